Source: an optimization exercise on an open RTL-to-GDS flow (aim: small area). Production flows keep margins and buffers that such runs may drop. RTL that was checked went through simulation tests only; none was proved equivalent to the original. Order is by start time. A run may have started before the one above it ended, and the first run may already hold edits. Some runs may be left out. An edit can pass the tests and still lose a function that they never use. For run 1, only the layout was checked, not whether the RTL still works.

**flow/config.mk**
```make
export PLATFORM = sky130hd
export DESIGN_NAME = riscv_kernel
export DESIGN_NICKNAME = riscv_kernel
export VERILOG_FILES = /design/flow/design.v
export SDC_FILE = /design/flow/constraint.sdc
export NUM_CORES = 4
export LEC_CHECK = 0
export CAP_MARGIN = 20
export CORE_MARGIN = 2
export CORE_UTILIZATION = 40
export SLEW_MARGIN = 20
```
**flow/constraint.sdc**
```tcl
create_clock -name core_clock -period 15.0 [get_ports {ap_clk}]
set_input_delay 3.0000 -clock core_clock [delete_from_list [all_inputs] [get_ports {ap_clk}]]
set_output_delay 3.0000 -clock core_clock [all_outputs]
set_load 0.01 [all_outputs]
```
**flow/design.v**
```verilog
module ALU(
    input [31:0] Operand1,
    input [31:0] Operand2,
    input [3:0] AluType,
    output reg [31:0] AluOut,
	output reg [31:0] AluToPC
);
    wire [63:0] Product;
    assign Product = Operand1 * Operand2;
	always@(*) begin
		case (AluType)
			4'b0000: AluToPC = Operand1 + Operand2;
			4'b1000: AluToPC = Operand1 - Operand2;
			4'b0111: AluToPC = Operand1 & Operand2;
			4'b0110 : AluToPC = Operand1 | Operand2;
			4'b0100: AluToPC = Operand1 ^ Operand2;
			4'b0010: begin
					if(Operand1[31] == Operand2[31]) 
						AluToPC = (Operand1 < Operand2) ? 32'b1 : 32'b0;
					else 
						AluToPC = (Operand1[31] < Operand2[31]) ? 32'b0 : 32'b1; 
                  end
			4'b0011: AluToPC = (Operand1 < Operand2) ? 32'b1 : 32'b0;
			4'b0001: AluToPC = Operand1 << Operand2[4:0];
			4'b0101: AluToPC = Operand1 >> Operand2[4:0];
			4'b1101: AluToPC = $signed(Operand1) >>> Operand2[4:0]; 
			4'b1010: AluToPC = Operand2;
			default: AluToPC = 32'h0;
		endcase
	end
	always@(*) begin
		case (AluType)
			4'b1011: AluOut = Product[31:0];
			default: AluOut = AluToPC;
		endcase
	end
endmodule
module BranchDecision(
    input [2:0] BranchType,
    input [31:0] Operand1,
    input [31:0] Operand2,
    output reg BranchJump
);
	always@(*) begin
		case (BranchType)
			3'b000: BranchJump = 1'b0; 
			3'b110: BranchJump = Operand1 == Operand2 ? 1'b1 : 1'b0; 
			3'b111: BranchJump = Operand1 != Operand2 ? 1'b1 : 1'b0;
			3'b010: BranchJump = $signed(Operand1) < $signed(Operand2) ? 1'b1 : 1'b0;
			3'b011: BranchJump = $signed(Operand1) >= $signed(Operand2) ? 1'b1 : 1'b0;
			3'b100: BranchJump = Operand1 < Operand2 ? 1'b1 : 1'b0; 
			3'b101: BranchJump = Operand1 >= Operand2 ? 1'b1 : 1'b0; 
			default: BranchJump = 1'b0;
		endcase
	end
endmodule
module ControlSignal(
    input [6:0] Opcode,
    input [2:0] Funct3,
    input [6:0] Funct7,
    output reg JalD, 
    output reg JalrD, 
    output reg [2:0] RegWriteD,
    output reg MemToRegD, 
    output reg [3:0] MemWriteD, 
    output reg LoadNpcD, 
    output reg [1:0] RegReadD, 
    output reg [2:0] BranchTypeD, 
    output reg [3:0] AluTypeD, 
    output reg AluSrc1D, 
    output reg [1:0] AluSrc2D, 
    output reg [2:0] ImmType, 
	output reg VecRegWriteD,
    output reg VecSrcSel,
	output reg MemWriteVecD
);
	always@(*) begin
		JalD         =  Opcode == 7'b1101111;  
		JalrD        =  Opcode == 7'b1100111;  
		RegWriteD = Opcode == 7'b1000011 ? (Funct3 == 3'b001 ? 3'b011 : 3'b000) : (Opcode == 7'b0000011 ? Funct3 + 3'b001 : (Opcode == 7'b0100011 || Opcode == 7'b1100011 ? 3'b000 : 3'b011));
		VecRegWriteD =  (Opcode == 7'b1000011 && Funct3 == 3'b010) ? 1'b1 : 1'b0;
		MemWriteVecD =  Opcode == 7'b1000011 && Funct3 == 3'b100;
		MemToRegD    =  Opcode == 7'b0000011;  
		MemWriteD    =  Opcode == 7'b0100011 ? 4'b1111 >> (3'b100 - (3'b001 << Funct3)) : 4'b0000; 
		LoadNpcD     =  Opcode == 7'b1101111 || Opcode == 7'b1100111;  
		RegReadD[1]  =  Opcode != 7'b0110111 && Opcode != 7'b0010111 && Opcode != 7'b1101111;  
		RegReadD[0]  =  Opcode == 7'b0100011 || Opcode == 7'b0110011 || Opcode == 7'b1100011;  
		BranchTypeD  =  Opcode == 7'b1100011 ? Funct3 - 3'b010 : 3'b000;  
		AluSrc1D     =  Opcode == 7'b0010111; 
		AluSrc2D[1]  =  Opcode != 7'b0110011 && Opcode != 7'b1100011 && ~(Opcode == 7'b0010011 && (Funct3 == 3'b001 || Funct3 == 3'b101)); 
		AluSrc2D[0]  =  Opcode == 7'b0010011 && (Funct3 == 3'b001 || Funct3 == 3'b101);
		VecSrcSel = Opcode == 7'b1000011 && Funct3 == 3'b001;
		case(Opcode)
			7'b0000011:   ImmType = 3'd1;
			7'b0100011:  ImmType = 3'd2;
			7'b0010011: ImmType = 3'd1;
			7'b0110111:    ImmType = 3'd4;
			7'b0010111:  ImmType = 3'd4;
			7'b1100011: ImmType = 3'd3;
			7'b1101111:    ImmType = 3'd5;
			7'b1100111:   ImmType = 3'd1;
			7'b1000011: ImmType = Funct3 == 3'b010 ? 3'd1 : 3'd2;
			default:    ImmType = 3'b000;
		endcase
		case(Opcode) 
			7'b0110011: AluTypeD = {1'b0 ,Funct3} + (Funct7 == 7'b0000001 ? 4'b1011 : (Funct7 == 7'b0100000 ? 4'b1000 : 4'b0000));
			7'b0010011: AluTypeD = {1'b0 ,Funct3} + (Funct7 == 7'b0100000 && Funct3 == 3'b101 ? 4'b1000 : 4'b0000);
			7'b0110111:    AluTypeD = 4'b1010;
			7'b1000011: AluTypeD = Funct3 == 3'b001 ? 4'b1111 : 4'b0000;
			default:    AluTypeD = 4'b0000;
		endcase
	end
endmodule
module DataProcess(
    input [31:0] din,
    input [1:0] LoadedBytesSelect,
    input [2:0] RegWriteW,
    output reg [31:0] dout
);    
	always@(*) begin
		case(RegWriteW)
			3'b000: dout = 32'h00000000;
			3'b001: 
				case(LoadedBytesSelect)
					2'b00: dout = {{24{din[7]}}, din[7:0]};
					2'b01: dout = {{24{din[15]}}, din[15:8]};
					2'b10: dout = {{24{din[23]}}, din[23:16]};
					2'b11: dout = {{24{din[31]}}, din[31:24]};
					default: dout = 32'h00000000;
				endcase
			3'b010:
				case(LoadedBytesSelect)
					2'b00: dout = {{16{din[15]}}, din[15:0]};
					2'b10: dout = {{16{din[31]}}, din[31:16]};
					default: dout = 32'h00000000;
				endcase
			3'b011:
				dout = din;
			3'b101:
				case(LoadedBytesSelect)
					2'b00: dout = {{24{1'b0}}, din[7:0]};
					2'b01: dout = {{24{1'b0}}, din[15:8]};
					2'b10: dout = {{24{1'b0}}, din[23:16]};
					2'b11: dout = {{24{1'b0}}, din[31:24]};
					default: dout = 32'h00000000;
				endcase
			3'b110:
				case(LoadedBytesSelect)
					2'b00: dout = {{16{1'b0}}, din[15:0]};
					2'b10: dout = {{16{1'b0}}, din[31:16]};
					default: dout = 32'h00000000;
				endcase
			default: dout = 32'h00000000;
		endcase
	end
endmodule
module HazardSolving(
    input rst,
	input start,
    input BranchE, 
	input JalrE,
	input JalD, 
    input [4:0] Rs1D, 
	input [4:0] Rs2D,
	input [4:0] Rs1E,
	input [4:0] Rs2E,
	input [4:0] RdE,
	input [4:0] RdM,
	input [4:0] RdW,
    input [1:0] RegReadE,
    input MemToRegE,
    input [2:0] RegWriteM, 
    input [2:0] RegWriteW,
    output reg StallF, FlushF, StallD, FlushD, StallE, FlushE, StallM, FlushM, StallW, FlushW,
    output reg [1:0] Forward1E, 
    output reg [1:0] Forward2E
);
	always@(*) begin
		FlushF <= rst; 
		FlushD <= rst || (BranchE || JalrE || JalD);
		FlushE <= rst || (MemToRegE && (RdE == Rs1D || RdE == Rs2D)) || (BranchE || JalrE);
		FlushM <= rst;
		FlushW <= rst;
		StallF <= (~rst && (MemToRegE && (RdE == Rs1D || RdE == Rs2D))) || (~rst && ~start);
		StallD <= (~rst && (MemToRegE && (RdE == Rs1D || RdE == Rs2D))) || (~rst && ~start);
		StallE <= ~rst && ~start; 
		StallM <= ~rst && ~start; 
		StallW <= ~rst && ~start; 
	end
	always@(*) begin
		Forward1E[0] <= RdW != 0 && |RegWriteW && RegReadE[1] && (RdW == Rs1E) && ~(|RegWriteM && RegReadE[1] && (RdM == Rs1E));
		Forward1E[1] <= RdM != 0 && |RegWriteM && RegReadE[1] && (RdM == Rs1E);
		Forward2E[0] <= RdW != 0 && |RegWriteW && RegReadE[0] && (RdW == Rs2E) && ~(|RegWriteM && RegReadE[0] && (RdM == Rs2E));
		Forward2E[1] <= RdM != 0 && |RegWriteM && RegReadE[0] && (RdM == Rs2E);
	end
endmodule
module ImmOperand(
    input [31:7] Instpart,
    input [2:0] ImmType,
    output reg [31:0] Out
);
	always@(*) begin
		case(ImmType)
			3'd1: Out <= { {21{Instpart[31]}}, Instpart[30:20] };
			3'd2: Out <= { {21{Instpart[31]}}, Instpart[30:25], Instpart[11:7] };
			3'd3: Out <= { {20{Instpart[31]}}, Instpart[7], Instpart[30:25], Instpart[11:8], 1'b0 };
			3'd4: Out <= { Instpart[31:12], {12{1'b0}} };
			3'd5: Out <= { {12{Instpart[31]}}, Instpart[19:12], Instpart[20], Instpart[30:21], 1'b0 };
			default: Out <= 32'h0;
		endcase
	end
endmodule
module IFIDreg(
    input clk,
    input en,
    input clear,
    input [31:0] PC_IF, 
    input [31:0] DataInstF, 
    output reg [31:0] DataInstD,
    output reg [31:0] PC_ID
);
    always @(posedge clk) begin
        if(en) begin
            PC_ID <= clear ? 32'b0 : PC_IF;
            DataInstD <= clear ? 32'b0 : DataInstF;
        end
        else begin
            PC_ID <= PC_ID;
            DataInstD <= DataInstD;
        end
    end
endmodule
module IDEXreg (
    input clk,
    input en,
    input clear,
    input [31:0] PC_ID,
    input [31:0] JalNPC,
    input [31:0] ImmD,
    input [4:0] RdD,
    input [4:0] Rs1D,
    input [4:0] Rs2D,
    input [31:0] RegOut1D,
    input [31:0] RegOut2D,
    input [31:0] VecRegOut1D,
    input [31:0] VecRegOut2D,
    input JalrD,
    input [2:0] RegWriteD,
    input MemToRegD,
    input [3:0] MemWriteD,
    input LoadNpcD,
    input [1:0] RegReadD,
    input [2:0] BranchTypeD,
    input [3:0] AluTypeD,
    input AluSrc1D,
    input [1:0] AluSrc2D,
    input VecSrcSelD,
    input VecRegWriteD,
    input MemWriteVecD,
    output reg [31:0] PC_EX,
    output reg [31:0] BrNPC,
    output reg [31:0] ImmE,
    output reg [4:0] RdE,
    output reg [4:0] Rs1E,
    output reg [4:0] Rs2E,
    output reg [31:0] RegOut1E,
    output reg [31:0] RegOut2E,
    output reg [31:0] VecRegOut1E,
    output reg [31:0] VecRegOut2E,
    output reg JalrE,
    output reg [2:0] RegWriteE,
    output reg MemToRegE,
    output reg [3:0] MemWriteE,
    output reg LoadNpcE,
    output reg [1:0] RegReadE,
    output reg [2:0] BranchTypeE,
    output reg [3:0] AluTypeE,
    output reg AluSrc1E,
    output reg [1:0] AluSrc2E,
    output reg VecSrcSelE,
    output reg VecRegWriteE,
    output reg MemWriteVecE
);
    always @(posedge clk) begin
        if (en)
            if (clear) begin
                PC_EX <= 32'b0;
                BrNPC <= 32'b0;
                ImmE <= 32'b0;
                RdE <= 32'b0;
                Rs1E <= 5'b0;
                Rs2E <= 5'b0;
                RegOut1E <= 32'b0;
                RegOut2E <= 32'b0;
                VecRegOut1E <= 32'b0;
                VecRegOut2E <= 32'b0;
                JalrE <= 1'b0;
                RegWriteE <= 1'b0;
                MemToRegE <= 1'b0;
                MemWriteE <= 1'b0;
                LoadNpcE <= 1'b0;
                RegReadE <= 2'b00;
                BranchTypeE <= 3'b0;
                AluTypeE <= 5'b0;
                AluSrc1E <= 1'b0;
                AluSrc2E <= 2'b0;
                VecSrcSelE <= 1'b0;
                VecRegWriteE <= 1'b0;
                MemWriteVecE <= 1'b0;
            end
            else begin
                PC_EX <= PC_ID;
                BrNPC <= JalNPC;
                ImmE <= ImmD;
                RdE <= RdD;
                Rs1E <= Rs1D;
                Rs2E <= Rs2D;
                RegOut1E <= RegOut1D;
                RegOut2E <= RegOut2D;
                VecRegOut1E <= VecRegOut1D;
                VecRegOut2E <= VecRegOut2D;
                JalrE <= JalrD;
                RegWriteE <= RegWriteD;
                MemToRegE <= MemToRegD;
                MemWriteE <= MemWriteD;
                LoadNpcE <= LoadNpcD;
                RegReadE <= RegReadD;
                BranchTypeE <= BranchTypeD;
                AluTypeE <= AluTypeD;
                AluSrc1E <= AluSrc1D;
                AluSrc2E <= AluSrc2D;
                VecSrcSelE <= VecSrcSelD;
                VecRegWriteE <= VecRegWriteD;
                MemWriteVecE <= MemWriteVecD;
            end
        else begin
            PC_EX <= PC_EX;
            BrNPC <= BrNPC;
            ImmE <= ImmE;
            RdE <= RdE;
            Rs1E <= Rs1E;
            Rs2E <= Rs2E;
            RegOut1E <= RegOut1E;
            RegOut2E <= RegOut2E;
            VecRegOut1E <= VecRegOut1D;
            VecRegOut2E <= VecRegOut2E;
            JalrE <= JalrE;
            RegWriteE <= RegWriteE;
            MemToRegE <= MemToRegE;
            MemWriteE <= MemWriteE;
            LoadNpcE <= LoadNpcE;
            RegReadE <= RegReadE;
            BranchTypeE <= BranchTypeE;
            AluTypeE <= AluTypeE;
            AluSrc1E <= AluSrc1E;
            AluSrc2E <= AluSrc2E;
            VecSrcSelE <= VecSrcSelE;
            VecRegWriteE <= VecRegWriteE;
            MemWriteVecE <= MemWriteVecE;
        end
    end
endmodule
module EXMEMreg (
    input clk,
    input en,
    input clear,
    input [31:0] PC_EX,
    input [31:0] AluOutE,
    input [31:0] ForwardData2,
    input [31:0] VecRegOut1E,
    input [31:0] VecRegOut2E,
    input [4:0] RdE,
    input [2:0] RegWriteE,
    input MemToRegE,
    input [3:0] MemWriteE,
    input LoadNpcE,
    input VecSrcSelE,
    input VecRegWriteE,
    input MemWriteVecE,
    output reg [31:0] PC_MEM,
    output reg [31:0] AluOutM,
    output reg [31:0] StoreDataM,
    output reg [4:0] RdM,
    output reg [2:0] RegWriteM,
    output reg MemToRegM,
    output reg [3:0] MemWriteM,
    output reg [63:0] VecRegWriteData,
    output reg LoadNpcM,
    output reg VecSrcSelM,
    output reg VecRegWriteM,
    output reg MemWriteVecM
);
    always @(posedge clk) begin
        if (en) begin
            AluOutM <= clear ? 32'b0 : AluOutE;
            StoreDataM <= clear ? 32'b0 : ForwardData2;
            RdM <= clear ? 5'h0 : RdE;
            PC_MEM <= clear ? 32'b0 : PC_EX;
            RegWriteM <= clear ? 3'b0 : RegWriteE;
            MemToRegM <= clear ? 1'b0 : MemToRegE;
            MemWriteM <= clear ? 4'b0 : MemWriteE;
            LoadNpcM <= clear ? 1'b0 : LoadNpcE;
            VecRegWriteData <= clear ? 64'b0 : {VecRegOut2E, VecRegOut1E};
            VecSrcSelM <= clear ? 64'b0 : VecSrcSelE;
            VecRegWriteM <= clear ? 64'b0 : VecRegWriteE;
            MemWriteVecM <= clear ? 1'b0 : MemWriteVecE;
        end 
        else begin
            AluOutM <= AluOutM;
            StoreDataM <= StoreDataM;
            RdM <= RdM;
            PC_MEM <= PC_MEM;
            RegWriteM <= RegWriteM;
            MemToRegM <= MemToRegM;
            MemWriteM <= MemWriteM;
            LoadNpcM <= LoadNpcM;
            VecRegWriteData <= VecRegWriteData;
            VecSrcSelM <= VecSrcSelM;
            VecRegWriteM <= VecRegWriteM;
            MemWriteVecM <= MemWriteVecM;
        end
    end
endmodule
module MEMWBreg (
    input clk,
    input en,
    input clear,
    input [31:0] AluOutM,
    input [31:0] RamDataM,
    input [63:0] VecDataM,
    output reg [63:0] VecDataW,
    output reg [31:0] RamDataW,
    output reg [1:0] LoadedBytesSelect,
    input  [31:0] ResultM,
    output reg  [31:0] ResultW,
    input  [ 4:0] RdM,
    output reg  [ 4:0] RdW,
    input [2:0] RegWriteM,
    output reg [2:0] RegWriteW,
    input MemToRegM,
    output reg MemToRegW,
    input VecRegWriteM,
    output reg VecRegWriteW
);
    always @(posedge clk) begin
        if (en) begin
            LoadedBytesSelect <= clear ? 2'b00 : AluOutM[1:0];
            RegWriteW <= clear ? 3'b0 : RegWriteM;
            MemToRegW <= clear ? 1'b0 : MemToRegM;
            ResultW <= clear ? 0 : ResultM;
            RdW <= clear ? 5'b0 : RdM;
            RamDataW <= clear ? 32'b0 : RamDataM;
            VecDataW <= VecDataM;
            VecRegWriteW <= clear ? 1'b0 : VecRegWriteM;
        end
        else begin
            LoadedBytesSelect <= LoadedBytesSelect;
            RegWriteW <= RegWriteW;
            MemToRegW <= MemToRegW;
            ResultW <= ResultW;
            RdW <= RdW;
            RamDataW <= RamDataM;
            VecDataW <= VecDataW;
            VecRegWriteW <= VecRegWriteW;
        end
    end
endmodule
module PCGenerator(
    input clk,
    input clear,
    input en,
    input [31:0] PC_IF, 
    input [31:0] JalTarget,
    input [31:0] JalrTarget,
    input [31:0] BranchTarget,
    input JalD,
    input BranchE,
    input JalrE,
    output reg [31:0] PC_Out
);
    always @(posedge clk) begin
        if(clear)
            PC_Out <= 32'd0;
        else if(en) begin
            if(BranchE)
		         PC_Out <= BranchTarget;
            else if(JalrE)
			     PC_Out <= JalrTarget;
		    else if(JalD) 
			     PC_Out <= JalTarget;
		    else
			     PC_Out <= PC_IF + 32'd4;
	    end
	    else 
	       PC_Out <= PC_Out;
	end
endmodule
module RegisterFile(
    input clk,
    input rst,
    input [4:0] Address1,
    input [4:0] Address2,
    input [4:0] Address3,
    input RegWriteEN3,
    input [31:0] RegDataW3,
    output wire [31:0] RegDataR1,
    output wire [31:0] RegDataR2
);
    reg [31:0] RegFile[31:1];
    integer i;
    always@(posedge clk) begin
        if(rst) begin
            for(i=1; i<32; i=i+1)
                RegFile[i] <= 32'b0;
        end
        else if( (RegWriteEN3 == 1'b1) && (Address3 != 5'b0) )
            RegFile[Address3] <= RegDataW3;
    end
    wire wr = RegWriteEN3 && (Address3 != 5'b0);
    assign RegDataR1 = (Address1==5'b0) ? 32'b0 : ((wr && Address1 == Address3) ? RegDataW3 : RegFile[Address1]);
    assign RegDataR2 = (Address2==5'b0) ? 32'b0 : ((wr && Address2 == Address3) ? RegDataW3 : RegFile[Address2]);
endmodule
module VecALU(
    input [31:0] Operand1,
    input [31:0] Operand2,
    input Vec_en,
    input [3:0] AluType,
    output [31:0] AluOut
);
    reg [31:0] a;
    reg [31:0] b;
    assign AluOut = a + b;
    always @(*) begin
        if(Vec_en) begin
            a = Operand1 * Operand1;
            b = Operand2 * Operand2;
        end
        else begin
            a = 32'b0;
            b = 32'b0;
        end
    end
endmodule
module Vec_reg(
    input clk,
    input rst,
    input [1:0] AddressR,
    input [1:0] AddressW,
    input RegWriteEN,
    input [63:0] RegDataW,
    output wire [31:0] RegDataR1,
    output wire [31:0] RegDataR2
);
    reg [31:0] RegFile[3:0];
    integer i;
    wire [1:0] AddressW1 = AddressW + 2'd1;
    wire [1:0] AddressR1 = AddressR + 2'd1;
    always@(posedge clk) begin
        if(rst)
            for(i=0; i<4; i=i+1)
                RegFile[i] <= 32'b0;
        else if(RegWriteEN == 1'b1) begin
                RegFile[AddressW] <= RegDataW[31:0];
                RegFile[AddressW1] <= RegDataW[63:32];
            end
    end
    assign RegDataR1 = (RegWriteEN && AddressR == AddressW) ? RegDataW[31:0] :
                       (RegWriteEN && AddressR == AddressW1) ? RegDataW[63:32] : RegFile[AddressR];
    assign RegDataR2 = (RegWriteEN && AddressR1 == AddressW) ? RegDataW[31:0] :
                       (RegWriteEN && AddressR1 == AddressW1) ? RegDataW[63:32] : RegFile[AddressR1];
endmodule
module riscv_kernel #(
    parameter AddressWidth_imem = 32'd6,   
    parameter AddressWidth_dmem = 32'd5,   
    parameter imem_size = 32'd40,
    parameter DataWidth = 32'd32
) (
    input ap_clk,
    input ap_rst,
    input ap_start,
    output ap_done,
    output ap_idle,
    output [AddressWidth_imem-1:0] imem_address0,
    output imem_ce0,
    input [DataWidth-1:0] imem_q0,
    output [AddressWidth_dmem-1:0] dmem_address0,
    output dmem_ce0,
    output dmem_we0,
    output [DataWidth-1:0] dmem_d0,
    output [63:0] dmem_vecd,
    input [DataWidth-1:0] dmem_q0,
    input [63:0] dmem_vecq,
    output dmem_vec_en
);
  wire StallF, FlushF, StallD, FlushD, StallE, FlushE, StallM, FlushM, StallW, FlushW;
  wire [31:0] PC_In;
  wire [31:0] PC_IF;
  wire [31:0] Inst;
  wire [31:0] PC_ID;
  wire JalD, JalrD, LoadNpcD, MemToRegD, AluSrc1D;
  wire [ 2:0] RegWriteD;
  wire [ 3:0] MemWriteD;
  wire [ 1:0] RegReadD;
  wire [ 2:0] BranchTypeD;
  wire [ 3:0] AluTypeD;
  wire [ 1:0] AluSrc2D;
  wire [ 2:0] RegWriteW;
  wire [ 4:0] RdW;
  wire [31:0] RegWriteData;
  wire [31:0] RamDataW_Ext;
  wire [ 2:0] ImmType;
  wire [31:0] ImmD;
  wire [31:0] JalNPC;
  wire [31:0] BrNPC;
  wire [31:0] ImmE;
  wire [6:0] OpcodeD, Funct7D;
  wire [2:0] Funct3D;
  wire [4:0] Rs1D, Rs2D, RdD;
  wire [4:0] Rs1E, Rs2E, RdE;
  wire [31:0] RegOut1D;
  wire [31:0] RegOut1E;
  wire [31:0] RegOut2D;
  wire [31:0] RegOut2E;
  wire [31:0] VecRegOut1D;
  wire [31:0] VecRegOut2D;
  wire [31:0] VecRegOut1E;
  wire [31:0] VecRegOut2E;
  wire JalrE;
  wire [2:0] RegWriteE;
  wire MemToRegE;
  wire [3:0] MemWriteE;
  wire LoadNpcE;
  wire [1:0] RegReadE;
  wire [2:0] BranchTypeE;
  wire [3:0] AluTypeE;
  wire AluSrc1E;
  wire [1:0] AluSrc2E;
  wire [31:0] Operand1;
  wire [31:0] Operand2;
  wire BranchE;
  wire [31:0] AluOutE;
  wire [31:0] AluOutM;
  wire [31:0] ForwardData1;
  wire [31:0] ForwardData2;
  wire [31:0] PC_EX;
  wire [31:0] StoreDataM;
  wire [4:0] RdM;
  wire [31:0] PC_MEM;
  wire [2:0] RegWriteM;
  wire MemToRegM;
  wire [3:0] MemWriteM;
  wire LoadNpcM;
  wire [31:0] RamDataW;
  wire [63:0] VecDataW;
  wire [31:0] ResultM;
  wire [31:0] ResultW;
  wire MemToRegW;
  wire [1:0] Forward1E;
  wire [1:0] Forward2E;
  wire [1:0] LoadedBytesSelect;
  wire [31:0] AluToPC;
  wire [63:0] VecData_raw;
  reg  kernel_start_reg;
  wire clk = ap_clk;
  wire rst = ap_rst;
  PCGenerator PCGenerator (
      .clk(clk),
      .clear(FlushF),
      .en(~StallF),
      .PC_IF(PC_In),
      .JalrTarget(AluToPC),
      .JalTarget(JalNPC),
      .BranchTarget(BrNPC),
      .BranchE(BranchE),
      .JalD(JalD),
      .JalrE(JalrE),
      .PC_Out(PC_In)
  );
  wire [31:0] DataInstF;
  assign imem_address0 = PC_In[(AddressWidth_imem+1):2];
  assign imem_ce0 = 1'b1;
  assign DataInstF = imem_q0;
  IFIDreg IFIDreg (
      .clk(clk),
      .en(~StallD),
      .clear(FlushD),
      .DataInstF(DataInstF),
      .DataInstD(Inst),
      .PC_IF(PC_In),
      .PC_ID(PC_ID)
  );
  assign {Funct7D, Rs2D, Rs1D, Funct3D, RdD, OpcodeD} = Inst;
  assign JalNPC = ImmD + PC_ID;
  wire VecSrcSelD, VecSrcSelE, VecSrcSelM;
  wire VecRegWriteD, VecRegWriteE, VecRegWriteM, VecRegWriteW;
  wire MemWriteVecD, MemWriteVecE, MemWriteVecM;
  ControlSignal ControlSignal (
      .Opcode(OpcodeD),
      .Funct3(Funct3D),
      .Funct7(Funct7D),
      .JalD(JalD),
      .JalrD(JalrD),
      .RegWriteD(RegWriteD),
      .VecRegWriteD(VecRegWriteD),
      .MemToRegD(MemToRegD),
      .MemWriteD(MemWriteD),
      .LoadNpcD(LoadNpcD),
      .RegReadD(RegReadD),
      .BranchTypeD(BranchTypeD),
      .AluTypeD(AluTypeD),
      .AluSrc1D(AluSrc1D),
      .AluSrc2D(AluSrc2D),
      .ImmType(ImmType),
      .VecSrcSel(VecSrcSelD),
      .MemWriteVecD(MemWriteVecD)
  );
  ImmOperand ImmOperand (
      .Instpart(Inst[31:7]),
      .ImmType(ImmType),
      .Out(ImmD)
  );
  RegisterFile RegisterFile (
      .clk(clk),
      .rst(rst),
      .Address1(Rs1D),
      .Address2(Rs2D),
      .Address3(RdW),
      .RegWriteEN3(|RegWriteW),
      .RegDataW3(RegWriteData),
      .RegDataR1(RegOut1D),
      .RegDataR2(RegOut2D)
  );
  Vec_reg Vec_registerfile (
      .clk(clk),
      .rst(rst),
      .AddressR(Rs2D[1:0]),
      .AddressW(RdW[1:0]),
      .RegWriteEN(VecRegWriteW),
      .RegDataW(VecDataW),
      .RegDataR1(VecRegOut1D),
      .RegDataR2(VecRegOut2D)
  );
  IDEXreg IDEXreg (
      .clk(clk),
      .en(~StallE),
      .clear(FlushE),
      .PC_ID(PC_ID),
      .PC_EX(PC_EX),
      .JalNPC(JalNPC),
      .BrNPC(BrNPC),
      .ImmD(ImmD),
      .ImmE(ImmE),
      .RdD(RdD),
      .RdE(RdE),
      .Rs1D(Rs1D),
      .Rs1E(Rs1E),
      .Rs2D(Rs2D),
      .Rs2E(Rs2E),
      .RegOut1D(RegOut1D),
      .RegOut1E(RegOut1E),
      .RegOut2D(RegOut2D),
      .RegOut2E(RegOut2E),
      .VecRegOut1D(VecRegOut1D),
      .VecRegOut1E(VecRegOut1E),
      .VecRegOut2D(VecRegOut2D),
      .VecRegOut2E(VecRegOut2E),
      .JalrD(JalrD),
      .JalrE(JalrE),
      .RegWriteD(RegWriteD),
      .RegWriteE(RegWriteE),
      .MemToRegD(MemToRegD),
      .MemToRegE(MemToRegE),
      .MemWriteD(MemWriteD),
      .MemWriteE(MemWriteE),
      .LoadNpcD(LoadNpcD),
      .LoadNpcE(LoadNpcE),
      .RegReadD(RegReadD),
      .RegReadE(RegReadE),
      .BranchTypeD(BranchTypeD),
      .BranchTypeE(BranchTypeE),
      .AluTypeD(AluTypeD),
      .AluTypeE(AluTypeE),
      .AluSrc1D(AluSrc1D),
      .AluSrc1E(AluSrc1E),
      .AluSrc2D(AluSrc2D),
      .AluSrc2E(AluSrc2E),
      .VecSrcSelD(VecSrcSelD),
      .VecSrcSelE(VecSrcSelE),
      .VecRegWriteD(VecRegWriteD),
      .VecRegWriteE(VecRegWriteE),
      .MemWriteVecD(MemWriteVecD),
      .MemWriteVecE(MemWriteVecE)
  );
  wire [31:0] VecRegSrc1;
  wire [31:0] VecRegSrc2;
  wire [31:0] VecAluOutE;
  assign VecRegSrc1 = VecRegWriteM && RdM == Rs2E ? VecData_raw[31:0] : VecRegOut1E;
  assign VecRegSrc2 = VecRegWriteM && RdM == Rs2E ? VecData_raw[63:32] : VecRegOut2E;
  assign ForwardData1 = Forward1E[1] ? (AluOutM) : (Forward1E[0] ? RegWriteData : RegOut1E);
  assign Operand1 = AluSrc1E ? PC_EX : ForwardData1;
  assign ForwardData2 = Forward2E[1] ? (AluOutM) : (Forward2E[0] ? RegWriteData : RegOut2E);
  assign Operand2 = AluSrc2E[1] ? (ImmE) : (AluSrc2E[0] ? Rs2E : ForwardData2);
  VecALU u_VecALU (
      .Operand1(VecRegSrc1),
      .Operand2(VecRegSrc2),
      .AluType (),
      .Vec_en  (VecSrcSelE),
      .AluOut  (VecAluOutE)
  );
  ALU ALU (
      .Operand1(Operand1),
      .Operand2(Operand2),
      .AluType (AluTypeE),
      .AluOut  (AluOutE),
      .AluToPC (AluToPC)
  );
  BranchDecision BranchDecision (
      .BranchType(BranchTypeE),
      .Operand1  (Operand1),
      .Operand2  (Operand2),
      .BranchJump(BranchE)
  );
  wire [31:0] AluOut_muxed = VecSrcSelE ? VecAluOutE : AluOutE;
  EXMEMreg EXMEMreg (
      .clk(clk),
      .en(~StallM),
      .clear(FlushM),
      .AluOutE(AluOut_muxed),
      .AluOutM(AluOutM),
      .VecRegOut1E(VecRegOut1E),
      .VecRegOut2E(VecRegOut2E),
      .ForwardData2(ForwardData2),
      .StoreDataM(StoreDataM),
      .RdE(RdE),
      .RdM(RdM),
      .PC_EX(PC_EX),
      .PC_MEM(PC_MEM),
      .RegWriteE(RegWriteE),
      .RegWriteM(RegWriteM),
      .MemToRegE(MemToRegE),
      .MemToRegM(MemToRegM),
      .MemWriteE(MemWriteE),
      .MemWriteM(MemWriteM),
      .LoadNpcE(LoadNpcE),
      .LoadNpcM(LoadNpcM),
      .VecRegWriteData(dmem_vecd),
      .VecSrcSelE(VecSrcSelE),
      .VecSrcSelM(VecSrcSelM),
      .VecRegWriteE(VecRegWriteE),
      .VecRegWriteM(VecRegWriteM),
      .MemWriteVecE(MemWriteVecE),
      .MemWriteVecM(MemWriteVecM)
  );
  assign ResultM = LoadNpcM ? (PC_MEM + 4) : AluOutM;
  wire [31:0] RamData_raw;
  wire [31:0] din;
  wire [ 3:0] WriteEN;
  assign din = StoreDataM << ({3'b000, AluOutM[1:0]} << 3'd3);
  assign WriteEN = MemWriteM << AluOutM[1:0];
  assign dmem_vec_en = MemWriteVecM;
  wire [31:0] d0;
  assign d0[31:24] = WriteEN[3] ? din[31:24] : 8'b0;
  assign d0[23:16] = WriteEN[2] ? din[23:16] : 8'b0;
  assign d0[15:8] = WriteEN[1] ? din[15:8] : 8'b0;
  assign d0[7:0] = WriteEN[0] ? din[7:0] : 8'b0;
  assign dmem_address0 = AluOutM[(AddressWidth_dmem+1):2];
  assign dmem_ce0 = 1'b1;
  assign dmem_we0 = |WriteEN || MemWriteVecM;
  assign dmem_d0 = d0;
  assign RamData_raw = dmem_q0;
  assign VecData_raw = dmem_vecq;
  MEMWBreg MEMWBreg (
      .clk(clk),
      .en(~StallW),
      .clear(FlushW),
      .AluOutM(AluOutM),
      .RamDataM(RamData_raw),
      .VecDataM(VecData_raw),
      .VecDataW(VecDataW),
      .RamDataW(RamDataW),
      .LoadedBytesSelect(LoadedBytesSelect),
      .ResultM(ResultM),
      .ResultW(ResultW),
      .RdM(RdM),
      .RdW(RdW),
      .RegWriteM(RegWriteM),
      .RegWriteW(RegWriteW),
      .MemToRegM(MemToRegM),
      .MemToRegW(MemToRegW),
      .VecRegWriteM(VecRegWriteM),
      .VecRegWriteW(VecRegWriteW)
  );
  DataProcess DataProcess (
      .din(RamDataW),
      .LoadedBytesSelect(LoadedBytesSelect),
      .RegWriteW(RegWriteW),
      .dout(RamDataW_Ext)
  );
  assign RegWriteData = ~MemToRegW ? ResultW : RamDataW_Ext;
  HazardSolving HazardSolving (
      .rst(rst),
      .start(kernel_start_reg),
      .BranchE(BranchE),
      .JalrE(JalrE),
      .JalD(JalD),
      .Rs1D(Rs1D),
      .Rs2D(Rs2D),
      .Rs1E(Rs1E),
      .Rs2E(Rs2E),
      .RegReadE(RegReadE),
      .MemToRegE(MemToRegE),
      .RdE(RdE),
      .RdM(RdM),
      .RegWriteM(RegWriteM),
      .RdW(RdW),
      .RegWriteW(RegWriteW),
      .StallF(StallF),
      .FlushF(FlushF),
      .StallD(StallD),
      .FlushD(FlushD),
      .StallE(StallE),
      .FlushE(FlushE),
      .StallM(StallM),
      .FlushM(FlushM),
      .StallW(StallW),
      .FlushW(FlushW),
      .Forward1E(Forward1E),
      .Forward2E(Forward2E)
  );
  wire kernel_done = PC_In[(AddressWidth_imem+1):2] == (imem_size);
  reg  kernel_done_reg;
  reg  kernel_idle_reg;
  always @(posedge clk) begin
    if (rst) kernel_idle_reg <= 1'b0;
    else if (PC_In[(AddressWidth_imem+1):2] == (imem_size - 1)) kernel_idle_reg <= 1'b1;
    else kernel_idle_reg <= kernel_idle_reg;
  end
  always @(posedge clk) begin
    if (rst) kernel_start_reg <= 1'b0;
    else if (ap_start) kernel_start_reg <= 1'b1;
    else kernel_start_reg <= kernel_start_reg;
  end
  assign ap_done = kernel_done;
  assign ap_idle = kernel_idle_reg;
endmodule
```
**flow/run.sh**
```bash
#!/bin/bash
# synth_recipe.tcl (not shown) runs the flow's synth.tcl, then flattens the netlist and writes it again
# the make line also repeats each setting of config.mk as NAME=value (left out here)
make -C /OpenROAD-flow-scripts/flow DESIGN_CONFIG=/design/flow/config.mk WORK_HOME=/design/flow/orfs CLKGATE_MAP_FILE= SYNTH_SCRIPT=/design/flow/synth_recipe.tcl finish
```
==> results of run 1 <==
[critical path, delay by kind of cell, from the launching register on]
| kind | cells | cell delay, ps |
|---|---|---|
| compound gates | 15 | 4330 |
| buf+inv | 5 | 800 |
| simple gates | 3 | 1750 |
| flops | 1 | 320 |
| fa+ha+maj | 11 | 4700 |
| xor+xnor | 1 | 680 |
[synth_stat cells (106+ instances only)]
cell	number	area [µm²]
and2_1	217	1360
ha_1	548	6860
mux4_2	705	15900
nor2_1	2119	7950
a21oi_1	296	1480
fa_1	1146	22900
nor2b_1	279	1750
inv_1	1367	5130
o21ai_0	274	1370
buf_1	133	499
a211oi_1	268	2010
nor3_1	110	551
nand2_1	827	3100
xor2_1	109	955
clkbuf_1	676	2540
a32o_1	106	1060
edfxtp_1	1732	52000
mux2i_1	287	2870
xnor2_1	207	1810
[metal layers]
layer | routed length [µm] | share of wire | track usage
met1 | 204000 | 0.37 | 0.383
met2 | 244000 | 0.45 | 0.450
met3 | 58900 | 0.11 | 0.0652
met4 | 36700 | 0.068 | 0.169
met5 | 75 | 0.00014 | 0
[cells by family (layout without fill, tap and decap cells)]
kind of cell             Yosys count  count (layout)  share of synthesized area
AO/OA/AOI/OAI                   1696            1696                     0.0845
XOR/XNOR                         325             325                     0.0205
adder cells (fa/ha/maj)         1694            1694                      0.206
buffers and inverters           2322            2328                     0.0621
flip-flops                      1832            1832                      0.373
multiplexers                    1065            1065                      0.135
other                              2              76                  0.0000519
AND/OR/NAND/NOR                 3922            3922                      0.118
[through the flow]
stage / worst slack [ps] / utilization / hold slack [ps] / area, µm² / std cells
6_report: 2180 / 0.442 / 476 / 159000 / 17700
5_1_grt: 1760 / 0.442 / 513 / 159000 / 17700
4_1_cts: 2450 / 0.441 / 479 / 159000 / 17700
3_5_place_dp: 1620 / 0.425 / 464 / 153000 / 17300
3_3_place_gp: 1720 / 0.425 / 451 / 153000 / 17300
2_1_floorplan: 3370 / - / 441 / 145000 / 12900
[final cells by class]
cell class,instances,area share
Clock inverter,93,0.00514
Antenna cell,42,0.000662
Clock buffer,244,0.0319
Multi-Input combinational cell,8736,0.519
Tap cell,4773,0.0376
Inverter,1412,0.0334
Sequential cell,1832,0.340
Timing Repair Buffer,579,0.0317
[final timing paths]
check                                  start                                  end  slack [ps]  depth (start not counted)
max            MEMWBreg.RdW[1]$_SDFFCE_PP0N_   EXMEMreg.AluOutM[31]$_SDFFCE_PP0N_        2180                         35
min          IDEXreg.BrNPC[12]$_SDFFCE_PN0N_  PCGenerator.PC_Out[12]$_SDFFE_PP0N_         480                          2
max reg2reg    MEMWBreg.RdW[1]$_SDFFCE_PP0N_   EXMEMreg.AluOutM[31]$_SDFFCE_PP0N_        2180                         35
min reg2reg  IDEXreg.BrNPC[12]$_SDFFCE_PN0N_  PCGenerator.PC_Out[12]$_SDFFE_PP0N_         480                          2
==> flow_summary.json, run 1 <==
{
  "clkSlewWorstSetupHoldPaths_ps": 60,
  "htreeDepth": 4,
  "synth_area_um2": 145000,
  "yosysWarnings": 15,
  "regMostFlops": "RegisterFile.RegFile",
  "startpoint_type": "register",
  "initialDrtViolationCount": 14100,
  "hold_path.class": "reg2reg",
  "max_freq_ghz": 0.0780,
  "routed_wl_um": 543000,
  "rsz0062_at_grt": "no",
  "drv_cap": 0,
  "clk_path_buf_depth": 4,
  "routed_via_density": 6.03,
  "fillCellCount": 33700,
  "required_ps": 15650,
  "synth_cell_types": 120,
  "period_minus_slack_ps": 12820,
  "cts_root_buffer": "clkbuf_16",
  "cp_max_fo": 13,
  "syn_area_per_cell_um2": 11.3,
  "postCtsSetupRepairBufs": 0,
  "hold_buffers": 0,
  "via_count": 107000,
  "path_class": "reg2reg",
  "slew_violations": 0,
  "netlist_instances": 12900,
  "regArea_um2": 54000,
  "post_cts_resized": 0,
  "final_common_cell": "nor2_1",
  "ant_nets": 0,
  "avgRoutedWirePerCell_um": 30.6,
  "fp.dieH_um": 605,
  "finalNetCount": 14600,
  "grt.total_usage": 0.293,
  "synth_edf_count": 1732,
  "insertion_delay_ps": 920,
  "mostFrequentLayoutCells": "nor2_1 (2,110), edfxtp_1 (1,732), inv_1 (1,365)",
  "final_hold_viol_count": 0,
  "slew_headroom": 0.121,
  "place.gp.congestion": 1.02,
  "outcome": "finished clean",
  "route.detailed.drc": 0,
  "numCtsBuffers": 191,
  "grt_max_degree": 188,
  "setup_viol": 0,
  "cts.sinks": 1832,
  "cp_slowest_cell": "nor4_1",
  "grt_overflow": 0,
  "fp.coreArea_um2": 359000,
  "syn_to_final_growth_pct": 9.77,
  "start_util": 0.402,
  "io_buffers": 241,
  "drive_gt1_frac": 0.128,
  "end_kind": "register",
  "antenna_found_initial": 49,
  "largest_register_ffs": 1024,
  "synth_ff_type": "edfxtp_1",
  "multi_input_area_um2": 82500,
  "grt_pass1_vias": 107000,
  "cts_tree": "built",
  "crit_top_cell": "fa_1",
  "yosysSeqAreaShare": 0.373,
  "place_hpwl_um": 382000,
  "arrival_ps": 13470,
  "dr.pass1.iters": 9,
  "skew_ps": 115,
  "dieArea_um2": 367000,
  "ys_async_sr_fraction": 0,
  "die_w_um": 605,
  "core.rowCount": 220,
  "ios": 244,
  "grt_pass1_wl_um": 773000,
  "tns_ps": 0,
  "tightest_slew_ps": 1310,
  "top_regs": "RegisterFile.RegFile: 1024 flops, Vec_registerfile.RegFile: 128 flops",
  "fin_crit_sh": 0.855,
  "crit_path_max_incr_delay_ps": 830,
  "ys_ff_latch": 1832
}
Power of run 1 is not shown: the default activity estimate is doubtful for this run.
==> run 2, diff against run 1 <==
==> flow/design.v (replaced) <==
module MulSq (
    input         sq,
    input  [31:0] a,
    input  [31:0] b,
    input  [31:0] x,
    input  [31:0] y,
    output [31:0] p
);
  wire [31:0] xu, yu, xl, yl;
  genvar r, c;
  generate
    for (r = 0; r < 32; r = r + 1) begin : g_op
      assign xu[r] = sq ? x[r] : a[r];
      assign yl[r] = sq ? y[r] : b[r];
      if (r == 0) begin : g_z
        assign yu[r] = b[r];
        assign xl[r] = a[r];
      end else begin : g_nz
        assign yu[r] = sq ? x[r-1] : b[r];
        assign xl[r] = sq ? y[r-1] : a[r];
      end
    end
  endgenerate
  wire [31:0] row[0:31];
  generate
    for (r = 0; r < 32; r = r + 1) begin : g_row
      for (c = 0; c < 32; c = c + 1) begin : g_bit
        if (c < r) begin : g_lo
          assign row[r][c] = 1'b0;
        end else if (c - r >= r + 2) begin : g_u
          assign row[r][c] = xu[r] & yu[c-r];
        end else if (r >= (c - r) + 2) begin : g_l
          assign row[r][c] = xl[r] & yl[c-r];
        end else if (c - r == r) begin : g_d
          assign row[r][c] = sq ? (x[r] ^ y[r]) : (a[r] & b[r]);
        end else if (c - r == r + 1) begin : g_e
          assign row[r][c] = sq ? (x[r] & y[r]) : (a[r] & b[r+1]);
        end else begin : g_f
          assign row[r][c] = ~sq & a[r] & b[r-1];
        end
      end
    end
  endgenerate
  assign p = row[0] + row[1] + row[2] + row[3] + row[4] + row[5] + row[6] + row[7]
           + row[8] + row[9] + row[10] + row[11] + row[12] + row[13] + row[14] + row[15]
           + row[16] + row[17] + row[18] + row[19] + row[20] + row[21] + row[22] + row[23]
           + row[24] + row[25] + row[26] + row[27] + row[28] + row[29] + row[30] + row[31];
endmodule
module riscv_kernel #(
    parameter AddressWidth_imem = 32'd6,
    parameter AddressWidth_dmem = 32'd5,
    parameter imem_size = 32'd40,
    parameter DataWidth = 32'd32
) (
    input ap_clk,
    input ap_rst,
    input ap_start,
    output ap_done,
    output ap_idle,
    output [AddressWidth_imem-1:0] imem_address0,
    output imem_ce0,
    input [DataWidth-1:0] imem_q0,
    output [AddressWidth_dmem-1:0] dmem_address0,
    output dmem_ce0,
    output dmem_we0,
    output [DataWidth-1:0] dmem_d0,
    output [63:0] dmem_vecd,
    input [DataWidth-1:0] dmem_q0,
    input [63:0] dmem_vecq,
    output dmem_vec_en
);
  wire clk = ap_clk;
  wire rst = ap_rst;
  reg        started;
  reg        idle_r;
  reg [31:0] pc;
  reg        vD;
  reg [31:2] instD;
  reg        vE;
  reg [31:2] instE;
  reg [31:0] pcE;
  reg [63:0] vecE;
  reg        wrM;        
  reg        loadM, storeM, vstoreM, vloadM;
  reg [ 2:0] f3M;
  reg [ 4:0] rdM;
  reg [31:0] aluM;
  reg [63:0] dataM;
  reg [31:0] rf[1:31];
  reg [31:0] vr[0:3];
  wire [4:0] opD  = instD[6:2];
  wire [4:0] rs1D = instD[19:15];
  wire [4:0] rs2D = instD[24:20];
  wire jalD = vD & (opD == 5'b11011);
  wire [31:0] immJ = {{12{instD[31]}}, instD[19:12], instD[20], instD[30:21], 1'b0};
  wire [31:0] pcD = pc - 32'd4;
  wire [1:0] vrs0D = rs2D[1:0];
  wire [1:0] vrs1D = rs2D[1:0] + 2'd1;
  wire [1:0] vwa0 = rdM[1:0];
  wire [1:0] vwa1 = rdM[1:0] + 2'd1;
  wire [4:0] opE  = instE[6:2];
  wire [2:0] f3E  = instE[14:12];
  wire [4:0] rdE  = instE[11:7];
  wire [4:0] rs1E = instE[19:15];
  wire [4:0] rs2E = instE[24:20];
  wire isLoadE   = opE == 5'b00000;
  wire isOpImmE  = opE == 5'b00100;
  wire isAuipcE  = opE == 5'b00101;
  wire isStoreE  = opE == 5'b01000;
  wire isOpE     = opE == 5'b01100;
  wire isLuiE    = opE == 5'b01101;
  wire isVecE    = opE == 5'b10000;
  wire isBranchE = opE == 5'b11000;
  wire isJalrE   = opE == 5'b11001;
  wire isJalE    = opE == 5'b11011;
  wire isVsqE    = isVecE & (f3E == 3'b001);
  wire isVloadE  = isVecE & (f3E == 3'b010);
  wire isVstoreE = isVecE & (f3E == 3'b100);
  wire isMulE    = isOpE & instE[25];
  wire writesE   = isLoadE | isOpImmE | isAuipcE | isOpE | isLuiE | isJalrE | isJalE | isVsqE;
  wire [31:0] immI = {{20{instE[31]}}, instE[31:20]};
  wire [31:0] immS = {{20{instE[31]}}, instE[31:25], instE[11:7]};
  wire [31:0] immB = {{20{instE[31]}}, instE[7], instE[30:25], instE[11:8], 1'b0};
  wire [31:0] immU = {instE[31:12], 12'b0};
  wire [31:0] immE = (isStoreE | isVstoreE) ? immS :
                     (isLuiE | isAuipcE)   ? immU : immI;
  wire loaduse = vE & isLoadE & ((rdE == rs1D) | (rdE == rs2D));
  wire hold    = ~started | loaduse;
  wire [32*32-1:0] rflat;
  assign rflat[31:0] = 32'b0;
  genvar gi;
  generate
    for (gi = 1; gi < 32; gi = gi + 1) begin : g_rflat
      assign rflat[gi*32 +: 32] = rf[gi];
    end
  endgenerate
  wire [31:0] rd1 = rflat[rs1E*32 +: 32];
  wire [31:0] rd2 = rflat[rs2E*32 +: 32];
  wire fwd1 = wrM & (rdM == rs1E);
  wire fwd2 = wrM & (rdM == rs2E);
  wire [31:0] opA = fwd1 ? aluM : rd1;
  wire [31:0] opB = fwd2 ? aluM : rd2;
  wire [31:0] op1 = isAuipcE ? pcE : isLuiE ? 32'b0 : opA;
  wire [31:0] op2 = (isOpE | isBranchE) ? opB : immE;
  wire isSltE = (isOpE | isOpImmE) & (f3E[2:1] == 2'b01);
  wire subE   = isBranchE | isSltE | (isOpE & instE[30] & (f3E == 3'b000));
  wire [32:0] sum = {1'b0, op1} + {1'b0, subE ? ~op2 : op2} + {32'b0, subE};
  wire eq  = op1 == op2;
  wire ltu = ~sum[32];
  wire lt  = (op1[31] ^ op2[31]) ? op1[31] : sum[31];
  reg takeE;
  always @(*) begin
    case (f3E)
      3'b000:  takeE = eq;
      3'b001:  takeE = ~eq;
      3'b100:  takeE = lt;
      3'b101:  takeE = ~lt;
      3'b110:  takeE = ltu;
      3'b111:  takeE = ~ltu;
      default: takeE = 1'b0;
    endcase
  end
  wire branchE = vE & isBranchE & takeE;
  wire jalrE   = vE & isJalrE;
  wire [31:0] pcAdd = pcE + (isBranchE ? immB : 32'd4);
  wire [4:0] sh = op2[4:0];
  wire sra = instE[30];
  wire [31:0] shl = op1 << sh;
  wire [31:0] shr = $signed({sra & op1[31], op1}) >>> sh;
  wire fwdV = vloadM & (rdM == rs2E);
  wire [31:0] lane0 = fwdV ? dmem_vecq[31:0]  : vecE[31:0];
  wire [31:0] lane1 = fwdV ? dmem_vecq[63:32] : vecE[63:32];
  wire [31:0] prod;
  MulSq u_mul (
      .sq(isVecE),
      .a (opA),
      .b (opB),
      .x (lane0),
      .y (lane1),
      .p (prod)
  );
  reg [31:0] resE;
  always @(*) begin
    if (isJalE | isJalrE) resE = pcAdd;
    else if (isVsqE | isMulE) resE = prod;
    else if (isOpE | isOpImmE) begin
      case (f3E)
        3'b001:  resE = shl;
        3'b010:  resE = {31'b0, lt};
        3'b011:  resE = {31'b0, ltu};
        3'b100:  resE = op1 ^ op2;
        3'b101:  resE = shr;
        3'b110:  resE = op1 | op2;
        3'b111:  resE = op1 & op2;
        default: resE = sum[31:0];
      endcase
    end else resE = sum[31:0];
  end
  wire [1:0] ba = aluM[1:0];
  wire [31:0] stData = f3M[1] ? dataM[31:0] : f3M[0] ? {16'b0, dataM[15:0]} : {24'b0, dataM[7:0]};
  assign dmem_d0 = stData << {ba, 3'b000};
  assign dmem_vecd = dataM;
  assign dmem_address0 = aluM[6:2];
  assign dmem_we0 = storeM | vstoreM;
  assign dmem_vec_en = vstoreM;
  assign dmem_ce0 = 1'b1;
  wire [31:0] qs = dmem_q0 >> {ba, 3'b000};
  reg  [31:0] ldData;
  always @(*) begin
    case (f3M[1:0])
      2'b00:   ldData = {{24{qs[7] & ~f3M[2]}}, qs[7:0]};
      2'b01:   ldData = ba[0] ? 32'b0 : {{16{qs[15] & ~f3M[2]}}, qs[15:0]};
      default: ldData = dmem_q0;
    endcase
  end
  wire [31:0] wbData = loadM ? ldData : aluM;
  always @(posedge clk) begin
    if (rst) started <= 1'b0;
    else if (ap_start) started <= 1'b1;
    if (rst) idle_r <= 1'b0;
    else if (pc[7:2] == imem_size - 1) idle_r <= 1'b1;
    if (rst) pc <= 32'b0;
    else if (!hold) begin
      if (branchE) pc <= pcAdd;
      else if (jalrE) pc <= sum[31:0];
      else if (jalD) pc <= pcD + immJ;
      else pc <= pc + 32'd4;
    end
    if (!hold) instD <= imem_q0[31:2];
    if (rst) vD <= 1'b0;
    else if (!hold) vD <= ~(branchE | jalrE | jalD);
    instE <= instD;
    pcE   <= pcD;
    vecE  <= {vr[vrs1D], vr[vrs0D]};
    vE    <= ~rst & vD & ~hold & ~branchE & ~jalrE;
    aluM    <= resE;
    dataM   <= {vecE[63:32], isVecE ? vecE[31:0] : opB};
    rdM     <= rdE;
    f3M     <= f3E;
    wrM     <= ~rst & vE & writesE & (rdE != 5'd0);
    loadM   <= vE & isLoadE;
    storeM  <= ~rst & vE & isStoreE;
    vstoreM <= ~rst & vE & isVstoreE;
    vloadM  <= ~rst & vE & isVloadE;
  end
  generate
    for (gi = 1; gi < 32; gi = gi + 1) begin : g_rf
      always @(posedge clk) begin
        if (rst) rf[gi] <= 32'b0;
        else if (wrM && rdM == gi) rf[gi] <= wbData;
      end
    end
    for (gi = 0; gi < 4; gi = gi + 1) begin : g_vr
      always @(posedge clk) begin
        if (rst) vr[gi] <= 32'b0;
        else if (vloadM && vwa0 == gi) vr[gi] <= dmem_vecq[31:0];
        else if (vloadM && vwa1 == gi) vr[gi] <= dmem_vecq[63:32];
      end
    end
  endgenerate
  assign imem_address0 = pc[7:2];
  assign imem_ce0 = 1'b1;
  assign ap_done = pc[7:2] == imem_size;
  assign ap_idle = idle_r;
endmodule
==> run 2 against run 1 <==
Compared with the run above: sequential share of layout area down 7.3 points; global-route usage up 2.8 points; wire length down 26%; critical path depth down 4; cell count down 24%; critical endpoint is now aluM[31]$_DFF_P_; largest cell class unchanged.
==> flow_summary.json, run 2 <==
{
  "place_hpwl_um": 288000,
  "outcome": "finished clean",
  "ys_async_sr_fraction": 0,
  "ios": 244,
  "avgRoutedWirePerCell_um": 29.9,
  "dr.pass1.iters": 8,
  "finalNetCount": 11000,
  "synth_area_um2": 96900,
  "routed_wl_um": 404000,
  "met1_usage": 0.417,
  "crit_path_max_incr_delay_ps": 810,
  "cp_max_fo": 44,
  "final_common_cell": "nor2_1",
  "grt_max_degree": 232,
  "yosys-top-cells-count": "nor2_1 (1,470), dfxtp_1 (1,391), nand2_1 (1,017)",
  "setup_viol": 0,
  "grt.total_usage": 0.321,
  "cts.sinks": 1421,
  "antenna_found_initial": 26,
  "fp.coreArea_um2": 241000,
  "start_util": 0.403,
  "crit_start": "instE[20]$_DFF_P_",
  "yosysSeqAreaShare": 0.297,
  "path_class": "reg2reg",
  "die_w_um": 496,
  "routed_via_density": 6.26,
  "ys_ff_latch": 1421,
  "synth_edf_count": 30,
  "fp.dieH_um": 496,
  "io_buffers": 239,
  "worstReg2RegStart": "instE[20]$_DFF_P_",
  "hold_path.class": "reg2reg",
  "hold_depth": 0,
  "synth_cell_types": 104,
  "fillCellCount": 22800,
  "mostFrequentLayoutCells": "nor2_1 (1,435), dfxtp_1 (1,382), nand2_1 (1,013)",
  "regMostFlops": "rf",
  "tightest_slew_ps": 1290,
  "final_hold_viol_count": 0,
  "initialDrtViolationCount": 9721,
  "startpoint_type": "register",
  "synth_most_common_cell": "nor2_1",
  "grt_pass1_wl_um": 580000,
  "end_kind": "register",
  "critPathTopFamily": "adder cells",
  "cts_root_buffer": "clkbuf_16",
  "final_cells": 13500,
  "core.rowCount": 180,
  "numCtsBuffers": 162,
  "post_cts_resized": 0,
  "fin_crit_sh": 0.796,
  "postCtsSetupRepairBufs": 0,
  "cts_tree": "built",
  "grt_overflow": 0,
  "htreeDepth": 4,
  "largest_register_ffs": 992,
  "top_regs": "rf: 992 flops, vr: 128 flops",
  "yosysWarnings": 4,
  "ant_nets": 0,
  "use_met2": 0.490,
  "yosysTopAreaCell": "dfxtp_1",
  "place.gp.congestion": 1.04,
  "placed_cells": 13200,
  "skew_ps": 79.7,
  "synth.area.top_cells": "dfxtp_1 (29%), mux4_2 (15%), fa_1 (8.6%)",
  "period_minus_slack_ps": 11940,
  "drive_gt1_frac": 0.146,
  "drv_cap": 0,
  "tns_ps": 0,
  "slew_violations": 0,
  "cp.depth": 31,
  "use_met3": 0.0667,
  "insertion_delay_ps": 860,
  "slew_headroom": 0.143,
  "rrSetupSlack_ps": 3060,
  "rsz0062_at_grt": "no",
  "syn_area_per_cell_um2": 9.27,
  "clkSlewWorstSetupHoldPaths_ps": 60,
  "synth_ff_type": "dfxtp_1",
  "dieArea_um2": 246000,
  "hold_buffers": 0,
  "crit_top_cell": "xnor2_1",
  "crit_end": "aluM[31]$_DFF_P_",
  "max_freq_ghz": 0.0837,
  "cp_num_buf_inv": 4,
  "clk_path_buf_depth": 3,
  "cp_slowest_cell": "buf_4",
  "arrival_ps": 12660,
  "route.detailed.drc": 0,
  "r2r_end": "aluM[31]$_DFF_P_",
  "syn_to_final_growth_pct": 11.0,
  "netlist_instances": 10500,
  "r2r_cells": 31,
  "globalRoute.busiestLayer": "met2",
  "yosys.area.top_type_share": 0.287,
  "grt_pass1_vias": 81400,
  "required_ps": 15720,
  "via_count": 84400
}
-- run 2: cell count changes after synthesis, moves of 90 or more --
cell,delta
edfxtp_1,-1702
dfxtp_1,+1291
inv_1,-838
fa_1,-729
nor2_1,-649
a211oi_1,+558
ha_1,-256
a21oi_1,+252
nor2b_1,-218
nand2_1,+190
and2_1,-154
nand3_1,+120
a32o_1,-102
mux2i_1,-90
-- run 2: worst min-delay path by stage --
stage | from | endpoint | slack [ps]
2_1_floorplan | vecE[63]$_DFF_P_ | dataM[63]$_DFF_P_ | 310
3_3_place_gp | vecE[63]$_DFF_P_ | dataM[63]$_DFF_P_ | 310
3_5_place_dp | vecE[63]$_DFF_P_ | dataM[63]$_DFF_P_ | 320
4_1_cts | vecE[63]$_DFF_P_ | dataM[63]$_DFF_P_ | 340
5_1_grt | vecE[63]$_DFF_P_ | dataM[63]$_DFF_P_ | 350
6_report | vecE[63]$_DFF_P_ | dataM[63]$_DFF_P_ | 330
-- run 2: cell families (layout without fill, tap and decap cells) --
group | after synthesis | in the layout | synth area share
flip-flops | 1421 | 1421 | 0.297
adder cells (fa/ha/maj) | 709 | 709 | 0.124
AO/OA/AOI/OAI | 2346 | 2346 | 0.167
buffers and inverters | 1507 | 1342 | 0.0650
multiplexers | 926 | 926 | 0.178
XOR/XNOR | 269 | 269 | 0.0252
other | 1 | 21 | 0.0000387
AND/OR/NAND/NOR | 3278 | 3278 | 0.145
-- run 2: per-stage QoR --
| stage | hold WS (ps) | utilization | area [µm²] | setup slack (ps) |
|---|---|---|---|---|
| 6_report | 333 | 0.447 | 108000 | 3060 |
| 5_1_grt | 348 | 0.447 | 108000 | 2550 |
| 2_1_floorplan | 310 | - | 97000 | 4830 |
| 3_5_place_dp | 323 | 0.424 | 102000 | 2700 |
| 4_1_cts | 335 | 0.447 | 108000 | 3090 |
| 3_3_place_gp | 312 | 0.423 | 102000 | 2680 |
-- run 2: final cells by class --
type / instances / area, µm² / share of cell area
multi-input combinational: 7530 / 62700 / 0.583
sequential: 1421 / 28800 / 0.267
clock buffer: 234 / 4680 / 0.0434
timing repair buffer: 505 / 4530 / 0.0421
tap: 3185 / 3990 / 0.0370
inverter: 540 / 2030 / 0.0189
clock inverter: 63 / 867 / 0.00805
antenna: 19 / 47.5 / 0.000442
-- run 2: layer usage --
metal / vias to the layer above / wire length (µm)
li1: 36800 / -
met1: 42000 / 158000
met2: 4550 / 179000
met3: 1080 / 37400
met4: 12 / 28700
met5: - / 83
Power of run 2 is not shown: the default activity estimate is doubtful for this run.
==> run 3, diff against run 2 <==
==> flow/design.v (replaced) <==
module MulSq (
    input         sq,
    input  [31:0] a,
    input  [31:0] b,
    input  [31:0] x,
    input  [31:0] y,
    output [31:0] ps,
    output [31:0] pc
);
  wire [31:0] xu, yu, xl, yl;
  genvar r;
  generate
    for (r = 0; r < 32; r = r + 1) begin : g_op
      assign xu[r] = sq ? x[r] : a[r];
      assign yl[r] = sq ? y[r] : b[r];
      if (r == 0) begin : g_z
        assign yu[r] = b[r];
        assign xl[r] = a[r];
      end else begin : g_nz
        assign yu[r] = sq ? x[r-1] : b[r];
        assign xl[r] = sq ? y[r-1] : a[r];
      end
    end
  endgenerate
  wire t1 = (sq ? (x[0] ^ y[0]) : (a[0] & b[0]));
  wire t2 = (sq ? (x[0] & y[0]) : (a[0] & b[1]));
  wire t3 = (xu[0] & yu[2]);
  wire t4 = (xu[0] & yu[3]);
  wire t5 = (xu[0] & yu[4]);
  wire t6 = (xu[0] & yu[5]);
  wire t7 = (xu[0] & yu[6]);
  wire t8 = (xu[0] & yu[7]);
  wire t9 = (xu[0] & yu[8]);
  wire t10 = (xu[0] & yu[9]);
  wire t11 = (xu[0] & yu[10]);
  wire t12 = (xu[0] & yu[11]);
  wire t13 = (xu[0] & yu[12]);
  wire t14 = (xu[0] & yu[13]);
  wire t15 = (xu[0] & yu[14]);
  wire t16 = (xu[0] & yu[15]);
  wire t17 = (xu[0] & yu[16]);
  wire t18 = (xu[0] & yu[17]);
  wire t19 = (xu[0] & yu[18]);
  wire t20 = (xu[0] & yu[19]);
  wire t21 = (xu[0] & yu[20]);
  wire t22 = (xu[0] & yu[21]);
  wire t23 = (xu[0] & yu[22]);
  wire t24 = (xu[0] & yu[23]);
  wire t25 = (xu[0] & yu[24]);
  wire t26 = (xu[0] & yu[25]);
  wire t27 = (xu[0] & yu[26]);
  wire t28 = (xu[0] & yu[27]);
  wire t29 = (xu[0] & yu[28]);
  wire t30 = (xu[0] & yu[29]);
  wire t31 = (xu[0] & yu[30]);
  wire t32 = (xu[0] & yu[31]);
  wire t33 = (~sq & a[1] & b[0]);
  wire t34 = (sq ? (x[1] ^ y[1]) : (a[1] & b[1]));
  wire t35 = (sq ? (x[1] & y[1]) : (a[1] & b[2]));
  wire t36 = (xu[1] & yu[3]);
  wire t37 = (xu[1] & yu[4]);
  wire t38 = (xu[1] & yu[5]);
  wire t39 = (xu[1] & yu[6]);
  wire t40 = (xu[1] & yu[7]);
  wire t41 = (xu[1] & yu[8]);
  wire t42 = (xu[1] & yu[9]);
  wire t43 = (xu[1] & yu[10]);
  wire t44 = (xu[1] & yu[11]);
  wire t45 = (xu[1] & yu[12]);
  wire t46 = (xu[1] & yu[13]);
  wire t47 = (xu[1] & yu[14]);
  wire t48 = (xu[1] & yu[15]);
  wire t49 = (xu[1] & yu[16]);
  wire t50 = (xu[1] & yu[17]);
  wire t51 = (xu[1] & yu[18]);
  wire t52 = (xu[1] & yu[19]);
  wire t53 = (xu[1] & yu[20]);
  wire t54 = (xu[1] & yu[21]);
  wire t55 = (xu[1] & yu[22]);
  wire t56 = (xu[1] & yu[23]);
  wire t57 = (xu[1] & yu[24]);
  wire t58 = (xu[1] & yu[25]);
  wire t59 = (xu[1] & yu[26]);
  wire t60 = (xu[1] & yu[27]);
  wire t61 = (xu[1] & yu[28]);
  wire t62 = (xu[1] & yu[29]);
  wire t63 = (xu[1] & yu[30]);
  wire t64 = (xl[2] & yl[0]);
  wire t65 = (~sq & a[2] & b[1]);
  wire t66 = (sq ? (x[2] ^ y[2]) : (a[2] & b[2]));
  wire t67 = (sq ? (x[2] & y[2]) : (a[2] & b[3]));
  wire t68 = (xu[2] & yu[4]);
  wire t69 = (xu[2] & yu[5]);
  wire t70 = (xu[2] & yu[6]);
  wire t71 = (xu[2] & yu[7]);
  wire t72 = (xu[2] & yu[8]);
  wire t73 = (xu[2] & yu[9]);
  wire t74 = (xu[2] & yu[10]);
  wire t75 = (xu[2] & yu[11]);
  wire t76 = (xu[2] & yu[12]);
  wire t77 = (xu[2] & yu[13]);
  wire t78 = (xu[2] & yu[14]);
  wire t79 = (xu[2] & yu[15]);
  wire t80 = (xu[2] & yu[16]);
  wire t81 = (xu[2] & yu[17]);
  wire t82 = (xu[2] & yu[18]);
  wire t83 = (xu[2] & yu[19]);
  wire t84 = (xu[2] & yu[20]);
  wire t85 = (xu[2] & yu[21]);
  wire t86 = (xu[2] & yu[22]);
  wire t87 = (xu[2] & yu[23]);
  wire t88 = (xu[2] & yu[24]);
  wire t89 = (xu[2] & yu[25]);
  wire t90 = (xu[2] & yu[26]);
  wire t91 = (xu[2] & yu[27]);
  wire t92 = (xu[2] & yu[28]);
  wire t93 = (xu[2] & yu[29]);
  wire t94 = (xl[3] & yl[0]);
  wire t95 = (xl[3] & yl[1]);
  wire t96 = (~sq & a[3] & b[2]);
  wire t97 = (sq ? (x[3] ^ y[3]) : (a[3] & b[3]));
  wire t98 = (sq ? (x[3] & y[3]) : (a[3] & b[4]));
  wire t99 = (xu[3] & yu[5]);
  wire t100 = (xu[3] & yu[6]);
  wire t101 = (xu[3] & yu[7]);
  wire t102 = (xu[3] & yu[8]);
  wire t103 = (xu[3] & yu[9]);
  wire t104 = (xu[3] & yu[10]);
  wire t105 = (xu[3] & yu[11]);
  wire t106 = (xu[3] & yu[12]);
  wire t107 = (xu[3] & yu[13]);
  wire t108 = (xu[3] & yu[14]);
  wire t109 = (xu[3] & yu[15]);
  wire t110 = (xu[3] & yu[16]);
  wire t111 = (xu[3] & yu[17]);
  wire t112 = (xu[3] & yu[18]);
  wire t113 = (xu[3] & yu[19]);
  wire t114 = (xu[3] & yu[20]);
  wire t115 = (xu[3] & yu[21]);
  wire t116 = (xu[3] & yu[22]);
  wire t117 = (xu[3] & yu[23]);
  wire t118 = (xu[3] & yu[24]);
  wire t119 = (xu[3] & yu[25]);
  wire t120 = (xu[3] & yu[26]);
  wire t121 = (xu[3] & yu[27]);
  wire t122 = (xu[3] & yu[28]);
  wire t123 = (xl[4] & yl[0]);
  wire t124 = (xl[4] & yl[1]);
  wire t125 = (xl[4] & yl[2]);
  wire t126 = (~sq & a[4] & b[3]);
  wire t127 = (sq ? (x[4] ^ y[4]) : (a[4] & b[4]));
  wire t128 = (sq ? (x[4] & y[4]) : (a[4] & b[5]));
  wire t129 = (xu[4] & yu[6]);
  wire t130 = (xu[4] & yu[7]);
  wire t131 = (xu[4] & yu[8]);
  wire t132 = (xu[4] & yu[9]);
  wire t133 = (xu[4] & yu[10]);
  wire t134 = (xu[4] & yu[11]);
  wire t135 = (xu[4] & yu[12]);
  wire t136 = (xu[4] & yu[13]);
  wire t137 = (xu[4] & yu[14]);
  wire t138 = (xu[4] & yu[15]);
  wire t139 = (xu[4] & yu[16]);
  wire t140 = (xu[4] & yu[17]);
  wire t141 = (xu[4] & yu[18]);
  wire t142 = (xu[4] & yu[19]);
  wire t143 = (xu[4] & yu[20]);
  wire t144 = (xu[4] & yu[21]);
  wire t145 = (xu[4] & yu[22]);
  wire t146 = (xu[4] & yu[23]);
  wire t147 = (xu[4] & yu[24]);
  wire t148 = (xu[4] & yu[25]);
  wire t149 = (xu[4] & yu[26]);
  wire t150 = (xu[4] & yu[27]);
  wire t151 = (xl[5] & yl[0]);
  wire t152 = (xl[5] & yl[1]);
  wire t153 = (xl[5] & yl[2]);
  wire t154 = (xl[5] & yl[3]);
  wire t155 = (~sq & a[5] & b[4]);
  wire t156 = (sq ? (x[5] ^ y[5]) : (a[5] & b[5]));
  wire t157 = (sq ? (x[5] & y[5]) : (a[5] & b[6]));
  wire t158 = (xu[5] & yu[7]);
  wire t159 = (xu[5] & yu[8]);
  wire t160 = (xu[5] & yu[9]);
  wire t161 = (xu[5] & yu[10]);
  wire t162 = (xu[5] & yu[11]);
  wire t163 = (xu[5] & yu[12]);
  wire t164 = (xu[5] & yu[13]);
  wire t165 = (xu[5] & yu[14]);
  wire t166 = (xu[5] & yu[15]);
  wire t167 = (xu[5] & yu[16]);
  wire t168 = (xu[5] & yu[17]);
  wire t169 = (xu[5] & yu[18]);
  wire t170 = (xu[5] & yu[19]);
  wire t171 = (xu[5] & yu[20]);
  wire t172 = (xu[5] & yu[21]);
  wire t173 = (xu[5] & yu[22]);
  wire t174 = (xu[5] & yu[23]);
  wire t175 = (xu[5] & yu[24]);
  wire t176 = (xu[5] & yu[25]);
  wire t177 = (xu[5] & yu[26]);
  wire t178 = (xl[6] & yl[0]);
  wire t179 = (xl[6] & yl[1]);
  wire t180 = (xl[6] & yl[2]);
  wire t181 = (xl[6] & yl[3]);
  wire t182 = (xl[6] & yl[4]);
  wire t183 = (~sq & a[6] & b[5]);
  wire t184 = (sq ? (x[6] ^ y[6]) : (a[6] & b[6]));
  wire t185 = (sq ? (x[6] & y[6]) : (a[6] & b[7]));
  wire t186 = (xu[6] & yu[8]);
  wire t187 = (xu[6] & yu[9]);
  wire t188 = (xu[6] & yu[10]);
  wire t189 = (xu[6] & yu[11]);
  wire t190 = (xu[6] & yu[12]);
  wire t191 = (xu[6] & yu[13]);
  wire t192 = (xu[6] & yu[14]);
  wire t193 = (xu[6] & yu[15]);
  wire t194 = (xu[6] & yu[16]);
  wire t195 = (xu[6] & yu[17]);
  wire t196 = (xu[6] & yu[18]);
  wire t197 = (xu[6] & yu[19]);
  wire t198 = (xu[6] & yu[20]);
  wire t199 = (xu[6] & yu[21]);
  wire t200 = (xu[6] & yu[22]);
  wire t201 = (xu[6] & yu[23]);
  wire t202 = (xu[6] & yu[24]);
  wire t203 = (xu[6] & yu[25]);
  wire t204 = (xl[7] & yl[0]);
  wire t205 = (xl[7] & yl[1]);
  wire t206 = (xl[7] & yl[2]);
  wire t207 = (xl[7] & yl[3]);
  wire t208 = (xl[7] & yl[4]);
  wire t209 = (xl[7] & yl[5]);
  wire t210 = (~sq & a[7] & b[6]);
  wire t211 = (sq ? (x[7] ^ y[7]) : (a[7] & b[7]));
  wire t212 = (sq ? (x[7] & y[7]) : (a[7] & b[8]));
  wire t213 = (xu[7] & yu[9]);
  wire t214 = (xu[7] & yu[10]);
  wire t215 = (xu[7] & yu[11]);
  wire t216 = (xu[7] & yu[12]);
  wire t217 = (xu[7] & yu[13]);
  wire t218 = (xu[7] & yu[14]);
  wire t219 = (xu[7] & yu[15]);
  wire t220 = (xu[7] & yu[16]);
  wire t221 = (xu[7] & yu[17]);
  wire t222 = (xu[7] & yu[18]);
  wire t223 = (xu[7] & yu[19]);
  wire t224 = (xu[7] & yu[20]);
  wire t225 = (xu[7] & yu[21]);
  wire t226 = (xu[7] & yu[22]);
  wire t227 = (xu[7] & yu[23]);
  wire t228 = (xu[7] & yu[24]);
  wire t229 = (xl[8] & yl[0]);
  wire t230 = (xl[8] & yl[1]);
  wire t231 = (xl[8] & yl[2]);
  wire t232 = (xl[8] & yl[3]);
  wire t233 = (xl[8] & yl[4]);
  wire t234 = (xl[8] & yl[5]);
  wire t235 = (xl[8] & yl[6]);
  wire t236 = (~sq & a[8] & b[7]);
  wire t237 = (sq ? (x[8] ^ y[8]) : (a[8] & b[8]));
  wire t238 = (sq ? (x[8] & y[8]) : (a[8] & b[9]));
  wire t239 = (xu[8] & yu[10]);
  wire t240 = (xu[8] & yu[11]);
  wire t241 = (xu[8] & yu[12]);
  wire t242 = (xu[8] & yu[13]);
  wire t243 = (xu[8] & yu[14]);
  wire t244 = (xu[8] & yu[15]);
  wire t245 = (xu[8] & yu[16]);
  wire t246 = (xu[8] & yu[17]);
  wire t247 = (xu[8] & yu[18]);
  wire t248 = (xu[8] & yu[19]);
  wire t249 = (xu[8] & yu[20]);
  wire t250 = (xu[8] & yu[21]);
  wire t251 = (xu[8] & yu[22]);
  wire t252 = (xu[8] & yu[23]);
  wire t253 = (xl[9] & yl[0]);
  wire t254 = (xl[9] & yl[1]);
  wire t255 = (xl[9] & yl[2]);
  wire t256 = (xl[9] & yl[3]);
  wire t257 = (xl[9] & yl[4]);
  wire t258 = (xl[9] & yl[5]);
  wire t259 = (xl[9] & yl[6]);
  wire t260 = (xl[9] & yl[7]);
  wire t261 = (~sq & a[9] & b[8]);
  wire t262 = (sq ? (x[9] ^ y[9]) : (a[9] & b[9]));
  wire t263 = (sq ? (x[9] & y[9]) : (a[9] & b[10]));
  wire t264 = (xu[9] & yu[11]);
  wire t265 = (xu[9] & yu[12]);
  wire t266 = (xu[9] & yu[13]);
  wire t267 = (xu[9] & yu[14]);
  wire t268 = (xu[9] & yu[15]);
  wire t269 = (xu[9] & yu[16]);
  wire t270 = (xu[9] & yu[17]);
  wire t271 = (xu[9] & yu[18]);
  wire t272 = (xu[9] & yu[19]);
  wire t273 = (xu[9] & yu[20]);
  wire t274 = (xu[9] & yu[21]);
  wire t275 = (xu[9] & yu[22]);
  wire t276 = (xl[10] & yl[0]);
  wire t277 = (xl[10] & yl[1]);
  wire t278 = (xl[10] & yl[2]);
  wire t279 = (xl[10] & yl[3]);
  wire t280 = (xl[10] & yl[4]);
  wire t281 = (xl[10] & yl[5]);
  wire t282 = (xl[10] & yl[6]);
  wire t283 = (xl[10] & yl[7]);
  wire t284 = (xl[10] & yl[8]);
  wire t285 = (~sq & a[10] & b[9]);
  wire t286 = (sq ? (x[10] ^ y[10]) : (a[10] & b[10]));
  wire t287 = (sq ? (x[10] & y[10]) : (a[10] & b[11]));
  wire t288 = (xu[10] & yu[12]);
  wire t289 = (xu[10] & yu[13]);
  wire t290 = (xu[10] & yu[14]);
  wire t291 = (xu[10] & yu[15]);
  wire t292 = (xu[10] & yu[16]);
  wire t293 = (xu[10] & yu[17]);
  wire t294 = (xu[10] & yu[18]);
  wire t295 = (xu[10] & yu[19]);
  wire t296 = (xu[10] & yu[20]);
  wire t297 = (xu[10] & yu[21]);
  wire t298 = (xl[11] & yl[0]);
  wire t299 = (xl[11] & yl[1]);
  wire t300 = (xl[11] & yl[2]);
  wire t301 = (xl[11] & yl[3]);
  wire t302 = (xl[11] & yl[4]);
  wire t303 = (xl[11] & yl[5]);
  wire t304 = (xl[11] & yl[6]);
  wire t305 = (xl[11] & yl[7]);
  wire t306 = (xl[11] & yl[8]);
  wire t307 = (xl[11] & yl[9]);
  wire t308 = (~sq & a[11] & b[10]);
  wire t309 = (sq ? (x[11] ^ y[11]) : (a[11] & b[11]));
  wire t310 = (sq ? (x[11] & y[11]) : (a[11] & b[12]));
  wire t311 = (xu[11] & yu[13]);
  wire t312 = (xu[11] & yu[14]);
  wire t313 = (xu[11] & yu[15]);
  wire t314 = (xu[11] & yu[16]);
  wire t315 = (xu[11] & yu[17]);
  wire t316 = (xu[11] & yu[18]);
  wire t317 = (xu[11] & yu[19]);
  wire t318 = (xu[11] & yu[20]);
  wire t319 = (xl[12] & yl[0]);
  wire t320 = (xl[12] & yl[1]);
  wire t321 = (xl[12] & yl[2]);
  wire t322 = (xl[12] & yl[3]);
  wire t323 = (xl[12] & yl[4]);
  wire t324 = (xl[12] & yl[5]);
  wire t325 = (xl[12] & yl[6]);
  wire t326 = (xl[12] & yl[7]);
  wire t327 = (xl[12] & yl[8]);
  wire t328 = (xl[12] & yl[9]);
  wire t329 = (xl[12] & yl[10]);
  wire t330 = (~sq & a[12] & b[11]);
  wire t331 = (sq ? (x[12] ^ y[12]) : (a[12] & b[12]));
  wire t332 = (sq ? (x[12] & y[12]) : (a[12] & b[13]));
  wire t333 = (xu[12] & yu[14]);
  wire t334 = (xu[12] & yu[15]);
  wire t335 = (xu[12] & yu[16]);
  wire t336 = (xu[12] & yu[17]);
  wire t337 = (xu[12] & yu[18]);
  wire t338 = (xu[12] & yu[19]);
  wire t339 = (xl[13] & yl[0]);
  wire t340 = (xl[13] & yl[1]);
  wire t341 = (xl[13] & yl[2]);
  wire t342 = (xl[13] & yl[3]);
  wire t343 = (xl[13] & yl[4]);
  wire t344 = (xl[13] & yl[5]);
  wire t345 = (xl[13] & yl[6]);
  wire t346 = (xl[13] & yl[7]);
  wire t347 = (xl[13] & yl[8]);
  wire t348 = (xl[13] & yl[9]);
  wire t349 = (xl[13] & yl[10]);
  wire t350 = (xl[13] & yl[11]);
  wire t351 = (~sq & a[13] & b[12]);
  wire t352 = (sq ? (x[13] ^ y[13]) : (a[13] & b[13]));
  wire t353 = (sq ? (x[13] & y[13]) : (a[13] & b[14]));
  wire t354 = (xu[13] & yu[15]);
  wire t355 = (xu[13] & yu[16]);
  wire t356 = (xu[13] & yu[17]);
  wire t357 = (xu[13] & yu[18]);
  wire t358 = (xl[14] & yl[0]);
  wire t359 = (xl[14] & yl[1]);
  wire t360 = (xl[14] & yl[2]);
  wire t361 = (xl[14] & yl[3]);
  wire t362 = (xl[14] & yl[4]);
  wire t363 = (xl[14] & yl[5]);
  wire t364 = (xl[14] & yl[6]);
  wire t365 = (xl[14] & yl[7]);
  wire t366 = (xl[14] & yl[8]);
  wire t367 = (xl[14] & yl[9]);
  wire t368 = (xl[14] & yl[10]);
  wire t369 = (xl[14] & yl[11]);
  wire t370 = (xl[14] & yl[12]);
  wire t371 = (~sq & a[14] & b[13]);
  wire t372 = (sq ? (x[14] ^ y[14]) : (a[14] & b[14]));
  wire t373 = (sq ? (x[14] & y[14]) : (a[14] & b[15]));
  wire t374 = (xu[14] & yu[16]);
  wire t375 = (xu[14] & yu[17]);
  wire t376 = (xl[15] & yl[0]);
  wire t377 = (xl[15] & yl[1]);
  wire t378 = (xl[15] & yl[2]);
  wire t379 = (xl[15] & yl[3]);
  wire t380 = (xl[15] & yl[4]);
  wire t381 = (xl[15] & yl[5]);
  wire t382 = (xl[15] & yl[6]);
  wire t383 = (xl[15] & yl[7]);
  wire t384 = (xl[15] & yl[8]);
  wire t385 = (xl[15] & yl[9]);
  wire t386 = (xl[15] & yl[10]);
  wire t387 = (xl[15] & yl[11]);
  wire t388 = (xl[15] & yl[12]);
  wire t389 = (xl[15] & yl[13]);
  wire t390 = (~sq & a[15] & b[14]);
  wire t391 = (sq ? (x[15] ^ y[15]) : (a[15] & b[15]));
  wire t392 = (sq ? (x[15] & y[15]) : (a[15] & b[16]));
  wire t393 = (xl[16] & yl[0]);
  wire t394 = (xl[16] & yl[1]);
  wire t395 = (xl[16] & yl[2]);
  wire t396 = (xl[16] & yl[3]);
  wire t397 = (xl[16] & yl[4]);
  wire t398 = (xl[16] & yl[5]);
  wire t399 = (xl[16] & yl[6]);
  wire t400 = (xl[16] & yl[7]);
  wire t401 = (xl[16] & yl[8]);
  wire t402 = (xl[16] & yl[9]);
  wire t403 = (xl[16] & yl[10]);
  wire t404 = (xl[16] & yl[11]);
  wire t405 = (xl[16] & yl[12]);
  wire t406 = (xl[16] & yl[13]);
  wire t407 = (xl[16] & yl[14]);
  wire t408 = (~sq & a[16] & b[15]);
  wire t409 = (xl[17] & yl[0]);
  wire t410 = (xl[17] & yl[1]);
  wire t411 = (xl[17] & yl[2]);
  wire t412 = (xl[17] & yl[3]);
  wire t413 = (xl[17] & yl[4]);
  wire t414 = (xl[17] & yl[5]);
  wire t415 = (xl[17] & yl[6]);
  wire t416 = (xl[17] & yl[7]);
  wire t417 = (xl[17] & yl[8]);
  wire t418 = (xl[17] & yl[9]);
  wire t419 = (xl[17] & yl[10]);
  wire t420 = (xl[17] & yl[11]);
  wire t421 = (xl[17] & yl[12]);
  wire t422 = (xl[17] & yl[13]);
  wire t423 = (xl[17] & yl[14]);
  wire t424 = (xl[18] & yl[0]);
  wire t425 = (xl[18] & yl[1]);
  wire t426 = (xl[18] & yl[2]);
  wire t427 = (xl[18] & yl[3]);
  wire t428 = (xl[18] & yl[4]);
  wire t429 = (xl[18] & yl[5]);
  wire t430 = (xl[18] & yl[6]);
  wire t431 = (xl[18] & yl[7]);
  wire t432 = (xl[18] & yl[8]);
  wire t433 = (xl[18] & yl[9]);
  wire t434 = (xl[18] & yl[10]);
  wire t435 = (xl[18] & yl[11]);
  wire t436 = (xl[18] & yl[12]);
  wire t437 = (xl[18] & yl[13]);
  wire t438 = (xl[19] & yl[0]);
  wire t439 = (xl[19] & yl[1]);
  wire t440 = (xl[19] & yl[2]);
  wire t441 = (xl[19] & yl[3]);
  wire t442 = (xl[19] & yl[4]);
  wire t443 = (xl[19] & yl[5]);
  wire t444 = (xl[19] & yl[6]);
  wire t445 = (xl[19] & yl[7]);
  wire t446 = (xl[19] & yl[8]);
  wire t447 = (xl[19] & yl[9]);
  wire t448 = (xl[19] & yl[10]);
  wire t449 = (xl[19] & yl[11]);
  wire t450 = (xl[19] & yl[12]);
  wire t451 = (xl[20] & yl[0]);
  wire t452 = (xl[20] & yl[1]);
  wire t453 = (xl[20] & yl[2]);
  wire t454 = (xl[20] & yl[3]);
  wire t455 = (xl[20] & yl[4]);
  wire t456 = (xl[20] & yl[5]);
  wire t457 = (xl[20] & yl[6]);
  wire t458 = (xl[20] & yl[7]);
  wire t459 = (xl[20] & yl[8]);
  wire t460 = (xl[20] & yl[9]);
  wire t461 = (xl[20] & yl[10]);
  wire t462 = (xl[20] & yl[11]);
  wire t463 = (xl[21] & yl[0]);
  wire t464 = (xl[21] & yl[1]);
  wire t465 = (xl[21] & yl[2]);
  wire t466 = (xl[21] & yl[3]);
  wire t467 = (xl[21] & yl[4]);
  wire t468 = (xl[21] & yl[5]);
  wire t469 = (xl[21] & yl[6]);
  wire t470 = (xl[21] & yl[7]);
  wire t471 = (xl[21] & yl[8]);
  wire t472 = (xl[21] & yl[9]);
  wire t473 = (xl[21] & yl[10]);
  wire t474 = (xl[22] & yl[0]);
  wire t475 = (xl[22] & yl[1]);
  wire t476 = (xl[22] & yl[2]);
  wire t477 = (xl[22] & yl[3]);
  wire t478 = (xl[22] & yl[4]);
  wire t479 = (xl[22] & yl[5]);
  wire t480 = (xl[22] & yl[6]);
  wire t481 = (xl[22] & yl[7]);
  wire t482 = (xl[22] & yl[8]);
  wire t483 = (xl[22] & yl[9]);
  wire t484 = (xl[23] & yl[0]);
  wire t485 = (xl[23] & yl[1]);
  wire t486 = (xl[23] & yl[2]);
  wire t487 = (xl[23] & yl[3]);
  wire t488 = (xl[23] & yl[4]);
  wire t489 = (xl[23] & yl[5]);
  wire t490 = (xl[23] & yl[6]);
  wire t491 = (xl[23] & yl[7]);
  wire t492 = (xl[23] & yl[8]);
  wire t493 = (xl[24] & yl[0]);
  wire t494 = (xl[24] & yl[1]);
  wire t495 = (xl[24] & yl[2]);
  wire t496 = (xl[24] & yl[3]);
  wire t497 = (xl[24] & yl[4]);
  wire t498 = (xl[24] & yl[5]);
  wire t499 = (xl[24] & yl[6]);
  wire t500 = (xl[24] & yl[7]);
  wire t501 = (xl[25] & yl[0]);
  wire t502 = (xl[25] & yl[1]);
  wire t503 = (xl[25] & yl[2]);
  wire t504 = (xl[25] & yl[3]);
  wire t505 = (xl[25] & yl[4]);
  wire t506 = (xl[25] & yl[5]);
  wire t507 = (xl[25] & yl[6]);
  wire t508 = (xl[26] & yl[0]);
  wire t509 = (xl[26] & yl[1]);
  wire t510 = (xl[26] & yl[2]);
  wire t511 = (xl[26] & yl[3]);
  wire t512 = (xl[26] & yl[4]);
  wire t513 = (xl[26] & yl[5]);
  wire t514 = (xl[27] & yl[0]);
  wire t515 = (xl[27] & yl[1]);
  wire t516 = (xl[27] & yl[2]);
  wire t517 = (xl[27] & yl[3]);
  wire t518 = (xl[27] & yl[4]);
  wire t519 = (xl[28] & yl[0]);
  wire t520 = (xl[28] & yl[1]);
  wire t521 = (xl[28] & yl[2]);
  wire t522 = (xl[28] & yl[3]);
  wire t523 = (xl[29] & yl[0]);
  wire t524 = (xl[29] & yl[1]);
  wire t525 = (xl[29] & yl[2]);
  wire t526 = (xl[30] & yl[0]);
  wire t527 = (xl[30] & yl[1]);
  wire t528 = (xl[31] & yl[0]);
  wire t529 = t29 ^ t60;
  wire t530 = t29 & t60;
  wire t531 = t30 ^ t61 ^ t91;
  wire t532 = (t30 & t61) | (t91 & (t30 ^ t61));
  wire t533 = t120 ^ t148;
  wire t534 = t120 & t148;
  wire t535 = t31 ^ t62 ^ t92;
  wire t536 = (t31 & t62) | (t92 & (t31 ^ t62));
  wire t537 = t121 ^ t149 ^ t176;
  wire t538 = (t121 & t149) | (t176 & (t121 ^ t149));
  wire t539 = t202 ^ t227;
  wire t540 = t202 & t227;
  wire t541 = t32 ^ t63 ^ t93;
  wire t542 = (t32 & t63) | (t93 & (t32 ^ t63));
  wire t543 = t122 ^ t150 ^ t177;
  wire t544 = (t122 & t150) | (t177 & (t122 ^ t150));
  wire t545 = t203 ^ t228 ^ t252;
  wire t546 = (t203 & t228) | (t252 & (t203 ^ t228));
  wire t547 = t275 ^ t297;
  wire t548 = t275 & t297;
  wire t549 = t20 ^ t51;
  wire t550 = t20 & t51;
  wire t551 = t21 ^ t52 ^ t82;
  wire t552 = (t21 & t52) | (t82 & (t21 ^ t52));
  wire t553 = t111 ^ t139;
  wire t554 = t111 & t139;
  wire t555 = t22 ^ t53 ^ t83;
  wire t556 = (t22 & t53) | (t83 & (t22 ^ t53));
  wire t557 = t112 ^ t140 ^ t167;
  wire t558 = (t112 & t140) | (t167 & (t112 ^ t140));
  wire t559 = t193 ^ t218;
  wire t560 = t193 & t218;
  wire t561 = t23 ^ t54 ^ t84;
  wire t562 = (t23 & t54) | (t84 & (t23 ^ t54));
  wire t563 = t113 ^ t141 ^ t168;
  wire t564 = (t113 & t141) | (t168 & (t113 ^ t141));
  wire t565 = t194 ^ t219 ^ t243;
  wire t566 = (t194 & t219) | (t243 & (t194 ^ t219));
  wire t567 = t266 ^ t288;
  wire t568 = t266 & t288;
  wire t569 = t24 ^ t55 ^ t85;
  wire t570 = (t24 & t55) | (t85 & (t24 ^ t55));
  wire t571 = t114 ^ t142 ^ t169;
  wire t572 = (t114 & t142) | (t169 & (t114 ^ t142));
  wire t573 = t195 ^ t220 ^ t244;
  wire t574 = (t195 & t220) | (t244 & (t195 ^ t220));
  wire t575 = t267 ^ t289 ^ t310;
  wire t576 = (t267 & t289) | (t310 & (t267 ^ t289));
  wire t577 = t330 ^ t349;
  wire t578 = t330 & t349;
  wire t579 = t25 ^ t56 ^ t86;
  wire t580 = (t25 & t56) | (t86 & (t25 ^ t56));
  wire t581 = t115 ^ t143 ^ t170;
  wire t582 = (t115 & t143) | (t170 & (t115 ^ t143));
  wire t583 = t196 ^ t221 ^ t245;
  wire t584 = (t196 & t221) | (t245 & (t196 ^ t221));
  wire t585 = t268 ^ t290 ^ t311;
  wire t586 = (t268 & t290) | (t311 & (t268 ^ t290));
  wire t587 = t331 ^ t350 ^ t368;
  wire t588 = (t331 & t350) | (t368 & (t331 ^ t350));
  wire t589 = t385 ^ t401;
  wire t590 = t385 & t401;
  wire t591 = t26 ^ t57 ^ t87;
  wire t592 = (t26 & t57) | (t87 & (t26 ^ t57));
  wire t593 = t116 ^ t144 ^ t171;
  wire t594 = (t116 & t144) | (t171 & (t116 ^ t144));
  wire t595 = t197 ^ t222 ^ t246;
  wire t596 = (t197 & t222) | (t246 & (t197 ^ t222));
  wire t597 = t269 ^ t291 ^ t312;
  wire t598 = (t269 & t291) | (t312 & (t269 ^ t291));
  wire t599 = t332 ^ t351 ^ t369;
  wire t600 = (t332 & t351) | (t369 & (t332 ^ t351));
  wire t601 = t386 ^ t402 ^ t417;
  wire t602 = (t386 & t402) | (t417 & (t386 ^ t402));
  wire t603 = t431 ^ t444;
  wire t604 = t431 & t444;
  wire t605 = t27 ^ t58 ^ t88;
  wire t606 = (t27 & t58) | (t88 & (t27 ^ t58));
  wire t607 = t117 ^ t145 ^ t172;
  wire t608 = (t117 & t145) | (t172 & (t117 ^ t145));
  wire t609 = t198 ^ t223 ^ t247;
  wire t610 = (t198 & t223) | (t247 & (t198 ^ t223));
  wire t611 = t270 ^ t292 ^ t313;
  wire t612 = (t270 & t292) | (t313 & (t270 ^ t292));
  wire t613 = t333 ^ t352 ^ t370;
  wire t614 = (t333 & t352) | (t370 & (t333 ^ t352));
  wire t615 = t387 ^ t403 ^ t418;
  wire t616 = (t387 & t403) | (t418 & (t387 ^ t403));
  wire t617 = t432 ^ t445 ^ t457;
  wire t618 = (t432 & t445) | (t457 & (t432 ^ t445));
  wire t619 = t468 ^ t478;
  wire t620 = t468 & t478;
  wire t621 = t28 ^ t59 ^ t89;
  wire t622 = (t28 & t59) | (t89 & (t28 ^ t59));
  wire t623 = t118 ^ t146 ^ t173;
  wire t624 = (t118 & t146) | (t173 & (t118 ^ t146));
  wire t625 = t199 ^ t224 ^ t248;
  wire t626 = (t199 & t224) | (t248 & (t199 ^ t224));
  wire t627 = t271 ^ t293 ^ t314;
  wire t628 = (t271 & t293) | (t314 & (t271 ^ t293));
  wire t629 = t334 ^ t353 ^ t371;
  wire t630 = (t334 & t353) | (t371 & (t334 ^ t353));
  wire t631 = t388 ^ t404 ^ t419;
  wire t632 = (t388 & t404) | (t419 & (t388 ^ t404));
  wire t633 = t433 ^ t446 ^ t458;
  wire t634 = (t433 & t446) | (t458 & (t433 ^ t446));
  wire t635 = t469 ^ t479 ^ t488;
  wire t636 = (t469 & t479) | (t488 & (t469 ^ t479));
  wire t637 = t496 ^ t503;
  wire t638 = t496 & t503;
  wire t639 = t90 ^ t119 ^ t147;
  wire t640 = (t90 & t119) | (t147 & (t90 ^ t119));
  wire t641 = t174 ^ t200 ^ t225;
  wire t642 = (t174 & t200) | (t225 & (t174 ^ t200));
  wire t643 = t249 ^ t272 ^ t294;
  wire t644 = (t249 & t272) | (t294 & (t249 ^ t272));
  wire t645 = t315 ^ t335 ^ t354;
  wire t646 = (t315 & t335) | (t354 & (t315 ^ t335));
  wire t647 = t372 ^ t389 ^ t405;
  wire t648 = (t372 & t389) | (t405 & (t372 ^ t389));
  wire t649 = t420 ^ t434 ^ t447;
  wire t650 = (t420 & t434) | (t447 & (t420 ^ t434));
  wire t651 = t459 ^ t470 ^ t480;
  wire t652 = (t459 & t470) | (t480 & (t459 ^ t470));
  wire t653 = t489 ^ t497 ^ t504;
  wire t654 = (t489 & t497) | (t504 & (t489 ^ t497));
  wire t655 = t510 ^ t515 ^ t519;
  wire t656 = (t510 & t515) | (t519 & (t510 ^ t515));
  wire t657 = t175 ^ t201 ^ t226;
  wire t658 = (t175 & t201) | (t226 & (t175 ^ t201));
  wire t659 = t250 ^ t273 ^ t295;
  wire t660 = (t250 & t273) | (t295 & (t250 ^ t273));
  wire t661 = t316 ^ t336 ^ t355;
  wire t662 = (t316 & t336) | (t355 & (t316 ^ t336));
  wire t663 = t373 ^ t390 ^ t406;
  wire t664 = (t373 & t390) | (t406 & (t373 ^ t390));
  wire t665 = t421 ^ t435 ^ t448;
  wire t666 = (t421 & t435) | (t448 & (t421 ^ t435));
  wire t667 = t460 ^ t471 ^ t481;
  wire t668 = (t460 & t471) | (t481 & (t460 ^ t471));
  wire t669 = t490 ^ t498 ^ t505;
  wire t670 = (t490 & t498) | (t505 & (t490 ^ t498));
  wire t671 = t511 ^ t516 ^ t520;
  wire t672 = (t511 & t516) | (t520 & (t511 ^ t516));
  wire t673 = t523 ^ t531 ^ t533;
  wire t674 = (t523 & t531) | (t533 & (t523 ^ t531));
  wire t675 = t251 ^ t274 ^ t296;
  wire t676 = (t251 & t274) | (t296 & (t251 ^ t274));
  wire t677 = t317 ^ t337 ^ t356;
  wire t678 = (t317 & t337) | (t356 & (t317 ^ t337));
  wire t679 = t374 ^ t391 ^ t407;
  wire t680 = (t374 & t391) | (t407 & (t374 ^ t391));
  wire t681 = t422 ^ t436 ^ t449;
  wire t682 = (t422 & t436) | (t449 & (t422 ^ t436));
  wire t683 = t461 ^ t472 ^ t482;
  wire t684 = (t461 & t472) | (t482 & (t461 ^ t472));
  wire t685 = t491 ^ t499 ^ t506;
  wire t686 = (t491 & t499) | (t506 & (t491 ^ t499));
  wire t687 = t512 ^ t517 ^ t521;
  wire t688 = (t512 & t517) | (t521 & (t512 ^ t517));
  wire t689 = t524 ^ t526 ^ t535;
  wire t690 = (t524 & t526) | (t535 & (t524 ^ t526));
  wire t691 = t537 ^ t539 ^ t532;
  wire t692 = (t537 & t539) | (t532 & (t537 ^ t539));
  wire t693 = t318 ^ t338 ^ t357;
  wire t694 = (t318 & t338) | (t357 & (t318 ^ t338));
  wire t695 = t375 ^ t392 ^ t408;
  wire t696 = (t375 & t392) | (t408 & (t375 ^ t392));
  wire t697 = t423 ^ t437 ^ t450;
  wire t698 = (t423 & t437) | (t450 & (t423 ^ t437));
  wire t699 = t462 ^ t473 ^ t483;
  wire t700 = (t462 & t473) | (t483 & (t462 ^ t473));
  wire t701 = t492 ^ t500 ^ t507;
  wire t702 = (t492 & t500) | (t507 & (t492 ^ t500));
  wire t703 = t513 ^ t518 ^ t522;
  wire t704 = (t513 & t518) | (t522 & (t513 ^ t518));
  wire t705 = t525 ^ t527 ^ t528;
  wire t706 = (t525 & t527) | (t528 & (t525 ^ t527));
  wire t707 = t541 ^ t543 ^ t545;
  wire t708 = (t541 & t543) | (t545 & (t541 ^ t543));
  wire t709 = t547 ^ t536 ^ t538;
  wire t710 = (t547 & t536) | (t538 & (t547 ^ t536));
  wire t711 = t14 ^ t45;
  wire t712 = t14 & t45;
  wire t713 = t15 ^ t46 ^ t76;
  wire t714 = (t15 & t46) | (t76 & (t15 ^ t46));
  wire t715 = t105 ^ t133;
  wire t716 = t105 & t133;
  wire t717 = t16 ^ t47 ^ t77;
  wire t718 = (t16 & t47) | (t77 & (t16 ^ t47));
  wire t719 = t106 ^ t134 ^ t161;
  wire t720 = (t106 & t134) | (t161 & (t106 ^ t134));
  wire t721 = t187 ^ t212;
  wire t722 = t187 & t212;
  wire t723 = t17 ^ t48 ^ t78;
  wire t724 = (t17 & t48) | (t78 & (t17 ^ t48));
  wire t725 = t107 ^ t135 ^ t162;
  wire t726 = (t107 & t135) | (t162 & (t107 ^ t135));
  wire t727 = t188 ^ t213 ^ t237;
  wire t728 = (t188 & t213) | (t237 & (t188 ^ t213));
  wire t729 = t260 ^ t282;
  wire t730 = t260 & t282;
  wire t731 = t18 ^ t49 ^ t79;
  wire t732 = (t18 & t49) | (t79 & (t18 ^ t49));
  wire t733 = t108 ^ t136 ^ t163;
  wire t734 = (t108 & t136) | (t163 & (t108 ^ t136));
  wire t735 = t189 ^ t214 ^ t238;
  wire t736 = (t189 & t214) | (t238 & (t189 ^ t214));
  wire t737 = t261 ^ t283 ^ t304;
  wire t738 = (t261 & t283) | (t304 & (t261 ^ t283));
  wire t739 = t324 ^ t343;
  wire t740 = t324 & t343;
  wire t741 = t19 ^ t50 ^ t80;
  wire t742 = (t19 & t50) | (t80 & (t19 ^ t50));
  wire t743 = t109 ^ t137 ^ t164;
  wire t744 = (t109 & t137) | (t164 & (t109 ^ t137));
  wire t745 = t190 ^ t215 ^ t239;
  wire t746 = (t190 & t215) | (t239 & (t190 ^ t215));
  wire t747 = t262 ^ t284 ^ t305;
  wire t748 = (t262 & t284) | (t305 & (t262 ^ t284));
  wire t749 = t325 ^ t344 ^ t362;
  wire t750 = (t325 & t344) | (t362 & (t325 ^ t344));
  wire t751 = t379 ^ t395;
  wire t752 = t379 & t395;
  wire t753 = t81 ^ t110 ^ t138;
  wire t754 = (t81 & t110) | (t138 & (t81 ^ t110));
  wire t755 = t165 ^ t191 ^ t216;
  wire t756 = (t165 & t191) | (t216 & (t165 ^ t191));
  wire t757 = t240 ^ t263 ^ t285;
  wire t758 = (t240 & t263) | (t285 & (t240 ^ t263));
  wire t759 = t306 ^ t326 ^ t345;
  wire t760 = (t306 & t326) | (t345 & (t306 ^ t326));
  wire t761 = t363 ^ t380 ^ t396;
  wire t762 = (t363 & t380) | (t396 & (t363 ^ t380));
  wire t763 = t411 ^ t425 ^ t438;
  wire t764 = (t411 & t425) | (t438 & (t411 ^ t425));
  wire t765 = t166 ^ t192 ^ t217;
  wire t766 = (t166 & t192) | (t217 & (t166 ^ t192));
  wire t767 = t241 ^ t264 ^ t286;
  wire t768 = (t241 & t264) | (t286 & (t241 ^ t264));
  wire t769 = t307 ^ t327 ^ t346;
  wire t770 = (t307 & t327) | (t346 & (t307 ^ t327));
  wire t771 = t364 ^ t381 ^ t397;
  wire t772 = (t364 & t381) | (t397 & (t364 ^ t381));
  wire t773 = t412 ^ t426 ^ t439;
  wire t774 = (t412 & t426) | (t439 & (t412 ^ t426));
  wire t775 = t451 ^ t551 ^ t553;
  wire t776 = (t451 & t551) | (t553 & (t451 ^ t551));
  wire t777 = t242 ^ t265 ^ t287;
  wire t778 = (t242 & t265) | (t287 & (t242 ^ t265));
  wire t779 = t308 ^ t328 ^ t347;
  wire t780 = (t308 & t328) | (t347 & (t308 ^ t328));
  wire t781 = t365 ^ t382 ^ t398;
  wire t782 = (t365 & t382) | (t398 & (t365 ^ t382));
  wire t783 = t413 ^ t427 ^ t440;
  wire t784 = (t413 & t427) | (t440 & (t413 ^ t427));
  wire t785 = t452 ^ t463 ^ t555;
  wire t786 = (t452 & t463) | (t555 & (t452 ^ t463));
  wire t787 = t557 ^ t559 ^ t552;
  wire t788 = (t557 & t559) | (t552 & (t557 ^ t559));
  wire t789 = t309 ^ t329 ^ t348;
  wire t790 = (t309 & t329) | (t348 & (t309 ^ t329));
  wire t791 = t366 ^ t383 ^ t399;
  wire t792 = (t366 & t383) | (t399 & (t366 ^ t383));
  wire t793 = t414 ^ t428 ^ t441;
  wire t794 = (t414 & t428) | (t441 & (t414 ^ t428));
  wire t795 = t453 ^ t464 ^ t474;
  wire t796 = (t453 & t464) | (t474 & (t453 ^ t464));
  wire t797 = t561 ^ t563 ^ t565;
  wire t798 = (t561 & t563) | (t565 & (t561 ^ t563));
  wire t799 = t567 ^ t556 ^ t558;
  wire t800 = (t567 & t556) | (t558 & (t567 ^ t556));
  wire t801 = t367 ^ t384 ^ t400;
  wire t802 = (t367 & t384) | (t400 & (t367 ^ t384));
  wire t803 = t415 ^ t429 ^ t442;
  wire t804 = (t415 & t429) | (t442 & (t415 ^ t429));
  wire t805 = t454 ^ t465 ^ t475;
  wire t806 = (t454 & t465) | (t475 & (t454 ^ t465));
  wire t807 = t484 ^ t569 ^ t571;
  wire t808 = (t484 & t569) | (t571 & (t484 ^ t569));
  wire t809 = t573 ^ t575 ^ t577;
  wire t810 = (t573 & t575) | (t577 & (t573 ^ t575));
  wire t811 = t562 ^ t564 ^ t566;
  wire t812 = (t562 & t564) | (t566 & (t562 ^ t564));
  wire t813 = t416 ^ t430 ^ t443;
  wire t814 = (t416 & t430) | (t443 & (t416 ^ t430));
  wire t815 = t455 ^ t466 ^ t476;
  wire t816 = (t455 & t466) | (t476 & (t455 ^ t466));
  wire t817 = t485 ^ t493 ^ t579;
  wire t818 = (t485 & t493) | (t579 & (t485 ^ t493));
  wire t819 = t581 ^ t583 ^ t585;
  wire t820 = (t581 & t583) | (t585 & (t581 ^ t583));
  wire t821 = t587 ^ t589 ^ t570;
  wire t822 = (t587 & t589) | (t570 & (t587 ^ t589));
  wire t823 = t572 ^ t574 ^ t576;
  wire t824 = (t572 & t574) | (t576 & (t572 ^ t574));
  wire t825 = t456 ^ t467 ^ t477;
  wire t826 = (t456 & t467) | (t477 & (t456 ^ t467));
  wire t827 = t486 ^ t494 ^ t501;
  wire t828 = (t486 & t494) | (t501 & (t486 ^ t494));
  wire t829 = t591 ^ t593 ^ t595;
  wire t830 = (t591 & t593) | (t595 & (t591 ^ t593));
  wire t831 = t597 ^ t599 ^ t601;
  wire t832 = (t597 & t599) | (t601 & (t597 ^ t599));
  wire t833 = t603 ^ t580 ^ t582;
  wire t834 = (t603 & t580) | (t582 & (t603 ^ t580));
  wire t835 = t584 ^ t586 ^ t588;
  wire t836 = (t584 & t586) | (t588 & (t584 ^ t586));
  wire t837 = t487 ^ t495 ^ t502;
  wire t838 = (t487 & t495) | (t502 & (t487 ^ t495));
  wire t839 = t508 ^ t605 ^ t607;
  wire t840 = (t508 & t605) | (t607 & (t508 ^ t605));
  wire t841 = t609 ^ t611 ^ t613;
  wire t842 = (t609 & t611) | (t613 & (t609 ^ t611));
  wire t843 = t615 ^ t617 ^ t619;
  wire t844 = (t615 & t617) | (t619 & (t615 ^ t617));
  wire t845 = t592 ^ t594 ^ t596;
  wire t846 = (t592 & t594) | (t596 & (t592 ^ t594));
  wire t847 = t598 ^ t600 ^ t602;
  wire t848 = (t598 & t600) | (t602 & (t598 ^ t600));
  wire t849 = t509 ^ t514 ^ t621;
  wire t850 = (t509 & t514) | (t621 & (t509 ^ t514));
  wire t851 = t623 ^ t625 ^ t627;
  wire t852 = (t623 & t625) | (t627 & (t623 ^ t625));
  wire t853 = t629 ^ t631 ^ t633;
  wire t854 = (t629 & t631) | (t633 & (t629 ^ t631));
  wire t855 = t635 ^ t637 ^ t606;
  wire t856 = (t635 & t637) | (t606 & (t635 ^ t637));
  wire t857 = t608 ^ t610 ^ t612;
  wire t858 = (t608 & t610) | (t612 & (t608 ^ t610));
  wire t859 = t614 ^ t616 ^ t618;
  wire t860 = (t614 & t616) | (t618 & (t614 ^ t616));
  wire t861 = t529 ^ t639 ^ t641;
  wire t862 = (t529 & t639) | (t641 & (t529 ^ t639));
  wire t863 = t643 ^ t645 ^ t647;
  wire t864 = (t643 & t645) | (t647 & (t643 ^ t645));
  wire t865 = t649 ^ t651 ^ t653;
  wire t866 = (t649 & t651) | (t653 & (t649 ^ t651));
  wire t867 = t655 ^ t622 ^ t624;
  wire t868 = (t655 & t622) | (t624 & (t655 ^ t622));
  wire t869 = t626 ^ t628 ^ t630;
  wire t870 = (t626 & t628) | (t630 & (t626 ^ t628));
  wire t871 = t632 ^ t634 ^ t636;
  wire t872 = (t632 & t634) | (t636 & (t632 ^ t634));
  wire t873 = t530 ^ t657 ^ t659;
  wire t874 = (t530 & t657) | (t659 & (t530 ^ t657));
  wire t875 = t661 ^ t663 ^ t665;
  wire t876 = (t661 & t663) | (t665 & (t661 ^ t663));
  wire t877 = t667 ^ t669 ^ t671;
  wire t878 = (t667 & t669) | (t671 & (t667 ^ t669));
  wire t879 = t673 ^ t640 ^ t642;
  wire t880 = (t673 & t640) | (t642 & (t673 ^ t640));
  wire t881 = t644 ^ t646 ^ t648;
  wire t882 = (t644 & t646) | (t648 & (t644 ^ t646));
  wire t883 = t650 ^ t652 ^ t654;
  wire t884 = (t650 & t652) | (t654 & (t650 ^ t652));
  wire t885 = t534 ^ t675 ^ t677;
  wire t886 = (t534 & t675) | (t677 & (t534 ^ t675));
  wire t887 = t679 ^ t681 ^ t683;
  wire t888 = (t679 & t681) | (t683 & (t679 ^ t681));
  wire t889 = t685 ^ t687 ^ t689;
  wire t890 = (t685 & t687) | (t689 & (t685 ^ t687));
  wire t891 = t691 ^ t658 ^ t660;
  wire t892 = (t691 & t658) | (t660 & (t691 ^ t658));
  wire t893 = t662 ^ t664 ^ t666;
  wire t894 = (t662 & t664) | (t666 & (t662 ^ t664));
  wire t895 = t668 ^ t670 ^ t672;
  wire t896 = (t668 & t670) | (t672 & (t668 ^ t670));
  wire t897 = t540 ^ t693 ^ t695;
  wire t898 = (t540 & t693) | (t695 & (t540 ^ t693));
  wire t899 = t697 ^ t699 ^ t701;
  wire t900 = (t697 & t699) | (t701 & (t697 ^ t699));
  wire t901 = t703 ^ t705 ^ t707;
  wire t902 = (t703 & t705) | (t707 & (t703 ^ t705));
  wire t903 = t709 ^ t676 ^ t678;
  wire t904 = (t709 & t676) | (t678 & (t709 ^ t676));
  wire t905 = t680 ^ t682 ^ t684;
  wire t906 = (t680 & t682) | (t684 & (t680 ^ t682));
  wire t907 = t686 ^ t688 ^ t690;
  wire t908 = (t686 & t688) | (t690 & (t686 ^ t688));
  wire t909 = t10 ^ t41;
  wire t910 = t10 & t41;
  wire t911 = t11 ^ t42 ^ t72;
  wire t912 = (t11 & t42) | (t72 & (t11 ^ t42));
  wire t913 = t101 ^ t129;
  wire t914 = t101 & t129;
  wire t915 = t12 ^ t43 ^ t73;
  wire t916 = (t12 & t43) | (t73 & (t12 ^ t43));
  wire t917 = t102 ^ t130 ^ t157;
  wire t918 = (t102 & t130) | (t157 & (t102 ^ t130));
  wire t919 = t183 ^ t208;
  wire t920 = t183 & t208;
  wire t921 = t13 ^ t44 ^ t74;
  wire t922 = (t13 & t44) | (t74 & (t13 ^ t44));
  wire t923 = t103 ^ t131 ^ t158;
  wire t924 = (t103 & t131) | (t158 & (t103 ^ t131));
  wire t925 = t184 ^ t209 ^ t233;
  wire t926 = (t184 & t209) | (t233 & (t184 ^ t209));
  wire t927 = t256 ^ t278;
  wire t928 = t256 & t278;
  wire t929 = t75 ^ t104 ^ t132;
  wire t930 = (t75 & t104) | (t132 & (t75 ^ t104));
  wire t931 = t159 ^ t185 ^ t210;
  wire t932 = (t159 & t185) | (t210 & (t159 ^ t185));
  wire t933 = t234 ^ t257 ^ t279;
  wire t934 = (t234 & t257) | (t279 & (t234 ^ t257));
  wire t935 = t300 ^ t320 ^ t339;
  wire t936 = (t300 & t320) | (t339 & (t300 ^ t320));
  wire t937 = t160 ^ t186 ^ t211;
  wire t938 = (t160 & t186) | (t211 & (t160 ^ t186));
  wire t939 = t235 ^ t258 ^ t280;
  wire t940 = (t235 & t258) | (t280 & (t235 ^ t258));
  wire t941 = t301 ^ t321 ^ t340;
  wire t942 = (t301 & t321) | (t340 & (t301 ^ t321));
  wire t943 = t358 ^ t713 ^ t715;
  wire t944 = (t358 & t713) | (t715 & (t358 ^ t713));
  wire t945 = t236 ^ t259 ^ t281;
  wire t946 = (t236 & t259) | (t281 & (t236 ^ t259));
  wire t947 = t302 ^ t322 ^ t341;
  wire t948 = (t302 & t322) | (t341 & (t302 ^ t322));
  wire t949 = t359 ^ t376 ^ t717;
  wire t950 = (t359 & t376) | (t717 & (t359 ^ t376));
  wire t951 = t719 ^ t721 ^ t714;
  wire t952 = (t719 & t721) | (t714 & (t719 ^ t721));
  wire t953 = t303 ^ t323 ^ t342;
  wire t954 = (t303 & t323) | (t342 & (t303 ^ t323));
  wire t955 = t360 ^ t377 ^ t393;
  wire t956 = (t360 & t377) | (t393 & (t360 ^ t377));
  wire t957 = t723 ^ t725 ^ t727;
  wire t958 = (t723 & t725) | (t727 & (t723 ^ t725));
  wire t959 = t729 ^ t718 ^ t720;
  wire t960 = (t729 & t718) | (t720 & (t729 ^ t718));
  wire t961 = t361 ^ t378 ^ t394;
  wire t962 = (t361 & t378) | (t394 & (t361 ^ t378));
  wire t963 = t409 ^ t731 ^ t733;
  wire t964 = (t409 & t731) | (t733 & (t409 ^ t731));
  wire t965 = t735 ^ t737 ^ t739;
  wire t966 = (t735 & t737) | (t739 & (t735 ^ t737));
  wire t967 = t724 ^ t726 ^ t728;
  wire t968 = (t724 & t726) | (t728 & (t724 ^ t726));
  wire t969 = t410 ^ t424 ^ t741;
  wire t970 = (t410 & t424) | (t741 & (t410 ^ t424));
  wire t971 = t743 ^ t745 ^ t747;
  wire t972 = (t743 & t745) | (t747 & (t743 ^ t745));
  wire t973 = t749 ^ t751 ^ t732;
  wire t974 = (t749 & t751) | (t732 & (t749 ^ t751));
  wire t975 = t734 ^ t736 ^ t738;
  wire t976 = (t734 & t736) | (t738 & (t734 ^ t736));
  wire t977 = t549 ^ t753 ^ t755;
  wire t978 = (t549 & t753) | (t755 & (t549 ^ t753));
  wire t979 = t757 ^ t759 ^ t761;
  wire t980 = (t757 & t759) | (t761 & (t757 ^ t759));
  wire t981 = t763 ^ t742 ^ t744;
  wire t982 = (t763 & t742) | (t744 & (t763 ^ t742));
  wire t983 = t746 ^ t748 ^ t750;
  wire t984 = (t746 & t748) | (t750 & (t746 ^ t748));
  wire t985 = t550 ^ t765 ^ t767;
  wire t986 = (t550 & t765) | (t767 & (t550 ^ t765));
  wire t987 = t769 ^ t771 ^ t773;
  wire t988 = (t769 & t771) | (t773 & (t769 ^ t771));
  wire t989 = t775 ^ t754 ^ t756;
  wire t990 = (t775 & t754) | (t756 & (t775 ^ t754));
  wire t991 = t758 ^ t760 ^ t762;
  wire t992 = (t758 & t760) | (t762 & (t758 ^ t760));
  wire t993 = t554 ^ t777 ^ t779;
  wire t994 = (t554 & t777) | (t779 & (t554 ^ t777));
  wire t995 = t781 ^ t783 ^ t785;
  wire t996 = (t781 & t783) | (t785 & (t781 ^ t783));
  wire t997 = t787 ^ t766 ^ t768;
  wire t998 = (t787 & t766) | (t768 & (t787 ^ t766));
  wire t999 = t770 ^ t772 ^ t774;
  wire t1000 = (t770 & t772) | (t774 & (t770 ^ t772));
  wire t1001 = t560 ^ t789 ^ t791;
  wire t1002 = (t560 & t789) | (t791 & (t560 ^ t789));
  wire t1003 = t793 ^ t795 ^ t797;
  wire t1004 = (t793 & t795) | (t797 & (t793 ^ t795));
  wire t1005 = t799 ^ t778 ^ t780;
  wire t1006 = (t799 & t778) | (t780 & (t799 ^ t778));
  wire t1007 = t782 ^ t784 ^ t786;
  wire t1008 = (t782 & t784) | (t786 & (t782 ^ t784));
  wire t1009 = t568 ^ t801 ^ t803;
  wire t1010 = (t568 & t801) | (t803 & (t568 ^ t801));
  wire t1011 = t805 ^ t807 ^ t809;
  wire t1012 = (t805 & t807) | (t809 & (t805 ^ t807));
  wire t1013 = t811 ^ t790 ^ t792;
  wire t1014 = (t811 & t790) | (t792 & (t811 ^ t790));
  wire t1015 = t794 ^ t796 ^ t798;
  wire t1016 = (t794 & t796) | (t798 & (t794 ^ t796));
  wire t1017 = t578 ^ t813 ^ t815;
  wire t1018 = (t578 & t813) | (t815 & (t578 ^ t813));
  wire t1019 = t817 ^ t819 ^ t821;
  wire t1020 = (t817 & t819) | (t821 & (t817 ^ t819));
  wire t1021 = t823 ^ t802 ^ t804;
  wire t1022 = (t823 & t802) | (t804 & (t823 ^ t802));
  wire t1023 = t806 ^ t808 ^ t810;
  wire t1024 = (t806 & t808) | (t810 & (t806 ^ t808));
  wire t1025 = t590 ^ t825 ^ t827;
  wire t1026 = (t590 & t825) | (t827 & (t590 ^ t825));
  wire t1027 = t829 ^ t831 ^ t833;
  wire t1028 = (t829 & t831) | (t833 & (t829 ^ t831));
  wire t1029 = t835 ^ t814 ^ t816;
  wire t1030 = (t835 & t814) | (t816 & (t835 ^ t814));
  wire t1031 = t818 ^ t820 ^ t822;
  wire t1032 = (t818 & t820) | (t822 & (t818 ^ t820));
  wire t1033 = t604 ^ t837 ^ t839;
  wire t1034 = (t604 & t837) | (t839 & (t604 ^ t837));
  wire t1035 = t841 ^ t843 ^ t845;
  wire t1036 = (t841 & t843) | (t845 & (t841 ^ t843));
  wire t1037 = t847 ^ t826 ^ t828;
  wire t1038 = (t847 & t826) | (t828 & (t847 ^ t826));
  wire t1039 = t830 ^ t832 ^ t834;
  wire t1040 = (t830 & t832) | (t834 & (t830 ^ t832));
  wire t1041 = t620 ^ t849 ^ t851;
  wire t1042 = (t620 & t849) | (t851 & (t620 ^ t849));
  wire t1043 = t853 ^ t855 ^ t857;
  wire t1044 = (t853 & t855) | (t857 & (t853 ^ t855));
  wire t1045 = t859 ^ t838 ^ t840;
  wire t1046 = (t859 & t838) | (t840 & (t859 ^ t838));
  wire t1047 = t842 ^ t844 ^ t846;
  wire t1048 = (t842 & t844) | (t846 & (t842 ^ t844));
  wire t1049 = t638 ^ t861 ^ t863;
  wire t1050 = (t638 & t861) | (t863 & (t638 ^ t861));
  wire t1051 = t865 ^ t867 ^ t869;
  wire t1052 = (t865 & t867) | (t869 & (t865 ^ t867));
  wire t1053 = t871 ^ t850 ^ t852;
  wire t1054 = (t871 & t850) | (t852 & (t871 ^ t850));
  wire t1055 = t854 ^ t856 ^ t858;
  wire t1056 = (t854 & t856) | (t858 & (t854 ^ t856));
  wire t1057 = t656 ^ t873 ^ t875;
  wire t1058 = (t656 & t873) | (t875 & (t656 ^ t873));
  wire t1059 = t877 ^ t879 ^ t881;
  wire t1060 = (t877 & t879) | (t881 & (t877 ^ t879));
  wire t1061 = t883 ^ t862 ^ t864;
  wire t1062 = (t883 & t862) | (t864 & (t883 ^ t862));
  wire t1063 = t866 ^ t868 ^ t870;
  wire t1064 = (t866 & t868) | (t870 & (t866 ^ t868));
  wire t1065 = t674 ^ t885 ^ t887;
  wire t1066 = (t674 & t885) | (t887 & (t674 ^ t885));
  wire t1067 = t889 ^ t891 ^ t893;
  wire t1068 = (t889 & t891) | (t893 & (t889 ^ t891));
  wire t1069 = t895 ^ t874 ^ t876;
  wire t1070 = (t895 & t874) | (t876 & (t895 ^ t874));
  wire t1071 = t878 ^ t880 ^ t882;
  wire t1072 = (t878 & t880) | (t882 & (t878 ^ t880));
  wire t1073 = t692 ^ t897 ^ t899;
  wire t1074 = (t692 & t897) | (t899 & (t692 ^ t897));
  wire t1075 = t901 ^ t903 ^ t905;
  wire t1076 = (t901 & t903) | (t905 & (t901 ^ t903));
  wire t1077 = t907 ^ t886 ^ t888;
  wire t1078 = (t907 & t886) | (t888 & (t907 ^ t886));
  wire t1079 = t890 ^ t892 ^ t894;
  wire t1080 = (t890 & t892) | (t894 & (t890 ^ t892));
  wire t1081 = t7 ^ t38;
  wire t1082 = t7 & t38;
  wire t1083 = t8 ^ t39 ^ t69;
  wire t1084 = (t8 & t39) | (t69 & (t8 ^ t39));
  wire t1085 = t98 ^ t126;
  wire t1086 = t98 & t126;
  wire t1087 = t9 ^ t40 ^ t70;
  wire t1088 = (t9 & t40) | (t70 & (t9 ^ t40));
  wire t1089 = t99 ^ t127 ^ t154;
  wire t1090 = (t99 & t127) | (t154 & (t99 ^ t127));
  wire t1091 = t180 ^ t205;
  wire t1092 = t180 & t205;
  wire t1093 = t71 ^ t100 ^ t128;
  wire t1094 = (t71 & t100) | (t128 & (t71 ^ t100));
  wire t1095 = t155 ^ t181 ^ t206;
  wire t1096 = (t155 & t181) | (t206 & (t155 ^ t181));
  wire t1097 = t230 ^ t253 ^ t909;
  wire t1098 = (t230 & t253) | (t909 & (t230 ^ t253));
  wire t1099 = t156 ^ t182 ^ t207;
  wire t1100 = (t156 & t182) | (t207 & (t156 ^ t182));
  wire t1101 = t231 ^ t254 ^ t276;
  wire t1102 = (t231 & t254) | (t276 & (t231 ^ t254));
  wire t1103 = t911 ^ t913 ^ t910;
  wire t1104 = (t911 & t913) | (t910 & (t911 ^ t913));
  wire t1105 = t232 ^ t255 ^ t277;
  wire t1106 = (t232 & t255) | (t277 & (t232 ^ t255));
  wire t1107 = t298 ^ t915 ^ t917;
  wire t1108 = (t298 & t915) | (t917 & (t298 ^ t915));
  wire t1109 = t919 ^ t912 ^ t914;
  wire t1110 = (t919 & t912) | (t914 & (t919 ^ t912));
  wire t1111 = t299 ^ t319 ^ t921;
  wire t1112 = (t299 & t319) | (t921 & (t299 ^ t319));
  wire t1113 = t923 ^ t925 ^ t927;
  wire t1114 = (t923 & t925) | (t927 & (t923 ^ t925));
  wire t1115 = t916 ^ t918 ^ t920;
  wire t1116 = (t916 & t918) | (t920 & (t916 ^ t918));
  wire t1117 = t711 ^ t929 ^ t931;
  wire t1118 = (t711 & t929) | (t931 & (t711 ^ t929));
  wire t1119 = t933 ^ t935 ^ t922;
  wire t1120 = (t933 & t935) | (t922 & (t933 ^ t935));
  wire t1121 = t924 ^ t926 ^ t928;
  wire t1122 = (t924 & t926) | (t928 & (t924 ^ t926));
  wire t1123 = t712 ^ t937 ^ t939;
  wire t1124 = (t712 & t937) | (t939 & (t712 ^ t937));
  wire t1125 = t941 ^ t943 ^ t930;
  wire t1126 = (t941 & t943) | (t930 & (t941 ^ t943));
  wire t1127 = t932 ^ t934 ^ t936;
  wire t1128 = (t932 & t934) | (t936 & (t932 ^ t934));
  wire t1129 = t716 ^ t945 ^ t947;
  wire t1130 = (t716 & t945) | (t947 & (t716 ^ t945));
  wire t1131 = t949 ^ t951 ^ t938;
  wire t1132 = (t949 & t951) | (t938 & (t949 ^ t951));
  wire t1133 = t940 ^ t942 ^ t944;
  wire t1134 = (t940 & t942) | (t944 & (t940 ^ t942));
  wire t1135 = t722 ^ t953 ^ t955;
  wire t1136 = (t722 & t953) | (t955 & (t722 ^ t953));
  wire t1137 = t957 ^ t959 ^ t946;
  wire t1138 = (t957 & t959) | (t946 & (t957 ^ t959));
  wire t1139 = t948 ^ t950 ^ t952;
  wire t1140 = (t948 & t950) | (t952 & (t948 ^ t950));
  wire t1141 = t730 ^ t961 ^ t963;
  wire t1142 = (t730 & t961) | (t963 & (t730 ^ t961));
  wire t1143 = t965 ^ t967 ^ t954;
  wire t1144 = (t965 & t967) | (t954 & (t965 ^ t967));
  wire t1145 = t956 ^ t958 ^ t960;
  wire t1146 = (t956 & t958) | (t960 & (t956 ^ t958));
  wire t1147 = t740 ^ t969 ^ t971;
  wire t1148 = (t740 & t969) | (t971 & (t740 ^ t969));
  wire t1149 = t973 ^ t975 ^ t962;
  wire t1150 = (t973 & t975) | (t962 & (t973 ^ t975));
  wire t1151 = t964 ^ t966 ^ t968;
  wire t1152 = (t964 & t966) | (t968 & (t964 ^ t966));
  wire t1153 = t752 ^ t977 ^ t979;
  wire t1154 = (t752 & t977) | (t979 & (t752 ^ t977));
  wire t1155 = t981 ^ t983 ^ t970;
  wire t1156 = (t981 & t983) | (t970 & (t981 ^ t983));
  wire t1157 = t972 ^ t974 ^ t976;
  wire t1158 = (t972 & t974) | (t976 & (t972 ^ t974));
  wire t1159 = t764 ^ t985 ^ t987;
  wire t1160 = (t764 & t985) | (t987 & (t764 ^ t985));
  wire t1161 = t989 ^ t991 ^ t978;
  wire t1162 = (t989 & t991) | (t978 & (t989 ^ t991));
  wire t1163 = t980 ^ t982 ^ t984;
  wire t1164 = (t980 & t982) | (t984 & (t980 ^ t982));
  wire t1165 = t776 ^ t993 ^ t995;
  wire t1166 = (t776 & t993) | (t995 & (t776 ^ t993));
  wire t1167 = t997 ^ t999 ^ t986;
  wire t1168 = (t997 & t999) | (t986 & (t997 ^ t999));
  wire t1169 = t988 ^ t990 ^ t992;
  wire t1170 = (t988 & t990) | (t992 & (t988 ^ t990));
  wire t1171 = t788 ^ t1001 ^ t1003;
  wire t1172 = (t788 & t1001) | (t1003 & (t788 ^ t1001));
  wire t1173 = t1005 ^ t1007 ^ t994;
  wire t1174 = (t1005 & t1007) | (t994 & (t1005 ^ t1007));
  wire t1175 = t996 ^ t998 ^ t1000;
  wire t1176 = (t996 & t998) | (t1000 & (t996 ^ t998));
  wire t1177 = t800 ^ t1009 ^ t1011;
  wire t1178 = (t800 & t1009) | (t1011 & (t800 ^ t1009));
  wire t1179 = t1013 ^ t1015 ^ t1002;
  wire t1180 = (t1013 & t1015) | (t1002 & (t1013 ^ t1015));
  wire t1181 = t1004 ^ t1006 ^ t1008;
  wire t1182 = (t1004 & t1006) | (t1008 & (t1004 ^ t1006));
  wire t1183 = t812 ^ t1017 ^ t1019;
  wire t1184 = (t812 & t1017) | (t1019 & (t812 ^ t1017));
  wire t1185 = t1021 ^ t1023 ^ t1010;
  wire t1186 = (t1021 & t1023) | (t1010 & (t1021 ^ t1023));
  wire t1187 = t1012 ^ t1014 ^ t1016;
  wire t1188 = (t1012 & t1014) | (t1016 & (t1012 ^ t1014));
  wire t1189 = t824 ^ t1025 ^ t1027;
  wire t1190 = (t824 & t1025) | (t1027 & (t824 ^ t1025));
  wire t1191 = t1029 ^ t1031 ^ t1018;
  wire t1192 = (t1029 & t1031) | (t1018 & (t1029 ^ t1031));
  wire t1193 = t1020 ^ t1022 ^ t1024;
  wire t1194 = (t1020 & t1022) | (t1024 & (t1020 ^ t1022));
  wire t1195 = t836 ^ t1033 ^ t1035;
  wire t1196 = (t836 & t1033) | (t1035 & (t836 ^ t1033));
  wire t1197 = t1037 ^ t1039 ^ t1026;
  wire t1198 = (t1037 & t1039) | (t1026 & (t1037 ^ t1039));
  wire t1199 = t1028 ^ t1030 ^ t1032;
  wire t1200 = (t1028 & t1030) | (t1032 & (t1028 ^ t1030));
  wire t1201 = t848 ^ t1041 ^ t1043;
  wire t1202 = (t848 & t1041) | (t1043 & (t848 ^ t1041));
  wire t1203 = t1045 ^ t1047 ^ t1034;
  wire t1204 = (t1045 & t1047) | (t1034 & (t1045 ^ t1047));
  wire t1205 = t1036 ^ t1038 ^ t1040;
  wire t1206 = (t1036 & t1038) | (t1040 & (t1036 ^ t1038));
  wire t1207 = t860 ^ t1049 ^ t1051;
  wire t1208 = (t860 & t1049) | (t1051 & (t860 ^ t1049));
  wire t1209 = t1053 ^ t1055 ^ t1042;
  wire t1210 = (t1053 & t1055) | (t1042 & (t1053 ^ t1055));
  wire t1211 = t1044 ^ t1046 ^ t1048;
  wire t1212 = (t1044 & t1046) | (t1048 & (t1044 ^ t1046));
  wire t1213 = t872 ^ t1057 ^ t1059;
  wire t1214 = (t872 & t1057) | (t1059 & (t872 ^ t1057));
  wire t1215 = t1061 ^ t1063 ^ t1050;
  wire t1216 = (t1061 & t1063) | (t1050 & (t1061 ^ t1063));
  wire t1217 = t1052 ^ t1054 ^ t1056;
  wire t1218 = (t1052 & t1054) | (t1056 & (t1052 ^ t1054));
  wire t1219 = t884 ^ t1065 ^ t1067;
  wire t1220 = (t884 & t1065) | (t1067 & (t884 ^ t1065));
  wire t1221 = t1069 ^ t1071 ^ t1058;
  wire t1222 = (t1069 & t1071) | (t1058 & (t1069 ^ t1071));
  wire t1223 = t1060 ^ t1062 ^ t1064;
  wire t1224 = (t1060 & t1062) | (t1064 & (t1060 ^ t1062));
  wire t1225 = t896 ^ t1073 ^ t1075;
  wire t1226 = (t896 & t1073) | (t1075 & (t896 ^ t1073));
  wire t1227 = t1077 ^ t1079 ^ t1066;
  wire t1228 = (t1077 & t1079) | (t1066 & (t1077 ^ t1079));
  wire t1229 = t1068 ^ t1070 ^ t1072;
  wire t1230 = (t1068 & t1070) | (t1072 & (t1068 ^ t1070));
  wire t1231 = t5 ^ t36;
  wire t1232 = t5 & t36;
  wire t1233 = t6 ^ t37 ^ t67;
  wire t1234 = (t6 & t37) | (t67 & (t6 ^ t37));
  wire t1235 = t96 ^ t124;
  wire t1236 = t96 & t124;
  wire t1237 = t68 ^ t97 ^ t125;
  wire t1238 = (t68 & t97) | (t125 & (t68 ^ t97));
  wire t1239 = t152 ^ t178 ^ t1081;
  wire t1240 = (t152 & t178) | (t1081 & (t152 ^ t178));
  wire t1241 = t153 ^ t179 ^ t204;
  wire t1242 = (t153 & t179) | (t204 & (t153 ^ t179));
  wire t1243 = t1083 ^ t1085 ^ t1082;
  wire t1244 = (t1083 & t1085) | (t1082 & (t1083 ^ t1085));
  wire t1245 = t229 ^ t1087 ^ t1089;
  wire t1246 = (t229 & t1087) | (t1089 & (t229 ^ t1087));
  wire t1247 = t1091 ^ t1084 ^ t1086;
  wire t1248 = (t1091 & t1084) | (t1086 & (t1091 ^ t1084));
  wire t1249 = t1093 ^ t1095 ^ t1097;
  wire t1250 = (t1093 & t1095) | (t1097 & (t1093 ^ t1095));
  wire t1251 = t1088 ^ t1090 ^ t1092;
  wire t1252 = (t1088 & t1090) | (t1092 & (t1088 ^ t1090));
  wire t1253 = t1099 ^ t1101 ^ t1103;
  wire t1254 = (t1099 & t1101) | (t1103 & (t1099 ^ t1101));
  wire t1255 = t1094 ^ t1096 ^ t1098;
  wire t1256 = (t1094 & t1096) | (t1098 & (t1094 ^ t1096));
  wire t1257 = t1105 ^ t1107 ^ t1109;
  wire t1258 = (t1105 & t1107) | (t1109 & (t1105 ^ t1107));
  wire t1259 = t1100 ^ t1102 ^ t1104;
  wire t1260 = (t1100 & t1102) | (t1104 & (t1100 ^ t1102));
  wire t1261 = t1111 ^ t1113 ^ t1115;
  wire t1262 = (t1111 & t1113) | (t1115 & (t1111 ^ t1113));
  wire t1263 = t1106 ^ t1108 ^ t1110;
  wire t1264 = (t1106 & t1108) | (t1110 & (t1106 ^ t1108));
  wire t1265 = t1117 ^ t1119 ^ t1121;
  wire t1266 = (t1117 & t1119) | (t1121 & (t1117 ^ t1119));
  wire t1267 = t1112 ^ t1114 ^ t1116;
  wire t1268 = (t1112 & t1114) | (t1116 & (t1112 ^ t1114));
  wire t1269 = t1123 ^ t1125 ^ t1127;
  wire t1270 = (t1123 & t1125) | (t1127 & (t1123 ^ t1125));
  wire t1271 = t1118 ^ t1120 ^ t1122;
  wire t1272 = (t1118 & t1120) | (t1122 & (t1118 ^ t1120));
  wire t1273 = t1129 ^ t1131 ^ t1133;
  wire t1274 = (t1129 & t1131) | (t1133 & (t1129 ^ t1131));
  wire t1275 = t1124 ^ t1126 ^ t1128;
  wire t1276 = (t1124 & t1126) | (t1128 & (t1124 ^ t1126));
  wire t1277 = t1135 ^ t1137 ^ t1139;
  wire t1278 = (t1135 & t1137) | (t1139 & (t1135 ^ t1137));
  wire t1279 = t1130 ^ t1132 ^ t1134;
  wire t1280 = (t1130 & t1132) | (t1134 & (t1130 ^ t1132));
  wire t1281 = t1141 ^ t1143 ^ t1145;
  wire t1282 = (t1141 & t1143) | (t1145 & (t1141 ^ t1143));
  wire t1283 = t1136 ^ t1138 ^ t1140;
  wire t1284 = (t1136 & t1138) | (t1140 & (t1136 ^ t1138));
  wire t1285 = t1147 ^ t1149 ^ t1151;
  wire t1286 = (t1147 & t1149) | (t1151 & (t1147 ^ t1149));
  wire t1287 = t1142 ^ t1144 ^ t1146;
  wire t1288 = (t1142 & t1144) | (t1146 & (t1142 ^ t1144));
  wire t1289 = t1153 ^ t1155 ^ t1157;
  wire t1290 = (t1153 & t1155) | (t1157 & (t1153 ^ t1155));
  wire t1291 = t1148 ^ t1150 ^ t1152;
  wire t1292 = (t1148 & t1150) | (t1152 & (t1148 ^ t1150));
  wire t1293 = t1159 ^ t1161 ^ t1163;
  wire t1294 = (t1159 & t1161) | (t1163 & (t1159 ^ t1161));
  wire t1295 = t1154 ^ t1156 ^ t1158;
  wire t1296 = (t1154 & t1156) | (t1158 & (t1154 ^ t1156));
  wire t1297 = t1165 ^ t1167 ^ t1169;
  wire t1298 = (t1165 & t1167) | (t1169 & (t1165 ^ t1167));
  wire t1299 = t1160 ^ t1162 ^ t1164;
  wire t1300 = (t1160 & t1162) | (t1164 & (t1160 ^ t1162));
  wire t1301 = t1171 ^ t1173 ^ t1175;
  wire t1302 = (t1171 & t1173) | (t1175 & (t1171 ^ t1173));
  wire t1303 = t1166 ^ t1168 ^ t1170;
  wire t1304 = (t1166 & t1168) | (t1170 & (t1166 ^ t1168));
  wire t1305 = t1177 ^ t1179 ^ t1181;
  wire t1306 = (t1177 & t1179) | (t1181 & (t1177 ^ t1179));
  wire t1307 = t1172 ^ t1174 ^ t1176;
  wire t1308 = (t1172 & t1174) | (t1176 & (t1172 ^ t1174));
  wire t1309 = t1183 ^ t1185 ^ t1187;
  wire t1310 = (t1183 & t1185) | (t1187 & (t1183 ^ t1185));
  wire t1311 = t1178 ^ t1180 ^ t1182;
  wire t1312 = (t1178 & t1180) | (t1182 & (t1178 ^ t1180));
  wire t1313 = t1189 ^ t1191 ^ t1193;
  wire t1314 = (t1189 & t1191) | (t1193 & (t1189 ^ t1191));
  wire t1315 = t1184 ^ t1186 ^ t1188;
  wire t1316 = (t1184 & t1186) | (t1188 & (t1184 ^ t1186));
  wire t1317 = t1195 ^ t1197 ^ t1199;
  wire t1318 = (t1195 & t1197) | (t1199 & (t1195 ^ t1197));
  wire t1319 = t1190 ^ t1192 ^ t1194;
  wire t1320 = (t1190 & t1192) | (t1194 & (t1190 ^ t1192));
  wire t1321 = t1201 ^ t1203 ^ t1205;
  wire t1322 = (t1201 & t1203) | (t1205 & (t1201 ^ t1203));
  wire t1323 = t1196 ^ t1198 ^ t1200;
  wire t1324 = (t1196 & t1198) | (t1200 & (t1196 ^ t1198));
  wire t1325 = t1207 ^ t1209 ^ t1211;
  wire t1326 = (t1207 & t1209) | (t1211 & (t1207 ^ t1209));
  wire t1327 = t1202 ^ t1204 ^ t1206;
  wire t1328 = (t1202 & t1204) | (t1206 & (t1202 ^ t1204));
  wire t1329 = t1213 ^ t1215 ^ t1217;
  wire t1330 = (t1213 & t1215) | (t1217 & (t1213 ^ t1215));
  wire t1331 = t1208 ^ t1210 ^ t1212;
  wire t1332 = (t1208 & t1210) | (t1212 & (t1208 ^ t1210));
  wire t1333 = t1219 ^ t1221 ^ t1223;
  wire t1334 = (t1219 & t1221) | (t1223 & (t1219 ^ t1221));
  wire t1335 = t1214 ^ t1216 ^ t1218;
  wire t1336 = (t1214 & t1216) | (t1218 & (t1214 ^ t1216));
  wire t1337 = t1225 ^ t1227 ^ t1229;
  wire t1338 = (t1225 & t1227) | (t1229 & (t1225 ^ t1227));
  wire t1339 = t1220 ^ t1222 ^ t1224;
  wire t1340 = (t1220 & t1222) | (t1224 & (t1220 ^ t1222));
  wire t1341 = t4 ^ t35;
  wire t1342 = t4 & t35;
  wire t1343 = t66 ^ t95 ^ t123;
  wire t1344 = (t66 & t95) | (t123 & (t66 ^ t95));
  wire t1345 = t151 ^ t1233 ^ t1235;
  wire t1346 = (t151 & t1233) | (t1235 & (t151 ^ t1233));
  wire t1347 = t1237 ^ t1239 ^ t1234;
  wire t1348 = (t1237 & t1239) | (t1234 & (t1237 ^ t1239));
  wire t1349 = t1241 ^ t1243 ^ t1238;
  wire t1350 = (t1241 & t1243) | (t1238 & (t1241 ^ t1243));
  wire t1351 = t1245 ^ t1247 ^ t1242;
  wire t1352 = (t1245 & t1247) | (t1242 & (t1245 ^ t1247));
  wire t1353 = t1249 ^ t1251 ^ t1246;
  wire t1354 = (t1249 & t1251) | (t1246 & (t1249 ^ t1251));
  wire t1355 = t1253 ^ t1255 ^ t1250;
  wire t1356 = (t1253 & t1255) | (t1250 & (t1253 ^ t1255));
  wire t1357 = t1257 ^ t1259 ^ t1254;
  wire t1358 = (t1257 & t1259) | (t1254 & (t1257 ^ t1259));
  wire t1359 = t1261 ^ t1263 ^ t1258;
  wire t1360 = (t1261 & t1263) | (t1258 & (t1261 ^ t1263));
  wire t1361 = t1265 ^ t1267 ^ t1262;
  wire t1362 = (t1265 & t1267) | (t1262 & (t1265 ^ t1267));
  wire t1363 = t1269 ^ t1271 ^ t1266;
  wire t1364 = (t1269 & t1271) | (t1266 & (t1269 ^ t1271));
  wire t1365 = t1273 ^ t1275 ^ t1270;
  wire t1366 = (t1273 & t1275) | (t1270 & (t1273 ^ t1275));
  wire t1367 = t1277 ^ t1279 ^ t1274;
  wire t1368 = (t1277 & t1279) | (t1274 & (t1277 ^ t1279));
  wire t1369 = t1281 ^ t1283 ^ t1278;
  wire t1370 = (t1281 & t1283) | (t1278 & (t1281 ^ t1283));
  wire t1371 = t1285 ^ t1287 ^ t1282;
  wire t1372 = (t1285 & t1287) | (t1282 & (t1285 ^ t1287));
  wire t1373 = t1289 ^ t1291 ^ t1286;
  wire t1374 = (t1289 & t1291) | (t1286 & (t1289 ^ t1291));
  wire t1375 = t1293 ^ t1295 ^ t1290;
  wire t1376 = (t1293 & t1295) | (t1290 & (t1293 ^ t1295));
  wire t1377 = t1297 ^ t1299 ^ t1294;
  wire t1378 = (t1297 & t1299) | (t1294 & (t1297 ^ t1299));
  wire t1379 = t1301 ^ t1303 ^ t1298;
  wire t1380 = (t1301 & t1303) | (t1298 & (t1301 ^ t1303));
  wire t1381 = t1305 ^ t1307 ^ t1302;
  wire t1382 = (t1305 & t1307) | (t1302 & (t1305 ^ t1307));
  wire t1383 = t1309 ^ t1311 ^ t1306;
  wire t1384 = (t1309 & t1311) | (t1306 & (t1309 ^ t1311));
  wire t1385 = t1313 ^ t1315 ^ t1310;
  wire t1386 = (t1313 & t1315) | (t1310 & (t1313 ^ t1315));
  wire t1387 = t1317 ^ t1319 ^ t1314;
  wire t1388 = (t1317 & t1319) | (t1314 & (t1317 ^ t1319));
  wire t1389 = t1321 ^ t1323 ^ t1318;
  wire t1390 = (t1321 & t1323) | (t1318 & (t1321 ^ t1323));
  wire t1391 = t1325 ^ t1327 ^ t1322;
  wire t1392 = (t1325 & t1327) | (t1322 & (t1325 ^ t1327));
  wire t1393 = t1329 ^ t1331 ^ t1326;
  wire t1394 = (t1329 & t1331) | (t1326 & (t1329 ^ t1331));
  wire t1395 = t1333 ^ t1335 ^ t1330;
  wire t1396 = (t1333 & t1335) | (t1330 & (t1333 ^ t1335));
  wire t1397 = t1337 ^ t1339 ^ t1334;
  wire t1398 = (t1337 & t1339) | (t1334 & (t1337 ^ t1339));
  wire t1399 = t3 ^ t34;
  wire t1400 = t3 & t34;
  wire t1401 = t65 ^ t94 ^ t1341;
  wire t1402 = (t65 & t94) | (t1341 & (t65 ^ t94));
  wire t1403 = t1231 ^ t1343 ^ t1342;
  wire t1404 = (t1231 & t1343) | (t1342 & (t1231 ^ t1343));
  wire t1405 = t1232 ^ t1345 ^ t1344;
  wire t1406 = (t1232 & t1345) | (t1344 & (t1232 ^ t1345));
  wire t1407 = t1236 ^ t1347 ^ t1346;
  wire t1408 = (t1236 & t1347) | (t1346 & (t1236 ^ t1347));
  wire t1409 = t1240 ^ t1349 ^ t1348;
  wire t1410 = (t1240 & t1349) | (t1348 & (t1240 ^ t1349));
  wire t1411 = t1244 ^ t1351 ^ t1350;
  wire t1412 = (t1244 & t1351) | (t1350 & (t1244 ^ t1351));
  wire t1413 = t1248 ^ t1353 ^ t1352;
  wire t1414 = (t1248 & t1353) | (t1352 & (t1248 ^ t1353));
  wire t1415 = t1252 ^ t1355 ^ t1354;
  wire t1416 = (t1252 & t1355) | (t1354 & (t1252 ^ t1355));
  wire t1417 = t1256 ^ t1357 ^ t1356;
  wire t1418 = (t1256 & t1357) | (t1356 & (t1256 ^ t1357));
  wire t1419 = t1260 ^ t1359 ^ t1358;
  wire t1420 = (t1260 & t1359) | (t1358 & (t1260 ^ t1359));
  wire t1421 = t1264 ^ t1361 ^ t1360;
  wire t1422 = (t1264 & t1361) | (t1360 & (t1264 ^ t1361));
  wire t1423 = t1268 ^ t1363 ^ t1362;
  wire t1424 = (t1268 & t1363) | (t1362 & (t1268 ^ t1363));
  wire t1425 = t1272 ^ t1365 ^ t1364;
  wire t1426 = (t1272 & t1365) | (t1364 & (t1272 ^ t1365));
  wire t1427 = t1276 ^ t1367 ^ t1366;
  wire t1428 = (t1276 & t1367) | (t1366 & (t1276 ^ t1367));
  wire t1429 = t1280 ^ t1369 ^ t1368;
  wire t1430 = (t1280 & t1369) | (t1368 & (t1280 ^ t1369));
  wire t1431 = t1284 ^ t1371 ^ t1370;
  wire t1432 = (t1284 & t1371) | (t1370 & (t1284 ^ t1371));
  wire t1433 = t1288 ^ t1373 ^ t1372;
  wire t1434 = (t1288 & t1373) | (t1372 & (t1288 ^ t1373));
  wire t1435 = t1292 ^ t1375 ^ t1374;
  wire t1436 = (t1292 & t1375) | (t1374 & (t1292 ^ t1375));
  wire t1437 = t1296 ^ t1377 ^ t1376;
  wire t1438 = (t1296 & t1377) | (t1376 & (t1296 ^ t1377));
  wire t1439 = t1300 ^ t1379 ^ t1378;
  wire t1440 = (t1300 & t1379) | (t1378 & (t1300 ^ t1379));
  wire t1441 = t1304 ^ t1381 ^ t1380;
  wire t1442 = (t1304 & t1381) | (t1380 & (t1304 ^ t1381));
  wire t1443 = t1308 ^ t1383 ^ t1382;
  wire t1444 = (t1308 & t1383) | (t1382 & (t1308 ^ t1383));
  wire t1445 = t1312 ^ t1385 ^ t1384;
  wire t1446 = (t1312 & t1385) | (t1384 & (t1312 ^ t1385));
  wire t1447 = t1316 ^ t1387 ^ t1386;
  wire t1448 = (t1316 & t1387) | (t1386 & (t1316 ^ t1387));
  wire t1449 = t1320 ^ t1389 ^ t1388;
  wire t1450 = (t1320 & t1389) | (t1388 & (t1320 ^ t1389));
  wire t1451 = t1324 ^ t1391 ^ t1390;
  wire t1452 = (t1324 & t1391) | (t1390 & (t1324 ^ t1391));
  wire t1453 = t1328 ^ t1393 ^ t1392;
  wire t1454 = (t1328 & t1393) | (t1392 & (t1328 ^ t1393));
  wire t1455 = t1332 ^ t1395 ^ t1394;
  wire t1456 = (t1332 & t1395) | (t1394 & (t1332 ^ t1395));
  wire t1457 = t1336 ^ t1397 ^ t1396;
  wire t1458 = (t1336 & t1397) | (t1396 & (t1336 ^ t1397));
  assign ps = {t1457, t1455, t1453, t1451, t1449, t1447, t1445, t1443, t1441, t1439, t1437, t1435, t1433, t1431, t1429, t1427, t1425, t1423, t1421, t1419, t1417, t1415, t1413, t1411, t1409, t1407, t1405, t1403, t1401, t64, t2, t1};
  assign pc = {t1456, t1454, t1452, t1450, t1448, t1446, t1444, t1442, t1440, t1438, t1436, t1434, t1432, t1430, t1428, t1426, t1424, t1422, t1420, t1418, t1416, t1414, t1412, t1410, t1408, t1406, t1404, t1402, t1400, t1399, t33, 1'b0};
endmodule
module riscv_kernel #(
    parameter AddressWidth_imem = 32'd6,
    parameter AddressWidth_dmem = 32'd5,
    parameter imem_size = 32'd40,
    parameter DataWidth = 32'd32
) (
    input ap_clk,
    input ap_rst,
    input ap_start,
    output ap_done,
    output ap_idle,
    output [AddressWidth_imem-1:0] imem_address0,
    output imem_ce0,
    input [DataWidth-1:0] imem_q0,
    output [AddressWidth_dmem-1:0] dmem_address0,
    output dmem_ce0,
    output dmem_we0,
    output [DataWidth-1:0] dmem_d0,
    output [63:0] dmem_vecd,
    input [DataWidth-1:0] dmem_q0,
    input [63:0] dmem_vecq,
    output dmem_vec_en
);
  wire clk = ap_clk;
  wire rst = ap_rst;
  reg        started;
  reg        idle_r;
  reg [31:0] pc;
  reg        vD;
  reg [31:2] instD;
  reg        vE;
  reg [31:2] instE;
  reg [31:0] tE;         
  reg [63:0] vecE;
  reg        wrM;        
  reg        loadM, storeM, vstoreM, vloadM;
  reg [ 2:0] f3M;
  reg [ 4:0] rdM;
  reg [31:0] aluM;
  reg [63:0] dataM;
  reg [31:0] rf[1:31];
  reg [31:0] vr[0:3];
  wire [4:0] opD  = instD[6:2];
  wire [4:0] rs1D = instD[19:15];
  wire [4:0] rs2D = instD[24:20];
  wire jalD = vD & (opD == 5'b11011);
  wire [31:0] immJ = {{12{instD[31]}}, instD[19:12], instD[20], instD[30:21], 1'b0};
  wire [31:0] pcD = pc - 32'd4;
  wire isLuiD   = opD == 5'b01101;
  wire isAuipcD = opD == 5'b00101;
  wire isBrD    = opD == 5'b11000;
  wire isLinkD  = opD[4] & opD[0];           
  wire [31:0] immBD = {{20{instD[31]}}, instD[7], instD[30:25], instD[11:8], 1'b0};
  wire [31:0] immUD = {instD[31:12], 12'b0};
  wire [31:0] tgtD = (isLuiD ? 32'b0 : pcD) +
                     ((isLuiD | isAuipcD) ? immUD : isBrD ? immBD : immJ);
  wire [1:0] vrs0D = rs2D[1:0];
  wire [1:0] vrs1D = rs2D[1:0] + 2'd1;
  wire [1:0] vwa0 = rdM[1:0];
  wire [1:0] vwa1 = rdM[1:0] + 2'd1;
  wire [4:0] opE  = instE[6:2];
  wire [2:0] f3E  = instE[14:12];
  wire [4:0] rdE  = instE[11:7];
  wire [4:0] rs1E = instE[19:15];
  wire [4:0] rs2E = instE[24:20];
  wire isLoadE   = opE == 5'b00000;
  wire isOpImmE  = opE == 5'b00100;
  wire isAuipcE  = opE == 5'b00101;
  wire isStoreE  = opE == 5'b01000;
  wire isOpE     = opE == 5'b01100;
  wire isLuiE    = opE == 5'b01101;
  wire isVecE    = opE == 5'b10000;
  wire isBranchE = opE == 5'b11000;
  wire isJalrE   = opE == 5'b11001;
  wire isJalE    = opE == 5'b11011;
  wire isVsqE    = isVecE & (f3E == 3'b001);
  wire isVloadE  = isVecE & (f3E == 3'b010);
  wire isVstoreE = isVecE & (f3E == 3'b100);
  wire isMulE    = isOpE & instE[25];
  wire writesE   = isLoadE | isOpImmE | isAuipcE | isOpE | isLuiE | isJalrE | isJalE | isVsqE;
  wire [31:0] immI = {{20{instE[31]}}, instE[31:20]};
  wire [31:0] immS = {{20{instE[31]}}, instE[31:25], instE[11:7]};
  wire [31:0] immE = (isStoreE | isVstoreE) ? immS : immI;
  wire loaduse = vE & isLoadE & ((rdE == rs1D) | (rdE == rs2D));
  wire hold    = ~started | loaduse;
  wire [31:0] mulS, mulC;    
  wire [32*32-1:0] rflat;
  assign rflat[31:0] = 32'b0;
  genvar gi;
  generate
    for (gi = 1; gi < 32; gi = gi + 1) begin : g_rflat
      assign rflat[gi*32 +: 32] = rf[gi];
    end
  endgenerate
  reg [31:0] rd1, rd2;
  integer k;
  always @(*) begin
    rd1 = 32'b0;
    rd2 = 32'b0;
    for (k = 1; k < 32; k = k + 1) begin
      rd1 = rd1 | (rflat[k*32 +: 32] & {32{rs1E == k}});
      rd2 = rd2 | (rflat[k*32 +: 32] & {32{rs2E == k}});
    end
  end
  wire fwd1 = wrM & (rdM == rs1E);
  wire fwd2 = wrM & (rdM == rs2E);
  wire [31:0] opA = fwd1 ? aluM : rd1;
  wire [31:0] opB = fwd2 ? aluM : rd2;
  wire [31:0] op1 = opA;
  wire [31:0] op2 = (isOpE | isBranchE) ? opB : immE;
  wire isShiftE = (isOpE | isOpImmE) & (f3E[1:0] == 2'b01);
  wire shRight  = f3E[2];
  wire [4:0] sh = op2[4:0];
  wire [31:0] sgn = {32{shRight & instE[30] & opA[31]}};
  wire [31:0] opAx = opA ^ sgn;
  reg  [31:0] opArev;
  integer ri;
  always @(*) for (ri = 0; ri < 32; ri = ri + 1) opArev[ri] = opAx[31-ri];
  wire [31:0] mulA = (isShiftE & shRight) ? opArev : opA;
  wire [31:0] mulB = isShiftE ? (32'd1 << sh) : opB;
  wire isSltE = (isOpE | isOpImmE) & (f3E[2:1] == 2'b01);
  wire subE   = isBranchE | isSltE | (isOpE & instE[30] & (f3E == 3'b000));
  wire mulOpE = isVsqE | isMulE | isShiftE;
  wire [31:0] addA = mulOpE ? mulS : op1;
  wire [31:0] addB = mulOpE ? mulC : subE ? ~op2 : op2;
  wire [31:0] sum = addA + addB + {31'b0, subE};
  wire eq  = sum == 32'b0;
  wire ltu = (op1[31] ^ op2[31]) ? op2[31] : sum[31];
  wire lt  = (op1[31] ^ op2[31]) ? op1[31] : sum[31];
  reg takeE;
  always @(*) begin
    case (f3E)
      3'b000:  takeE = eq;
      3'b001:  takeE = ~eq;
      3'b100:  takeE = lt;
      3'b101:  takeE = ~lt;
      3'b110:  takeE = ltu;
      3'b111:  takeE = ~ltu;
      default: takeE = 1'b0;
    endcase
  end
  wire branchE = vE & isBranchE & takeE;
  wire jalrE   = vE & isJalrE;
  wire fwdV = vloadM & (rdM == rs2E);
  wire [31:0] lane0 = fwdV ? dmem_vecq[31:0]  : vecE[31:0];
  wire [31:0] lane1 = fwdV ? dmem_vecq[63:32] : vecE[63:32];
  wire [31:0] prod = sum;
  MulSq u_mul (
      .sq(isVecE),
      .a (mulA),
      .b (mulB),
      .x (lane0),
      .y (lane1),
      .ps(mulS),
      .pc(mulC)
  );
  reg [31:0] prodRev;
  always @(*) for (ri = 0; ri < 32; ri = ri + 1) prodRev[ri] = prod[31-ri];
  wire [31:0] shr = prodRev ^ sgn;
  reg [31:0] resE;
  always @(*) begin
    if (isJalE | isJalrE | isLuiE | isAuipcE) resE = tE;
    else if (isVsqE | isMulE) resE = prod;
    else if (isOpE | isOpImmE) begin
      case (f3E)
        3'b001:  resE = prod;
        3'b010:  resE = {31'b0, lt};
        3'b011:  resE = {31'b0, ltu};
        3'b100:  resE = op1 ^ op2;
        3'b101:  resE = shr;
        3'b110:  resE = op1 | op2;
        3'b111:  resE = op1 & op2;
        default: resE = sum[31:0];
      endcase
    end else resE = sum[31:0];
  end
  wire [1:0] ba = aluM[1:0];
  wire [31:0] stData = f3M[1] ? dataM[31:0] : f3M[0] ? {16'b0, dataM[15:0]} : {24'b0, dataM[7:0]};
  assign dmem_d0 = stData << {ba, 3'b000};
  assign dmem_vecd = dataM;
  assign dmem_address0 = aluM[6:2];
  assign dmem_we0 = storeM | vstoreM;
  assign dmem_vec_en = vstoreM;
  assign dmem_ce0 = 1'b1;
  wire [31:0] qs = dmem_q0 >> {ba, 3'b000};
  reg  [31:0] ldData;
  always @(*) begin
    case (f3M[1:0])
      2'b00:   ldData = {{24{qs[7] & ~f3M[2]}}, qs[7:0]};
      2'b01:   ldData = ba[0] ? 32'b0 : {{16{qs[15] & ~f3M[2]}}, qs[15:0]};
      default: ldData = dmem_q0;
    endcase
  end
  wire [31:0] wbData = loadM ? ldData : aluM;
  wire [31:0] wbGated = wbData & {32{~rst}};
  always @(posedge clk) begin
    if (rst) started <= 1'b0;
    else if (ap_start) started <= 1'b1;
    if (rst) idle_r <= 1'b0;
    else if (pc[7:2] == imem_size - 1) idle_r <= 1'b1;
    if (rst) pc <= 32'b0;
    else if (!hold) begin
      if (branchE) pc <= tE;
      else if (jalrE) pc <= sum[31:0];
      else if (jalD) pc <= tgtD;
      else pc <= pc + 32'd4;
    end
    if (!hold) instD <= imem_q0[31:2];
    if (rst) vD <= 1'b0;
    else if (!hold) vD <= ~(branchE | jalrE | jalD);
    instE <= instD;
    tE    <= isLinkD ? pc : tgtD;
    vecE  <= {vr[vrs1D], vr[vrs0D]};
    vE    <= ~rst & vD & ~hold & ~branchE & ~jalrE;
    aluM    <= resE;
    dataM   <= {vecE[63:32], isVecE ? vecE[31:0] : opB};
    rdM     <= rdE;
    f3M     <= f3E;
    wrM     <= ~rst & vE & writesE & (rdE != 5'd0);
    loadM   <= vE & isLoadE;
    storeM  <= ~rst & vE & isStoreE;
    vstoreM <= ~rst & vE & isVstoreE;
    vloadM  <= ~rst & vE & isVloadE;
  end
  generate
    for (gi = 1; gi < 32; gi = gi + 1) begin : g_rf
      always @(posedge clk) begin
        if (rst | (wrM && rdM == gi)) rf[gi] <= wbGated;
      end
    end
    for (gi = 0; gi < 4; gi = gi + 1) begin : g_vr
      always @(posedge clk) begin
        if (rst) vr[gi] <= 32'b0;
        else if (vloadM && vwa0 == gi) vr[gi] <= dmem_vecq[31:0];
        else if (vloadM && vwa1 == gi) vr[gi] <= dmem_vecq[63:32];
      end
    end
  endgenerate
  assign imem_address0 = pc[7:2];
  assign imem_ce0 = 1'b1;
  assign ap_done = pc[7:2] == imem_size;
  assign ap_idle = idle_r;
endmodule
==> run 3 against run 2 <==
Compared with the run above: synthesized area is 12% lower; cell count is 16% lower; largest cell class unchanged; still clean on timing, DRC and antenna; setup slack worse by 2000 ps; non-clock buffer count is 128 higher; sequential share of layout area is 13 points higher; fmax is 14% lower; core utilization is 1.6 points higher; first-iteration DRC count is 45% higher; clock skew is 5.1 ps higher; via count is 8.7% lower; wire length is 4.5% higher; synthesized cell count is 22% lower.
==> flow_summary.json, run 3 <==
{
  "dieArea_um2": 217000,
  "rrSetupSlack_ps": 1040,
  "drv_cap": 0,
  "crit_top_cell": "fa_1",
  "post-route-util": 0.464,
  "clk_path_buf_depth": 3,
  "cts_tree": "built",
  "skew_ps": 84.8,
  "initialDrtViolationCount": 14100,
  "setup_ws_ps": 1040,
  "yosysSeqAreaShare": 0.453,
  "final_common_cell": "edfxtp_1",
  "yosys-top-cells-count": "edfxtp_1 (1,022), nand2_1 (792), nor2_1 (709)",
  "core.rowCount": 169,
  "yosysTopAreaCell": "edfxtp_1",
  "grt_max_degree": 118,
  "regMostFlops": "rf",
  "syn_area_per_cell_um2": 10.5,
  "largest_register_ffs": 992,
  "r2r_end": "pc[30]$_SDFFE_PP0N_",
  "synth_edf_count": 1022,
  "die_w_um": 466,
  "slew_headroom": 0.0987,
  "drive_gt1_frac": 0.115,
  "setup_viol": 0,
  "top_regs": "rf: 992 flops, vr: 128 flops",
  "synth_cell_types": 113,
  "cp_num_buf_inv": 6,
  "routed_wl_um": 422000,
  "fp.coreArea_um2": 212000,
  "via_count": 77100,
  "placed_cells": 11000,
  "crit_end": "pc[30]$_SDFFE_PP0N_",
  "grt_pass1_vias": 73600,
  "required_ps": 15710,
  "tightest_slew_ps": 1340,
  "postCtsSetupRepairBufs": 0,
  "insertion_delay_ps": 840,
  "place.gp.congestion": 1.05,
  "cp.depth": 43,
  "final_cells": 11300,
  "cts.sinks": 1421,
  "max_freq_ghz": 0.0716,
  "cts_root_buffer": "clkbuf_16",
  "start_util": 0.403,
  "mostFrequentLayoutCells": "edfxtp_1 (1,022), nand2_1 (775), a22oi_1 (699)",
  "yosysWarnings": 3,
  "critPathTopFamily": "compound AO/OA/AOI/OAI gates",
  "period_minus_slack_ps": 13960,
  "yosys.area.top_type_share": 0.359,
  "slew_violations": 0,
  "rsz0062_at_grt": "no",
  "grt_pass1_wl_um": 575000,
  "synth_ff_type": "edfxtp_1",
  "r2r_cells": 43,
  "ys_ff_latch": 1421,
  "end_kind": "register",
  "ys_async_sr_fraction": 0,
  "finalNetCount": 9063,
  "hp-start": "vecE[63]$_DFF_P_",
  "netlist_instances": 8147,
  "post_cts_resized": 0,
  "routed_via_density": 6.82,
  "post-place-ws_ps": 1600,
  "synth_area_um2": 85400,
  "outcome": "finished clean",
  "crit_path_max_incr_delay_ps": 770,
  "startpoint_type": "register",
  "synth_most_common_cell": "edfxtp_1",
  "place_hpwl_um": 277000,
  "worstReg2RegStart": "instE[20]$_DFF_P_",
  "clkSlewWorstSetupHoldPaths_ps": 60,
  "synth.area.top_cells": "edfxtp_1 (36%), fa_1 (9.6%), dfxtp_1 (9.4%)",
  "grt_overflow": 0,
  "crit_start": "instE[20]$_DFF_P_",
  "cp_max_fo": 26,
  "tns_ps": 0,
  "path_class": "reg2reg",
  "htreeDepth": 4,
  "final_hold_viol_count": 0,
  "arrival_ps": 14660,
  "antenna_found_initial": 21,
  "hold_buffers": 0,
  "ant_nets": 0,
  "fin_crit_sh": 0.930,
  "dr.pass1.iters": 10,
  "fp.dieH_um": 466,
  "cp_slowest_cell": "dfxtp_1",
  "numCtsBuffers": 149,
  "io_buffers": 239,
  "avgRoutedWirePerCell_um": 37.3,
  "hold_path.class": "reg2reg",
  "ios": 244,
  "grt.total_usage": 0.376,
  "route.detailed.drc": 0,
  "syn_to_final_growth_pct": 15.1
}
-- run 3: worst min path at each step --
| stage | to | slack (ps) | cells past startpoint |
|---|---|---|---|
| floorplan | dataM[63]$_DFF_P_ | 310 | 0 |
| global placement | dataM[63]$_DFF_P_ | 320 | 0 |
| detailed placement | dataM[63]$_DFF_P_ | 310 | 0 |
| CTS | dataM[63]$_DFF_P_ | 340 | 0 |
| global route | dataM[63]$_DFF_P_ | 340 | 0 |
| finish | dataM[63]$_DFF_P_ | 340 | 0 |
-- run 3: cell families after synthesis --
| logic type | share of synthesized area |
|---|---|
| adder cells (fa/ha/maj) | 0.121 |
| multiplexers | 0.0453 |
| XOR/XNOR | 0.0294 |
| AO/OA/AOI/OAI | 0.163 |
| AND/OR/NAND/NOR | 0.136 |
| flip-flops | 0.453 |
| buffers and inverters | 0.0527 |
| other | 0.0000439 |
-- run 3: metrics by stage --
stage	hold slack, ps	instance area, µm²
floorplan	310	85400
global placement	319	92900
detailed placement	313	92900
CTS	337	98000
global route	341	98300
finish	337	98300
-- run 3: area by class of cell --
type | count | area [µm²]
clock buffers | 184 | 3960
clock inverters | 87 | 1190
flip-flops and latches | 1421 | 38700
repair buffers | 633 | 5480
multi-input cells | 5613 | 43400
diodes | 13 | 32.5
fillers | 19400 | 114000
inverters | 535 | 2010
well taps | 2821 | 3530
-- run 3: routing by layer --
layer	track usage	routed length (µm)
met5	0.00307	213
met1	0.443	142000
met3	0.151	63800
met2	0.546	175000
met4	0.289	41300
Power of run 3 is not shown: the default activity estimate is doubtful for this run.
==> run 4, diff against run 3 <==
--- a/flow/design.v
+++ b/flow/design.v
@@ -1517,6 +1517,7 @@
   reg [31:2] instE;
   reg [31:0] tE;         
   reg [63:0] vecE;
+  reg [31:1] sel1E, sel2E;    
   reg        wrM;        
   reg        loadM, storeM, vstoreM, vloadM;
   reg [ 2:0] f3M;
@@ -1525,6 +1526,27 @@
   reg [63:0] dataM;
   reg [31:0] rf[1:31];
   reg [31:0] vr[0:3];
+  function [31:0] bkadd(input [31:0] a, input [31:0] b, input ci);
+    reg [31:0] g, p, gg, pp;
+    integer i, l;
+    begin
+      p = a ^ b;
+      g = (a & b);
+      g[0] = g[0] | (p[0] & ci);
+      gg = g; pp = p;
+      for (l = 1; l < 32; l = l * 2)
+        for (i = 2*l-1; i < 32; i = i + 2*l) begin
+          gg[i] = gg[i] | (pp[i] & gg[i-l]);
+          pp[i] = pp[i] & pp[i-l];
+        end
+      for (l = 8; l >= 1; l = l / 2)
+        for (i = 3*l-1; i < 32; i = i + 2*l) begin
+          gg[i] = gg[i] | (pp[i] & gg[i-l]);
+          pp[i] = pp[i] & pp[i-l];
+        end
+      bkadd = p ^ {gg[30:0], ci};
+    end
+  endfunction
   wire [4:0] opD  = instD[6:2];
   wire [4:0] rs1D = instD[19:15];
   wire [4:0] rs2D = instD[24:20];
@@ -1537,12 +1559,16 @@
   wire isLinkD  = opD[4] & opD[0];           
   wire [31:0] immBD = {{20{instD[31]}}, instD[7], instD[30:25], instD[11:8], 1'b0};
   wire [31:0] immUD = {instD[31:12], 12'b0};
-  wire [31:0] tgtD = (isLuiD ? 32'b0 : pcD) +
-                     ((isLuiD | isAuipcD) ? immUD : isBrD ? immBD : immJ);
+  wire [31:0] tgtD = bkadd(isLuiD ? 32'b0 : pcD,
+                           (isLuiD | isAuipcD) ? immUD : isBrD ? immBD : immJ, 1'b0);
   wire [1:0] vrs0D = rs2D[1:0];
   wire [1:0] vrs1D = rs2D[1:0] + 2'd1;
   wire [1:0] vwa0 = rdM[1:0];
   wire [1:0] vwa1 = rdM[1:0] + 2'd1;
+  function [31:1] dec5(input [4:0] a);
+    integer j;
+    for (j = 1; j < 32; j = j + 1) dec5[j] = (a == j);
+  endfunction
   wire [4:0] opE  = instE[6:2];
   wire [2:0] f3E  = instE[14:12];
   wire [4:0] rdE  = instE[11:7];
@@ -1583,8 +1609,8 @@
     rd1 = 32'b0;
     rd2 = 32'b0;
     for (k = 1; k < 32; k = k + 1) begin
-      rd1 = rd1 | (rflat[k*32 +: 32] & {32{rs1E == k}});
-      rd2 = rd2 | (rflat[k*32 +: 32] & {32{rs2E == k}});
+      rd1 = rd1 | (rflat[k*32 +: 32] & {32{sel1E[k]}});
+      rd2 = rd2 | (rflat[k*32 +: 32] & {32{sel2E[k]}});
     end
   end
   wire fwd1 = wrM & (rdM == rs1E);
@@ -1694,6 +1720,8 @@
     if (rst) vD <= 1'b0;
     else if (!hold) vD <= ~(branchE | jalrE | jalD);
     instE <= instD;
+    sel1E <= dec5(rs1D);
+    sel2E <= dec5(rs2D);
     tE    <= isLinkD ? pc : tgtD;
     vecE  <= {vr[vrs1D], vr[vrs0D]};
     vE    <= ~rst & vD & ~hold & ~branchE & ~jalrE;
==> flow/flow/run.sh (new file) <==
#!/bin/bash
set -euo pipefail
export BUFFER_PORTS_ARGS="-buffer_cell sky130_fd_sc_hd__buf_1"
bash standard.sh > standard.log 2>&1
==> flow/standard.sh (new file) <==
#!/bin/bash
# synth_recipe.tcl (not shown) runs the flow's synth.tcl, then flattens the netlist and writes it again
# the make line also repeats each setting of config.mk as NAME=value (left out here)
make -C /OpenROAD-flow-scripts/flow DESIGN_CONFIG=/design/flow/config.mk WORK_HOME=/design/flow/orfs CLKGATE_MAP_FILE= SYNTH_SCRIPT=/design/flow/synth_recipe.tcl "${@:-finish}"
--- a/flow/config.mk
+++ b/flow/config.mk
@@ -8,4 +8,7 @@
 export CAP_MARGIN = 20
 export CORE_MARGIN = 2
 export CORE_UTILIZATION = 40
+export CTS_CLUSTER_DIAMETER = 100
+export CTS_CLUSTER_SIZE = 20
 export SLEW_MARGIN = 20
+export SYNTH_HIERARCHICAL = 1
removed: flow/run.sh
==> run 4 against run 3 <==
Compared with the run above: wire length down 3.2%; worst hold slack got worse by 5.5 ps; global-route usage down 1.2 points; non-clock buffer count decreased by 62; critical path type unchanged; largest cell class unchanged; highest routed layer unchanged.
==> flow_summary.json, run 4 <==
{
  "ios": 244,
  "grt_overflow": 0,
  "die_w_um": 466,
  "final_hold_viol_count": 0,
  "hold_buffers": 0,
  "cp_max_fo": 40,
  "tns_ps": 0,
  "slew_headroom": 0.0996,
  "core.rowCount": 169,
  "top_regs": "rf: 992 flops, vr: 128 flops",
  "tightest_slew_ps": 1340,
  "antenna_found_initial": 20,
  "dieArea_um2": 217000,
  "post-place-ws_ps": 1610,
  "cp_slowest_cell": "nor3_2",
  "holdWs_ps": 332,
  "grt_max_degree": 134,
  "dr.pass1.iters": 13,
  "cts.sinks": 1483,
  "crit_top_cell": "fa_1",
  "clk_path_buf_depth": 3,
  "grt.total_usage": 0.364,
  "grt_pass1_wl_um": 554000,
  "place.gp.congestion": 1.05,
  "route.detailed.drc": 0,
  "post_cts_resized": 0,
  "avgRoutedWirePerCell_um": 38.2,
  "end_kind": "register",
  "mostFrequentLayoutCells": "edfxtp_1 (1,022), nand2_1 (814), nor2_1 (645)",
  "crit_path_max_incr_delay_ps": 960,
  "setup_viol": 0,
  "regMostFlops": "rf",
  "routed_via_density": 6.88,
  "arrival_ps": 14550,
  "io_buffers": 239,
  "insertion_delay_ps": 830,
  "drv_cap": 0,
  "initialDrtViolationCount": 14600,
  "final_common_cell": "edfxtp_1",
  "largest_register_ffs": 992,
  "required_ps": 15700,
  "place_hpwl_um": 272000,
  "ant_nets": 0,
  "clkSlewWorstSetupHoldPaths_ps": 90,
  "fp.dieH_um": 466,
  "max_freq_ghz": 0.0722,
  "outcome": "finished clean",
  "hold_path.class": "reg2reg",
  "finalNetCount": 8537,
  "synth_area_um2": 85400,
  "postCtsSetupRepairBufs": 0,
  "slew_violations": 0,
  "numCtsBuffers": 90,
  "startpoint_type": "register",
  "skew_ps": 79.0,
  "period_minus_slack_ps": 13850,
  "cts_tree": "built",
  "grt_pass1_vias": 69500,
  "via_count": 73700,
  "syn_area_per_cell_um2": 11.0,
  "setup_ws_ps": 1150,
  "cts_root_buffer": "clkbuf_16",
  "r2r_cells": 36,
  "yosysWarnings": 9,
  "path_class": "reg2reg",
  "drive_gt1_frac": 0.110,
  "syn_to_final_growth_pct": 8.96,
  "htreeDepth": 3,
  "start_util": 0.403,
  "hold_depth": 0,
  "post-route-util": 0.439,
  "netlist_instances": 7770,
  "routed_wl_um": 408000,
  "fin_crit_sh": 0.923,
  "fp.coreArea_um2": 212000,
  "rsz0062_at_grt": "no"
}
## run 4: area by class of cell
class	count	area (µm²)
fill	19900	119000
multi-input combinational	5296	41900
sequential	1483	40000
tap	2821	3530
timing repair buffer	571	3440
clock buffer	125	2400
inverter	370	1400
clock inverter	22	333
antenna	16	40.0
## run 4: path summary, 6_finish.rpt
| check | from | to | slack, ps |
|---|---|---|---|
| setup / recovery | sel2E[7]$_DFF_P_ | pc[6]$_SDFFE_PP0N_ | 1150 |
| hold / removal | vecE[63]$_DFF_P_ | dataM[63]$_DFF_P_ | 330 |
| setup reg to reg | sel2E[7]$_DFF_P_ | pc[6]$_SDFFE_PP0N_ | 1150 |
| hold reg to reg | vecE[63]$_DFF_P_ | dataM[63]$_DFF_P_ | 330 |
## run 4: critical path: cells and delay by family, from the launching register on
| family | cells | cell delay [ps] |
|---|---|---|
| flip-flops | 1 | 630 |
| adder cells (fa/ha/maj) | 8 | 4050 |
| buffers and inverters | 1 | 70 |
| AO/OA/AOI/OAI | 11 | 3580 |
| AND/OR/NAND/NOR | 14 | 4620 |
| multiplexers | 2 | 690 |
## run 4: per-layer routing
layer / vias to the layer above / track usage / part of all wire
met1: 36300 / 0.476 / 0.36
met3: 1766 / 0.142 / 0.16
met5: - / 0.00483 / 0.0016
met4: 34 / 0.217 / 0.079
met2: 6833 / 0.506 / 0.40
li1: 28700 / - / -
## run 4: through the flow
stage	std cells	cell area (µm²)
final	10700	93100
after global routing	10700	93000
after CTS	10700	93000
after detailed placement	10500	90200
after global placement	10500	90200
after floorplan	7771	85400
Power of run 4 is not shown: the default activity estimate is doubtful for this run.
==> run 5, diff against run 4 <==
==> flow/run.sh (new file) <==
#!/bin/bash
# synth_recipe.tcl (not shown) runs the flow's synth.tcl, then flattens the netlist and writes it again
# the make line also repeats each setting of config.mk as NAME=value (left out here)
make -C /OpenROAD-flow-scripts/flow DESIGN_CONFIG=/design/flow/config.mk WORK_HOME=/design/flow/orfs CLKGATE_MAP_FILE= SYNTH_SCRIPT=/design/flow/synth_recipe.tcl finish
removed: flow/flow/run.sh
removed: flow/standard.sh
==> run 5 against run 4 <==
Compared with the run above: still clean on timing, DRC and antenna; worst hold slack improved by 20 ps; first-iteration DRC count grew 1.0%; wire length fell by 1.6%; via count fell by 0.14%; critical path depth fell by 2; final area increased by 1.5%; register-to-register slack better by 320 ps; synthesized area unchanged; setup slack better by 320 ps; die area stayed put; critical path type unchanged.
==> flow_summary.json, run 5 <==
{
  "drive_gt1_frac": 0.108,
  "fp.coreArea_um2": 212000,
  "core.rowCount": 169,
  "dpl_cell_area_um2": 91600,
  "crit_path_max_incr_delay_ps": 740,
  "slew_headroom": 0.0822,
  "cts_root_buffer": "clkbuf_16",
  "routed_wl_um": 402000,
  "dieArea_um2": 217000,
  "initialDrtViolationCount": 14700,
  "fp.dieH_um": 466,
  "skew_ps": 59.2,
  "design_area_um2": 94500,
  "syn_to_final_growth_pct": 10.6,
  "outcome": "finished clean",
  "grt_pass1_vias": 69300,
  "grt_overflow": 0,
  "cp_max_fo": 40,
  "post_cts_resized": 0,
  "m1WireLength_um": 144000,
  "yosysWarnings": 9,
  "route.detailed.drc": 0,
  "end_kind": "register",
  "start_util": 0.403,
  "finalNetCount": 8528,
  "slew_violations": 0,
  "final_hold_viol_count": 0,
  "ant_nets": 0,
  "synth_area_um2": 85400,
  "io_buffers": 239,
  "grt_pass1_wl_um": 546000,
  "avgRoutedWirePerCell_um": 37.6,
  "tns_ps": 0,
  "numCtsBuffers": 90,
  "syn_area_per_cell_um2": 11.0,
  "routed.top_layer": "met5",
  "ios": 244,
  "clk_path_buf_depth": 3,
  "crit_top_cell": "fa_1",
  "hold_path.class": "reg2reg",
  "netlist_instances": 7770,
  "fillCellCount": 19800,
  "postCtsSetupRepairBufs": 0,
  "htreeDepth": 3,
  "grt_max_degree": 109,
  "met3_length_um": 64500,
  "path_class": "reg2reg",
  "rrSetupSlack_ps": 1480,
  "tightest_slew_ps": 1380,
  "routed_via_density": 6.87,
  "required_ps": 15670,
  "regMostFlops": "rf",
  "clkSlewWorstSetupHoldPaths_ps": 90,
  "insertion_delay_ps": 820,
  "place_hpwl_um": 266000,
  "rsz0062_at_grt": "no",
  "period_minus_slack_ps": 13520,
  "final_common_cell": "edfxtp_1",
  "die_w_um": 466,
  "max_freq_ghz": 0.0739,
  "dr.pass1.iters": 14,
  "holdWs_ps": 352,
  "grt.total_usage": 0.357,
  "largest_register_ffs": 992,
  "arrival_ps": 14190,
  "fin_crit_sh": 0.902,
  "drv_cap": 0,
  "mostFrequentLayoutCells": "edfxtp_1 (1,022), nand2_1 (814), nor2_1 (646)",
  "cts_tree": "built",
  "setup_viol": 0,
  "hold_buffers": 0,
  "top_regs": "rf: 992 flops, vr: 128 flops",
  "met2_length_um": 162000,
  "place.gp.congestion": 1.05,
  "startpoint_type": "register",
  "via_count": 73600,
  "cts.sinks": 1483,
  "cp_slowest_cell": "nor3_1",
  "antenna_found_initial": 22
}
run 5: path summary, 6_finish.rpt:
check	to	from	cells past startpoint
worst max-delay path	pc[5]$_SDFFE_PP0N_	sel1E[30]$_DFF_P_	34
worst min-delay path	dataM[41]$_DFF_P_	vecE[41]$_DFF_P_	0
worst max register to register	pc[5]$_SDFFE_PP0N_	sel1E[30]$_DFF_P_	34
worst min register to register	dataM[41]$_DFF_P_	vecE[41]$_DFF_P_	0
run 5: worst max-delay path: cells and delay by family, from the launching register on:
family | cells | cell delay [ps]
fa+ha+maj | 8 | 4080
xor+xnor | 1 | 260
compound gates | 11 | 3720
flops | 1 | 650
simple gates | 10 | 3370
mux | 2 | 690
buf+inv | 2 | 520
run 5: stage by stage:
step                       util  worst slack, ps  std cells
after floorplan               -             3810       7771
after global placement    0.432             1850      10500
after detailed placement  0.432             1750      10500
after CTS                 0.445             1870      10700
after global routing      0.445             1140      10700
final                     0.445             1480      10700
run 5: metal layers:
layer,GRT usage,vias up
met5,0,-
met4,0.218,18
met3,0.148,1693
met2,0.498,6851
met1,0.459,36300
li1,-,28700
run 5: final cells by class:
| type | instances | area (µm²) | area share |
|---|---|---|---|
| Clock buffer | 141 | 2480 | 0.0263 |
| Clock inverter | 20 | 337 | 0.00356 |
| Sequential cell | 1483 | 40000 | 0.424 |
| Antenna cell | 12 | 30.0 | 0.000318 |
| Multi-Input combinational cell | 5296 | 41900 | 0.443 |
| Timing Repair Buffer | 562 | 4830 | 0.0511 |
| Inverter | 370 | 1400 | 0.0148 |
| Tap cell | 2821 | 3530 | 0.0374 |
Power of run 5 is not shown: the default activity estimate is doubtful for this run.
==> run 6, diff against run 5 <==
==> flow/flow/run.sh (new file) <==
#!/bin/bash
set -euo pipefail
export BUFFER_PORTS_ARGS="-buffer_cell sky130_fd_sc_hd__buf_1"
bash standard.sh > standard.log 2>&1
==> flow/standard.sh (new file) <==
#!/bin/bash
# synth_recipe.tcl (not shown) runs the flow's synth.tcl, then flattens the netlist and writes it again
# the make line also repeats each setting of config.mk as NAME=value (left out here)
make -C /OpenROAD-flow-scripts/flow DESIGN_CONFIG=/design/flow/config.mk WORK_HOME=/design/flow/orfs CLKGATE_MAP_FILE= SYNTH_SCRIPT=/design/flow/synth_recipe.tcl "${@:-finish}"
--- a/flow/config.mk
+++ b/flow/config.mk
@@ -7,8 +7,8 @@
 export LEC_CHECK = 0
 export CAP_MARGIN = 20
 export CORE_MARGIN = 2
-export CORE_UTILIZATION = 40
-export CTS_CLUSTER_DIAMETER = 100
-export CTS_CLUSTER_SIZE = 20
+export CORE_UTILIZATION = 55
+export CTS_CLUSTER_DIAMETER = 140
+export CTS_CLUSTER_SIZE = 25
 export SLEW_MARGIN = 20
 export SYNTH_HIERARCHICAL = 1
removed: flow/run.sh
==> run 6 against run 5 <==
Compared with the run above: clock skew shrank 20 ps; non-clock buffer count shrank 6; still clean; largest cell class unchanged; cell count shrank 7.6%.
==> flow_summary.json, run 6 <==
{
  "fp.coreArea_um2": 154000,
  "finalNetCount": 8503,
  "io_buffers": 239,
  "skew_ps": 39.5,
  "dieArea_um2": 158000,
  "grt_pass1_wl_um": 536000,
  "regMostFlops": "rf",
  "syn_to_final_growth_pct": 6.92,
  "placed_cells": 9748,
  "core.rowCount": 144,
  "top_regs": "rf: 992 flops, vr: 128 flops",
  "path_class": "reg2reg",
  "max_freq_ghz": 0.0723,
  "hold_path.class": "reg2reg",
  "post_cts_resized": 0,
  "final_hold_viol_count": 0,
  "crit_top_cell": "fa_1",
  "avgRoutedWirePerCell_um": 40.0,
  "cp_max_fo": 16,
  "grt_overflow": 0,
  "multi_input_area_um2": 41900,
  "antenna_found_initial": 26,
  "dr.pass1.iters": 13,
  "setup_viol": 0,
  "clk_path_buf_depth": 3,
  "arrival_ps": 14420,
  "ios": 244,
  "mostFrequentLayoutCells": "edfxtp_1 (1,022), nand2_1 (814), nor2_1 (646)",
  "min_to": "dataM[63]$_DFF_P_",
  "synth_area_um2": 85400,
  "yosysWarnings": 9,
  "final_common_cell": "edfxtp_1",
  "drv_cap": 0,
  "drive_gt1_frac": 0.103,
  "fin_crit_sh": 0.922,
  "cts_tree": "built",
  "regArea_um2": 40000,
  "place.gp.congestion": 1.03,
  "routed_wl_um": 396000,
  "r2r_cells": 39,
  "rrSetupSlack_ps": 1180,
  "r2r_end": "pc[26]$_SDFFE_PP0N_",
  "slew_headroom": 0.143,
  "fillCellCount": 13000,
  "postCtsSetupRepairBufs": 0,
  "period_minus_slack_ps": 13820,
  "ant_nets": 0,
  "grt.total_usage": 0.486,
  "initialDrtViolationCount": 16100,
  "slew_violations": 0,
  "fp.dieH_um": 398,
  "route.detailed.drc": 0,
  "largest_register_ffs": 992,
  "netlist_instances": 7770,
  "post-route-util": 0.592,
  "final_cells": 9895,
  "rsz0062_at_grt": "no",
  "numCtsBuffers": 71,
  "grt_pass1_vias": 68400,
  "grt_max_degree": 153,
  "tightest_slew_ps": 1290,
  "tns_ps": 0,
  "crit_path_max_incr_delay_ps": 1180,
  "worstReg2RegStart": "sel2E[4]$_DFF_P_",
  "cts_root_buffer": "clkbuf_16",
  "place_hpwl_um": 262000,
  "die_w_um": 398,
  "start_util": 0.554,
  "syn_area_per_cell_um2": 11.0,
  "routed_via_density": 7.53,
  "htreeDepth": 3,
  "via_count": 74500,
  "cp_slowest_cell": "dfxtp_2",
  "required_ps": 15590,
  "hp-start": "vecE[63]$_DFF_P_",
  "outcome": "finished clean",
  "hold_buffers": 0,
  "hold_depth": 0,
  "end_kind": "register",
  "insertion_delay_ps": 760,
  "clkSlewWorstSetupHoldPaths_ps": 110,
  "startpoint_type": "register",
  "cts.sinks": 1483
}
-- run 6: worst max-delay path by stage --
stage | end | slack, ps | from | cells after the start
after global routing | pc[5]$_SDFFE_PP0N_ | 870 | rdM[0]$_DFF_P_ | 35
after detailed placement | pc[6]$_SDFFE_PP0N_ | 1600 | rdM[0]$_DFF_P_ | 35
after global placement | pc[4]$_SDFFE_PP0N_ | 1730 | rdM[0]$_DFF_P_ | 35
after floorplan | pc[4]$_SDFFE_PP0N_ | 3810 | dmem_vecq[14] | 31
final | pc[26]$_SDFFE_PP0N_ | 1180 | sel2E[4]$_DFF_P_ | 39
after CTS | pc[26]$_SDFFE_PP0N_ | 1580 | rdM[0]$_DFF_P_ | 36
-- run 6: final cells by class --
class,count,share of cell area
Multi-Input combinational cell,5296,0.458
Sequential cell,1483,0.438
Timing Repair Buffer,556,0.0362
Tap cell,2044,0.0280
Clock buffer,97,0.0212
Inverter,370,0.0153
Clock inverter,9,0.00174
Antenna cell,40,0.00110
-- run 6: through the flow --
step           setup WS (ps)  hold slack [ps]  area (µm²)
2_1_floorplan           3810              310       85400
3_3_place_gp            1730              323       89000
3_5_place_dp            1600              324       89100
4_1_cts                 1580              349       91200
5_1_grt                  873              357       91300
6_report                1180              347       91300
-- run 6: layer usage --
metal,up-vias,part of all wire,track usage
met4,24,0.064,0.235
li1,28700,-,-
met3,1641,0.19,0.240
met1,36500,0.36,0.674
met5,-,0.0013,0.0160
met2,7595,0.38,0.624
-- run 6: critical path, delay by kind of cell (launching register included) --
kind                     cells  cell delay [ps]
XOR/XNOR                     1              530
AND/OR/NAND/NOR             12             2500
multiplexers                 3              760
adder cells (fa/ha/maj)      8             3970
flip-flops                   1             1180
buffers and inverters        6              910
AO/OA/AOI/OAI                9             3760
Power of run 6 is not shown: the default activity estimate is doubtful for this run.

[what the ideal ports hide]
How much do the figures lean on ideal ports? The routed layouts below were timed once more, with nothing changed but the port constraints. Step 1: set_driving_cell puts a clkbuf_16 on ap_clk and a buf_2 on each other input, an assumption about the parent block. Step 2 moves the port delays by t, midway between the first and last clock arrival at a register: inputs arrive t later, outputs are due t later. That takes back most of the time a late clock gives input paths. Slacks: no drivers / after step 1 / after step 2; pairs: no drivers / after step 1.
run	t (ns)	setup slack, ns	worst register clock-pin slew, ns	worst data-port slew with drivers (ns)
run 1	0.940	2.181 / 2.181 / 1.440	0.07 / 0.07	0.26
run 2	0.912	3.060 / 3.060 / 2.471	0.07 / 0.07	0.15
run 3	0.889	1.043 / 1.043 / 1.043	0.07 / 0.07	0.13
run 4	0.883	1.151 / 1.151 / 1.151	0.10 / 0.10	0.09
run 5	0.872	1.476 / 1.476 / 1.476	0.09 / 0.09	0.10
run 6	0.825	1.176 / 1.176 / 1.176	0.11 / 0.11	0.10
After both steps setup and hold are still met in every run listed. For run 1, which loses most, drivers alone change the setup slack by 0.000 ns; drivers and shift together by -0.741 ns.
